Background: an optimization exercise with open tools, aiming at small area. Do not read the settings as production practice. Where RTL was checked, it was by simulation tests only, not by an equivalence proof against the original. The runs stand in the order in which they began. Some may have run side by side, so a run need not build on the results above it, and the first need not be the original design. Not every run is shown, and edits may drop behaviour that the tests do not exercise. The RTL of runs 10 to 15, 17 and 18 was laid out without a check of its function. The clock port is modelled as an ideal driver; clocking choices that lean on that would not hold on a real chip.

[flow/design.v]
module t1b_ultrasonic(
    input clk_50M, reset, echo_rx,
    output reg trig,
    output op,
    output wire [15:0] distance_out
);
parameter TRIG_CYCLES  = 501;    
parameter STAB_CYCLES  = 50;     
parameter DELAY_CYCLES = 600_000;  
parameter INIT       = 3'd0,	 
          TRIG_STATE = 3'd1,
          ECHO_WAIT  = 3'd2,
          MEASURE    = 3'd3,
          DELAY      = 3'd4;
reg [2:0] state;              	 
reg [19:0] counter;              
reg [16:0] echo_counter;         
reg [15:0] distance_reg;         
assign distance_out = distance_reg;			 
assign op = (distance_reg <= 16'd70) ? 1'b1 : 1'b0;  
always @(posedge clk_50M or negedge reset) 
begin
    if(!reset) begin    
        state <= INIT;
        counter <= 0;
        echo_counter <= 0;
        trig <= 0;
        distance_reg <= 0;
    end
    else begin
        case(state)		 
            INIT: begin						
                trig <= 0;		 
                if(counter < STAB_CYCLES-1)
                    counter <= counter + 1;		 
                else begin
                    counter <= 0;
                    state <= TRIG_STATE;		 
                end
            end
            TRIG_STATE: begin
                trig <= (counter > 0) ? 1 : 0;	 
                if(counter < TRIG_CYCLES)
                    counter <= counter + 1;		 
                else begin
                    counter <= 0;    
                    trig <= 0;
                    state <= ECHO_WAIT;
                end
            end
            ECHO_WAIT: begin
                if(echo_rx) begin		
                    echo_counter <= 0;   
                    state <= MEASURE;	
                end
            end
            MEASURE: begin
                if(echo_rx) begin
                    echo_counter <= echo_counter + 1;		 
                end
                else begin
                    distance_reg <= ((echo_counter ) / 294) - 1;  
                    state <= DELAY;
                    counter <= 0; 
                end
            end
            DELAY: begin
                if(counter < DELAY_CYCLES-1-echo_counter+50)  
                    counter <= counter + 1; 
                else begin
                    counter <= 0;
                    state <= TRIG_STATE;   
                end
            end
        endcase
    end
end
endmodule
[flow/run.sh]
#!/bin/bash
# synth_recipe.tcl (not shown) runs the flow's synth.tcl, then flattens the netlist and writes it again
# the make line also repeats each setting of config.mk as NAME=value (left out here)
make -C /OpenROAD-flow-scripts/flow DESIGN_CONFIG=/design/flow/config.mk WORK_HOME=/design/flow/orfs CLKGATE_MAP_FILE= SYNTH_SCRIPT=/design/flow/synth_recipe.tcl finish
[flow/config.mk]
export PLATFORM = sky130hd
export DESIGN_NAME = t1b_ultrasonic
export DESIGN_NICKNAME = t1b_ultrasonic
export VERILOG_FILES = /design/flow/design.v
export SDC_FILE = /design/flow/constraint.sdc
export NUM_CORES = 4
export LEC_CHECK = 0
export CAP_MARGIN = 20
export CORE_MARGIN = 2
export CORE_UTILIZATION = 40
export SLEW_MARGIN = 20
[flow/constraint.sdc]
create_clock -name core_clock -period 20.0 [get_ports {clk_50M}]
set_input_delay 4.0000 -clock core_clock [delete_from_list [all_inputs] [get_ports {clk_50M}]]
set_output_delay 4.0000 -clock core_clock [all_outputs]
set_load 0.01 [all_outputs]
==> impl_results.md, run 1 <==
* Most used cell, CP: xnor2_1
* Number of global-route vias before repair at 8880
* Synthesized Nets at 1314
* Synth top area cells: dfrtp_1 (15%), xnor2_1 (7.3%), o21ai_0 (6.2%)
* Placer Congestion at 0.950
* CTS resizes at 0
* WP data arrival at 14.16 ns
* RSZ-0062 raised after global routing: false
* DRC violations left at 0
* Die H at 156 µm
* I/O pin cnt at 21
* Max Cap Viol at 0
* Synth Register Bits at 57
* Post-synth top flop: dfrtp_1
* Yosys top cell by area: dfrtp_1
* Area share of the largest cell type after synthesis at 0.154
* Final Max Tran Viols at 0
* H-Tree Depth at 3
* Slew margin rel. at 0.302
* Initial antenna violation count at 0
* Setup Fix Bufs, Post-CTS at 0
* F_max at 71.7 MHz
* HPWL after DPL at 22.9 mm
* Critical-path top delay cell: nand3_1
* Most frequent cells in the layout: nand2_1 (128), o21ai_0 (114), nor2_1 (112)
* Area Growth Syn to Fin at 6.54%
* CTS Buf Count at 9
* Clk sinks at 57
* Count of mapped cells out of synthesis at 1278
* Via density at 6.41
* Clk buf depth at 2
* Antenna cells at 0
* Clk Tree Root Cell: clkbuf_16
* Seq/Total Area, Yosys at 0.154
* Critical path startpoint category: flop
* Port Buffers at 20
* Starting density of the core at 0.408
* First-pass GRT wire length at 48.4 mm
* Number of synthesized flops with an enable pin at 0
* Yosys warns at 1
* Share of cells above drive strength 1 at 0.0764
* Die Area at 24300 µm²
* Post-synth ARST share at 1.00
* Crit-path max cell delay at 0.87 ns
* DRT Wirelength at 30.2 mm
* Synth cell types at 111
* Max reg flops at 20
* Final min period at 13.95 ns
* Outcome: complete, no violations
* Gr usage total at 0.244
* Largest fanout on the critical path at 25
* Worst-Margin Slew at 1.03 ns
* Post-route setup TNS at 0 ns
* Syn avg cell area at 7.23 µm²
* Setup violators final at 0
* Period Utilization, post-route at 0.698
* Worst EP required at 20.21 ns
* Total grt overflow at 0
* Routed len/inst at 19.6 µm
* First-iteration detailed-routing DRC count at 1025
* Final hold vios at 0
* DR vias at 9881
* WS Path Type: reg -> reg
* Commonest non-fill, non-tap cell in the layout: nand2_1
* Pin count of the biggest net entering global routing at 58
* Layout fillers at 2330
* Hold buffer count at cts at 0
* Critical Path End Type: flop
* Setup Skew at 0.00756 ns
* Number of cell rows at 55
* Die width at 156 µm
* Core Area at 22600 µm²
* Drt first pass iters at 8
* Worst skew pair latency at 0.33 ns
* Synth Cell Area at 9240 µm²
* Tightest Hold Check Type: reg -> reg
* Detail Route Antenna Nets at 0
* CTS tree: yes
* Final net count at 1287
* Clock-pin transition on the worst setup and hold timing paths at 0.06 ns
[path summary, 6_finish.rpt]
path	cells after the start	endpoint	slack (ns)	startpoint
min in group asynchronous	2	counter[13]	3.83	reset
max in group asynchronous	2	distance_reg[3]	15.66	reset
worst max register to register	36	distance_reg[6]	6.05	echo_counter[6]
worst min register to register	1	distance_reg[12]	0.50	distance_reg[12]
worst max-delay path	36	distance_reg[6]	6.05	echo_counter[6]
worst min-delay path	1	distance_reg[12]	0.50	distance_reg[12]
[Yosys cell counts (15+ instances only)]
library cell,number
a21oi_1,81
clkbuf_1,37
buf_2,15
nor4_1,21
nor2_1,112
nand3_1,37
dfrtp_1,57
xor2_1,24
a31oi_1,18
mux2i_1,19
ha_1,33
xnor2_1,77
o21ai_0,114
nor3_1,59
nand4_1,22
nand2b_1,17
o31ai_1,17
and3_1,27
inv_1,24
nand2_1,128
[routing by layer]
layer,track usage,up-vias,wire length [µm]
li1,-,4782,-
met1,0.335,4701,13800
met2,0.401,361,14000
met3,0.0414,37,1860
met4,0.0546,0,487
met5,0,-,0
[stage by stage]
step | worst slack (ns) | cell area [µm²] | hold WS (ns) | instances | util
after global routing | 4.91 | 9840 | 0.535 | 1541 | 0.435
after global placement | 6.97 | 9530 | 0.486 | 1525 | 0.421
after floorplan | 10.53 | 9240 | 0.510 | 1278 | -
after CTS | 6.46 | 9840 | 0.508 | 1541 | 0.435
after detailed placement | 6.51 | 9530 | 0.497 | 1525 | 0.421
final | 6.05 | 9840 | 0.502 | 1541 | 0.435
[cells by family (layout without fill, tap and decap cells)]
kind of cell,after synthesis,after routing,synth area share
adder cells (fa/ha/maj),33,33,0.0447
multiplexers,31,31,0.0372
AND/OR/NAND/NOR,513,513,0.284
XOR/XNOR,103,103,0.0993
flip-flops,57,57,0.154
buffers and inverters,98,76,0.0493
AO/OA/AOI/OAI,443,443,0.331
[area by class of cell]
cell class              instances  area, µm²  share of cell area
inverters                      27        101              0.0103
multi-input cells            1123       7360               0.747
repair buffers                 33        293              0.0297
clock buffers                  14        274              0.0278
flip-flops and latches         57       1430               0.145
well taps                     285        357              0.0362
clock inverters                 2       35.0             0.00356
[critical path: cells and delay by family (launching register included)]
family	cells	cell delay (ns)
AO/OA/AOI/OAI	12	5.04
multiplexers	1	0.46
adder cells (fa/ha/maj)	2	0.65
flip-flops	1	0.85
XOR/XNOR	5	1.59
buffers and inverters	1	0.42
AND/OR/NAND/NOR	15	4.82
Power of run 1 is not shown: the default activity estimate is doubtful for this run.
==> run 2, diff against run 1 <==
==> flow/design.v (replaced) <==
module t1b_ultrasonic(
    input clk_50M, reset, echo_rx,
    output reg trig,
    output op,
    output wire [15:0] distance_out
);
reg        meas;             
reg [10:0] q;
reg [8:0]  r;
reg [8:0]  dreg;
wire qa    = &q[10:4];
wire r205  = r[7] & r[6] & r[3] & r[2] & r[0];
wire rwrap = r[8] & r[5] & r[2] & r[0];                           
wire hold  = qa & q[3] & ~q[2] & ~q[1] & q[0] & r205;             
wire mwrap = meas & ~q[10] & q[8] & q[7] & q[5] & q[4] & q[3] & q[2]
           & r[7] & r[6] & r[5] & r[4] & r[0];                    
wire load  = echo_rx & (hold | mwrap);
always @(*)
    trig = qa & ((q[3] & ~q[2] & ~q[1] & ~(q[0] & r205)) |
                 (~q[3] & q[2] & q[1] & q[0] & rwrap));
assign distance_out = {{7{&dreg}}, dreg};
assign op = (dreg <= 9'd70);
always @(posedge clk_50M or negedge reset) begin
    if (!reset) begin
        meas <= 1'b0;
        q    <= 11'd2039;
        r    <= 9'd241;
        dreg <= 9'd0;
    end else begin
        meas <= echo_rx & (meas | hold);
        if (meas & ~echo_rx)
            dreg <= q[8:0];
        if (load) begin
            q <= 11'h7ff;
            r <= 9'd0;
        end else if (~hold) begin
            if (rwrap) begin
                r <= 9'd0;
                q <= q + 11'd1;
            end else
                r <= r + 9'd1;
        end
    end
end
endmodule
==> run 2 against run 1 <==
  * Die area fell by 81%
  * Setup slack better by 7.8 ns
  * Clock skew decreased by 0.0035 ns
  * Largest cell class is now registers
  * Global-route usage decreased by 7.7 points
  * Final cell count shrank 86%
  * Hold slack got worse by 0.0077 ns
  * Count of clock-buffer cells in the layout is 6 lower
  * Sequential share of layout area rose by 26 points
  * Register-to-register slack improved by 12 ns
==> impl_results.md, run 2 <==
* Drt first pass iters at 4 (was 8)
* Synth top area cells: dfstp_2 (24%), dfrtp_1 (23%), mux2_2 (6.3%) (was dfrtp_1 (15%), xnor2_1 (7.3%), o21ai_0 (6.2%))
* Post-Layout Inst Area at 1920 µm² (was 9840 µm²)
* DRT Wirelength at 3.04 mm (was 30.2 mm)
* Period Utilization, post-route at 0.308 (was 0.698)
* Area share of the largest cell type after synthesis at 0.245 (was 0.154)
* WS Path Type: reg -> out (was reg -> reg)
* Share of cells above drive strength 1 at 0.287 (was 0.0764)
* Cell Count, Final, Fillers Out at 217 (was 1541)
* Critical Path End Type: output port (was flop)
* Setup Skew at 0.00404 ns (was 0.00756 ns)
* Worst EP required at 16.00 ns (was 20.21 ns)
* DRC violations left at 0 (unchanged)
* Worst skew pair latency at 0.28 ns (was 0.33 ns)
* Hold buffer count at cts at 0 (unchanged)
* Crit-path max cell delay at 0.58 ns (was 0.87 ns)
* First-iteration detailed-routing DRC count at 39 (was 1025)
* Seq/Total Area, Yosys at 0.478 (was 0.154)
* Area Growth Syn to Fin at 19.2% (was 6.54%)
* Placed insts at 209 (was 1525)
* Clock-pin transition on the worst setup and hold timing paths at 0.06 ns (about the same)
* WP data arrival at 2.17 ns (was 14.16 ns)
* Number of global-route vias before repair at 1140 (was 8880)
* Largest fanout on the critical path at 6 (was 25)
* Layout fillers at 338 (was 2330)
* Yosys warns at 1 (unchanged)
* Detail Route Antenna Nets at 0 (unchanged)
* R2R Setup Slk at 18.07 ns (was 6.05 ns)
* H-Tree Depth at 2 (was 3)
* Gr usage total at 0.167 (was 0.244)
* First-pass GRT wire length at 5.51 mm (was 48.4 mm)
* Final min period at 6.17 ns (was 13.95 ns)
* Synth Cell Area at 1610 µm² (was 9240 µm²)
* Largest Register: q
* Worst-Margin Slew at 0.596 ns (was 1.03 ns)
* Count of mapped cells out of synthesis at 148 (was 1278)
* Initial antenna violation count at 0 (unchanged)
* Worst slack, placed at 14.13 ns (was 6.51 ns)
* Commonest cells in the netlist: nand2_1 (17), dfrtp_1 (15), dfstp_2 (15) (was nand2_1 (128), o21ai_0 (114), nor2_1 (112))
* Starting density of the core at 0.408 (about the same)
* Die H at 67.4 µm (was 156 µm)
* Bufs and invs on worst path at 1 (unchanged)
* Port Buffers at 20 (unchanged)
* Area after DPL at 1810 µm² (was 9530 µm²)
* Placer Congestion at 0.747 (was 0.950)
* Die Area at 4550 µm² (was 24300 µm²)
* F_max at 162 MHz (was 71.7 MHz)
* Pin count of the biggest net entering global routing at 31 (was 58)
* Most frequent cells in the layout: clkdlybuf4s50_1 (20), nand2_1 (17), dfrtp_1 (15), dfstp_2 (15) (was nand2_1 (128), o21ai_0 (114), nor2_1 (112))
* Die width at 67.4 µm (was 156 µm)
* RSZ-0062 raised after global routing: false (unchanged)
* Yosys top cell by area: dfstp_2 (was dfrtp_1)
* Tightest Hold Check Type: reg -> reg (unchanged)
* Commonest non-fill, non-tap cell in the layout: clkdlybuf4s50_1 (was nand2_1)
* Clk sinks at 30 (was 57)
* CTS tree: yes (unchanged)
* Antenna cells at 0 (unchanged)
* CP delay by family, top: flip-flops (was compound AO/OA/AOI/OAI gates)
* Final Max Tran Viols at 0 (unchanged)
* Core Area at 3940 µm² (was 22600 µm²)
* Setup violators final at 0 (unchanged)
* Outcome: complete, no violations (unchanged)
* Synth cell types at 42 (was 111)
* Setup Fix Bufs, Post-CTS at 0 (unchanged)
* I/O pin cnt at 21 (unchanged)
* Critical path startpoint category: flop (unchanged)
* Synth Register Bits at 30 (was 57)
* CTS Buf Count at 5 (was 9)
* Final hold vios at 0 (unchanged)
* Max Cap Viol at 0 (unchanged)
* Number of synthesized flops with an enable pin at 0 (unchanged)
* Slew margin rel. at 0.600 (was 0.302)
* Post-route setup TNS at 0 ns (unchanged)
* CP Cell Sequence: and4_1 -> nand4_1 -> o22a_1 -> nor2_1 -> clkdlybuf4s50_1
* Total grt overflow at 0 (unchanged)
* Final net count at 171 (was 1287)
* Post-synth top flop: dfstp_2 (was dfrtp_1)
* Clk buf depth at 2 (unchanged)
* Most frequent cell after synthesis: nand2_1 (unchanged)
* HPWL after DPL at 2.18 mm (was 22.9 mm)
* Clk Tree Root Cell: clkbuf_8 (was clkbuf_16)
* Routed len/inst at 14.0 µm (was 19.6 µm)
* DR vias at 1177 (was 9881)
* Worst Slack Setup Final at 13.83 ns (was 6.05 ns)
* Via density at 5.42 (was 6.41)
* Post-synth ARST share at 1.00 (unchanged)
* CTS resizes at 0 (unchanged)
* Synthesized Nets at 153 (was 1314)
* Number of cell rows at 23 (was 55)
* Max reg flops at 11 (was 20)
* Syn avg cell area at 10.9 µm² (was 7.23 µm²)
* Critical-path top delay cell: dfstp_2 (was nand3_1)
run 2: routing by layer:
layer	part of all wire	track usage	vias to the layer above
met1	0.44	0.198	579
met5	0	0	-
met4	0.023	0.0918	0
met2	0.49	0.271	25
li1	-	-	566
met3	0.043	0.0500	7
run 2: final cells by class:
| type | instances | area (µm²) | share of cell area |
|---|---|---|---|
| flip-flops and latches | 30 | 769 | 0.401 |
| multi-input cells | 104 | 749 | 0.391 |
| repair buffers | 22 | 215 | 0.112 |
| clock buffers | 8 | 110 | 0.0574 |
| well taps | 50 | 62.6 | 0.0326 |
| inverters | 3 | 11.3 | 0.00587 |
run 2: cell families after synthesis:
kind of cell / count (synthesis) / share of synthesized area
mux: 11 / 0.0754
buf+inv: 14 / 0.0560
compound gates: 21 / 0.0964
flops: 30 / 0.478
fa+ha+maj: 2 / 0.0155
simple gates: 61 / 0.229
xor+xnor: 9 / 0.0490
run 2: final timing paths:
kind | endpoint | startpoint | cells after the start
worst max-delay path | trig | r[0] | 5
worst min-delay path | r[0] | r[0] | 1
worst max register to register | r[7] | q[2] | 5
worst min register to register | r[0] | r[0] | 1
max in group asynchronous | r[4] | reset | 2
min in group asynchronous | dreg[6] | reset | 2
run 2: metrics by stage:
| stage | hold slack, ns | util |
|---|---|---|
| 5_1_grt | 0.521 | 0.487 |
| 2_1_floorplan | 0.462 | - |
| 6_report | 0.495 | 0.487 |
| 3_5_place_dp | 0.481 | 0.459 |
| 4_1_cts | 0.495 | 0.487 |
| 3_3_place_gp | 0.477 | 0.459 |
Power of run 2 is not shown: the default activity estimate is doubtful for this run.
==> run 3, diff against run 2 <==
==> flow/design.v (replaced) <==
module t1b_ultrasonic(
    input clk_50M, reset, echo_rx,
    output reg trig,
    output op,
    output wire [15:0] distance_out
);
localparam [8:0] R0 = 9'b000010000, R241 = 9'b011001111;
wire rwrap, r204, r241;
reg        meas;             
reg [10:0] q;
reg [8:0]  r;
reg [8:0]  dreg;
wire [8:0] RNEXT = {r[7:0], ~(r[8] ^ r[4])};
assign rwrap = ((r ^ 9'b110001010) & 9'b001111101) == 9'd0;    
assign r204  = ((r ^ 9'b010011011) & 9'b110110100) == 9'd0;    
assign r241  = ((r ^ 9'b011001111) & 9'b100110111) == 9'd0;    
wire qa    = &q[10:4];
wire ew    = qa & q[3] & q[1] & ~q[0];                             
wire rclr  = load | rwrap;
wire cq    = (rwrap & ~ew) | (qa & q[3] & ~q[1] & q[0] & r204);   
wire mwrap = meas & ~q[10] & q[8] & q[7] & q[5] & q[4] & q[3] & q[2] & r241;  
wire load  = echo_rx & (ew | mwrap);
always @(*)
    trig = qa & ((q[3] & ~q[1]) | (~q[3] & q[2] & q[1] & q[0] & rwrap));
assign distance_out = {{7{&dreg[8:6]}}, dreg};
assign op = (dreg <= 9'd70);
always @(posedge clk_50M or negedge reset) begin
    if (!reset) begin
        meas <= 1'b0;
        q    <= 11'd2039;
        r    <= R241;
        dreg <= 9'd0;
    end else begin
        meas <= echo_rx & (meas | ew);
        if (meas & ~echo_rx)
            dreg <= q[8:0];
        r <= rclr ? R0 : RNEXT;
        q <= load ? 11'h7ff : q + {10'd0, cq};
    end
end
endmodule
--- a/flow/config.mk
+++ b/flow/config.mk
@@ -8,4 +8,6 @@
 export CAP_MARGIN = 20
 export CORE_MARGIN = 2
 export CORE_UTILIZATION = 40
+export CTS_CLUSTER_DIAMETER = 500
+export CTS_CLUSTER_SIZE = 50
 export SLEW_MARGIN = 20
==> run 3 against run 2 <==
  * Routed wire length fell by 15%
  * Flip-flop and latch count unchanged
  * Highest routed layer unchanged
  * Non-clock buffer count decreased by 1
  * Critical path type unchanged
  * Largest cell class unchanged
  * Cell area decreased by 14%
  * Still clean on timing, DRC and antenna
==> impl_results.md, run 3 <==
* Outcome: complete, no violations (unchanged)
* Placed insts at 178 (was 209)
* WS Path Type: reg -> out (unchanged)
* DRT Wirelength at 2.59 mm (was 3.04 mm)
* Routed len/inst at 13.9 µm (was 14.0 µm)
* Share of cells above drive strength 1 at 0.264 (was 0.287)
* Pin count of the biggest net entering global routing at 31 (unchanged)
* Yosys warns at 1 (unchanged)
* Main combinational cell family by area after synthesis: simple AND/OR/NAND/NOR gates (unchanged)
* Worst-Margin Slew at 0.742 ns (was 0.596 ns)
* Synth Cell Area at 1410 µm² (was 1610 µm²)
* Number of global-route vias before repair at 936 (was 1140)
* Final net count at 144 (was 171)
* Period Utilization, post-route at 0.316 (was 0.308)
* Largest Register: q (unchanged)
* DR WL met2 at 1.21 mm (was 1.49 mm)
* WP data arrival at 2.31 ns (was 2.17 ns)
* Adder-Cell Fraction of Synth Area at 0.0177 (was 0.0156)
* Final Max Tran Viols at 0 (unchanged)
* Critical-path top delay cell: clkdlybuf4s50_1 (was dfstp_2)
* Area after DPL at 1600 µm² (was 1810 µm²)
* I/O pin cnt at 21 (unchanged)
* Most frequent cell after synthesis: dfstp_2 (was nand2_1)
* Post-route setup TNS at 0 ns (unchanged)
* Worst skew pair latency at 0.34 ns (was 0.28 ns)
* Number of cell rows at 21 (was 23)
* Crit-path max cell delay at 0.55 ns (was 0.58 ns)
* Commonest cells in the netlist: dfstp_2 (16), dfrtp_1 (14), nand2_1 (14) (was nand2_1 (17), dfrtp_1 (15), dfstp_2 (15))
* Post-synth ARST share at 1.00 (unchanged)
* CTS tree: yes (unchanged)
* Area share of the largest cell type after synthesis at 0.298 (was 0.245)
* Post-synth top flop: dfstp_2 (unchanged)
* H-Tree Depth at 2 (unchanged)
* Synthesized Nets at 127 (was 153)
* CP delay by family, top: simple AND/OR/NAND/NOR gates (was flip-flops)
* Count of mapped cells out of synthesis at 122 (was 148)
* Max reg flops at 11 (unchanged)
* Critical Path End Type: output port (unchanged)
* Clk buf depth at 2 (unchanged)
* Final hold vios at 0 (unchanged)
* Worst EP required at 16.00 ns (about the same)
* RSZ-0062 raised after global routing: false (unchanged)
* Starting density of the core at 0.420 (was 0.408)
* Worst Slack Setup Final at 13.69 ns (was 13.83 ns)
* Antenna cells at 0 (unchanged)
* Placer Congestion at 0.833 (was 0.747)
* Initial antenna violation count at 0 (unchanged)
* Metal-1 WL at 1.22 mm (was 1.34 mm)
* CP Cell Sequence: nor4_1 -> nand3b_1 -> or3_1 -> a21oi_1 -> clkdlybuf4s50_1 (was and4_1 -> nand4_1 -> o22a_1 -> nor2_1 -> clkdlybuf4s50_1)
* Synth Area in Simple Gates at 0.221 (was 0.229)
* DR WL met3 at 92 µm (was 132 µm)
* Port Buffers at 20 (unchanged)
* CTS resizes at 0 (unchanged)
* Largest fanout on the critical path at 5 (was 6)
* Compound-Gate Fraction of Synth Area at 0.0319 (was 0.0964)
* HPWL after DPL at 1.88 mm (was 2.18 mm)
* Max layer used: met4 (unchanged)
* Critical path startpoint category: flop (unchanged)
* Clk Tree Root Cell: clkbuf_4 (was clkbuf_8)
* Die Area at 4020 µm² (was 4550 µm²)
* Number of synthesized flops with an enable pin at 0 (unchanged)
* Synth cell types at 32 (was 42)
* Commonest non-fill, non-tap cell in the layout: clkdlybuf4s50_1 (unchanged)
* First-pass GRT wire length at 4.49 mm (was 5.51 mm)
* Tightest Hold Check Type: reg -> reg (unchanged)
* Syn avg cell area at 11.6 µm² (was 10.9 µm²)
* Hold buffer count at cts at 0 (unchanged)
* R2R Setup Slk at 17.29 ns (was 18.07 ns)
* Clk sinks at 30 (unchanged)
* Drt first pass iters at 4 (unchanged)
* DR vias at 942 (was 1177)
* Final min period at 6.31 ns (was 6.17 ns)
* Worst slack, placed at 14.06 ns (was 14.13 ns)
* Post-synthesis mux area share at 0.0718 (was 0.0754)
* Synth top area cells: dfstp_2 (30%), dfrtp_1 (25%), mux2_2 (7.2%) (was dfstp_2 (24%), dfrtp_1 (23%), mux2_2 (6.3%))
* Synth Register Bits at 30 (unchanged)
* Core Area at 3360 µm² (was 3940 µm²)
* Yosys top cell by area: dfstp_2 (unchanged)
* Cell Count, Final, Fillers Out at 186 (was 217)
* Setup violators final at 0 (unchanged)
* Post-Layout Inst Area at 1660 µm² (was 1920 µm²)
* Die width at 63.4 µm (was 67.4 µm)
* DRC violations left at 0 (unchanged)
* Seq/Total Area, Yosys at 0.546 (was 0.478)
* Setup Fix Bufs, Post-CTS at 0 (unchanged)
* CTS Buf Count at 5 (unchanged)
* Total grt overflow at 0 (unchanged)
* Via density at 5.06 (was 5.42)
* Clock-pin transition on the worst setup and hold timing paths at 0.09 ns (was 0.06 ns)
* Setup Skew at 0.00998 ns (was 0.00404 ns)
* Post-Synth XOR/XNOR Area at 0.0559 (was 0.0490)
* Die H at 63.4 µm (was 67.4 µm)
* Slew margin rel. at 0.505 (was 0.600)
* Detail Route Antenna Nets at 0 (unchanged)
* Max Cap Viol at 0 (unchanged)
* F_max at 158 MHz (was 162 MHz)
* Area Growth Syn to Fin at 17.5% (was 19.2%)
* First-iteration detailed-routing DRC count at 24 (was 39)
* Gr usage total at 0.150 (was 0.167)
* Most frequent cells in the layout: clkdlybuf4s50_1 (20), dfstp_2 (16), nand2_1 (14), dfrtp_1 (14), mux2_2 (9) (was clkdlybuf4s50_1 (20), nand2_1 (17), dfrtp_1 (15), dfstp_2 (15))
* Bufs and invs on worst path at 1 (unchanged)
[run 3: cell count changes in the layout (fill, tap and decap cells not counted), moves of 4 or more]
cell      delta
a21oi_2      -7
and3_1       +4
clkbuf_4     +5
clkbuf_8     -7
nand4_1      -6
o21ai_0      -5
[run 3: logic make-up (layout without fill, tap and decap cells)]
group                      Yosys count  after routing
AOI/OAI and AO/OA                    7              7
buffers and inverters               11             29
DFF                                 30             30
muxes                                9              9
xor gates and xnor gates             9              9
and+or+nand+nor                     54             54
adders and majority gates            2              2
[run 3: area by class of cell]
type	count	area, µm²
Tap cell	46	57.6
Clock buffer	7	55.1
Fill cell	333	1710
Sequential cell	30	771
Timing Repair Buffer	21	208
Clock inverter	1	5.00
Multi-Input combinational cell	81	562
[run 3: worst paths after layout]
path	startpoint	to	cells after the start
setup / recovery	r[4]	trig	5
hold reg to reg	r[6]	r[7]	1
min in group asynchronous	reset	dreg[8]	2
hold / removal	r[6]	r[7]	1
max in group asynchronous	reset	q[6]	2
setup reg to reg	q[4]	q[8]	10
[run 3: per-layer routing]
| metal | vias to the layer above | GRT usage |
|---|---|---|
| met3 | 6 | 0.0446 |
| met2 | 19 | 0.217 |
| met5 | - | 0 |
| met1 | 461 | 0.195 |
| li1 | 456 | - |
| met4 | 0 | 0.0978 |
[run 3: stage by stage]
step | util | hold WS (ns)
2_1_floorplan | - | 0.469
3_3_place_gp | 0.475 | 0.488
3_5_place_dp | 0.475 | 0.488
4_1_cts | 0.493 | 0.494
5_1_grt | 0.493 | 0.499
6_report | 0.493 | 0.499
Power of run 3 is not shown: the default activity estimate is doubtful for this run.
==> run 4, diff against run 3 <==
==> flow/flow/run.sh (new file) <==
#!/bin/bash
# Standard ORFS flow (standard.sh, standard synthesis unchanged) with
# three layout settings changed:
#  - port buffers use the smallest buffer (buf_1) instead of clkdlybuf4s50_1,
#  - the clock tree is a single level of CLKBUF_N buffers (flow/clkbuf.tcl),
#  - power recovery downsizes gates that have slack to spare.
# Every tool's output goes to the ORFS logs; make's output to standard.log.
set -euo pipefail
here=$(pwd)
cat >> config.mk <<EOC
export BUFFER_PORTS_ARGS = -buffer_cell sky130_fd_sc_hd__buf_1
export PRE_CTS_TCL = $here/flow/clkbuf.tcl
export CTS_ARGS = -clk_nets clk_50M
export CLKBUF_CELL = sky130_fd_sc_hd__clkbuf_8
export CLKBUF_N = 2
export RECOVER_POWER = 100
EOC
bash standard.sh > standard.log 2>&1
==> flow/flow/clkbuf.tcl (new file) <==
# Pre-CTS hook: drive the registers' clock pins from a few clock buffers fed
# straight from the clock port (balanced, one level), instead of TritonCTS's
# H-tree, which is oversized for a design this small. The sinks are split
# into CLKBUF_N groups of nearly equal size by x position; each buffer sits
# at its group's centroid. CTS then runs with -clk_nets clk_50M and finds
# nothing left to do.
set cell  $::env(CLKBUF_CELL)
set nbuf  $::env(CLKBUF_N)
set block [ord::get_db_block]
set clknet [$block findNet clk_50M]
set master [[ord::get_db] findMaster $cell]
set sinks {}
foreach it [$clknet getITerms] {
  set bb [[$it getInst] getBBox]
  lappend sinks [list $it [expr {([$bb xMin] + [$bb xMax]) / 2}] [expr {([$bb yMin] + [$bb yMax]) / 2}]]
}
set sinks [lsort -integer -index 1 $sinks]
set n [llength $sinks]
for {set g 0} {$g < $nbuf} {incr g} {
  set lo [expr {$g * $n / $nbuf}]
  set hi [expr {($g + 1) * $n / $nbuf - 1}]
  set inst [odb::dbInst_create $block $master clkbuf_root_$g]
  set net [odb::dbNet_create $block clknet_root_$g]
  $net setSigType CLOCK
  set sx 0; set sy 0; set k 0
  foreach s [lrange $sinks $lo $hi] {
    lassign $s it x y
    $it disconnect
    $it connect $net
    set sx [expr {$sx + $x}]; set sy [expr {$sy + $y}]; incr k
  }
  [$inst findITerm A] connect $clknet
  [$inst findITerm X] connect $net
  $inst setLocation [expr {$sx / $k}] [expr {$sy / $k}]
  $inst setPlacementStatus PLACED
  puts "clkbuf.tcl: clkbuf_root_$g ($cell) drives $k sinks"
}
detailed_placement
==> flow/standard.sh (new file) <==
#!/bin/bash
# synth_recipe.tcl (not shown) runs the flow's synth.tcl, then flattens the netlist and writes it again
# the make line also repeats each setting of config.mk as NAME=value (left out here)
make -C /OpenROAD-flow-scripts/flow DESIGN_CONFIG=/design/flow/config.mk WORK_HOME=/design/flow/orfs CLKGATE_MAP_FILE= SYNTH_SCRIPT=/design/flow/synth_recipe.tcl "${@:-finish}"
--- a/flow/config.mk
+++ b/flow/config.mk
@@ -8,6 +8,10 @@
 export CAP_MARGIN = 20
 export CORE_MARGIN = 2
 export CORE_UTILIZATION = 40
-export CTS_CLUSTER_DIAMETER = 500
-export CTS_CLUSTER_SIZE = 50
 export SLEW_MARGIN = 20
+export BUFFER_PORTS_ARGS = -buffer_cell sky130_fd_sc_hd__buf_1
+export PRE_CTS_TCL = /design/flow/flow/clkbuf.tcl
+export CTS_ARGS = -clk_nets clk_50M
+export CLKBUF_CELL = sky130_fd_sc_hd__clkbuf_8
+export CLKBUF_N = 2
+export RECOVER_POWER = 100
removed: flow/run.sh
==> run 4 against run 3 <==
  * Now fails the layout checks on capacitance limit, slew limit
  * Clock skew fell by 0.0039 ns
  * Register-to-register slack barely moved
  * Setup slack improved by 0.30 ns
  * Synthesized cell count did not move
  * Maximum frequency rose by 4.9%
  * Die area did not move
  * Sequential share of layout area rose by 4.4 points
==> impl_results.md, run 4 <==
* Most frequent cell after synthesis: dfstp_2 (unchanged)
* Final hold vios at 0 (unchanged)
* Critical path startpoint category: flop (unchanged)
* DRC violations left at 0 (unchanged)
* Placer Congestion at 0.794 (was 0.833)
* Post-synth top flop: dfstp_2 (unchanged)
* Syn avg cell area at 11.6 µm² (unchanged)
* Most frequent cells in the layout: buf_1 (20), dfstp_2 (16), nand2_1 (14), dfrtp_1 (14), mux2_2 (9) (was clkdlybuf4s50_1 (20), dfstp_2 (16), nand2_1 (14), dfrtp_1 (14), mux2_2 (9))
* Setup Fix Bufs, Post-CTS at 0 (unchanged)
* Post-synth ARST share at 1.00 (unchanged)
* Yosys warns at 1 (unchanged)
* Max Cap Viol at 2 (was 0)
* Total grt overflow at 0 (unchanged)
* Post-route setup TNS at 0 ns (unchanged)
* Via density at 5.11 (was 5.06)
* Largest fanout on the critical path at 5 (unchanged)
* Synth Cell Area at 1410 µm² (unchanged)
* Port Buffers at 20 (unchanged)
* Synth Register Bits at 30 (unchanged)
* Worst EP required at 16.00 ns (about the same)
* Setup Skew at 0.00606 ns (was 0.00998 ns)
* Max reg flops at 11 (unchanged)
* Area Growth Syn to Fin at 7.27% (was 17.5%)
* WP data arrival at 2.01 ns (was 2.31 ns)
* Critical Path End Type: output port (unchanged)
* Synth top area cells: dfstp_2 (30%), dfrtp_1 (25%), mux2_2 (7.2%) (unchanged)
* First-pass GRT wire length at 4.09 mm (was 4.49 mm)
* DR vias at 936 (was 942)
* Number of global-route vias before repair at 844 (was 936)
* WS Path Type: reg -> out (unchanged)
* Hold Crit Start: r[0] (was r[6])
* Die width at 63.4 µm (unchanged)
* RSZ-0062 raised after global routing: false (unchanged)
* Commonest non-fill, non-tap cell in the layout: buf_1 (was clkdlybuf4s50_1)
* Worst-Margin Slew at 1.79 ns (was 0.742 ns)
* Core Area at 3360 µm² (unchanged)
* Worst skew pair latency at 0.39 ns (was 0.34 ns)
* CTS resizes at 0 (unchanged)
* Hold buffer count at cts at 0 (unchanged)
* Layout Check Fails: capacitance limit, slew limit
* Die H at 63.4 µm (unchanged)
* Area share of the largest cell type after synthesis at 0.298 (unchanged)
* Synthesized Nets at 127 (unchanged)
* Routed len/inst at 12.9 µm (was 13.9 µm)
* Die Area at 4020 µm² (unchanged)
* Count of mapped cells out of synthesis at 122 (unchanged)
* Yosys top cell by area: dfstp_2 (unchanged)
* Share of cells above drive strength 1 at 0.241 (was 0.264)
* First-iteration detailed-routing DRC count at 40 (was 24)
* Commonest cells in the netlist: dfstp_2 (16), dfrtp_1 (14), nand2_1 (14) (unchanged)
* Number of synthesized flops with an enable pin at 0 (unchanged)
* Final net count at 144 (unchanged)
* I/O pin cnt at 21 (unchanged)
* Slew margin rel. at -0.205 (was 0.505)
* DRT Wirelength at 2.37 mm (was 2.59 mm)
* Min Hold Slack at 0.494 ns (was 0.499 ns)
* FF-to-FF Start: q[4] (unchanged)
* Drt first pass iters at 4 (unchanged)
* F_max at 166 MHz (was 158 MHz)
* Largest Register: q (unchanged)
* Outcome: finished with violations (was complete, no violations)
* Period Utilization, post-route at 0.301 (was 0.316)
* Synth cell types at 32 (unchanged)
* Initial antenna violation count at 0 (unchanged)
* CP Launch Point: r[4] (unchanged)
* Gr usage total at 0.132 (was 0.150)
* CTS Buf Count at 3 (was 5)
* Antenna cells at 0 (unchanged)
* Tightest Hold Check Type: reg -> reg (unchanged)
* Pin count of the biggest net entering global routing at 31 (unchanged)
* Layout fillers at 345 (was 333)
* Final min period at 6.01 ns (was 6.31 ns)
* Detail Route Antenna Nets at 0 (unchanged)
* Starting density of the core at 0.420 (unchanged)
* Setup violators final at 0 (unchanged)
* HPWL after DPL at 1.72 mm (was 1.88 mm)
* Final Max Tran Viols at 52 (was 0)
* CTS tree: yes (unchanged)
* Number of cell rows at 21 (unchanged)
* Clock-pin transition on the worst setup and hold timing paths at 0.09 ns (about the same)
* Seq/Total Area, Yosys at 0.546 (unchanged)
[run 4: changes by cell type in the layout (fill, tap and decap cells not counted), sizes merged]
cell / before / now
clkdlybuf4s50: 20 / 0
clkinv: 1 / 0
buf: 1 / 20
clkbuf: 7 / 6
[run 4: kinds of logic (layout without fill, tap and decap cells)]
kind of cell | count (synthesis) | count (layout) | share of synthesized area
and+or+nand+nor | 54 | 54 | 0.221
muxes | 9 | 9 | 0.0718
DFF | 30 | 30 | 0.546
AOI/OAI and AO/OA | 7 | 7 | 0.0319
adders and majority gates | 2 | 2 | 0.0177
buffers and inverters | 11 | 26 | 0.0558
xor gates and xnor gates | 9 | 9 | 0.0558
[run 4: final timing paths]
path	endpoint	slack, ns	cells past startpoint
max	trig	13.99	5
min	r[1]	0.49	1
max reg2reg	q[8]	17.30	10
min reg2reg	r[1]	0.49	1
max in group asynchronous	r[4]	15.04	2
min in group asynchronous	dreg[8]	4.06	2
[run 4: per-layer routing]
layer | routed length, µm | GRT usage | vias up
met4 | 27 | 0.0435 | 0
met1 | 1190 | 0.187 | 458
met3 | 85 | 0.0375 | 2
met5 | 0 | 0 | -
met2 | 1070 | 0.195 | 26
li1 | - | - | 450
[run 4: per-stage QoR]
stage / setup WS (ns) / cells / utilization / cell area [µm²]
after detailed placement: 14.42 / 178 / 0.438 / 1470
after CTS: 13.98 / 183 / 0.453 / 1520
final: 13.99 / 183 / 0.450 / 1510
after global routing: 13.75 / 183 / 0.450 / 1510
after global placement: 14.49 / 178 / 0.438 / 1470
after floorplan: 14.62 / 122 / - / 1410
[run 4: worst max-delay path, cell delays in order (launching register included)]
cell,delay [ns]
dfrtp_1,0.43
nor4_1,0.31
nand3b_1,0.20
or3_1,0.38
a21oi_1,0.14
buf_1,0.17
[run 4: cell type report, clock buffers not listed]
| class | instances | area (µm²) | area share |
|---|---|---|---|
| timing repair buffer | 21 | 78.8 | 0.0521 |
| tap | 46 | 57.6 | 0.0380 |
| buffer | 2 | 27.5 | 0.0182 |
| multi-input combinational | 81 | 557 | 0.368 |
| sequential | 30 | 771 | 0.509 |
Power of run 4 is not shown: the default activity estimate is doubtful for this run.
==> run 5, diff against run 4 <==
==> flow/flow/run.sh (replaced) <==
#!/bin/bash
# Standard ORFS flow (standard.sh, standard synthesis unchanged) with
# two layout settings changed:
#  - port buffers use the smallest buffer (buf_1) instead of clkdlybuf4s50_1,
#  - the clock tree is one root buffer and CLKBUF_N leaf buffers
#    (flow/clkbuf.tcl) instead of TritonCTS's H-tree.
# Every tool's output goes to the ORFS logs; make's output to standard.log.
set -euo pipefail
here=$(pwd)
cat >> config.mk <<EOC
export BUFFER_PORTS_ARGS = -buffer_cell sky130_fd_sc_hd__buf_1
export PRE_CTS_TCL = $here/flow/clkbuf.tcl
export CTS_ARGS = -clk_nets clk_50M
export CLKBUF_CELL = sky130_fd_sc_hd__clkbuf_8
export CLKBUF_N = 2
export CLKROOT_CELL = sky130_fd_sc_hd__clkbuf_1
EOC
bash standard.sh > standard.log 2>&1
==> flow/flow/clkbuf.tcl (replaced) <==
# Pre-CTS hook: a two-level clock tree sized for this small design, in place
# of TritonCTS's H-tree. The clock port drives one root buffer (CLKROOT_CELL),
# which drives CLKBUF_N leaf buffers (CLKBUF_CELL); the register clock pins
# are split into CLKBUF_N groups of nearly equal size by x position, and each
# leaf buffer sits at its group's centroid. CTS then runs with
# -clk_nets clk_50M, sees a single sink and leaves the tree as it is.
set cell  $::env(CLKBUF_CELL)
set nbuf  $::env(CLKBUF_N)
set block [ord::get_db_block]
set clknet [$block findNet clk_50M]
set master [[ord::get_db] findMaster $cell]
set rootm  [[ord::get_db] findMaster $::env(CLKROOT_CELL)]
set sinks {}
foreach it [$clknet getITerms] {
  set bb [[$it getInst] getBBox]
  lappend sinks [list $it [expr {([$bb xMin] + [$bb xMax]) / 2}] [expr {([$bb yMin] + [$bb yMax]) / 2}]]
}
set sinks [lsort -integer -index 1 $sinks]
set n [llength $sinks]
set root [odb::dbInst_create $block $rootm clkbuf_root]
set rootnet [odb::dbNet_create $block clknet_root]
$rootnet setSigType CLOCK
[$root findITerm A] connect $clknet
[$root findITerm X] connect $rootnet
set rx 0; set ry 0
for {set g 0} {$g < $nbuf} {incr g} {
  set lo [expr {$g * $n / $nbuf}]
  set hi [expr {($g + 1) * $n / $nbuf - 1}]
  set inst [odb::dbInst_create $block $master clkbuf_leaf_$g]
  set net [odb::dbNet_create $block clknet_leaf_$g]
  $net setSigType CLOCK
  set sx 0; set sy 0; set k 0
  foreach s [lrange $sinks $lo $hi] {
    lassign $s it x y
    $it disconnect
    $it connect $net
    set sx [expr {$sx + $x}]; set sy [expr {$sy + $y}]; incr k
  }
  [$inst findITerm A] connect $rootnet
  [$inst findITerm X] connect $net
  $inst setLocation [expr {$sx / $k}] [expr {$sy / $k}]
  $inst setPlacementStatus PLACED
  set rx [expr {$rx + $sx / $k}]; set ry [expr {$ry + $sy / $k}]
  puts "clkbuf.tcl: clkbuf_leaf_$g ($cell) drives $k sinks"
}
$root setLocation [expr {$rx / $nbuf}] [expr {$ry / $nbuf}]
$root setPlacementStatus PLACED
detailed_placement
--- a/flow/config.mk
+++ b/flow/config.mk
@@ -14,4 +14,4 @@
 export CTS_ARGS = -clk_nets clk_50M
 export CLKBUF_CELL = sky130_fd_sc_hd__clkbuf_8
 export CLKBUF_N = 2
-export RECOVER_POWER = 100
+export CLKROOT_CELL = sky130_fd_sc_hd__clkbuf_1
==> run 5 against run 4 <==
  * Now clean on timing, DRC and antenna
  * Critical path depth did not move
  * Setup slack improved by 0.0063 ns
  * Via count fell by 0.43%
  * Synthesized area did not move
  * Flip-flop and latch count did not move
  * Critical endpoint unchanged
==> impl_results.md, run 5 <==
* DRT Wirelength at 2.38 mm (was 2.37 mm)
* Area Growth Syn to Fin at 6.56% (was 7.27%)
* I/O pin cnt at 21 (unchanged)
* Worst skew pair latency at 0.37 ns (was 0.39 ns)
* Hold depth at 1 (unchanged)
* Number of global-route vias before repair at 828 (was 844)
* Setup Skew at 0.00299 ns (was 0.00606 ns)
* Via density at 5.15 (was 5.11)
* Most frequent cells in the layout: buf_1 (20), dfstp_2 (16), nand2_1 (14), dfrtp_1 (14), mux2_2 (9) (unchanged)
* Total grt overflow at 0 (unchanged)
* Critical path startpoint category: flop (unchanged)
* Critical-path top delay cell: dfrtp_1 (unchanged)
* Outcome: complete, no violations (was finished with violations)
* Worst-Margin Slew at 0.707 ns (was 1.79 ns)
* WP data arrival at 2.01 ns (about the same)
* Synth cell types at 32 (unchanged)
* Syn avg cell area at 11.6 µm² (unchanged)
* Synth Register Bits at 30 (unchanged)
* Detail Route Antenna Nets at 0 (unchanged)
* DR vias at 932 (was 936)
* HPWL after DPL at 1.72 mm (unchanged)
* Critical Path End Type: output port (unchanged)
* Share of cells above drive strength 1 at 0.237 (was 0.241)
* Setup violators final at 0 (unchanged)
* Die H at 63.4 µm (unchanged)
* Post-synth top flop: dfstp_2 (unchanged)
* Final design utilization at 0.447 (was 0.450)
* Layout fillers at 343 (was 345)
* Number of synthesized flops with an enable pin at 0 (unchanged)
* Die width at 63.4 µm (unchanged)
* Final Max Tran Viols at 0 (was 52)
* Synth Cell Area at 1410 µm² (unchanged)
* Largest Register: q (unchanged)
* First-iteration detailed-routing DRC count at 34 (was 40)
* Placer Congestion at 0.794 (unchanged)
* Period Utilization, post-route at 0.300 (was 0.301)
* Slew margin rel. at 0.528 (was -0.205)
* Area share of the largest cell type after synthesis at 0.298 (unchanged)
* CP Cell Sequence: nor4_1 -> nand3b_1 -> or3_1 -> a21oi_1 -> buf_1 (unchanged)
* WS Path Type: reg -> out (unchanged)
* CTS resizes at 0 (unchanged)
* Pin count of the biggest net entering global routing at 31 (unchanged)
* Post-route setup TNS at 0 ns (unchanged)
* Starting density of the core at 0.420 (unchanged)
* Core Area at 3360 µm² (unchanged)
* DRC violations left at 0 (unchanged)
* Clock-pin transition on the worst setup and hold timing paths at 0.09 ns (about the same)
* Most frequent cell after synthesis: dfstp_2 (unchanged)
* Initial antenna violation count at 0 (unchanged)
* First-pass GRT wire length at 4.05 mm (was 4.09 mm)
* Post-synth ARST share at 1.00 (unchanged)
* Antenna cells at 0 (unchanged)
* Drt first pass iters at 4 (unchanged)
* Largest fanout on the critical path at 5 (unchanged)
* Setup Fix Bufs, Post-CTS at 0 (unchanged)
* Max reg flops at 11 (unchanged)
* Final net count at 142 (was 144)
* Hold buffer count at cts at 0 (unchanged)
* Routed len/inst at 13.1 µm (was 12.9 µm)
* Synthesized Nets at 127 (unchanged)
* F_max at 166 MHz (about the same)
* Worst Reg-to-Reg Cells at 10 (unchanged)
* Commonest cells in the netlist: dfstp_2 (16), dfrtp_1 (14), nand2_1 (14) (unchanged)
* Number of cell rows at 21 (unchanged)
* Final min period at 6.01 ns (about the same)
* Max Cap Viol at 0 (was 2)
* RSZ-0062 raised after global routing: false (unchanged)
* Yosys warns at 1 (unchanged)
* Count of mapped cells out of synthesis at 122 (unchanged)
* Yosys top cell by area: dfstp_2 (unchanged)
* Crit-path max cell delay at 0.43 ns (about the same)
* Port Buffers at 20 (unchanged)
* Seq/Total Area, Yosys at 0.546 (unchanged)
* Tightest Hold Check Type: reg -> reg (unchanged)
* Final hold vios at 0 (unchanged)
* Synth top area cells: dfstp_2 (30%), dfrtp_1 (25%), mux2_2 (7.2%) (unchanged)
* Commonest non-fill, non-tap cell in the layout: buf_1 (unchanged)
* Worst EP required at 16.00 ns (about the same)
* Gr usage total at 0.122 (was 0.132)
* Die Area at 4020 µm² (unchanged)
-- run 5: path summary, 6_finish.rpt --
path,from,slack (ns),end
max,r[4],13.99,trig
min,r[0],0.50,r[1]
max reg2reg,q[4],17.31,q[8]
min reg2reg,r[0],0.50,r[1]
max in group asynchronous,reset,16.05,q[0]
min in group asynchronous,reset,3.63,dreg[8]
-- run 5: per-stage QoR --
| stage | area [µm²] | hold slack, ns | setup WS (ns) | cells |
|---|---|---|---|---|
| finish | 1500 | 0.498 | 13.99 | 181 |
| global route | 1500 | 0.517 | 13.78 | 181 |
| floorplan | 1410 | 0.469 | 14.62 | 122 |
| detailed placement | 1470 | 0.487 | 14.42 | 178 |
| global placement | 1470 | 0.486 | 14.49 | 178 |
| CTS | 1500 | 0.489 | 14.42 | 181 |
-- run 5: logic make-up (layout without fill, tap and decap cells) --
kind of cell             after synthesis  in the layout  synth area share
AO/OA/AOI/OAI                          7              7            0.0319
XOR/XNOR                               9              9            0.0558
adder cells (fa/ha/maj)                2              2            0.0177
buffers and inverters                 11             24            0.0558
flip-flops                            30             30             0.546
multiplexers                           9              9            0.0718
AND/OR/NAND/NOR                       54             54             0.221
-- run 5: routing by layer --
layer | wire length [µm] | vias to the layer above | global-route usage
met5 | 0 | - | 0
met4 | 28 | 0 | 0.0109
met3 | 61 | 2 | 0.0107
met2 | 1060 | 23 | 0.193
met1 | 1220 | 460 | 0.189
li1 | - | 447 | -
-- run 5: area by class of cell --
cell class                      instances  area, µm²  share of cell area
Timing Repair Buffer                   21       82.6              0.0549
Buffer                                  3       31.3              0.0208
Tap cell                               46       57.6              0.0383
Multi-Input combinational cell         81        562               0.374
Sequential cell                        30        771               0.512
-- run 5: critical path: cells and delay by family (launching register included) --
kind            cells  cell delay, ns
compound gates      1            0.14
buf+inv             1            0.17
flops               1            0.43
simple gates        3            0.91
Power of run 5 is not shown: the default activity estimate is doubtful for this run.
==> run 6, diff against run 5 <==
--- a/flow/flow/run.sh
+++ b/flow/flow/run.sh
@@ -1,6 +1,8 @@
 #!/bin/bash
 # Standard ORFS flow (standard.sh, standard synthesis unchanged) with
-# two layout settings changed:
+# three layout settings changed:
+#  - after floorplan, the combinational logic is re-mapped for area with
+#    OpenROAD's restructure (flow/rmp.tcl); registers are left as synthesized,
 #  - port buffers use the smallest buffer (buf_1) instead of clkdlybuf4s50_1,
 #  - the clock tree is one root buffer and CLKBUF_N leaf buffers
 #    (flow/clkbuf.tcl) instead of TritonCTS's H-tree.
@@ -8,6 +10,7 @@
 set -euo pipefail
 here=$(pwd)
 cat >> config.mk <<EOC
+export POST_FLOORPLAN_TCL = $here/flow/rmp.tcl
 export BUFFER_PORTS_ARGS = -buffer_cell sky130_fd_sc_hd__buf_1
 export PRE_CTS_TCL = $here/flow/clkbuf.tcl
 export CTS_ARGS = -clk_nets clk_50M
==> flow/flow/rmp.tcl (new file) <==
# Post-floorplan hook: area recovery on the combinational logic. Removes the
# buffers that synthesis inserted and re-maps the logic between registers and
# ports for area with OpenROAD's restructure (ABC). Registers are untouched.
remove_buffers
restructure -target area \
  -liberty_file [lindex $::env(LIB_FILES) 0] \
  -tielo_port sky130_fd_sc_hd__conb_1/LO -tiehi_port sky130_fd_sc_hd__conb_1/HI \
  -work_dir $::env(OBJECTS_DIR) -abc_logfile $::env(LOG_DIR)/2_1_restructure_abc.log
report_design_area
--- a/flow/config.mk
+++ b/flow/config.mk
@@ -9,6 +9,7 @@
 export CORE_MARGIN = 2
 export CORE_UTILIZATION = 40
 export SLEW_MARGIN = 20
+export POST_FLOORPLAN_TCL = /design/flow/flow/rmp.tcl
 export BUFFER_PORTS_ARGS = -buffer_cell sky130_fd_sc_hd__buf_1
 export PRE_CTS_TCL = /design/flow/flow/clkbuf.tcl
 export CTS_ARGS = -clk_nets clk_50M
==> run 6 against run 5 <==
  * Still clean
  * First-iteration DRC count is 8.8% lower
  * Cell area is 7.3% lower
  * Flip-flop and latch count stayed put
  * Clock skew is 0.0012 ns higher
  * Hold slack worse by 0.057 ns
  * Utilization is 3.3 points lower
  * Register-to-register slack worse by 0.14 ns
  * Critical path type unchanged
  * Critical endpoint unchanged
  * Largest cell class unchanged
==> impl_results.md, run 6 <==
* Outcome: complete, no violations (unchanged)
* Area share of the largest cell type after synthesis at 0.298 (unchanged)
* WS Path Type: reg -> out (unchanged)
* Largest Register: q (unchanged)
* Final hold vios at 0 (unchanged)
* Met2 GRT Util at 0.226 (was 0.193)
* Final min period at 6.40 ns (was 6.01 ns)
* Crit-path max cell delay at 0.57 ns (was 0.43 ns)
* Period Utilization, post-route at 0.320 (was 0.300)
* Worst skew pair latency at 0.35 ns (was 0.37 ns)
* WP depth at 10 (was 5)
* DR vias at 917 (was 932)
* I/O pin cnt at 21 (unchanged)
* Via density at 4.96 (was 5.15)
* Synth Cell Area at 1410 µm² (unchanged)
* Antenna cells at 0 (unchanged)
* Die Area at 4020 µm² (unchanged)
* Seq/Total Area, Yosys at 0.546 (unchanged)
* Starting density of the core at 0.420 (unchanged)
* Tightest Hold Check Type: reg -> reg (unchanged)
* Reg area at 771 µm² (unchanged)
* Synth top area cells: dfstp_2 (30%), dfrtp_1 (25%), mux2_2 (7.2%) (unchanged)
* RSZ-0062 raised after global routing: false (unchanged)
* Hold buffer count at cts at 0 (unchanged)
* WP data arrival at 2.40 ns (was 2.01 ns)
* FF-to-FF Start: q[7] (was q[4])
* Synth cell types at 32 (unchanged)
* Commonest cells in the netlist: dfstp_2 (16), dfrtp_1 (14), nand2_1 (14) (unchanged)
* Core Area at 3360 µm² (unchanged)
* Met3 Use GR at 0.0161 (was 0.0107)
* Drt first pass iters at 4 (unchanged)
* Bufs and invs on worst path at 2 (was 1)
* Share of cells above drive strength 1 at 0.137 (was 0.237)
* Detail Route Antenna Nets at 0 (unchanged)
* Critical-path top delay cell: dfstp_2 (was dfrtp_1)
* Synth Register Bits at 30 (unchanged)
* Max Cap Viol at 0 (unchanged)
* CP Cell Sequence: nand4_1 -> nand4b_1 -> nor4_1 -> o21ai_0 -> nor2_1 -> nand2_1 -> clkinv_1 -> nor2_1 -> a211oi_1 -> buf_1 (was nor4_1 -> nand3b_1 -> or3_1 -> a21oi_1 -> buf_1)
* Pin count of the biggest net entering global routing at 31 (unchanged)
* Setup Skew at 0.00415 ns (was 0.00299 ns)
* Critical Path End Type: output port (unchanged)
* Most frequent cells in the layout: buf_1 (20), clkinv_1 (17), dfstp_2 (16) (was buf_1 (20), dfstp_2 (16), nand2_1 (14), dfrtp_1 (14), mux2_2 (9))
* Number of cell rows at 21 (unchanged)
* Post-route setup TNS at 0 ns (unchanged)
* Post-synth top flop: dfstp_2 (unchanged)
* DRC violations left at 0 (unchanged)
* Routed len/inst at 12.2 µm (was 13.1 µm)
* Most Crowded Layer GR: met2 (unchanged)
* Post-synth ARST share at 1.00 (unchanged)
* CP Launch Point: q[7] (was r[4])
* Worst EP required at 16.00 ns (about the same)
* CTS resizes at 0 (unchanged)
* GR Layer Usage met1 at 0.151 (was 0.189)
* Worst-Margin Slew at 1.01 ns (was 0.707 ns)
* Yosys warns at 1 (unchanged)
* First-pass GRT wire length at 4.04 mm (was 4.05 mm)
* Clock-pin transition on the worst setup and hold timing paths at 0.09 ns (about the same)
* Slew margin rel. at 0.317 (was 0.528)
* Port Buffers at 20 (unchanged)
* Commonest non-fill, non-tap cell in the layout: buf_1 (unchanged)
* CP endpoint: trig (unchanged)
* Worst Reg-to-Reg Cells at 14 (was 10)
* Die H at 63.4 µm (unchanged)
* F_max at 156 MHz (was 166 MHz)
* Setup violators final at 0 (unchanged)
* Number of global-route vias before repair at 911 (was 828)
* Syn avg cell area at 11.6 µm² (unchanged)
* Area Growth Syn to Fin at -1.24% (was 6.56%)
* Initial antenna violation count at 0 (unchanged)
* Setup Fix Bufs, Post-CTS at 0 (unchanged)
* Critical path startpoint category: flop (unchanged)
* Total grt overflow at 0 (unchanged)
* Final net count at 144 (was 142)
* Layout fillers at 361 (was 343)
* CP delay by family, top: simple AND/OR/NAND/NOR gates (unchanged)
* Yosys top cell by area: dfstp_2 (unchanged)
* R2R Setup Slk at 17.17 ns (was 17.31 ns)
* Max reg flops at 11 (unchanged)
* HPWL after DPL at 1.73 mm (was 1.72 mm)
* Most frequent cell after synthesis: dfstp_2 (unchanged)
* DRT Wirelength at 2.26 mm (was 2.38 mm)
* Multi-input logic area at 388 µm² (was 562 µm²)
* Placer Congestion at 0.841 (was 0.794)
* Final Max Tran Viols at 0 (unchanged)
* Gr usage total at 0.119 (was 0.122)
* Synthesized Nets at 127 (unchanged)
* Reg2reg end: q[10] (was q[8])
* Count of mapped cells out of synthesis at 122 (unchanged)
* Most used cell, CP: nor2_1
* First-iteration detailed-routing DRC count at 31 (was 34)
* Number of synthesized flops with an enable pin at 0 (unchanged)
* Die width at 63.4 µm (unchanged)
* Largest fanout on the critical path at 4 (was 5)
## run 6: through the flow
stage / setup WS [ns] / cell area, µm² / hold WS [ns] / cells / util
finish: 13.60 / 1390 / 0.441 / 185 / 0.414
global route: 13.28 / 1390 / 0.466 / 185 / 0.414
CTS: 13.98 / 1390 / 0.433 / 185 / 0.414
detailed placement: 13.99 / 1360 / 0.433 / 182 / 0.405
global placement: 14.09 / 1360 / 0.436 / 182 / 0.405
floorplan: 14.62 / 1410 / 0.469 / 122 / -
## run 6: how the worst min path moves through the flow
stage	depth (start not counted)	endpoint	startpoint	slack, ns
2_1_floorplan	1	r[7]	r[6]	0.47
3_3_place_gp	2	r[7]	r[6]	0.44
3_5_place_dp	2	r[7]	r[6]	0.43
4_1_cts	2	r[7]	r[6]	0.43
5_1_grt	2	r[7]	r[6]	0.47
6_report	2	r[7]	r[6]	0.44
## run 6: cell families after synthesis
family                     share of synthesized area
adders and majority gates                     0.0177
buffers and inverters                         0.0558
xor gates and xnor gates                      0.0558
DFF                                            0.546
muxes                                         0.0718
AOI/OAI and AO/OA                             0.0319
and+or+nand+nor                                0.221
## run 6: worst reg2reg max path, cell delays in order, from the launching register on
cell and delay, ns:
dfstp_2 0.57, nand4_1 0.13, nand4b_1 0.24, nor4_1 0.18
o21ai_0 0.17, nor2_1 0.21, nand2_1 0.10, nor2_1 0.17
nand2_1 0.13, nor3_1 0.24, nand2_1 0.14, nor2_1 0.18
nand2_1 0.10, clkinv_1 0.06, o221ai_1 0.10
## run 6: area by class of cell
class                   instances  share of cell area
inverters                      17              0.0458
multi-input cells              68               0.278
repair buffers                 21              0.0592
flip-flops and latches         30               0.553
well taps                      46              0.0413
plain buffers                   3              0.0224
## run 6: metal layers
| layer | up-vias | wire (µm) |
|---|---|---|
| li1 | 451 | - |
| met1 | 440 | 1020 |
| met2 | 26 | 1120 |
| met3 | 0 | 119 |
| met4 | 0 | 0 |
| met5 | - | 0 |
Power of run 6 is not shown: the default activity estimate is doubtful for this run.
==> run 7, diff against run 6 <==
--- a/flow/flow/run.sh
+++ b/flow/flow/run.sh
@@ -14,8 +14,8 @@
 export BUFFER_PORTS_ARGS = -buffer_cell sky130_fd_sc_hd__buf_1
 export PRE_CTS_TCL = $here/flow/clkbuf.tcl
 export CTS_ARGS = -clk_nets clk_50M
-export CLKBUF_CELL = sky130_fd_sc_hd__clkbuf_8
-export CLKBUF_N = 2
+export CLKBUF_CELL = sky130_fd_sc_hd__clkbuf_4
+export CLKBUF_N = 3
 export CLKROOT_CELL = sky130_fd_sc_hd__clkbuf_1
 EOC
 bash standard.sh > standard.log 2>&1
--- a/flow/config.mk
+++ b/flow/config.mk
@@ -13,6 +13,6 @@
 export BUFFER_PORTS_ARGS = -buffer_cell sky130_fd_sc_hd__buf_1
 export PRE_CTS_TCL = /design/flow/flow/clkbuf.tcl
 export CTS_ARGS = -clk_nets clk_50M
-export CLKBUF_CELL = sky130_fd_sc_hd__clkbuf_8
-export CLKBUF_N = 2
+export CLKBUF_CELL = sky130_fd_sc_hd__clkbuf_4
+export CLKBUF_N = 3
 export CLKROOT_CELL = sky130_fd_sc_hd__clkbuf_1
==> run 7 against run 6 <==
  * Clock skew increased by 0.012 ns
  * Flip-flop and latch count unchanged
  * Sequential share of layout area increased by 0.20 points
  * Maximum frequency decreased by 0.73%
  * Synthesized cell count unchanged
  * First-iteration DRC count increased by 55%
  * Register-to-register slack got worse by 0.02 ns
  * Critical endpoint unchanged
==> impl_results.md, run 7 <==
* Outcome: complete, no violations (unchanged)
* Critical Path End Type: output port (unchanged)
* Largest Register: q (unchanged)
* Placer Congestion at 0.841 (unchanged)
* Worst slack, placed at 13.99 ns (unchanged)
* Cell Count, Final, Fillers Out at 186 (was 185)
* Number of global-route vias before repair at 943 (was 911)
* RSZ-0062 raised after global routing: false (unchanged)
* Clock-pin transition on the worst setup and hold timing paths at 0.11 ns (was 0.09 ns)
* Setup Skew at 0.0163 ns (was 0.00415 ns)
* WP data arrival at 2.45 ns (was 2.40 ns)
* Final min period at 6.45 ns (was 6.40 ns)
* Most frequent cell after synthesis: dfstp_2 (unchanged)
* DR vias at 917 (unchanged)
* Setup Fix Bufs, Post-CTS at 0 (unchanged)
* Yosys warns at 1 (unchanged)
* Commonest cells in the netlist: dfstp_2 (16), dfrtp_1 (14), nand2_1 (14) (unchanged)
* Via density at 4.93 (was 4.96)
* Critical-path top delay cell: dfstp_2 (unchanged)
* Synth Register Bits at 30 (unchanged)
* FF-to-FF Start: q[7] (unchanged)
* WS Path Type: reg -> out (unchanged)
* Antenna cells at 0 (unchanged)
* Starting density of the core at 0.420 (unchanged)
* Total grt overflow at 0 (unchanged)
* Worst-Margin Slew at 1.01 ns (about the same)
* Detail Route Antenna Nets at 0 (unchanged)
* Post-synth top flop: dfstp_2 (unchanged)
* HPWL after DPL at 1.73 mm (unchanged)
* Share of cells above drive strength 1 at 0.143 (was 0.137)
* Final hold vios at 0 (unchanged)
* Area share of the largest cell type after synthesis at 0.298 (unchanged)
* Critical path startpoint category: flop (unchanged)
* Final net count at 145 (was 144)
* Yosys top cell by area: dfstp_2 (unchanged)
* First-pass GRT wire length at 4.15 mm (was 4.04 mm)
* Number of synthesized flops with an enable pin at 0 (unchanged)
* Worst Reg-to-Reg Cells at 14 (unchanged)
* Setup violators final at 0 (unchanged)
* CP Launch Point: q[7] (unchanged)
* Port Buffers at 20 (unchanged)
* WP depth at 10 (unchanged)
* Seq/Total Area, Yosys at 0.546 (unchanged)
* Core Area at 3360 µm² (unchanged)
* Synth Cell Area at 1410 µm² (unchanged)
* CP delay by family, top: simple AND/OR/NAND/NOR gates (unchanged)
* Post-synth ARST share at 1.00 (unchanged)
* Post-route setup TNS at 0 ns (unchanged)
* Synth cell types at 32 (unchanged)
* R2R Setup Slk at 17.15 ns (was 17.17 ns)
* DRT Wirelength at 2.30 mm (was 2.26 mm)
* Synthesized Nets at 127 (unchanged)
* Commonest non-fill, non-tap cell in the layout: buf_1 (unchanged)
* CTS resizes at 0 (unchanged)
* Crit-path max cell delay at 0.57 ns (about the same)
* Worst Slack Setup Final at 13.55 ns (was 13.60 ns)
* Number of cell rows at 21 (unchanged)
* Period Utilization, post-route at 0.322 (was 0.320)
* Most used cell, CP: nor2_1 (unchanged)
* Initial antenna violation count at 0 (unchanged)
* Die Area at 4020 µm² (unchanged)
* Syn avg cell area at 11.6 µm² (unchanged)
* Final Max Tran Viols at 0 (unchanged)
* Routed len/inst at 12.4 µm (was 12.2 µm)
* Bufs and invs on worst path at 2 (unchanged)
* Synth top area cells: dfstp_2 (30%), dfrtp_1 (25%), mux2_2 (7.2%) (unchanged)
* Die H at 63.4 µm (unchanged)
* First-iteration detailed-routing DRC count at 48 (was 31)
* Worst EP required at 16.00 ns (about the same)
* Max Cap Viol at 0 (unchanged)
* CP Cell Sequence: nand4_1 -> nand4b_1 -> nor4_1 -> o21ai_0 -> nor2_1 -> nand2_1 -> clkinv_1 -> nor2_1 -> a211oi_1 -> buf_1 (unchanged)
* CP endpoint: trig (unchanged)
* Die width at 63.4 µm (unchanged)
* Area Growth Syn to Fin at -1.60% (was -1.24%)
* DRC violations left at 0 (unchanged)
* Gr usage total at 0.122 (was 0.119)
* Reg2reg end: q[10] (unchanged)
* Pin count of the biggest net entering global routing at 31 (unchanged)
* Final design utilization at 0.413 (was 0.414)
* Placed insts at 182 (unchanged)
* Max reg flops at 11 (unchanged)
* F_max at 155 MHz (was 156 MHz)
* Most frequent cells in the layout: buf_1 (20), clkinv_1 (17), dfstp_2 (16) (unchanged)
* Count of mapped cells out of synthesis at 122 (unchanged)
* Worst skew pair latency at 0.39 ns (was 0.35 ns)
* Drt first pass iters at 4 (unchanged)
* I/O pin cnt at 21 (unchanged)
* Tightest Hold Check Type: reg -> reg (unchanged)
* Hold buffer count at cts at 0 (unchanged)
* Slew margin rel. at 0.319 (was 0.317)
* Largest fanout on the critical path at 4 (unchanged)
[run 7: how the worst min path moves through the flow]
stage / startpoint / end / cells past startpoint
3_5_place_dp: r[6] / r[7] / 2
2_1_floorplan: r[6] / r[7] / 1
5_1_grt: r[6] / r[7] / 2
4_1_cts: r[6] / r[7] / 2
6_report: r[6] / r[7] / 2
3_3_place_gp: r[6] / r[7] / 2
[run 7: cell families after synthesis]
kind of cell             count (synthesis)  share of synthesized area
buffers and inverters                   11                     0.0558
adder cells (fa/ha/maj)                  2                     0.0177
AND/OR/NAND/NOR                         54                      0.221
XOR/XNOR                                 9                     0.0558
flip-flops                              30                      0.546
AO/OA/AOI/OAI                            7                     0.0319
multiplexers                             9                     0.0718
[run 7: tightest hold or removal path: stages, from the launching register on]
cell,delay (ns)
dfstp_2,0.37
clkinv_1,0.04
nor2_1,0.04
[run 7: final cells by class]
type	count	area (µm²)
Multi-Input combinational cell	68	388
Sequential cell	30	771
Fill cell	361	1970
Tap cell	46	57.6
Buffer	4	26.3
Timing Repair Buffer	21	82.6
Inverter	17	63.8
[run 7: through the flow]
stage | cell area [µm²] | hold slack [ns]
2_1_floorplan | 1410 | 0.469
3_3_place_gp | 1360 | 0.436
3_5_place_dp | 1360 | 0.433
4_1_cts | 1390 | 0.433
5_1_grt | 1390 | 0.468
6_report | 1390 | 0.443
[run 7: metal layers]
layer	vias up	share of wire	global-route usage	wire, µm
met3	0	0.052	0.0179	120
met5	-	0	0	0
met1	440	0.45	0.152	1050
li1	454	-	-	-
met2	23	0.49	0.234	1140
met4	0	0	0.00543	0
Power of run 7 is not shown: the default activity estimate is doubtful for this run.
==> run 8, diff against run 7 <==
--- a/flow/design.v
+++ b/flow/design.v
@@ -7,8 +7,12 @@
 localparam [8:0] R0 = 9'b000010000, R241 = 9'b011001111;
 wire rwrap, r204, r241;
 reg        meas;             
-reg [10:0] q;
-reg [8:0]  r;
+localparam [10:0] QP = 11'b00000000000;
+localparam [8:0]  RP = 9'b011001111;
+reg [10:0] qs;
+reg [8:0]  rs;
+wire [10:0] q = qs ^ QP;
+wire [8:0]  r = rs ^ RP;
 reg [8:0]  dreg;
 wire [8:0] RNEXT = {r[7:0], ~(r[8] ^ r[4])};
 assign rwrap = ((r ^ 9'b110001010) & 9'b001111101) == 9'd0;    
@@ -27,15 +31,15 @@
 always @(posedge clk_50M or negedge reset) begin
     if (!reset) begin
         meas <= 1'b0;
-        q    <= 11'd2039;
-        r    <= R241;
+        qs   <= 11'd2039 ^ QP;
+        rs   <= R241 ^ RP;
         dreg <= 9'd0;
     end else begin
         meas <= echo_rx & (meas | ew);
         if (meas & ~echo_rx)
             dreg <= q[8:0];
-        r <= rclr ? R0 : RNEXT;
-        q <= load ? 11'h7ff : q + {10'd0, cq};
+        rs <= (rclr ? R0 : RNEXT) ^ RP;
+        qs <= (load ? 11'h7ff : q + {10'd0, cq}) ^ QP;
     end
 end
 endmodule
--- a/flow/flow/run.sh
+++ b/flow/flow/run.sh
@@ -14,8 +14,8 @@
 export BUFFER_PORTS_ARGS = -buffer_cell sky130_fd_sc_hd__buf_1
 export PRE_CTS_TCL = $here/flow/clkbuf.tcl
 export CTS_ARGS = -clk_nets clk_50M
-export CLKBUF_CELL = sky130_fd_sc_hd__clkbuf_4
-export CLKBUF_N = 3
+export CLKBUF_CELL = sky130_fd_sc_hd__clkbuf_8
+export CLKBUF_N = 2
 export CLKROOT_CELL = sky130_fd_sc_hd__clkbuf_1
 EOC
 bash standard.sh > standard.log 2>&1
==> flow/flow/libfilter.py (new file) <==
#!/usr/bin/env python3
# Writes a copy of a liberty file without the cells whose names match any of
# the given glob patterns (the platform's DONT_USE_CELLS), for restructure,
# which maps to every cell of the liberty file it is given.
import fnmatch, re, sys
src, dst = sys.argv[1], sys.argv[2]
pats = sys.argv[3].split()
text = open(src).read()
out = []
pos = 0
dropped = 0
for m in re.finditer(r'\n\s*cell\s*\(\s*"?([\w]+)"?\s*\)\s*\{', text):
    if m.start() < pos:
        continue
    name = m.group(1)
    if not any(fnmatch.fnmatch(name, p) for p in pats):
        continue
    # find the matching closing brace of this cell group
    depth = 0
    i = m.end() - 1
    while True:
        c = text[i]
        if c == '{':
            depth += 1
        elif c == '}':
            depth -= 1
            if depth == 0:
                break
        i += 1
    out.append(text[pos:m.start()])
    pos = i + 1
    dropped += 1
out.append(text[pos:])
open(dst, 'w').write(''.join(out))
print("libfilter: dropped %d cells" % dropped)
==> flow/flow/rmp.tcl (replaced) <==
# Post-floorplan hook: area recovery on the combinational logic. Removes the
# buffers that synthesis inserted and re-maps the logic between registers and
# ports for area with OpenROAD's restructure (ABC). Registers are untouched.
# restructure maps to any cell of the liberty file it is given, so it gets a
# copy without the platform's don't-use cells (flow/libfilter.py).
set rmp_lib $::env(OBJECTS_DIR)/restructure.lib
exec python3 [file dirname [info script]]/libfilter.py \
  [lindex $::env(LIB_FILES) 0] $rmp_lib $::env(DONT_USE_CELLS)
remove_buffers
restructure -target area \
  -liberty_file $rmp_lib \
  -tielo_port sky130_fd_sc_hd__conb_1/LO -tiehi_port sky130_fd_sc_hd__conb_1/HI \
  -work_dir $::env(OBJECTS_DIR) -abc_logfile $::env(LOG_DIR)/2_1_restructure_abc.log
report_design_area
--- a/flow/config.mk
+++ b/flow/config.mk
@@ -13,6 +13,6 @@
 export BUFFER_PORTS_ARGS = -buffer_cell sky130_fd_sc_hd__buf_1
 export PRE_CTS_TCL = /design/flow/flow/clkbuf.tcl
 export CTS_ARGS = -clk_nets clk_50M
-export CLKBUF_CELL = sky130_fd_sc_hd__clkbuf_4
-export CLKBUF_N = 3
+export CLKBUF_CELL = sky130_fd_sc_hd__clkbuf_8
+export CLKBUF_N = 2
 export CLKROOT_CELL = sky130_fd_sc_hd__clkbuf_1
==> run 8 against run 7 <==
  * Still clean
  * Sequential share of layout area decreased by 0.39 points
  * Setup slack got worse by 0.15 ns
  * Maximum frequency fell by 2.3%
  * Critical path depth is the same
  * Final cell count shrank 1.6%
  * Critical path type unchanged
  * Highest routed layer unchanged
==> impl_results.md, run 8 <==
* Area Growth Syn to Fin at -0.806% (was -1.60%)
* Compound-Gate Fraction of Synth Area at 0.0349 (was 0.0319)
* Critical path startpoint category: flop (unchanged)
* Synth Cell Area at 1400 µm² (was 1410 µm²)
* Die width at 63.1 µm (was 63.4 µm)
* Worst Reg-to-Reg Cells at 13 (was 14)
* Initial antenna violation count at 0 (unchanged)
* Setup Fix Bufs, Post-CTS at 0 (unchanged)
* DRT Wirelength at 2.32 mm (was 2.30 mm)
* Synthesized Nets at 126 (was 127)
* Total grt overflow at 0 (unchanged)
* Die H at 63.1 µm (was 63.4 µm)
* Critical Path End Type: output port (unchanged)
* Largest fanout on the critical path at 4 (unchanged)
* Yosys top cell by area: dfrtp_1 (was dfstp_2)
* Reg2reg end: qs[10] (was q[10])
* Most frequent cell after synthesis: dfrtp_1 (was dfstp_2)
* Post-synth top flop: dfrtp_1 (was dfstp_2)
* Post-Layout Inst Area at 1390 µm² (about the same)
* Setup violators final at 0 (unchanged)
* CP Launch Point: qs[3] (was q[7])
* RSZ-0062 raised after global routing: false (unchanged)
* Critical-path top delay cell: or4_1 (was dfstp_2)
* Number of global-route vias before repair at 935 (was 943)
* F_max at 152 MHz (was 155 MHz)
* First-pass GRT wire length at 4.29 mm (was 4.15 mm)
* Period Utilization, post-route at 0.330 (was 0.322)
* Syn avg cell area at 11.5 µm² (was 11.6 µm²)
* Die Area at 3980 µm² (was 4020 µm²)
* Synth Area in Simple Gates at 0.215 (was 0.221)
* Area after DPL at 1350 µm² (was 1360 µm²)
* Number of synthesized flops with an enable pin at 0 (unchanged)
* Via density at 4.97 (was 4.93)
* WS Path Type: reg -> out (unchanged)
* Adder-Cell Fraction of Synth Area at 0.0179 (was 0.0177)
* Final min period at 6.60 ns (was 6.45 ns)
* Final Max Tran Viols at 0 (unchanged)
* Worst Slack Setup Final at 13.40 ns (was 13.55 ns)
* Post-route setup TNS at 0 ns (unchanged)
* Post-Synth XOR/XNOR Area at 0.0565 (was 0.0559)
* Commonest cells in the netlist: dfrtp_1 (20), nand2_1 (16), dfstp_2 (10) (was dfstp_2 (16), dfrtp_1 (14), nand2_1 (14))
* Slew margin rel. at 0.510 (was 0.319)
* Area share of the largest cell type after synthesis at 0.358 (was 0.298)
* Outcome: complete, no violations (unchanged)
* Tightest Hold Check Type: reg -> reg (unchanged)
* Hold depth at 1 (was 2)
* Number of cell rows at 21 (unchanged)
* I/O pin cnt at 21 (unchanged)
* Detail Route Antenna Nets at 0 (unchanged)
* Setup Skew at 0.000946 ns (was 0.0163 ns)
* Starting density of the core at 0.418 (was 0.420)
* Seq/Total Area, Yosys at 0.547 (was 0.546)
* Synth top area cells: dfrtp_1 (36%), dfstp_2 (19%), mux2_2 (7.3%) (was dfstp_2 (30%), dfrtp_1 (25%), mux2_2 (7.2%))
* CP endpoint: trig (unchanged)
* Clock-pin transition on the worst setup and hold timing paths at 0.09 ns (was 0.11 ns)
* Count of mapped cells out of synthesis at 121 (was 122)
* Main combinational cell family by area after synthesis: simple AND/OR/NAND/NOR gates (unchanged)
* Core Area at 3340 µm² (was 3360 µm²)
* DRC violations left at 0 (unchanged)
* Worst slack, placed at 13.82 ns (was 13.99 ns)
* Antenna cells at 0 (unchanged)
* CTS resizes at 0 (unchanged)
* Final hold vios at 0 (unchanged)
* Final net count at 142 (was 145)
* Gr usage total at 0.129 (was 0.122)
* Placer Congestion at 0.820 (was 0.841)
* Max Cap Viol at 0 (unchanged)
* First-iteration detailed-routing DRC count at 58 (was 48)
* Worst EP required at 16.00 ns (about the same)
* Hold buffer count at cts at 0 (unchanged)
* Drt first pass iters at 4 (unchanged)
* FF-to-FF Start: qs[3] (was q[7])
* Routed len/inst at 12.7 µm (was 12.4 µm)
* CP Cell Sequence: clkinv_1 -> or4_1 -> nor4_1 -> o21ai_0 -> nor2_1 -> nand2_1 -> clkinv_1 -> nor2_1 -> a211oi_1 -> buf_1 (was nand4_1 -> nand4b_1 -> nor4_1 -> o21ai_0 -> nor2_1 -> nand2_1 -> clkinv_1 -> nor2_1 -> a211oi_1 -> buf_1)
* Max reg flops at 11 (unchanged)
* Share of cells above drive strength 1 at 0.102 (was 0.143)
* Post-synthesis mux area share at 0.0726 (was 0.0718)
* Most frequent cells in the layout: dfrtp_1 (20), buf_1 (20), clkinv_1 (15) (was buf_1 (20), clkinv_1 (17), dfstp_2 (16))
* Pin count of the biggest net entering global routing at 31 (unchanged)
* Yosys warns at 1 (unchanged)
* HPWL after DPL at 1.77 mm (was 1.73 mm)
* Largest Register: qs (was q)
* Post-synth ARST share at 1.00 (unchanged)
* Crit-path max cell delay at 0.49 ns (was 0.57 ns)
* Synth cell types at 34 (was 32)
* DR vias at 909 (was 917)
* R2R Setup Slk at 16.89 ns (was 17.15 ns)
* WP data arrival at 2.60 ns (was 2.45 ns)
* Synth Register Bits at 30 (unchanged)
* Port Buffers at 20 (unchanged)
* Worst-Margin Slew at 0.729 ns (was 1.01 ns)
* Worst skew pair latency at 0.37 ns (was 0.39 ns)
[run 8: cell types whose count changed after synthesis, moves of 3 or more]
cell,change
and2_1,-4
dfstp_2,-6
dfrtp_1,+6
nand2b_1,-4
or2b_1,+5
and3_1,-3
[run 8: logic make-up after synthesis]
kind of cell,Yosys count
AO/OA/AOI/OAI,7
XOR/XNOR,9
adder cells (fa/ha/maj),2
buffers and inverters,11
flip-flops,30
multiplexers,9
AND/OR/NAND/NOR,53
[run 8: through the flow]
step / utilization / hold WS [ns] / instances
floorplan: - / 0.405 / 121
global placement: 0.406 / 0.422 / 180
detailed placement: 0.406 / 0.428 / 180
CTS: 0.415 / 0.427 / 183
global route: 0.415 / 0.467 / 183
finish: 0.415 / 0.438 / 183
[run 8: area by class of cell]
class	instances	area (µm²)
Fill cell	350	1950
Inverter	15	56.3
Timing Repair Buffer	22	90.1
Buffer	3	31.3
Multi-Input combinational cell	67	387
Sequential cell	30	763
Tap cell	46	57.6
[run 8: worst min path at each step]
stage / start / end / slack (ns)
after global routing: rs[3] / rs[4] / 0.47
after CTS: rs[3] / rs[4] / 0.43
final: rs[7] / rs[8] / 0.44
after floorplan: rs[3] / rs[4] / 0.41
after global placement: rs[7] / rs[8] / 0.42
after detailed placement: rs[3] / rs[4] / 0.43
[run 8: worst max-delay path, delay by kind of cell (launching register included)]
family | cells | cell delay [ns]
simple gates | 5 | 1.11
flops | 1 | 0.40
buf+inv | 3 | 0.38
compound gates | 2 | 0.34
[run 8: per-layer routing]
layer / share of wire / vias to the layer above / global-route usage
met5: 0 / - / 0
met4: 0 / 0 / 0.00556
met3: 0.056 / 0 / 0.0143
met2: 0.47 / 30 / 0.214
met1: 0.47 / 425 / 0.190
li1: - / 454 / -
Power of run 8 is not shown: the default activity estimate is doubtful for this run.
==> run 9, diff against run 8 <==
--- a/flow/flow/run.sh
+++ b/flow/flow/run.sh
@@ -2,7 +2,9 @@
 # Standard ORFS flow (standard.sh, standard synthesis unchanged) with
 # three layout settings changed:
 #  - after floorplan, the combinational logic is re-mapped for area with
-#    OpenROAD's restructure (flow/rmp.tcl); registers are left as synthesized,
+#    OpenROAD's restructure (flow/rmp.tcl, with the platform's don't-use
+#    cells filtered out of its liberty by flow/libfilter.py); registers are
+#    left as synthesized,
 #  - port buffers use the smallest buffer (buf_1) instead of clkdlybuf4s50_1,
 #  - the clock tree is one root buffer and CLKBUF_N leaf buffers
 #    (flow/clkbuf.tcl) instead of TritonCTS's H-tree.
--- a/flow/config.mk
+++ b/flow/config.mk
@@ -8,6 +8,7 @@
 export CAP_MARGIN = 20
 export CORE_MARGIN = 2
 export CORE_UTILIZATION = 40
+export GPL_TIMING_DRIVEN = 0
 export SLEW_MARGIN = 20
 export POST_FLOORPLAN_TCL = /design/flow/flow/rmp.tcl
 export BUFFER_PORTS_ARGS = -buffer_cell sky130_fd_sc_hd__buf_1
==> run 9 against run 8 <==
  * Still clean
  * Cell area is 0.99% lower
  * Clock skew is 0.0010 ns higher
  * Final cell count shrank 1.1%
  * Flip-flop and latch count unchanged
  * Global-route usage shrank 0.77 points
  * Utilization shrank 0.41 points
  * Routed wire length down 2.8%
  * Setup slack better by 0.0066 ns
  * Critical path depth is 2 lower
==> impl_results.md, run 9 <==
* Total grt overflow at 0 (unchanged)
* Number of synthesized flops with an enable pin at 0 (unchanged)
* Placed insts at 178 (was 180)
* DR vias at 902 (was 909)
* Worst EP required at 16.00 ns (about the same)
* Drt first pass iters at 4 (unchanged)
* Worst slack, placed at 13.81 ns (was 13.82 ns)
* Final net count at 140 (was 142)
* WS Path Type: reg -> out (unchanged)
* Area share of the largest cell type after synthesis at 0.358 (unchanged)
* Die H at 63.1 µm (unchanged)
* Number of cell rows at 21 (unchanged)
* Syn avg cell area at 11.5 µm² (unchanged)
* Post-route setup TNS at 0 ns (unchanged)
* Tightest Hold Check Type: reg -> reg (unchanged)
* Crit-path max cell delay at 0.69 ns (was 0.49 ns)
* Slew margin rel. at 0.487 (was 0.510)
* R2R Setup Slk at 16.88 ns (was 16.89 ns)
* Max reg flops at 11 (unchanged)
* Final Max Tran Viols at 0 (unchanged)
* Synthesized Nets at 126 (unchanged)
* Multi-input logic area at 387 µm² (unchanged)
* Largest fanout on the critical path at 5 (was 4)
* Critical path startpoint category: flop (unchanged)
* Layout fillers at 357 (was 350)
* Number of global-route vias before repair at 898 (was 935)
* Final min period at 6.59 ns (was 6.60 ns)
* Most frequent cells in the layout: dfrtp_1 (20), buf_1 (19), clkinv_1 (15) (was dfrtp_1 (20), buf_1 (20), clkinv_1 (15))
* FF-to-FF Start: rs[4] (was qs[3])
* Starting density of the core at 0.418 (unchanged)
* First-iteration detailed-routing DRC count at 50 (was 58)
* Worst skew pair latency at 0.35 ns (was 0.37 ns)
* Gr usage total at 0.121 (was 0.129)
* Commonest cells in the netlist: dfrtp_1 (20), nand2_1 (16), dfstp_2 (10) (unchanged)
* Synth top area cells: dfrtp_1 (36%), dfstp_2 (19%), mux2_2 (7.3%) (unchanged)
* Critical-path top delay cell: nor4_1 (was or4_1)
* Clock-pin transition on the worst setup and hold timing paths at 0.09 ns (about the same)
* DRC violations left at 0 (unchanged)
* Post-synth ARST share at 1.00 (unchanged)
* Post-synth top flop: dfrtp_1 (unchanged)
* CTS resizes at 0 (unchanged)
* HPWL after DPL at 1.66 mm (was 1.77 mm)
* Via density at 4.98 (was 4.97)
* Routed len/inst at 12.5 µm (was 12.7 µm)
* Reg area at 763 µm² (unchanged)
* Setup violators final at 0 (unchanged)
* Seq/Total Area, Yosys at 0.547 (unchanged)
* Max Cap Viol at 0 (unchanged)
* Initial antenna violation count at 0 (unchanged)
* First-pass GRT wire length at 4.11 mm (was 4.29 mm)
* Yosys warns at 1 (unchanged)
* CP Cell Sequence: nor4_1 -> o21ai_0 -> nor2_1 -> nand2_1 -> clkinv_1 -> nor2_1 -> a211oi_1 -> buf_1 (was clkinv_1 -> or4_1 -> nor4_1 -> o21ai_0 -> nor2_1 -> nand2_1 -> clkinv_1 -> nor2_1 -> a211oi_1 -> buf_1)
* Final hold vios at 0 (unchanged)
* Synth Register Bits at 30 (unchanged)
* Share of cells above drive strength 1 at 0.0963 (was 0.102)
* Die width at 63.1 µm (unchanged)
* Final design utilization at 0.411 (was 0.415)
* RSZ-0062 raised after global routing: false (unchanged)
* WP data arrival at 2.59 ns (was 2.60 ns)
* Setup Skew at 0.00199 ns (was 0.000946 ns)
* Cell Count, Final, Fillers Out at 181 (was 183)
* Core Area at 3340 µm² (unchanged)
* CP endpoint: trig (unchanged)
* Setup Fix Bufs, Post-CTS at 0 (unchanged)
* Synth Cell Area at 1400 µm² (unchanged)
* Worst-Margin Slew at 0.763 ns (was 0.729 ns)
* F_max at 152 MHz (about the same)
* Count of mapped cells out of synthesis at 121 (unchanged)
* Pin count of the biggest net entering global routing at 31 (unchanged)
* Most used cell, CP: nor2_1
* Reg2reg end: qs[10] (unchanged)
* I/O pin cnt at 21 (unchanged)
* Antenna cells at 0 (unchanged)
* Placer Congestion at 0.824 (was 0.820)
* Yosys top cell by area: dfrtp_1 (unchanged)
* Hold buffer count at cts at 0 (unchanged)
* Outcome: complete, no violations (unchanged)
* DRT Wirelength at 2.26 mm (was 2.32 mm)
* CP Launch Point: rs[4] (was qs[3])
* Critical Path End Type: output port (unchanged)
* Period Utilization, post-route at 0.330 (about the same)
* Worst Slack Setup Final at 13.41 ns (was 13.40 ns)
* Area Growth Syn to Fin at -1.79% (was -0.806%)
* Worst Reg-to-Reg Cells at 12 (was 13)
* Commonest non-fill, non-tap cell in the layout: dfrtp_1
* Most frequent cell after synthesis: dfrtp_1 (unchanged)
* Die Area at 3980 µm² (unchanged)
* Port Buffers at 20 (unchanged)
* Synth cell types at 34 (unchanged)
* Largest Register: qs (unchanged)
* Detail Route Antenna Nets at 0 (unchanged)
[run 9: final cells by class]
| type | count | area share |
|---|---|---|
| Multi-Input combinational cell | 67 | 0.282 |
| Timing Repair Buffer | 20 | 0.0557 |
| Inverter | 15 | 0.0411 |
| Sequential cell | 30 | 0.557 |
| Buffer | 3 | 0.0228 |
| Tap cell | 46 | 0.0420 |
[run 9: worst min-delay path by stage]
stage,from,end,slack (ns),cells after the start
after global routing,rs[7],rs[8],0.44,1
final,rs[3],rs[4],0.43,1
after global placement,rs[7],rs[8],0.42,1
after CTS,rs[7],rs[8],0.42,1
after floorplan,rs[3],rs[4],0.41,1
after detailed placement,rs[7],rs[8],0.43,1
[run 9: cells by family (layout without fill, tap and decap cells)]
family	after synthesis	in the layout	synth area share
DFF	30	30	0.547
adders and majority gates	2	0	0.0179
xor gates and xnor gates	9	0	0.0564
and+or+nand+nor	53	42	0.215
buffers and inverters	11	38	0.0564
muxes	9	0	0.0726
AOI/OAI and AO/OA	7	25	0.0349
[run 9: metrics by stage]
stage	instance area, µm²	hold slack (ns)
3_3_place_gp	1340	0.418
2_1_floorplan	1400	0.405
6_report	1370	0.435
4_1_cts	1370	0.425
5_1_grt	1370	0.440
3_5_place_dp	1340	0.426
[run 9: worst max-delay path, delay by kind of cell (launching register included)]
kind | cells | cell delay, ns
compound gates | 2 | 0.49
buf+inv | 2 | 0.23
flops | 1 | 0.42
simple gates | 4 | 1.08
[run 9: per-layer routing]
metal	global-route usage	wire length [µm]
met1	0.171	1110
met2	0.210	1010
met3	0.0143	136
met4	0.00278	0
met5	0	0
Power of run 9 is not shown: the default activity estimate is doubtful for this run.
==> run 10, diff against run 9 <==
--- a/flow/design.v
+++ b/flow/design.v
@@ -7,7 +7,7 @@
 localparam [8:0] R0 = 9'b000010000, R241 = 9'b011001111;
 wire rwrap, r204, r241;
 reg        meas;             
-localparam [10:0] QP = 11'b00000000000;
+localparam [10:0] QP = 11'b11111110111;
 localparam [8:0]  RP = 9'b011001111;
 reg [10:0] qs;
 reg [8:0]  rs;
==> run 10 against run 9 <==
  * Clock skew is essentially flat
  * Sequential share of layout area fell by 2.1 points
  * Synthesized area down 0.54%
  * Flip-flop and latch count is the same
  * Final cell count rose by 4.4%
  * Routed wire length fell by 1.1%
  * Critical endpoint unchanged
==> impl_results.md, run 10 <==
* Final Max Tran Viols at 0 (unchanged)
* Largest fanout on the critical path at 6 (was 5)
* Bufs and invs on worst path at 2 (unchanged)
* DR vias at 924 (was 902)
* Gr usage total at 0.117 (was 0.121)
* Setup Fix Bufs, Post-CTS at 0 (unchanged)
* R2R Setup Slk at 16.69 ns (was 16.88 ns)
* Area Growth Syn to Fin at 0.991% (was -1.79%)
* Period Utilization, post-route at 0.347 (was 0.330)
* Most frequent cells in the layout: dfrtp_1 (30), clkinv_1 (20), buf_1 (19) (was dfrtp_1 (20), buf_1 (19), clkinv_1 (15))
* F_max at 144 MHz (was 152 MHz)
* Count of mapped cells out of synthesis at 134 (was 121)
* Die width at 62.9 µm (was 63.1 µm)
* Worst-Margin Slew at 0.807 ns (was 0.763 ns)
* CTS resizes at 0 (unchanged)
* Post-route setup TNS at 0 ns (unchanged)
* Number of synthesized flops with an enable pin at 0 (unchanged)
* Synth Cell Area at 1390 µm² (was 1400 µm²)
* I/O pin cnt at 21 (unchanged)
* Crit-path max cell delay at 0.43 ns (was 0.69 ns)
* Most frequent cell after synthesis: dfrtp_1 (unchanged)
* Hold buffer count at cts at 0 (unchanged)
* Core Area at 3340 µm² (unchanged)
* Placer Congestion at 0.783 (was 0.824)
* Synthesized Nets at 140 (was 126)
* Area share of the largest cell type after synthesis at 0.541 (was 0.358)
* Yosys warns at 1 (unchanged)
* Max Cap Viol at 0 (unchanged)
* Final hold vios at 0 (unchanged)
* DRC violations left at 0 (unchanged)
* Via density at 4.89 (was 4.98)
* WP data arrival at 2.95 ns (was 2.59 ns)
* Total grt overflow at 0 (unchanged)
* Critical Path End Type: output port (unchanged)
* Die Area at 3960 µm² (was 3980 µm²)
* Post-synth ARST share at 1.00 (unchanged)
* CP Cell Sequence: or3_1 -> or3_1 -> nor3_1 -> clkinv_1 -> a21oi_1 -> or2_0 -> nor3_1 -> a22oi_1 -> nor2_1 -> buf_1 (was nor4_1 -> o21ai_0 -> nor2_1 -> nand2_1 -> clkinv_1 -> nor2_1 -> a211oi_1 -> buf_1)
* Starting density of the core at 0.416 (was 0.418)
* Critical-path top delay cell: dfrtp_1 (was nor4_1)
* HPWL after DPL at 1.71 mm (was 1.66 mm)
* Antenna cells at 0 (unchanged)
* Routed len/inst at 11.8 µm (was 12.5 µm)
* Reg area at 751 µm² (was 763 µm²)
* First-pass GRT wire length at 3.88 mm (was 4.11 mm)
* Port Buffers at 20 (unchanged)
* Worst EP required at 16.00 ns (about the same)
* Setup violators final at 0 (unchanged)
* Drt first pass iters at 4 (unchanged)
* Syn avg cell area at 10.4 µm² (was 11.5 µm²)
* Commonest non-fill, non-tap cell in the layout: dfrtp_1 (unchanged)
* Synth top area cells: dfrtp_1 (54%), nor2_1 (4.6%), o21ai_0 (3.6%) (was dfrtp_1 (36%), dfstp_2 (19%), mux2_2 (7.3%))
* Yosys top cell by area: dfrtp_1 (unchanged)
* Placed insts at 186 (was 178)
* Critical path startpoint category: flop (unchanged)
* Pin count of the biggest net entering global routing at 31 (unchanged)
* Synth Register Bits at 30 (unchanged)
* Final net count at 148 (was 140)
* Worst slack, placed at 13.43 ns (was 13.81 ns)
* Tightest Hold Check Type: reg -> reg (unchanged)
* Commonest cells in the netlist: dfrtp_1 (30), nor2_1 (17), nand2_1 (12) (was dfrtp_1 (20), nand2_1 (16), dfstp_2 (10))
* Share of cells above drive strength 1 at 0.0210 (was 0.0963)
* Final min period at 6.95 ns (was 6.59 ns)
* Initial antenna violation count at 0 (unchanged)
* Slew margin rel. at 0.456 (was 0.487)
* Seq/Total Area, Yosys at 0.541 (was 0.547)
* Post-synth top flop: dfrtp_1 (unchanged)
* Die H at 62.9 µm (was 63.1 µm)
* Worst skew pair latency at 0.35 ns (about the same)
* WS Path Type: reg -> out (unchanged)
* First-iteration detailed-routing DRC count at 34 (was 50)
* Synth cell types at 32 (was 34)
* Number of global-route vias before repair at 895 (was 898)
* Layout fillers at 351 (was 357)
* Detail Route Antenna Nets at 0 (unchanged)
* Cell Count, Final, Fillers Out at 189 (was 181)
* Max reg flops at 11 (unchanged)
* RSZ-0062 raised after global routing: false (unchanged)
* Setup Skew at 0.00235 ns (was 0.00199 ns)
* Worst Slack Setup Final at 13.05 ns (was 13.41 ns)
* Multi-input logic area at 412 µm² (was 387 µm²)
* Number of cell rows at 21 (unchanged)
* CP delay by family, top: simple AND/OR/NAND/NOR gates (unchanged)
* Outcome: complete, no violations (unchanged)
* DRT Wirelength at 2.23 mm (was 2.26 mm)
* Largest Register: qs (unchanged)
* Clock-pin transition on the worst setup and hold timing paths at 0.09 ns (about the same)
## run 10: cell types whose count changed after synthesis, moves of 5 or more
cell | previous run | this run
o21ai_0 | 1 | 10
or2b_1 | 5 | 0
dfstp_2 | 10 | 0
nor2_1 | 3 | 17
dfrtp_1 | 20 | 30
mux2_2 | 9 | 1
## run 10: kinds of logic (layout without fill, tap and decap cells)
logic type      count (synthesis)  in the layout  synth area share
simple gates                   62             41             0.232
flops                          30             30             0.541
compound gates                 16             29            0.0703
buf+inv                        13             43            0.0649
xor+xnor                        9              0            0.0568
fa+ha+maj                       3              0            0.0270
mux                             1              0           0.00811
## run 10: metrics by stage
stage | hold slack [ns] | utilization | instance area [µm²]
after floorplan | 0.412 | - | 1390
after global placement | 0.410 | 0.411 | 1370
after detailed placement | 0.418 | 0.411 | 1370
after CTS | 0.418 | 0.420 | 1400
after global routing | 0.436 | 0.420 | 1400
final | 0.429 | 0.420 | 1400
## run 10: final timing paths
path                           end  cells past startpoint   from
hold / removal               rs[8]                      1  rs[7]
setup / recovery              trig                     10  qs[7]
setup reg to reg             qs[9]                     13  qs[7]
max in group asynchronous    rs[5]                      1  reset
hold reg to reg              rs[8]                      1  rs[7]
min in group asynchronous  dreg[0]                      1  reset
## run 10: cell type report
| class | instances | share of cell area |
|---|---|---|
| Sequential cell | 30 | 0.535 |
| Multi-Input combinational cell | 70 | 0.293 |
| Tap cell | 46 | 0.0410 |
| Timing Repair Buffer | 20 | 0.0544 |
| Inverter | 20 | 0.0535 |
| Buffer | 3 | 0.0223 |
## run 10: routing by layer
layer / track usage / wire [µm]
met1: 0.152 / 1040
met2: 0.215 / 1050
met3: 0.0162 / 124
met4: 0.00833 / 17
met5: 0 / 0
Power of run 10 is not shown: the default activity estimate is doubtful for this run.
==> run 11, diff against run 10 <==
==> flow/design.v (replaced) <==
module t1b_ultrasonic(
    input clk_50M, reset, echo_rx,
    output reg trig,
    output op,
    output wire [15:0] distance_out
);
localparam [8:0] R0 = 9'b000010000, R242 = 9'b110011111;
wire rwrap, r204, r241;
reg        started;          
reg        meas;             
reg [10:0] q;
reg [8:0]  rs;                 
wire [8:0] r = rs ^ R0;
reg [8:0]  dreg;
wire [8:0] RNEXT = {r[7:0], ~(r[8] ^ r[4])};
assign rwrap = ((r ^ 9'b110001010) & 9'b001111101) == 9'd0;    
assign r204  = ((r ^ 9'b010011011) & 9'b110110100) == 9'd0;    
assign r241  = ((r ^ 9'b011001111) & 9'b100110111) == 9'd0;    
wire qa    = &q[10:4];
wire ew    = qa & q[3] & q[1] & ~q[0];                             
wire rclr  = load | rwrap;
wire cq    = (rwrap & ~ew) | (qa & q[3] & ~q[1] & q[0] & r204);   
wire mwrap = meas & ~q[10] & q[8] & q[7] & q[5] & q[4] & q[3] & q[2] & r241;  
wire load  = echo_rx & (ew | mwrap);
always @(*)
    trig = started & qa & ((q[3] & ~q[1]) | (~q[3] & q[2] & q[1] & q[0] & rwrap));
assign distance_out = {{7{&dreg[8:6]}}, dreg};
assign op = (dreg <= 9'd70);
always @(posedge clk_50M or negedge reset) begin
    if (!reset) begin
        started <= 1'b0;
        dreg    <= 9'd0;
    end else begin
        started <= 1'b1;
        if (started & meas & ~echo_rx)
            dreg <= q[8:0];
    end
end
wire setq = load | ~started;
wire [8:0] rs_next = (rclr ? R0 : RNEXT) ^ R0;
always @(posedge clk_50M) begin
    meas <= started & echo_rx & (meas | ew);
    rs   <= ~started ? (R242 ^ R0) : rs_next;
    q    <= ((q + {10'd0, cq}) | {11{setq}}) & {7'h7f, started, 3'b111};
end
endmodule
==> run 11 against run 10 <==
  * Critical path depth did not move
  * Largest cell class unchanged
  * Via count up 7.1%
  * Sequential share of layout area down 4.1 points
  * Die area decreased by 1.3%
  * Flip-flop and latch count is 1 higher
==> impl_results.md, run 11 <==
* Worst-Margin Slew at 0.625 ns (was 0.807 ns)
* Core Area at 3310 µm² (was 3340 µm²)
* Largest fanout on the critical path at 4 (was 6)
* Final min period at 6.65 ns (was 6.95 ns)
* Post-synth ARST share at 0.323 (was 1.00)
* Critical path startpoint category: flop (unchanged)
* Worst hold endpoint: rs[4] (was rs[8])
* RSZ-0062 raised after global routing: false (unchanged)
* Count of mapped cells out of synthesis at 138 (was 134)
* Detail Route Antenna Nets at 0 (unchanged)
* Critical Path End Type: output port (unchanged)
* First-pass GRT wire length at 4.00 mm (was 3.88 mm)
* Largest Register: q (was qs)
* Post-route setup TNS at 0 ns (unchanged)
* F_max at 150 MHz (was 144 MHz)
* CTS resizes at 0 (unchanged)
* Synthesized Nets at 143 (was 140)
* Clock-pin transition on the worst setup and hold timing paths at 0.09 ns (about the same)
* Commonest cells in the netlist: dfxtp_1 (21), nand2_1 (19), dfrtp_1 (10) (was dfrtp_1 (30), nor2_1 (17), nand2_1 (12))
* Die H at 62.5 µm (was 62.9 µm)
* Number of synthesized flops with an enable pin at 0 (unchanged)
* CP delay by family, top: simple AND/OR/NAND/NOR gates (unchanged)
* First-iteration detailed-routing DRC count at 32 (was 34)
* Setup violators final at 0 (unchanged)
* Syn avg cell area at 9.93 µm² (was 10.4 µm²)
* Worst EP required at 16.00 ns (about the same)
* Post-synth top flop: dfxtp_1 (was dfrtp_1)
* DRT Wirelength at 2.25 mm (was 2.23 mm)
* Synth cell types at 34 (was 32)
* Hold Crit Start: rs[3] (was rs[7])
* Die width at 62.5 µm (was 62.9 µm)
* DR vias at 990 (was 924)
* Total grt overflow at 0 (unchanged)
* Die Area at 3910 µm² (was 3960 µm²)
* Antenna cells at 0 (unchanged)
* DRC violations left at 0 (unchanged)
* Via density at 4.93 (was 4.89)
* Outcome: complete, no violations (unchanged)
* Starting density of the core at 0.414 (was 0.416)
* Reg2reg end: q[9] (was qs[9])
* Area Growth Syn to Fin at -0.913% (was 0.991%)
* Critical-path top delay cell: or4_1 (was dfrtp_1)
* Min Hold Slack at 0.425 ns (was 0.429 ns)
* HPWL after DPL at 1.77 mm (was 1.71 mm)
* Final hold vios at 0 (unchanged)
* Max reg flops at 11 (unchanged)
* Share of cells above drive strength 1 at 0.0129 (was 0.0210)
* Drt first pass iters at 4 (unchanged)
* CP Cell Sequence: clkinv_1 -> or4_1 -> o32a_1 -> or2_0 -> nor2_1 -> nand2_1 -> clkinv_1 -> o21ai_0 -> nor3_1 -> buf_1 (was or3_1 -> or3_1 -> nor3_1 -> clkinv_1 -> a21oi_1 -> or2_0 -> nor3_1 -> a22oi_1 -> nor2_1 -> buf_1)
* Crit-path max cell delay at 0.53 ns (was 0.43 ns)
* Final Max Tran Viols at 0 (unchanged)
* WP data arrival at 2.65 ns (was 2.95 ns)
* Routed len/inst at 11.2 µm (was 11.8 µm)
* Seq/Total Area, Yosys at 0.489 (was 0.541)
* Layout fillers at 358 (was 351)
* Final net count at 160 (was 148)
* Number of cell rows at 21 (unchanged)
* Initial antenna violation count at 0 (unchanged)
* Port Buffers at 20 (unchanged)
* Slew margin rel. at 0.582 (was 0.456)
* Synth Cell Area at 1370 µm² (was 1390 µm²)
* Most frequent cells in the layout: clkinv_1 (22), dfxtp_1 (21), buf_1 (20) (was dfrtp_1 (30), clkinv_1 (20), buf_1 (19))
* Worst skew pair latency at 0.36 ns (was 0.35 ns)
* Setup Skew at 0.00618 ns (was 0.00235 ns)
* Period Utilization, post-route at 0.333 (was 0.347)
* Tightest Hold Check Type: reg -> reg (unchanged)
* Pin count of the biggest net entering global routing at 17 (was 31)
* Worst Reg-to-Reg Cells at 11 (was 13)
* Most used cell, CP: clkinv_1
* Hold buffer count at cts at 0 (unchanged)
* FF-to-FF Start: q[0] (was qs[7])
* CP Launch Point: q[0] (was qs[7])
* Setup Fix Bufs, Post-CTS at 0 (unchanged)
* Gr usage total at 0.119 (was 0.117)
* Synth Register Bits at 31 (was 30)
* Number of global-route vias before repair at 878 (was 895)
* Hold depth at 1 (unchanged)
* I/O pin cnt at 21 (unchanged)
* Yosys warns at 1 (unchanged)
* Commonest non-fill, non-tap cell in the layout: clkinv_1 (was dfrtp_1)
* Placer Congestion at 0.817 (was 0.783)
* Synth top area cells: dfxtp_1 (31%), dfrtp_1 (18%), mux2_2 (6.6%) (was dfrtp_1 (54%), nor2_1 (4.6%), o21ai_0 (3.6%))
* WS Path Type: reg -> out (unchanged)
* Yosys top cell by area: dfxtp_1 (was dfrtp_1)
* Max Cap Viol at 0 (unchanged)
* Area share of the largest cell type after synthesis at 0.307 (was 0.541)
* Most frequent cell after synthesis: dfxtp_1 (was dfrtp_1)
* Bufs and invs on worst path at 3 (was 2)
* R2R Setup Slk at 17.30 ns (was 16.69 ns)
[run 11: changes by cell type in the layout (fill, tap and decap cells not counted), sizes merged, moves of 5 or more]
| cell | delta |
|---|---|
| dfrtp | -20 |
| nor2 | +11 |
| dfxtp | +21 |
| o22ai | -6 |
| or3 | -5 |
| o21ai | +12 |
| o21a | -7 |
[run 11: final cells by class]
| type | instances | area (µm²) | share of cell area |
|---|---|---|---|
| multi-input combinational | 79 | 440 | 0.324 |
| timing repair buffer | 20 | 75.1 | 0.0553 |
| buffer | 3 | 31.3 | 0.0230 |
| tap | 46 | 57.6 | 0.0424 |
| sequential | 31 | 671 | 0.494 |
| inverter | 22 | 82.6 | 0.0608 |
[run 11: how the worst max path moves through the flow]
stage            to  slack, ns  cells after the start
2_1_floorplan  trig      14.55                      4
3_3_place_gp   trig      13.79                     10
3_5_place_dp   trig      13.76                     10
4_1_cts        trig      13.74                     10
5_1_grt        trig      13.11                     10
6_report       trig      13.35                     10
[run 11: metrics by stage]
step	std cells	worst slack, ns	area (µm²)	util
global placement	198	13.79	1330	0.401
global route	201	13.11	1360	0.410
CTS	201	13.74	1360	0.410
finish	201	13.35	1360	0.410
floorplan	138	14.55	1370	-
detailed placement	198	13.76	1330	0.401
[run 11: cells by family (layout without fill, tap and decap cells)]
group / Yosys count / in the layout / synth area share
AO/OA/AOI/OAI: 14 / 33 / 0.0712
XOR/XNOR: 10 / 1 / 0.0639
adder cells (fa/ha/maj): 2 / 0 / 0.0183
buffers and inverters: 16 / 45 / 0.0685
flip-flops: 31 / 31 / 0.489
multiplexers: 8 / 0 / 0.0658
other: 1 / 1 / 0.00274
AND/OR/NAND/NOR: 56 / 44 / 0.220
[run 11: metal layers]
layer / part of all wire / routed length (µm) / GRT usage / up-vias
met5: 0 / 0 / 0 / -
met4: 0.0044 / 10 / 0.0139 / 0
met3: 0.052 / 117 / 0.0144 / 2
met2: 0.44 / 983 / 0.199 / 23
met1: 0.51 / 1140 / 0.172 / 453
li1: - / - / - / 512
Power of run 11 is not shown: the default activity estimate is doubtful for this run.
==> run 12, diff against run 11 <==
--- a/flow/design.v
+++ b/flow/design.v
@@ -4,7 +4,7 @@
     output op,
     output wire [15:0] distance_out
 );
-localparam [8:0] R0 = 9'b000010000, R242 = 9'b110011111;
+localparam [8:0] R0 = 9'b100000100, R242 = 9'b100001100;
 wire rwrap, r204, r241;
 reg        started;          
 reg        meas;             
@@ -13,9 +13,9 @@
 wire [8:0] r = rs ^ R0;
 reg [8:0]  dreg;
 wire [8:0] RNEXT = {r[7:0], ~(r[8] ^ r[4])};
-assign rwrap = ((r ^ 9'b110001010) & 9'b001111101) == 9'd0;    
-assign r204  = ((r ^ 9'b010011011) & 9'b110110100) == 9'd0;    
-assign r241  = ((r ^ 9'b011001111) & 9'b100110111) == 9'd0;    
+assign rwrap = ((r ^ 9'b011101100) & 9'b011111101) == 9'd0;    
+assign r204  = ((r ^ 9'b111010001) & 9'b110100111) == 9'd0;    
+assign r241  = ((r ^ 9'b110000110) & 9'b111100011) == 9'd0;    
 wire qa    = &q[10:4];
 wire ew    = qa & q[3] & q[1] & ~q[0];                             
 wire rclr  = load | rwrap;
==> run 12 against run 11 <==
  * Die area rose by 3.4%
  * Via count decreased by 6.4%
  * Synthesized area is 3.7% higher
  * Critical path depth is 2 higher
  * Global-route usage shrank 0.18 points
  * Clock skew hardly changed
  * Flip-flop and latch count unchanged
  * First-iteration DRC count fell by 13%
  * Routed wire length is 1.7% higher
  * Final cell count down 3.0%
  * Critical path type unchanged
==> impl_results.md, run 12 <==
* Post-route setup TNS at 0 ns (unchanged)
* WP depth at 12 (was 10)
* Synth top area cells: dfxtp_1 (30%), dfrtp_1 (18%), xnor2_1 (4.9%) (was dfxtp_1 (31%), dfrtp_1 (18%), mux2_2 (6.6%))
* Layout fillers at 393 (was 358)
* Yosys top cell by area: dfxtp_1 (unchanged)
* Max reg flops at 11 (unchanged)
* Final net count at 154 (was 160)
* Critical-path top delay cell: or4_1 (unchanged)
* Worst EP required at 16.00 ns (about the same)
* Hold depth at 1 (unchanged)
* Clock-pin transition on the worst setup and hold timing paths at 0.10 ns (was 0.09 ns)
* Placed insts at 192 (was 198)
* Final min period at 6.71 ns (was 6.65 ns)
* Most frequent cells in the layout: dfxtp_1 (21), buf_1 (20), clkinv_1 (20) (was clkinv_1 (22), dfxtp_1 (21), buf_1 (20))
* Total grt overflow at 0 (unchanged)
* Worst Slack Setup Final at 13.29 ns (was 13.35 ns)
* CTS resizes at 0 (unchanged)
* Worst-Margin Slew at 0.709 ns (was 0.625 ns)
* Number of cell rows at 21 (unchanged)
* Hold buffer count at cts at 0 (unchanged)
* Port Buffers at 20 (unchanged)
* CP delay by family, top: simple AND/OR/NAND/NOR gates (unchanged)
* First-iteration detailed-routing DRC count at 28 (was 32)
* Synthesized Nets at 145 (was 143)
* DRT Wirelength at 2.29 mm (was 2.25 mm)
* Final hold vios at 0 (unchanged)
* Die width at 63.6 µm (was 62.5 µm)
* Outcome: complete, no violations (unchanged)
* Core Area at 3360 µm² (was 3310 µm²)
* Count of mapped cells out of synthesis at 140 (was 138)
* Syn avg cell area at 10.1 µm² (was 9.93 µm²)
* I/O pin cnt at 21 (unchanged)
* Critical Path End Type: output port (unchanged)
* Synth Register Bits at 31 (unchanged)
* Worst Reg-to-Reg Cells at 16 (was 11)
* Number of synthesized flops with an enable pin at 0 (unchanged)
* Setup violators final at 0 (unchanged)
* Seq/Total Area, Yosys at 0.472 (was 0.489)
* Period Utilization, post-route at 0.335 (was 0.333)
* Initial antenna violation count at 0 (unchanged)
* Die Area at 4040 µm² (was 3910 µm²)
* WS Path Type: reg -> out (unchanged)
* Worst skew pair latency at 0.34 ns (was 0.36 ns)
* CP Cell Sequence: clkinv_1 -> or4_1 -> nor2_1 -> a31oi_1 -> o21a_1 -> or2_0 -> nor2_1 -> nand2_1 -> clkinv_1 -> nor2_1 -> nor4_1 -> buf_1 (was clkinv_1 -> or4_1 -> o32a_1 -> or2_0 -> nor2_1 -> nand2_1 -> clkinv_1 -> o21ai_0 -> nor3_1 -> buf_1)
* Synth cell types at 43 (was 34)
* Share of cells above drive strength 1 at 0.0134 (was 0.0129)
* Post-synth ARST share at 0.323 (unchanged)
* Largest fanout on the critical path at 3 (was 4)
* Critical path startpoint category: flop (unchanged)
* FF-to-FF Start: rs[3] (was q[0])
* F_max at 149 MHz (was 150 MHz)
* Reg2reg end: q[10] (was q[9])
* WP data arrival at 2.71 ns (was 2.65 ns)
* Setup Fix Bufs, Post-CTS at 0 (unchanged)
* RSZ-0062 raised after global routing: false (unchanged)
* Tightest Hold Check Type: reg -> reg (unchanged)
* Largest Register: q (unchanged)
* Area Growth Syn to Fin at -6.34% (was -0.913%)
* Most frequent cell after synthesis: dfxtp_1 (unchanged)
* First-pass GRT wire length at 4.04 mm (was 4.00 mm)
* Crit-path max cell delay at 0.55 ns (was 0.53 ns)
* CP Launch Point: rs[3] (was q[0])
* CP endpoint: trig (unchanged)
* R2R Setup Slk at 16.78 ns (was 17.30 ns)
* Slew margin rel. at 0.526 (was 0.582)
* Synth Cell Area at 1420 µm² (was 1370 µm²)
* Number of global-route vias before repair at 921 (was 878)
* Yosys warns at 1 (unchanged)
* Detail Route Antenna Nets at 0 (unchanged)
* Starting density of the core at 0.422 (was 0.414)
* Placer Congestion at 0.767 (was 0.817)
* Commonest cells in the netlist: dfxtp_1 (21), nand2_1 (18), dfrtp_1 (10) (was dfxtp_1 (21), nand2_1 (19), dfrtp_1 (10))
* Pin count of the biggest net entering global routing at 17 (unchanged)
* Bufs and invs on worst path at 3 (unchanged)
* Worst slack, placed at 13.66 ns (was 13.76 ns)
* Most used cell, CP: nor2_1 (was clkinv_1)
* Die H at 63.6 µm (was 62.5 µm)
* Routed len/inst at 11.7 µm (was 11.2 µm)
* Gr usage total at 0.118 (was 0.119)
* Drt first pass iters at 4 (unchanged)
* HPWL after DPL at 1.79 mm (was 1.77 mm)
* Final Max Tran Viols at 0 (unchanged)
* Post-synth top flop: dfxtp_1 (unchanged)
* Antenna cells at 0 (unchanged)
* Via density at 4.75 (was 4.93)
* DR vias at 927 (was 990)
* DRC violations left at 0 (unchanged)
* Max Cap Viol at 0 (unchanged)
* Setup Skew at 0.00641 ns (was 0.00618 ns)
* Cell Count, Final, Fillers Out at 195 (was 201)
* Area share of the largest cell type after synthesis at 0.296 (was 0.307)
* Commonest non-fill, non-tap cell in the layout: dfxtp_1 (was clkinv_1)
[run 12: cell types whose count changed after synthesis, moves of 3 or more]
cell and delta:
nor3_1 +3, mux2_2 -3, nor2b_1 -3, o21ai_0 +3
and3_1 +4, a21oi_1 -7, nand3_1 -4
[run 12: worst min path at each step]
stage	from	slack (ns)	end
after floorplan	rs[7]	0.41	rs[8]
after global placement	rs[7]	0.41	rs[8]
after detailed placement	rs[7]	0.42	rs[8]
after CTS	rs[7]	0.42	rs[8]
after global routing	rs[7]	0.45	rs[8]
final	rs[7]	0.42	rs[8]
[run 12: final cells by class]
type / instances / area, µm² / area share
multi-input combinational: 75 / 420 / 0.316
timing repair buffer: 20 / 75.1 / 0.0564
buffer: 3 / 31.3 / 0.0235
tap: 46 / 57.6 / 0.0433
inverter: 20 / 75.1 / 0.0564
sequential: 31 / 671 / 0.504
[run 12: kinds of logic (layout without fill, tap and decap cells)]
family | Yosys count | in the layout | synth area share
DFF | 31 | 31 | 0.472
adders and majority gates | 2 | 0 | 0.0176
and+or+nand+nor | 60 | 43 | 0.262
muxes | 5 | 0 | 0.0396
AOI/OAI and AO/OA | 16 | 30 | 0.0855
xor gates and xnor gates | 9 | 0 | 0.0555
buffers and inverters | 16 | 43 | 0.0652
other | 1 | 2 | 0.00264
[run 12: through the flow]
stage,util,hold WS (ns),area [µm²]
floorplan,-,0.411,1420
global placement,0.386,0.406,1300
detailed placement,0.386,0.416,1300
CTS,0.395,0.416,1330
global route,0.395,0.449,1330
finish,0.395,0.423,1330
[run 12: per-layer routing]
metal	up-vias	track usage	wire length, µm
li1	488	-	-
met1	427	0.156	1130
met2	10	0.209	1070
met3	2	0.0161	70
met4	0	0.0136	20
met5	-	0	0
Power of run 12 is not shown: the default activity estimate is doubtful for this run.
==> run 13, diff against run 12 <==
--- a/flow/design.v
+++ b/flow/design.v
@@ -4,7 +4,7 @@
     output op,
     output wire [15:0] distance_out
 );
-localparam [8:0] R0 = 9'b100000100, R242 = 9'b100001100;
+localparam [8:0] R0 = 9'b000111010, R242 = 9'b000111000;
 wire rwrap, r204, r241;
 reg        started;          
 reg        meas;             
@@ -12,10 +12,10 @@
 reg [8:0]  rs;                 
 wire [8:0] r = rs ^ R0;
 reg [8:0]  dreg;
-wire [8:0] RNEXT = {r[7:0], ~(r[8] ^ r[4])};
-assign rwrap = ((r ^ 9'b011101100) & 9'b011111101) == 9'd0;    
-assign r204  = ((r ^ 9'b111010001) & 9'b110100111) == 9'd0;    
-assign r241  = ((r ^ 9'b110000110) & 9'b111100011) == 9'd0;    
+wire [8:0] RNEXT = {r[7:0], ~(r[8] ^ r[3])};
+assign rwrap = ((r ^ 9'b001110101) & 9'b101011111) == 9'd0;    
+assign r204  = ((r ^ 9'b010111110) & 9'b110001111) == 9'd0;    
+assign r241  = ((r ^ 9'b000011100) & 9'b001111110) == 9'd0;    
 wire qa    = &q[10:4];
 wire ew    = qa & q[3] & q[1] & ~q[0];                             
 wire rclr  = load | rwrap;
==> run 13 against run 12 <==
  * Sequential share of layout area hardly changed
  * Routed wire length is 6.9% lower
  * Final cell count is 1.5% higher
  * Cell area hardly changed
  * Via count is 2.9% higher
  * Hold slack worse by 0.0039 ns
  * Critical endpoint unchanged
  * Largest cell class unchanged
  * Still clean
  * Flip-flop and latch count stayed put
  * Register-to-register slack worse by 0.20 ns
  * Setup slack worse by 0.17 ns
  * Critical path depth is 1 higher
  * Die area is 3.1% lower
  * Utilization is 0.67 points higher
==> impl_results.md, run 13 <==
* Outcome: complete, no violations (unchanged)
* Count of mapped cells out of synthesis at 130 (was 140)
* Compound-Gate Fraction of Synth Area at 0.0574 (was 0.0855)
* DRT Wirelength at 2.13 mm (was 2.29 mm)
* Commonest non-fill, non-tap cell in the layout: clkinv_1 (was dfxtp_1)
* Most Crowded Layer GR: met2 (unchanged)
* Largest Register: q (unchanged)
* Number of global-route vias before repair at 877 (was 921)
* Yosys warns at 1 (unchanged)
* Hold Crit Start: rs[5] (was rs[7])
* First-iteration detailed-routing DRC count at 32 (was 28)
* Post-Synth XOR/XNOR Area at 0.0638 (was 0.0555)
* Final min period at 6.88 ns (was 6.71 ns)
* Hold depth at 1 (unchanged)
* Area Growth Syn to Fin at -3.01% (was -6.34%)
* Critical path startpoint category: flop (unchanged)
* RSZ-0062 raised after global routing: false (unchanged)
* Synth Cell Area at 1370 µm² (was 1420 µm²)
* Most frequent cell after synthesis: dfxtp_1 (unchanged)
* Detail Route Antenna Nets at 0 (unchanged)
* Antenna cells at 0 (unchanged)
* Slew margin rel. at 0.553 (was 0.526)
* DR vias at 954 (was 927)
* Seq/Total Area, Yosys at 0.489 (was 0.472)
* Commonest cells in the netlist: dfxtp_1 (21), nand2_1 (17), dfrtp_1 (10) (was dfxtp_1 (21), nand2_1 (18), dfrtp_1 (10))
* Min Hold Slack at 0.419 ns (was 0.423 ns)
* Met2 GRT Util at 0.183 (was 0.209)
* Worst slack, placed at 13.50 ns (was 13.66 ns)
* Post-synth top flop: dfxtp_1 (unchanged)
* Final net count at 157 (was 154)
* DRC violations left at 0 (unchanged)
* Area after DPL at 1300 µm² (about the same)
* Worst skew pair latency at 0.36 ns (was 0.34 ns)
* Max Cap Viol at 0 (unchanged)
* Synth Area in Simple Gates at 0.260 (was 0.262)
* Post-synth ARST share at 0.323 (unchanged)
* Setup Fix Bufs, Post-CTS at 0 (unchanged)
* Worst-Margin Slew at 0.668 ns (was 0.709 ns)
* Most frequent cells in the layout: clkinv_1 (24), dfxtp_1 (21), buf_1 (20) (was dfxtp_1 (21), buf_1 (20), clkinv_1 (20))
* Worst hold endpoint: rs[6] (was rs[8])
* Met3 Use GR at 0.0180 (was 0.0161)
* Adder-Cell Fraction of Synth Area at 0.0182 (was 0.0176)
* First-pass GRT wire length at 3.61 mm (was 4.04 mm)
* Starting density of the core at 0.415 (was 0.422)
* Port Buffers at 20 (unchanged)
* Total grt overflow at 0 (unchanged)
* Period Utilization, post-route at 0.344 (was 0.335)
* CTS resizes at 0 (unchanged)
* Die H at 62.6 µm (was 63.6 µm)
* Synth cell types at 39 (was 43)
* Die width at 62.6 µm (was 63.6 µm)
* Worst EP required at 16.00 ns (about the same)
* Setup Skew at 0.00467 ns (was 0.00641 ns)
* Synth Register Bits at 31 (unchanged)
* Synthesized Nets at 135 (was 145)
* Pin count of the biggest net entering global routing at 17 (unchanged)
* Critical Path End Type: output port (unchanged)
* Number of cell rows at 21 (unchanged)
* Area share of the largest cell type after synthesis at 0.306 (was 0.296)
* Worst Reg-to-Reg Cells at 17 (was 16)
* Die Area at 3920 µm² (was 4040 µm²)
* Routed len/inst at 10.8 µm (was 11.7 µm)
* Core Area at 3310 µm² (was 3360 µm²)
* Yosys top cell by area: dfxtp_1 (unchanged)
* HPWL after DPL at 1.67 mm (was 1.79 mm)
* Final Max Tran Viols at 0 (unchanged)
* WS Path Type: reg -> out (unchanged)
* WP data arrival at 2.88 ns (was 2.71 ns)
* GR Layer Usage met1 at 0.137 (was 0.156)
* Reg2reg end: q[10] (unchanged)
* Post-synthesis mux area share at 0.0574 (was 0.0396)
* Setup violators final at 0 (unchanged)
* Syn avg cell area at 10.6 µm² (was 10.1 µm²)
* Placer Congestion at 0.783 (was 0.767)
* Share of cells above drive strength 1 at 0.0132 (was 0.0134)
* Main combinational cell family by area after synthesis: simple AND/OR/NAND/NOR gates (unchanged)
* Post-Layout Inst Area at 1330 µm² (about the same)
* Hold buffer count at cts at 0 (unchanged)
* F_max at 145 MHz (was 149 MHz)
* Initial antenna violation count at 0 (unchanged)
* Synth top area cells: dfxtp_1 (31%), dfrtp_1 (18%), mux2_2 (5.7%) (was dfxtp_1 (30%), dfrtp_1 (18%), xnor2_1 (4.9%))
* Number of synthesized flops with an enable pin at 0 (unchanged)
* FF-to-FF Start: q[4] (was rs[3])
* Tightest Hold Check Type: reg -> reg (unchanged)
* R2R Setup Slk at 16.58 ns (was 16.78 ns)
* Post-route setup TNS at 0 ns (unchanged)
* I/O pin cnt at 21 (unchanged)
* Gr usage total at 0.106 (was 0.118)
* Final hold vios at 0 (unchanged)
* Max reg flops at 11 (unchanged)
* Via density at 4.82 (was 4.75)
* Clock-pin transition on the worst setup and hold timing paths at 0.09 ns (was 0.10 ns)
* Largest fanout on the critical path at 3 (unchanged)
* Worst Slack Setup Final at 13.12 ns (was 13.29 ns)
* Drt first pass iters at 4 (unchanged)
==> run 13: worst max-delay path, cell delays in order, from the launching register on <==
cell	delay [ns]
dfxtp_1	0.36
clkinv_1	0.10
nor4_1	0.49
nand4_1	0.19
nor3_1	0.30
clkinv_1	0.11
a21oi_1	0.21
or2_0	0.21
nor2_1	0.08
nand2_1	0.09
clkinv_1	0.07
nor2_1	0.12
nor4_1	0.07
buf_1	0.13
==> run 13: layout make-up <==
cell class              count  area, µm²
multi-input cells          74        407
inverters                  24       90.1
fillers                   349       1980
flip-flops and latches     31        671
repair buffers             20       75.1
well taps                  46       57.6
plain buffers               3       31.3
==> run 13: logic make-up (layout without fill, tap and decap cells) <==
logic type | after synthesis | in the layout
buf+inv | 11 | 47
fa+ha+maj | 2 | 0
mux | 7 | 0
compound gates | 10 | 27
xor+xnor | 10 | 0
simple gates | 58 | 45
other cells | 1 | 2
flops | 31 | 31
==> run 13: through the flow <==
step / utilization / cells
3_3_place_gp: 0.393 / 195
3_5_place_dp: 0.393 / 195
2_1_floorplan: - / 130
5_1_grt: 0.402 / 198
4_1_cts: 0.402 / 198
6_report: 0.402 / 198
==> run 13: worst max-delay path by stage <==
stage,start,to,cells past startpoint
final,q[4],trig,13
after global routing,q[4],trig,13
after CTS,q[4],trig,13
after detailed placement,q[4],trig,13
after global placement,q[4],trig,13
after floorplan,rs[4],trig,4
==> run 13: per-layer routing <==
metal | routed length, µm | vias to the layer above
met4 | 56 | 0
met1 | 985 | 429
met3 | 107 | 5
li1 | - | 494
met5 | 0 | -
met2 | 984 | 26
Power of run 13 is not shown: the default activity estimate is doubtful for this run.
==> run 14, diff against run 13 <==
--- a/flow/design.v
+++ b/flow/design.v
@@ -4,7 +4,7 @@
     output op,
     output wire [15:0] distance_out
 );
-localparam [8:0] R0 = 9'b000111010, R242 = 9'b000111000;
+localparam [8:0] R0 = 9'b100000100, R242 = 9'b100001100;
 wire rwrap, r204, r241;
 reg        started;          
 reg        meas;             
@@ -12,10 +12,10 @@
 reg [8:0]  rs;                 
 wire [8:0] r = rs ^ R0;
 reg [8:0]  dreg;
-wire [8:0] RNEXT = {r[7:0], ~(r[8] ^ r[3])};
-assign rwrap = ((r ^ 9'b001110101) & 9'b101011111) == 9'd0;    
-assign r204  = ((r ^ 9'b010111110) & 9'b110001111) == 9'd0;    
-assign r241  = ((r ^ 9'b000011100) & 9'b001111110) == 9'd0;    
+wire [8:0] RNEXT = {r[7:0], ~(r[8] ^ r[4])};
+assign rwrap = ((r ^ 9'b011101100) & 9'b011111101) == 9'd0;    
+assign r204  = ((r ^ 9'b111010001) & 9'b110100111) == 9'd0;    
+assign r241  = ((r ^ 9'b110000110) & 9'b111100011) == 9'd0;    
 wire qa    = &q[10:4];
 wire ew    = qa & q[3] & q[1] & ~q[0];                             
 wire rclr  = load | rwrap;
--- a/flow/flow/rmp.tcl
+++ b/flow/flow/rmp.tcl
@@ -12,3 +12,25 @@
   -tielo_port sky130_fd_sc_hd__conb_1/LO -tiehi_port sky130_fd_sc_hd__conb_1/HI \
   -work_dir $::env(OBJECTS_DIR) -abc_logfile $::env(LOG_DIR)/2_1_restructure_abc.log
 report_design_area
+# restructure can leave tie cells whose outputs drive nothing; remove them
+set block [ord::get_db_block]
+foreach inst [$block getInsts] {
+  if {[[$inst getMaster] getName] ne "sky130_fd_sc_hd__conb_1"} { continue }
+  set used 0
+  foreach it [$inst getITerms] {
+    if {![$it isOutputSignal]} { continue }
+    set n [$it getNet]
+    if {$n eq "NULL"} { continue }
+    if {[llength [$n getITerms]] > 1 || [llength [$n getBTerms]] > 0} { set used 1 }
+  }
+  if {$used} { continue }
+  foreach it [$inst getITerms] {
+    set n [$it getNet]
+    if {$n eq "NULL"} { continue }
+    $it disconnect
+    if {[llength [$n getITerms]] == 0 && [llength [$n getBTerms]] == 0} { odb::dbNet_destroy $n }
+  }
+  puts "rmp.tcl: removed unused tie cell [$inst getName]"
+  odb::dbInst_destroy $inst
+}
+report_design_area
==> run 14 against run 13 <==
  * Sequential share of layout area grew 0.19 points
  * Via count shrank 2.6%
  * Routed wire length grew 5.8%
  * Hold slack gained 0.0055 ns
  * Highest routed layer unchanged
  * Flip-flop and latch count is the same
  * Setup slack gained 0.20 ns
==> impl_results.md, run 14 <==
* Outcome: complete, no violations (unchanged)
* WS Path Type: reg -> out (unchanged)
* Setup Skew at 0.00566 ns (was 0.00467 ns)
* Slew margin rel. at 0.496 (was 0.553)
* Share of cells above drive strength 1 at 0.0135 (was 0.0132)
* Total grt overflow at 0 (unchanged)
* FF-to-FF Start: rs[3] (was q[4])
* Post-Synth XOR/XNOR Area at 0.0555 (was 0.0638)
* Post-synth ARST share at 0.323 (unchanged)
* Port Buffers at 20 (unchanged)
* Starting density of the core at 0.422 (was 0.415)
* Critical path startpoint category: flop (unchanged)
* Setup Fix Bufs, Post-CTS at 0 (unchanged)
* Detail Route Antenna Nets at 0 (unchanged)
* Setup violators final at 0 (unchanged)
* DRT Wirelength at 2.26 mm (was 2.13 mm)
* Synth cell types at 43 (was 39)
* Worst Reg-to-Reg Cells at 16 (was 17)
* Clock-pin transition on the worst setup and hold timing paths at 0.10 ns (was 0.09 ns)
* Critical Path End Type: output port (unchanged)
* Max reg flops at 11 (unchanged)
* Hold depth at 1 (unchanged)
* Number of cell rows at 21 (unchanged)
* RSZ-0062 raised after global routing: false (unchanged)
* Worst slack, placed at 13.70 ns (was 13.50 ns)
* Main combinational cell family by area after synthesis: simple AND/OR/NAND/NOR gates (unchanged)
* Core Area at 3360 µm² (was 3310 µm²)
* Via density at 4.79 (was 4.82)
* F_max at 150 MHz (was 145 MHz)
* Crit-path max cell delay at 0.55 ns (was 0.49 ns)
* Compound-Gate Fraction of Synth Area at 0.0855 (was 0.0574)
* Max Cap Viol at 0 (unchanged)
* Hold Crit Start: rs[7] (was rs[5])
* Largest fanout on the critical path at 3 (unchanged)
* Die Area at 4040 µm² (was 3920 µm²)
* Worst skew pair latency at 0.34 ns (was 0.36 ns)
* First-pass GRT wire length at 3.95 mm (was 3.61 mm)
* Area share of the largest cell type after synthesis at 0.296 (was 0.306)
* Adder-Cell Fraction of Synth Area at 0.0176 (was 0.0182)
* Most frequent cells in the layout: dfxtp_1 (21), buf_1 (20), clkinv_1 (20) (was clkinv_1 (24), dfxtp_1 (21), buf_1 (20))
* Commonest cells in the netlist: dfxtp_1 (21), nand2_1 (18), dfrtp_1 (10) (was dfxtp_1 (21), nand2_1 (17), dfrtp_1 (10))
* CTS resizes at 0 (unchanged)
* Post-Layout Inst Area at 1330 µm² (about the same)
* R2R Setup Slk at 16.74 ns (was 16.58 ns)
* First-iteration detailed-routing DRC count at 28 (was 32)
* Post-synth top flop: dfxtp_1 (unchanged)
* Synthesized Nets at 145 (was 135)
* Critical-path top delay cell: or4_1 (was nor4_1)
* Most frequent cell after synthesis: dfxtp_1 (unchanged)
* Tightest Hold Check Type: reg -> reg (unchanged)
* DRC violations left at 0 (unchanged)
* Drt first pass iters at 4 (unchanged)
* Die H at 63.6 µm (was 62.6 µm)
* Area after DPL at 1290 µm² (was 1300 µm²)
* Initial antenna violation count at 0 (unchanged)
* Post-synthesis mux area share at 0.0396 (was 0.0574)
* Worst EP required at 16.00 ns (about the same)
* I/O pin cnt at 21 (unchanged)
* Die width at 63.6 µm (was 62.6 µm)
* Yosys warns at 1 (unchanged)
* CP delay by family, top: simple AND/OR/NAND/NOR gates (unchanged)
* Antenna cells at 0 (unchanged)
* Gr usage total at 0.116 (was 0.106)
* Seq/Total Area, Yosys at 0.472 (was 0.489)
* Most used cell, CP: nor2_1 (was clkinv_1)
* Reg area at 671 µm² (unchanged)
* Post-route setup TNS at 0 ns (unchanged)
* HPWL after DPL at 1.76 mm (was 1.67 mm)
* Pin count of the biggest net entering global routing at 17 (unchanged)
* WP data arrival at 2.68 ns (was 2.88 ns)
* Hold buffer count at cts at 0 (unchanged)
* DR vias at 929 (was 954)
* Number of global-route vias before repair at 872 (was 877)
* Final hold vios at 0 (unchanged)
* Synth top area cells: dfxtp_1 (30%), dfrtp_1 (18%), xnor2_1 (4.9%) (was dfxtp_1 (31%), dfrtp_1 (18%), mux2_2 (5.7%))
* Synth Cell Area at 1420 µm² (was 1370 µm²)
* Reg2reg end: q[10] (unchanged)
* Synth Register Bits at 31 (unchanged)
* Final Max Tran Viols at 0 (unchanged)
* Count of mapped cells out of synthesis at 140 (was 130)
* Worst hold endpoint: rs[8] (was rs[6])
* Worst Slack Setup Final at 13.32 ns (was 13.12 ns)
* Multi-input logic area at 417 µm² (was 407 µm²)
* Syn avg cell area at 10.1 µm² (was 10.6 µm²)
* Number of synthesized flops with an enable pin at 0 (unchanged)
* Yosys top cell by area: dfxtp_1 (unchanged)
* Area Growth Syn to Fin at -6.61% (was -3.01%)
* CP Cell Sequence: clkinv_1 -> or4_1 -> nor2_1 -> a31oi_1 -> o21a_1 -> or2_0 -> nor2_1 -> nand2_1 -> clkinv_1 -> nor2_1 -> nor4_1 -> buf_1 (was clkinv_1 -> nor4_1 -> nand4_1 -> nor3_1 -> clkinv_1 -> a21oi_1 -> or2_0 -> nor2_1 -> nand2_1 -> clkinv_1 -> nor2_1 -> nor4_1 -> buf_1)
* Final net count at 153 (was 157)
* Layout fillers at 371 (was 349)
* Period Utilization, post-route at 0.334 (was 0.344)
* Commonest non-fill, non-tap cell in the layout: dfxtp_1 (was clkinv_1)
* Routed len/inst at 11.6 µm (was 10.8 µm)
* Worst-Margin Slew at 0.754 ns (was 0.668 ns)
* Synth Area in Simple Gates at 0.262 (was 0.260)
* Final min period at 6.68 ns (was 6.88 ns)
* Placer Congestion at 0.755 (was 0.783)
* Largest Register: q (unchanged)
* Bufs and invs on worst path at 3 (was 4)
run 14: cell count changes in the layout (fill, tap and decap cells not counted), moves of 2 or more:
cell      previous run  this run
nor2_1              19        17
clkinv_1            24        20
o22ai_1              3         1
a22o_1               1         3
run 14: area by class of cell:
class | count | share of cell area
Multi-Input combinational cell | 74 | 0.314
Tap cell | 46 | 0.0434
Buffer | 3 | 0.0236
Inverter | 20 | 0.0566
Timing Repair Buffer | 20 | 0.0566
Sequential cell | 31 | 0.506
run 14: metrics by stage:
step / util / hold slack, ns / instances
finish: 0.394 / 0.425 / 194
global route: 0.394 / 0.463 / 194
CTS: 0.394 / 0.414 / 194
detailed placement: 0.385 / 0.414 / 191
global placement: 0.385 / 0.406 / 191
floorplan: - / 0.411 / 140
run 14: cells by family after synthesis:
| family | count (synthesis) |
|---|---|
| compound gates | 16 |
| xor+xnor | 9 |
| fa+ha+maj | 2 |
| buf+inv | 16 |
| flops | 31 |
| mux | 5 |
| other cells | 1 |
| simple gates | 60 |
run 14: how the worst max path moves through the flow:
stage | startpoint | endpoint | slack (ns) | depth (start not counted)
after global routing | rs[3] | trig | 12.99 | 12
after CTS | rs[3] | trig | 13.68 | 12
final | rs[3] | trig | 13.32 | 12
after floorplan | rs[4] | trig | 14.75 | 4
after global placement | rs[3] | trig | 13.74 | 12
after detailed placement | rs[3] | trig | 13.70 | 12
run 14: metal layers:
metal	track usage	part of all wire	vias to the layer above	wire length, µm
met1	0.157	0.50	426	1130
met5	0	0	-	0
met2	0.209	0.46	10	1050
met4	0.00815	0.0089	0	20
met3	0.0107	0.029	2	66
li1	-	-	491	-
Power of run 14 is not shown: the default activity estimate is doubtful for this run.
==> run 15, diff against run 14 <==
--- a/flow/design.v
+++ b/flow/design.v
@@ -4,7 +4,7 @@
     output op,
     output wire [15:0] distance_out
 );
-localparam [8:0] R0 = 9'b100000100, R242 = 9'b100001100;
+localparam [8:0] R0 = 9'b011001011, R242 = 9'b111001001;
 wire rwrap, r204, r241;
 reg        started;          
 reg        meas;             
@@ -12,10 +12,10 @@
 reg [8:0]  rs;                 
 wire [8:0] r = rs ^ R0;
 reg [8:0]  dreg;
-wire [8:0] RNEXT = {r[7:0], ~(r[8] ^ r[4])};
-assign rwrap = ((r ^ 9'b011101100) & 9'b011111101) == 9'd0;    
-assign r204  = ((r ^ 9'b111010001) & 9'b110100111) == 9'd0;    
-assign r241  = ((r ^ 9'b110000110) & 9'b111100011) == 9'd0;    
+wire [8:0] RNEXT = {r[7:0], ~(r[8] ^ r[3])};
+assign rwrap = ((r ^ 9'b100010111) & 9'b011100111) == 9'd0;    
+assign r204  = ((r ^ 9'b001101110) & 9'b110001111) == 9'd0;    
+assign r241  = ((r ^ 9'b011100100) & 9'b011101011) == 9'd0;    
 wire qa    = &q[10:4];
 wire ew    = qa & q[3] & q[1] & ~q[0];                             
 wire rclr  = load | rwrap;
==> run 15 against run 14 <==
  * Via count up 0.65%
  * Synthesized area fell by 1.5%
  * Die area decreased by 1.4%
  * Routed wire length shrank 4.7%
  * Critical path type unchanged
  * Clock skew grew 0.0071 ns
  * Sequential share of layout area rose by 0.14 points
  * Still clean on timing, DRC and antenna
  * Largest cell class unchanged
  * Flip-flop and latch count unchanged
  * Maximum frequency rose by 5.4%
  * Highest routed layer is now met3
  * Hold slack got worse by 0.0046 ns
  * Final cell count up 1.5%
==> impl_results.md, run 15 <==
* Area Growth Syn to Fin at -5.46% (was -6.61%)
* RSZ-0062 raised after global routing: false (unchanged)
* Initial antenna violation count at 0 (unchanged)
* Critical-path top delay cell: dfxtp_1 (was or4_1)
* Tightest Hold Check Type: reg -> reg (unchanged)
* Via density at 4.75 (was 4.79)
* Drt first pass iters at 4 (unchanged)
* Worst Reg-to-Reg Cells at 14 (was 16)
* Synth Cell Area at 1400 µm² (was 1420 µm²)
* Synthesized Nets at 136 (was 145)
* Critical path startpoint category: flop (unchanged)
* Pin count of the biggest net entering global routing at 17 (unchanged)
* Syn avg cell area at 10.7 µm² (was 10.1 µm²)
* Post-synth top flop: dfxtp_1 (unchanged)
* Core Area at 3340 µm² (was 3360 µm²)
* Worst EP required at 16.00 ns (about the same)
* Max Cap Viol at 0 (unchanged)
* Die width at 63.1 µm (was 63.6 µm)
* Setup violators final at 0 (unchanged)
* First-iteration detailed-routing DRC count at 59 (was 28)
* Outcome: complete, no violations (unchanged)
* Die H at 63.1 µm (was 63.6 µm)
* Setup Skew at 0.0128 ns (was 0.00566 ns)
* Placed insts at 194 (was 191)
* Synth cell types at 42 (was 43)
* Final Max Tran Viols at 0 (unchanged)
* DRT Wirelength at 2.15 mm (was 2.26 mm)
* Crit-path max cell delay at 0.39 ns (was 0.55 ns)
* Worst-Margin Slew at 0.770 ns (was 0.754 ns)
* Number of cell rows at 21 (unchanged)
* Yosys warns at 1 (unchanged)
* I/O pin cnt at 21 (unchanged)
* Post-Layout Inst Area at 1320 µm² (was 1330 µm²)
* Most frequent cell after synthesis: dfxtp_1 (unchanged)
* Placer Congestion at 0.871 (was 0.755)
* Port Buffers at 20 (unchanged)
* Detail Route Antenna Nets at 0 (unchanged)
* Share of cells above drive strength 1 at 0.0132 (was 0.0135)
* Commonest cells in the netlist: dfxtp_1 (21), nand2_1 (14), dfrtp_1 (10) (was dfxtp_1 (21), nand2_1 (18), dfrtp_1 (10))
* FF-to-FF Start: q[4] (was rs[3])
* WS Path Type: reg -> out (unchanged)
* CP endpoint: trig (unchanged)
* Routed len/inst at 10.9 µm (was 11.6 µm)
* Metal-1 WL at 1.03 mm (was 1.13 mm)
* Largest fanout on the critical path at 4 (was 3)
* Number of synthesized flops with an enable pin at 0 (unchanged)
* Commonest non-fill, non-tap cell in the layout: clkinv_1 (was dfxtp_1)
* Antenna cells at 0 (unchanged)
* Area after DPL at 1290 µm² (about the same)
* Post-synth ARST share at 0.323 (unchanged)
* Clock-pin transition on the worst setup and hold timing paths at 0.08 ns (was 0.10 ns)
* WP data arrival at 2.34 ns (was 2.68 ns)
* Critical Path End Type: output port (unchanged)
* CTS resizes at 0 (unchanged)
* Hold buffer count at cts at 0 (unchanged)
* Most used cell, CP: clkinv_1 (was nor2_1)
* Post-route setup TNS at 0 ns (unchanged)
* Die Area at 3990 µm² (was 4040 µm²)
* Most frequent cells in the layout: clkinv_1 (22), dfxtp_1 (21), nor2_1 (21) (was dfxtp_1 (21), buf_1 (20), clkinv_1 (20))
* HPWL after DPL at 1.74 mm (was 1.76 mm)
* Count of mapped cells out of synthesis at 131 (was 140)
* Synth Register Bits at 31 (unchanged)
* Final hold vios at 0 (unchanged)
* Synth top area cells: dfxtp_1 (30%), dfrtp_1 (18%), mux2_2 (6.4%) (was dfxtp_1 (30%), dfrtp_1 (18%), xnor2_1 (4.9%))
* Number of global-route vias before repair at 909 (was 872)
* F_max at 158 MHz (was 150 MHz)
* Final net count at 156 (was 153)
* Final min period at 6.34 ns (was 6.68 ns)
* CP Launch Point: q[8] (was rs[3])
* Max layer used: met3 (was met4)
* Setup Fix Bufs, Post-CTS at 0 (unchanged)
* Reg2reg end: q[9] (was q[10])
* Worst skew pair latency at 0.35 ns (was 0.34 ns)
* R2R Setup Slk at 17.37 ns (was 16.74 ns)
* DRC violations left at 0 (unchanged)
* Total grt overflow at 0 (unchanged)
* Period Utilization, post-route at 0.317 (was 0.334)
* DR vias at 935 (was 929)
* Seq/Total Area, Yosys at 0.479 (was 0.472)
* DR WL met2 at 1.07 mm (was 1.05 mm)
* Final design utilization at 0.396 (was 0.394)
* CP Cell Sequence: nand4_1 -> nor4_1 -> clkinv_1 -> o21ai_0 -> clkinv_1 -> nand2_1 -> nor2_1 -> nand2_1 -> clkinv_1 -> nor2_1 -> nor3_1 -> buf_1 (was clkinv_1 -> or4_1 -> nor2_1 -> a31oi_1 -> o21a_1 -> or2_0 -> nor2_1 -> nand2_1 -> clkinv_1 -> nor2_1 -> nor4_1 -> buf_1)
* Cell Count, Final, Fillers Out at 197 (was 194)
* Max reg flops at 11 (unchanged)
* Starting density of the core at 0.419 (was 0.422)
* First-pass GRT wire length at 3.93 mm (was 3.95 mm)
* Yosys top cell by area: dfxtp_1 (unchanged)
* DR WL met3 at 56 µm (was 66 µm)
* Gr usage total at 0.114 (was 0.116)
* Largest Register: q (unchanged)
* Area share of the largest cell type after synthesis at 0.301 (was 0.296)
* Slew margin rel. at 0.481 (was 0.496)
-- run 15: cell families after synthesis --
| family | Yosys count | synth area share |
|---|---|---|
| buf+inv | 13 | 0.0581 |
| xor+xnor | 9 | 0.0564 |
| mux | 8 | 0.0644 |
| compound gates | 13 | 0.0662 |
| flops | 31 | 0.479 |
| fa+ha+maj | 2 | 0.0179 |
| simple gates | 54 | 0.255 |
| other cells | 1 | 0.00268 |
-- run 15: worst min-delay path by stage --
stage,start,to,cells past startpoint
after floorplan,rs[1],rs[2],1
after global placement,rs[2],rs[3],1
after detailed placement,rs[2],rs[3],1
after CTS,rs[2],rs[3],1
after global routing,rs[2],rs[3],1
final,rs[2],rs[3],1
-- run 15: layer usage --
layer  GRT usage  vias up
li1            -      492
met1       0.155      432
met2       0.201       11
met3      0.0107        0
met4      0.0139        0
met5           0        -
-- run 15: through the flow --
stage / hold slack, ns / setup WS (ns)
6_report: 0.420 / 13.66
3_3_place_gp: 0.407 / 14.07
5_1_grt: 0.456 / 13.26
2_1_floorplan: 0.422 / 14.47
4_1_cts: 0.409 / 14.04
3_5_place_dp: 0.409 / 14.05
-- run 15: layout make-up --
| class | count | area (µm²) |
|---|---|---|
| multi-input cells | 75 | 405 |
| inverters | 22 | 82.6 |
| repair buffers | 20 | 75.1 |
| plain buffers | 3 | 31.3 |
| fillers | 348 | 2010 |
| well taps | 46 | 57.6 |
| flip-flops and latches | 31 | 671 |
-- run 15: critical path, delay by kind of cell, from the launching register on --
kind                   cells  cell delay [ns]
DFF                        1             0.39
and+or+nand+nor            7             1.00
buffers and inverters      4             0.47
AOI/OAI and AO/OA          1             0.14
Power of run 15 is not shown: the default activity estimate is doubtful for this run.
==> run 16, diff against run 15 <==
--- a/flow/design.v
+++ b/flow/design.v
@@ -4,7 +4,7 @@
     output op,
     output wire [15:0] distance_out
 );
-localparam [8:0] R0 = 9'b011001011, R242 = 9'b111001001;
+localparam [8:0] R0 = 9'b000111010, R242 = 9'b000111000;
 wire rwrap, r204, r241;
 reg        started;          
 reg        meas;             
@@ -13,9 +13,9 @@
 wire [8:0] r = rs ^ R0;
 reg [8:0]  dreg;
 wire [8:0] RNEXT = {r[7:0], ~(r[8] ^ r[3])};
-assign rwrap = ((r ^ 9'b100010111) & 9'b011100111) == 9'd0;    
-assign r204  = ((r ^ 9'b001101110) & 9'b110001111) == 9'd0;    
-assign r241  = ((r ^ 9'b011100100) & 9'b011101011) == 9'd0;    
+assign rwrap = ((r ^ 9'b001110101) & 9'b101011111) == 9'd0;    
+assign r204  = ((r ^ 9'b010111110) & 9'b110001111) == 9'd0;    
+assign r241  = ((r ^ 9'b000011100) & 9'b001111110) == 9'd0;    
 wire qa    = &q[10:4];
 wire ew    = qa & q[3] & q[1] & ~q[0];                             
 wire rclr  = load | rwrap;
@@ -31,7 +31,7 @@
         started <= 1'b0;
         dreg    <= 9'd0;
     end else begin
-        started <= 1'b1;
+        started <= reset;     
         if (started & meas & ~echo_rx)
             dreg <= q[8:0];
     end
==> flow/flow/run.sh (replaced) <==
#!/bin/bash
# Standard ORFS flow (standard.sh, standard synthesis unchanged) with
# three layout changes:
#  - after floorplan, the combinational logic is re-mapped for area with
#    OpenROAD's restructure (flow/rmp.tcl, with the platform's don't-use
#    cells filtered out of its liberty by flow/libfilter.py); registers are
#    left as synthesized. The re-mapped netlist is checked against the
#    synthesized one (flow/eqcheck.sh, Yosys equivalence with registers paired
#    by name); if the check fails, floorplan is redone without restructure,
#  - port buffers use the smallest buffer (buf_1) instead of clkdlybuf4s50_1,
#  - the clock tree is one root buffer and CLKBUF_N leaf buffers
#    (flow/clkbuf.tcl) instead of TritonCTS's H-tree.
# Each tool's output goes to the ORFS logs, make's output to standard*.log,
# the equivalence check's to eqcheck*.log.
set -euo pipefail
here=$(pwd)
cat >> config.mk <<EOC
export POST_FLOORPLAN_TCL = $here/flow/rmp.tcl
export BUFFER_PORTS_ARGS = -buffer_cell sky130_fd_sc_hd__buf_1
export PRE_CTS_TCL = $here/flow/clkbuf.tcl
export CTS_ARGS = -clk_nets clk_50M
export CLKBUF_CELL = sky130_fd_sc_hd__clkbuf_8
export CLKBUF_N = 2
export CLKROOT_CELL = sky130_fd_sc_hd__clkbuf_1
EOC
res=$here/orfs/results/$FLOW_PLATFORM/t1b_ultrasonic/base
bash standard.sh floorplan > standard_floorplan.log 2>&1
printf 'read_db %s\nwrite_verilog %s\n' $res/2_1_floorplan.odb $here/floorplan_netlist.v > write_fp_netlist.tcl
openroad -no_init -exit write_fp_netlist.tcl > write_fp_netlist.log 2>&1
if bash flow/eqcheck.sh $res/1_2_yosys.v $here/floorplan_netlist.v eqcheck.log; then
  echo "restructured netlist proven equivalent" > eqcheck_result.txt
else
  echo "restructured netlist NOT proven equivalent; floorplan redone without restructure" > eqcheck_result.txt
  rm -f $res/2_*
  RMP_SKIP=1 bash standard.sh floorplan > standard_floorplan_norestructure.log 2>&1
fi
bash standard.sh > standard.log 2>&1
==> flow/flow/eqcheck.sh (new file) <==
#!/bin/bash
# eqcheck.sh SYNTH_NETLIST.v LAYOUT_NETLIST.v LOG
# Combinational equivalence of two netlists of this design whose registers
# have the same names (Yosys: cells read as their liberty functions, equal
# register outputs paired by name, every register input and output proven
# equal). Exits 0 only if everything is proven.
lib=$FLOW_HOME/platforms/sky130hd/lib/sky130_fd_sc_hd__tt_025C_1v80.lib
yosys_exe=/OpenROAD-flow-scripts/tools/install/yosys/bin/yosys
[[ -x $yosys_exe ]] || yosys_exe=yosys
$yosys_exe -p "
read_liberty -ignore_miss_func $lib; read_verilog -sv $1; hierarchy -top t1b_ultrasonic
flatten; proc; async2sync; opt_clean; rename t1b_ultrasonic gold; design -stash gold
read_liberty -ignore_miss_func $lib; read_verilog -sv $2; hierarchy -top t1b_ultrasonic
flatten; proc; async2sync; opt_clean; rename t1b_ultrasonic gate; design -stash gate
design -copy-from gold -as gold gold; design -copy-from gate -as gate gate
equiv_make gold gate equiv; hierarchy -top equiv; equiv_simple; equiv_status -assert" > $3 2>&1
--- a/flow/flow/rmp.tcl
+++ b/flow/flow/rmp.tcl
@@ -7,6 +7,10 @@
 exec python3 [file dirname [info script]]/libfilter.py \
   [lindex $::env(LIB_FILES) 0] $rmp_lib $::env(DONT_USE_CELLS)
 remove_buffers
+if {[info exists ::env(RMP_SKIP)] && $::env(RMP_SKIP)} {
+  puts "rmp.tcl: restructure skipped"
+  return
+}
 restructure -target area \
   -liberty_file $rmp_lib \
   -tielo_port sky130_fd_sc_hd__conb_1/LO -tiehi_port sky130_fd_sc_hd__conb_1/HI \
==> run 16 against run 15 <==
  * Hold slack improved by 0.010 ns
  * Flip-flop and latch count unchanged
  * Maximum frequency decreased by 9.1%
  * Sequential share of layout area decreased by 0.52 points
  * Routed wire length increased by 0.70%
  * First-iteration DRC count increased by 8.5%
  * Synthesized cell count decreased by 1.5%
  * Utilization increased by 0.73 points
  * Critical path type unchanged
  * Largest cell class unchanged
==> impl_results.md, run 16 <==
* Die Area at 3910 µm² (was 3990 µm²)
* Total grt overflow at 0 (unchanged)
* Area Growth Syn to Fin at -2.38% (was -5.46%)
* Syn avg cell area at 10.6 µm² (was 10.7 µm²)
* Adder-Cell Fraction of Synth Area at 0.0183 (was 0.0179)
* Seq/Total Area, Yosys at 0.490 (was 0.479)
* Post-synth ARST share at 0.323 (unchanged)
* Critical Path End Type: output port (unchanged)
* Worst skew pair latency at 0.36 ns (was 0.35 ns)
* Synth top area cells: dfxtp_1 (31%), dfrtp_1 (18%), mux2_2 (5.8%) (was dfxtp_1 (30%), dfrtp_1 (18%), mux2_2 (6.4%))
* Post-synthesis mux area share at 0.0576 (was 0.0644)
* Share of cells above drive strength 1 at 0.0131 (was 0.0132)
* Pin count of the biggest net entering global routing at 17 (unchanged)
* Final hold vios at 0 (unchanged)
* Number of cell rows at 21 (unchanged)
* Outcome: complete, no violations (unchanged)
* Worst-Margin Slew at 0.711 ns (was 0.770 ns)
* Max reg flops at 11 (unchanged)
* Max Cap Viol at 0 (unchanged)
* HPWL after DPL at 1.69 mm (was 1.74 mm)
* Largest fanout on the critical path at 4 (unchanged)
* Post-synth top flop: dfxtp_1 (unchanged)
* Reg area at 671 µm² (unchanged)
* RSZ-0062 raised after global routing: false (unchanged)
* First-pass GRT wire length at 3.90 mm (was 3.93 mm)
* Post-Synth XOR/XNOR Area at 0.0640 (was 0.0564)
* Most used cell, CP: clkinv_1 (unchanged)
* Area share of the largest cell type after synthesis at 0.307 (was 0.301)
* CP Cell Sequence: clkinv_1 -> nor4_1 -> nand4b_1 -> nor3_1 -> clkinv_1 -> a21oi_1 -> or2_0 -> nor2_1 -> nand2_1 -> clkinv_1 -> nor2_1 -> nor3_1 -> buf_1 (was nand4_1 -> nor4_1 -> clkinv_1 -> o21ai_0 -> clkinv_1 -> nand2_1 -> nor2_1 -> nand2_1 -> clkinv_1 -> nor2_1 -> nor3_1 -> buf_1)
* Via density at 4.79 (was 4.75)
* Most frequent cell after synthesis: dfxtp_1 (unchanged)
* Die H at 62.5 µm (was 63.1 µm)
* CTS resizes at 0 (unchanged)
* DR vias at 953 (was 935)
* Setup violators final at 0 (unchanged)
* DRT Wirelength at 2.17 mm (was 2.15 mm)
* Crit-path max cell delay at 0.52 ns (was 0.39 ns)
* Initial antenna violation count at 0 (unchanged)
* Synth Cell Area at 1370 µm² (was 1400 µm²)
* Hold buffer count at cts at 0 (unchanged)
* Placer Congestion at 0.841 (was 0.871)
* Count of mapped cells out of synthesis at 129 (was 131)
* Yosys warns at 1 (unchanged)
* F_max at 144 MHz (was 158 MHz)
* Largest Register: q (unchanged)
* I/O pin cnt at 21 (unchanged)
* Antenna cells at 0 (unchanged)
* Number of global-route vias before repair at 913 (was 909)
* Yosys top cell by area: dfxtp_1 (unchanged)
* Final Max Tran Viols at 0 (unchanged)
* Setup Fix Bufs, Post-CTS at 0 (unchanged)
* Most frequent cells in the layout: clkinv_1 (22), nor2_1 (22), dfxtp_1 (21) (was clkinv_1 (22), dfxtp_1 (21), nor2_1 (21))
* Starting density of the core at 0.413 (was 0.419)
* Post-Layout Inst Area at 1340 µm² (was 1320 µm²)
* Synth Area in Simple Gates at 0.261 (was 0.255)
* First-iteration detailed-routing DRC count at 64 (was 59)
* Post-route setup TNS at 0 ns (unchanged)
* Tightest Hold Check Type: reg -> reg (unchanged)
* Synthesized Nets at 134 (was 136)
* DRC violations left at 0 (unchanged)
* Detail Route Antenna Nets at 0 (unchanged)
* Synth cell types at 38 (was 42)
* Final design utilization at 0.404 (was 0.396)
* Critical-path top delay cell: nor4_1 (was dfxtp_1)
* Area after DPL at 1310 µm² (was 1290 µm²)
* Multi-input logic area at 419 µm² (was 405 µm²)
* Die width at 62.5 µm (was 63.1 µm)
* Final min period at 6.97 ns (was 6.34 ns)
* Port Buffers at 20 (unchanged)
* Slew margin rel. at 0.525 (was 0.481)
* Drt first pass iters at 4 (unchanged)
* Worst EP required at 16.00 ns (about the same)
* Setup Skew at 0.00795 ns (was 0.0128 ns)
* Core Area at 3310 µm² (was 3340 µm²)
* WS Path Type: reg -> out (unchanged)
* Gr usage total at 0.115 (was 0.114)
* Synth Register Bits at 31 (unchanged)
* Main combinational cell family by area after synthesis: simple AND/OR/NAND/NOR gates (unchanged)
* Period Utilization, post-route at 0.348 (was 0.317)
* Layout fillers at 348 (unchanged)
* Final net count at 158 (was 156)
* Compound-Gate Fraction of Synth Area at 0.0576 (was 0.0662)
* Commonest cells in the netlist: dfxtp_1 (21), nand2_1 (17), dfrtp_1 (10) (was dfxtp_1 (21), nand2_1 (14), dfrtp_1 (10))
* WP data arrival at 2.97 ns (was 2.34 ns)
* Routed len/inst at 10.9 µm (about the same)
* Min Hold Slack at 0.430 ns (was 0.420 ns)
* Clock-pin transition on the worst setup and hold timing paths at 0.09 ns (was 0.08 ns)
* Critical path startpoint category: flop (unchanged)
* Number of synthesized flops with an enable pin at 0 (unchanged)
[run 16: cell types whose count changed after synthesis, sizes merged, moves of 3 or more]
cell | before | now
nand2b | 0 | 3
nor3b | 3 | 0
nand2 | 14 | 17
and2 | 0 | 5
and3 | 5 | 1
[run 16: through the flow]
step / worst slack, ns / instances
after floorplan: 14.85 / 129
after global placement: 13.48 / 196
after detailed placement: 13.44 / 196
after CTS: 13.43 / 199
after global routing: 12.60 / 199
final: 13.03 / 199
[run 16: path summary, 6_finish.rpt]
| path | startpoint | end | slack, ns | cells past startpoint |
|---|---|---|---|---|
| max | q[7] | trig | 13.03 | 13 |
| min | rs[5] | rs[6] | 0.43 | 1 |
| max reg2reg | q[7] | q[10] | 16.81 | 16 |
| min reg2reg | rs[5] | rs[6] | 0.43 | 1 |
| max in group asynchronous | reset | dreg[5] | 16.06 | 1 |
| min in group asynchronous | reset | dreg[7] | 3.59 | 1 |
[run 16: kinds of logic after synthesis]
family,after synthesis
adder cells (fa/ha/maj),2
flip-flops,31
AND/OR/NAND/NOR,58
buffers and inverters,11
multiplexers,7
XOR/XNOR,10
AO/OA/AOI/OAI,10
[run 16: per-layer routing]
metal | routed length, µm | vias to the layer above | global-route usage
li1 | - | 500 | -
met1 | 1030 | 441 | 0.146
met2 | 1050 | 10 | 0.212
met3 | 54 | 2 | 0.0126
met4 | 34 | 0 | 0.0194
met5 | 0 | - | 0
[run 16: cell type report]
class,instances,share of cell area
Tap cell,46,0.0431
Inverter,22,0.0618
Timing Repair Buffer,20,0.0562
Buffer,3,0.0234
Multi-Input combinational cell,77,0.314
Sequential cell,31,0.502
[run 16: critical path, delay by kind of cell, from the launching register on]
family | cells | cell delay (ns)
compound gates | 1 | 0.20
buf+inv | 4 | 0.43
flops | 1 | 0.35
simple gates | 8 | 1.62
Power of run 16 is not shown: the default activity estimate is doubtful for this run.
==> run 17, diff against run 16 <==
--- a/flow/design.v
+++ b/flow/design.v
@@ -4,7 +4,7 @@
     output op,
     output wire [15:0] distance_out
 );
-localparam [8:0] R0 = 9'b000111010, R242 = 9'b000111000;
+localparam [8:0] R0 = 9'b011001011, R242 = 9'b111001001;
 wire rwrap, r204, r241;
 reg        started;          
 reg        meas;             
@@ -13,9 +13,9 @@
 wire [8:0] r = rs ^ R0;
 reg [8:0]  dreg;
 wire [8:0] RNEXT = {r[7:0], ~(r[8] ^ r[3])};
-assign rwrap = ((r ^ 9'b001110101) & 9'b101011111) == 9'd0;    
-assign r204  = ((r ^ 9'b010111110) & 9'b110001111) == 9'd0;    
-assign r241  = ((r ^ 9'b000011100) & 9'b001111110) == 9'd0;    
+assign rwrap = ((r ^ 9'b100010111) & 9'b011100111) == 9'd0;    
+assign r204  = ((r ^ 9'b001101110) & 9'b110001111) == 9'd0;    
+assign r241  = ((r ^ 9'b011100100) & 9'b011101011) == 9'd0;    
 wire qa    = &q[10:4];
 wire ew    = qa & q[3] & q[1] & ~q[0];                             
 wire rclr  = load | rwrap;
==> run 17 against run 16 <==
  * Clock skew fell by 0.0054 ns
  * Synthesized cell count increased by 0.78%
  * Register-to-register slack improved by 0.67 ns
  * Routed wire length increased by 9.0%
  * Utilization shrank 0.21 points
  * Global-route usage rose by 0.49 points
  * Die area increased by 1.8%
==> impl_results.md, run 17 <==
* Seq/Total Area, Yosys at 0.481 (was 0.490)
* Port Buffers at 20 (unchanged)
* Setup Skew at 0.00252 ns (was 0.00795 ns)
* Die Area at 3980 µm² (was 3910 µm²)
* Area after DPL at 1310 µm² (about the same)
* Largest fanout on the critical path at 3 (was 4)
* Die width at 63.1 µm (was 62.5 µm)
* I/O pin cnt at 21 (unchanged)
* Post-Layout Inst Area at 1340 µm² (about the same)
* Share of cells above drive strength 1 at 0.0129 (was 0.0131)
* Hold Crit Start: rs[2] (was rs[5])
* Count of mapped cells out of synthesis at 130 (was 129)
* Die H at 63.1 µm (was 62.5 µm)
* R2R Setup Slk at 17.48 ns (was 16.81 ns)
* DR vias at 1001 (was 953)
* Reg2reg end: q[9] (was q[10])
* First-iteration detailed-routing DRC count at 54 (was 64)
* Final net count at 160 (was 158)
* Critical path startpoint category: flop (unchanged)
* Synthesized Nets at 135 (was 134)
* Setup Fix Bufs, Post-CTS at 0 (unchanged)
* Most frequent cell after synthesis: dfxtp_1 (unchanged)
* Total grt overflow at 0 (unchanged)
* Setup violators final at 0 (unchanged)
* Number of cell rows at 21 (unchanged)
* Tightest Hold Check Type: reg -> reg (unchanged)
* Final Max Tran Viols at 0 (unchanged)
* Yosys top cell by area: dfxtp_1 (unchanged)
* Max Cap Viol at 0 (unchanged)
* CTS resizes at 0 (unchanged)
* Crit-path max cell delay at 0.33 ns (was 0.52 ns)
* Post-synth ARST share at 0.323 (unchanged)
* Worst EP required at 16.00 ns (about the same)
* Yosys warns at 1 (unchanged)
* F_max at 171 MHz (was 144 MHz)
* Outcome: complete, no violations (unchanged)
* Via density at 4.98 (was 4.79)
* Min Hold Slack at 0.425 ns (was 0.430 ns)
* Layout fillers at 355 (was 348)
* Commonest non-fill, non-tap cell in the layout: clkinv_1
* Largest Register: q (unchanged)
* WP data arrival at 1.85 ns (was 2.97 ns)
* Initial antenna violation count at 0 (unchanged)
* Placed insts at 198 (was 196)
* Drt first pass iters at 4 (unchanged)
* DRC violations left at 0 (unchanged)
* Most frequent cells in the layout: clkinv_1 (25), dfxtp_1 (21), buf_1 (20), nor2_1 (20), o21ai_0 (12) (was clkinv_1 (22), nor2_1 (22), dfxtp_1 (21))
* Worst skew pair latency at 0.36 ns (about the same)
* Final min period at 5.85 ns (was 6.97 ns)
* Clock-pin transition on the worst setup and hold timing paths at 0.09 ns (about the same)
* Detail Route Antenna Nets at 0 (unchanged)
* Placer Congestion at 0.840 (was 0.841)
* Post-route setup TNS at 0 ns (unchanged)
* WS Path Type: reg -> out (unchanged)
* FF-to-FF Start: rs[1] (was q[7])
* Number of synthesized flops with an enable pin at 0 (unchanged)
* Worst Reg-to-Reg Cells at 12 (was 16)
* Synth cell types at 41 (was 38)
* DRT Wirelength at 2.36 mm (was 2.17 mm)
* Area Growth Syn to Fin at -3.95% (was -2.38%)
* CP Cell Sequence: nand3b_1 -> nor4_1 -> a21oi_1 -> nor2_1 -> nand2_1 -> a21oi_1 -> buf_1 (was clkinv_1 -> nor4_1 -> nand4b_1 -> nor3_1 -> clkinv_1 -> a21oi_1 -> or2_0 -> nor2_1 -> nand2_1 -> clkinv_1 -> nor2_1 -> nor3_1 -> buf_1)
* Syn avg cell area at 10.7 µm² (was 10.6 µm²)
* HPWL after DPL at 1.86 mm (was 1.69 mm)
* Period Utilization, post-route at 0.292 (was 0.348)
* Final hold vios at 0 (unchanged)
* Starting density of the core at 0.418 (was 0.413)
* Synth Cell Area at 1400 µm² (was 1370 µm²)
* Gr usage total at 0.120 (was 0.115)
* Most used cell, CP: a21oi_1 (was clkinv_1)
* RSZ-0062 raised after global routing: false (unchanged)
* Reg area at 671 µm² (unchanged)
* Post-synth top flop: dfxtp_1 (unchanged)
* Critical-path top delay cell: dfxtp_1 (was nor4_1)
* Multi-input logic area at 412 µm² (was 419 µm²)
* Pin count of the biggest net entering global routing at 17 (unchanged)
* Synth top area cells: dfxtp_1 (30%), dfrtp_1 (18%), mux2_2 (6.5%) (was dfxtp_1 (31%), dfrtp_1 (18%), mux2_2 (5.8%))
* Critical Path End Type: output port (unchanged)
* Area share of the largest cell type after synthesis at 0.301 (was 0.307)
* Commonest cells in the netlist: dfxtp_1 (21), nand2_1 (14), dfrtp_1 (10) (was dfxtp_1 (21), nand2_1 (17), dfrtp_1 (10))
* Core Area at 3340 µm² (was 3310 µm²)
* Hold depth at 1 (unchanged)
* Hold buffer count at cts at 0 (unchanged)
* Worst hold endpoint: rs[3] (was rs[6])
* Worst-Margin Slew at 0.803 ns (was 0.711 ns)
* Antenna cells at 0 (unchanged)
* Slew margin rel. at 0.463 (was 0.525)
* Number of global-route vias before repair at 928 (was 913)
* Routed len/inst at 11.8 µm (was 10.9 µm)
* First-pass GRT wire length at 4.04 mm (was 3.90 mm)
* Max reg flops at 11 (unchanged)
* Cell Count, Final, Fillers Out at 201 (was 199)
* Synth Register Bits at 31 (unchanged)
[run 17: changes by cell type after synthesis, moves of 2 or more]
cell      before  now
and3_2         0    2
nor3b_1        0    3
and2_1         4    0
buf_2          0    2
nand2_1       17   14
nand2b_1       3    0
or2b_1         1    3
and3_1         1    3
[run 17: cell type report]
type / count / share of cell area
Sequential cell: 31 / 0.500
Inverter: 25 / 0.0700
Buffer: 3 / 0.0233
Timing Repair Buffer: 20 / 0.0560
Multi-Input combinational cell: 76 / 0.307
Tap cell: 46 / 0.0430
[run 17: per-stage QoR]
stage	setup slack, ns	util
detailed placement	14.39	0.392
global placement	14.41	0.392
finish	14.15	0.402
global route	13.94	0.402
floorplan	14.47	-
CTS	14.38	0.402
[run 17: logic make-up after synthesis]
kind of cell	count (synthesis)	share of synthesized area
buf+inv	13	0.0583
compound gates	13	0.0664
flops	31	0.481
fa+ha+maj	2	0.0179
mux	8	0.0646
xor+xnor	9	0.0565
simple gates	54	0.256
[run 17: worst max path at each step]
stage	start	depth (start not counted)	to	slack (ns)
6_report	rs[1]	7	trig	14.15
5_1_grt	rs[1]	7	trig	13.94
4_1_cts	echo_rx	4	dreg[3]	14.38
3_5_place_dp	echo_rx	4	dreg[3]	14.39
3_3_place_gp	echo_rx	4	dreg[3]	14.41
2_1_floorplan	rs[1]	5	trig	14.47
[run 17: routing by layer]
layer / part of all wire / GRT usage
met1: 0.48 / 0.160
met2: 0.46 / 0.215
met3: 0.046 / 0.0125
met4: 0.011 / 0.0139
met5: 0 / 0
[run 17: worst max-delay path: cells and delay by family (launching register included)]
family	cells	cell delay, ns
AND/OR/NAND/NOR	4	0.73
flip-flops	1	0.33
AO/OA/AOI/OAI	2	0.25
buffers and inverters	1	0.17
Power of run 17 is not shown: the default activity estimate is doubtful for this run.
==> run 18, diff against run 17 <==
--- a/flow/design.v
+++ b/flow/design.v
@@ -4,7 +4,7 @@
     output op,
     output wire [15:0] distance_out
 );
-localparam [8:0] R0 = 9'b011001011, R242 = 9'b111001001;
+localparam [8:0] R0 = 9'b011101001, R242 = 9'b011100001;
 wire rwrap, r204, r241;
 reg        started;          
 reg        meas;             
@@ -13,9 +13,9 @@
 wire [8:0] r = rs ^ R0;
 reg [8:0]  dreg;
 wire [8:0] RNEXT = {r[7:0], ~(r[8] ^ r[3])};
-assign rwrap = ((r ^ 9'b100010111) & 9'b011100111) == 9'd0;    
-assign r204  = ((r ^ 9'b001101110) & 9'b110001111) == 9'd0;    
-assign r241  = ((r ^ 9'b011100100) & 9'b011101011) == 9'd0;    
+assign rwrap = ((r ^ 9'b111010110) & 9'b101110111) == 9'd0;    
+assign r204  = ((r ^ 9'b011111001) & 9'b000111111) == 9'd0;    
+assign r241  = ((r ^ 9'b001110000) & 9'b111111000) == 9'd0;    
 wire qa    = &q[10:4];
 wire ew    = qa & q[3] & q[1] & ~q[0];                             
 wire rclr  = load | rwrap;
==> run 18 against run 17 <==
  * Via count is 4.0% lower
  * Register-to-register slack worse by 0.12 ns
  * Routed wire length is 0.59% higher
  * Global-route usage is 0.31 points higher
  * Final cell count is 1.5% lower
  * Largest cell class unchanged
  * Cell area stayed put
  * Hold slack worse by 0.00079 ns
==> impl_results.md, run 18 <==
* Outcome: complete, no violations (unchanged)
* Synth cell types at 40 (was 41)
* CP Cell Sequence: nand4_1 -> nor3_1 -> a31oi_1 -> nor2_1 -> nand2_1 -> a211oi_1 -> buf_1 (was nand3b_1 -> nor4_1 -> a21oi_1 -> nor2_1 -> nand2_1 -> a21oi_1 -> buf_1)
* Worst slack, placed at 14.28 ns (was 14.39 ns)
* Reg2reg end: q[8] (was q[9])
* F_max at 164 MHz (was 171 MHz)
* Largest Register: q (unchanged)
* Number of global-route vias before repair at 950 (was 928)
* Area share of the largest cell type after synthesis at 0.307 (was 0.301)
* Max reg flops at 11 (unchanged)
* Final hold vios at 0 (unchanged)
* Share of cells above drive strength 1 at 0.0132 (was 0.0129)
* Post-synth top flop: dfxtp_1 (unchanged)
* RSZ-0062 raised after global routing: false (unchanged)
* Critical Path End Type: output port (unchanged)
* Antenna cells at 0 (unchanged)
* First-pass GRT wire length at 4.14 mm (was 4.04 mm)
* Syn avg cell area at 10.6 µm² (was 10.7 µm²)
* Die H at 62.6 µm (was 63.1 µm)
* Worst hold endpoint: rs[8] (was rs[3])
* Setup Skew at 0.00283 ns (was 0.00252 ns)
* Count of mapped cells out of synthesis at 129 (was 130)
* Gr usage total at 0.123 (was 0.120)
* DR vias at 961 (was 1001)
* DRC violations left at 0 (unchanged)
* Synth Cell Area at 1370 µm² (was 1400 µm²)
* Drt first pass iters at 4 (unchanged)
* Synthesized Nets at 134 (was 135)
* Most frequent cells in the layout: clkinv_1 (22), dfxtp_1 (21), nor2_1 (21) (was clkinv_1 (25), dfxtp_1 (21), buf_1 (20), nor2_1 (20), o21ai_0 (12))
* Yosys top cell by area: dfxtp_1 (unchanged)
* Most frequent cell after synthesis: dfxtp_1 (unchanged)
* Final Max Tran Viols at 0 (unchanged)
* Worst Reg-to-Reg Cells at 11 (was 12)
* Setup violators final at 0 (unchanged)
* WP data arrival at 2.09 ns (was 1.85 ns)
* Commonest non-fill, non-tap cell in the layout: clkinv_1 (unchanged)
* Slew margin rel. at 0.542 (was 0.463)
* Crit-path max cell delay at 0.40 ns (was 0.33 ns)
* WS Path Type: reg -> out (unchanged)
* Hold Crit Start: rs[7] (was rs[2])
* Initial antenna violation count at 0 (unchanged)
* Worst EP required at 16.00 ns (about the same)
* Largest fanout on the critical path at 4 (was 3)
* CTS resizes at 0 (unchanged)
* Commonest cells in the netlist: dfxtp_1 (21), nand2_1 (12), dfrtp_1 (10) (was dfxtp_1 (21), nand2_1 (14), dfrtp_1 (10))
* Hold depth at 1 (unchanged)
* Tightest Hold Check Type: reg -> reg (unchanged)
* Clock-pin transition on the worst setup and hold timing paths at 0.09 ns (about the same)
* Worst-Margin Slew at 0.685 ns (was 0.803 ns)
* Total grt overflow at 0 (unchanged)
* Die width at 62.6 µm (was 63.1 µm)
* Synth Register Bits at 31 (unchanged)
* Routed len/inst at 12.0 µm (was 11.8 µm)
* Final min period at 6.09 ns (was 5.85 ns)
* Post-route setup TNS at 0 ns (unchanged)
* Period Utilization, post-route at 0.304 (was 0.292)
* Max Cap Viol at 0 (unchanged)
* Pin count of the biggest net entering global routing at 17 (unchanged)
* Via density at 4.85 (was 4.98)
* Final net count at 157 (was 160)
* Hold buffer count at cts at 0 (unchanged)
* Critical-path top delay cell: dfxtp_1 (unchanged)
* Port Buffers at 20 (unchanged)
* DRT Wirelength at 2.38 mm (was 2.36 mm)
* Die Area at 3910 µm² (was 3980 µm²)
* Worst skew pair latency at 0.35 ns (was 0.36 ns)
* I/O pin cnt at 21 (unchanged)
* HPWL after DPL at 1.87 mm (was 1.86 mm)
* Area Growth Syn to Fin at -2.28% (was -3.95%)
* Worst Slack Setup Final at 13.91 ns (was 14.15 ns)
* Yosys warns at 1 (unchanged)
* Setup Fix Bufs, Post-CTS at 0 (unchanged)
* R2R Setup Slk at 17.36 ns (was 17.48 ns)
* First-iteration detailed-routing DRC count at 71 (was 54)
* FF-to-FF Start: q[7] (was rs[1])
* Number of synthesized flops with an enable pin at 0 (unchanged)
* Starting density of the core at 0.414 (was 0.418)
* Core Area at 3310 µm² (was 3340 µm²)
* Placer Congestion at 0.816 (was 0.840)
* Seq/Total Area, Yosys at 0.489 (was 0.481)
* Number of cell rows at 21 (unchanged)
* Detail Route Antenna Nets at 0 (unchanged)
* Critical path startpoint category: flop (unchanged)
* Post-synth ARST share at 0.323 (unchanged)
* Synth top area cells: dfxtp_1 (31%), dfrtp_1 (18%), mux2_2 (6.6%) (was dfxtp_1 (30%), dfrtp_1 (18%), mux2_2 (6.5%))
-- run 18: layout make-up --
cell class                 instances  area (µm²)
fill                             350        1970
sequential                        31         671
multi-input combinational         76         423
inverter                          22        82.6
timing repair buffer              20        75.1
tap                               46        57.6
buffer                             3        31.3
-- run 18: logic make-up after synthesis --
| family | after synthesis | synth area share |
|---|---|---|
| buf+inv | 10 | 0.0511 |
| fa+ha+maj | 2 | 0.0182 |
| flops | 31 | 0.489 |
| xor+xnor | 9 | 0.0575 |
| mux | 8 | 0.0657 |
| compound gates | 13 | 0.0639 |
| simple gates | 56 | 0.255 |
-- run 18: how the worst max path moves through the flow --
| stage | startpoint | to | slack (ns) |
|---|---|---|---|
| global placement | q[7] | trig | 14.34 |
| floorplan | rs[6] | trig | 14.89 |
| detailed placement | echo_rx | dreg[1] | 14.28 |
| finish | q[7] | trig | 13.91 |
| global route | q[7] | trig | 13.73 |
| CTS | echo_rx | dreg[1] | 14.28 |
-- run 18: critical path, delay by kind of cell, from the launching register on --
family                 cells  cell delay [ns]
AND/OR/NAND/NOR            4             0.75
flip-flops                 1             0.40
AO/OA/AOI/OAI              2             0.40
buffers and inverters      1             0.18
-- run 18: stage by stage --
step / util / hold WS, ns / std cells / cell area [µm²]
floorplan: - / 0.398 / 129 / 1370
global placement: 0.395 / 0.410 / 195 / 1310
detailed placement: 0.395 / 0.420 / 195 / 1310
CTS: 0.405 / 0.420 / 198 / 1340
global route: 0.405 / 0.449 / 198 / 1340
finish: 0.405 / 0.424 / 198 / 1340
-- run 18: metal layers --
metal | part of all wire | global-route usage | vias up
met5 | 0 | 0 | -
met4 | 0.0080 | 0.0111 | 0
li1 | - | - | 502
met3 | 0.031 | 0.0162 | 2
met2 | 0.49 | 0.233 | 8
met1 | 0.47 | 0.154 | 449
Power of run 18 is not shown: the default activity estimate is doubtful for this run.

## static timing again, ports no longer ideal
Ports are ideal in the flow. The routed layouts listed here were re-timed in OpenROAD. Step 1: set_driving_cell puts a clkbuf_16 on clk_50M and a buf_2 on each other input, an assumption about the parent block. Step 2 moves the port delays by t, midway between the first and last clock arrival at a register: inputs arrive t later, outputs are due t later. That takes back most of the time a late clock gives input paths. a / b / c = ideal / step 1 / step 2; a / b = the first two.
| run | t (ns) | setup slack, ns | slew at the worst register clock pin (ns) | cell pins on the clock port's net |
|---|---|---|---|---|
| run 1 | 0.360 | 6.049 / 6.049 / 6.049 | 0.06 / 0.06 | 1 |
| run 2 | 0.306 | 13.832 / 13.805 / 14.111 | 0.06 / 0.06 | 1 |
| run 3 | 0.355 | 13.690 / 13.669 / 14.024 | 0.09 / 0.09 | 1 |
| run 4 | 0.414 | 13.986 / 13.964 / 14.378 | 0.09 / 0.09 | 1 |
| run 5 | 0.390 | 13.993 / 13.971 / 14.360 | 0.09 / 0.09 | 1 |
| run 6 | 0.372 | 13.600 / 13.579 / 13.951 | 0.09 / 0.09 | 1 |
| run 7 | 0.402 | 13.553 / 13.532 / 13.934 | 0.11 / 0.11 | 1 |
| run 8 | 0.386 | 13.401 / 13.380 / 13.766 | 0.09 / 0.09 | 1 |
| run 9 | 0.371 | 13.407 / 13.387 / 13.758 | 0.09 / 0.09 | 1 |
| run 10 | 0.366 | 13.052 / 13.030 / 13.396 | 0.09 / 0.09 | 1 |
| run 11 | 0.374 | 13.347 / 13.326 / 13.700 | 0.09 / 0.09 | 1 |
| run 12 | 0.362 | 13.291 / 13.269 / 13.632 | 0.10 / 0.10 | 1 |
| run 13 | 0.381 | 13.119 / 13.096 / 13.477 | 0.09 / 0.09 | 1 |
| run 14 | 0.355 | 13.323 / 13.301 / 13.656 | 0.10 / 0.10 | 1 |
| run 15 | 0.366 | 13.664 / 13.641 / 14.008 | 0.10 / 0.10 | 1 |
| run 16 | 0.377 | 13.032 / 13.006 / 13.383 | 0.09 / 0.09 | 1 |
| run 17 | 0.384 | 14.151 / 14.128 / 14.358 | 0.09 / 0.09 | 1 |
| run 18 | 0.377 | 13.911 / 13.887 / 14.264 | 0.09 / 0.09 | 1 |
